From an optimization exercise on the open Yosys and OpenROAD flow, aimed at a short achievable clock period and few clock cycles; shortcuts taken in it are not production practice. Where RTL was checked, it was by simulation tests only, not by an equivalence proof against the original. The runs stand in the order in which they began. Some may have run side by side, so a run need not build on the results above it, and the first need not be the original design. Not every run is shown, and edits may drop behaviour that the tests do not exercise. The RTL of run 1 was laid out without a check of its function.

==> design.v <==
`timescale 1ns / 1ps
module ALU(
    input [15:0] A,
    input [15:0] B,
    input [2:0] AL_S,
    input C_in,            
    output reg [15:0] R,
    output reg C,          
    output reg Z           
);
    always @(*) begin
        case (AL_S)
            3'b000: begin   
                {C, R} = A + B;
            end
            3'b001: begin   
                {C, R} = A - B;
            end
            3'b010: begin   
                {C, R} = A + 16'h0001;
            end
            3'b011: begin   
                {C, R} = A - 16'h0001;
            end
            3'b100: begin   
                {C, R} = {A[15], A[14:0], 1'b0};
            end
            3'b101: begin   
                C = A[0];           
                R = {C_in, A[15:1]};  
            end
            default: begin
                R = 16'h0000;
                C = 1'b0;
            end
        endcase
        Z = (R == 16'h0000) ? 1'b1 : 1'b0;
    end
endmodule
`timescale 1ns / 1ps
module ID(
    input [15:0] instruction,
    output [4:0] opcode,
    output [2:0] rd,
    output [2:0] rs1, 
    output [2:0] rs2,
    output [4:0] address,
    output is_arithmetic,
    output is_immediate,
    output is_load,
    output is_store,
    output is_jump_unconditional,
    output is_jump_conditional
    );
    assign opcode = instruction[15:11];
    assign rd = instruction[10:8];   
    assign rs1 = instruction[4:2];   
    assign rs2 = instruction[7:5];   
    assign address = instruction[4:0];
    assign is_arithmetic = (instruction[15:13] == 3'b010);
    assign is_immediate = (instruction[15:13] == 3'b011);
    assign is_load = (instruction[15:13] == 3'b000);
    assign is_store = (instruction[15:13] == 3'b001);
    assign is_jump_unconditional = (instruction[15:13] == 3'b100);
    assign is_jump_conditional = (instruction[15:13] == 3'b101);
endmodule
`timescale 1ns / 1ps
module IR(
    input clk,
    input reset,
    input [15:0] data_in,
    input IR_L,
    output reg [15:0] data_out
    );
    always @(posedge clk) begin
        if (reset)
            data_out <= 16'h0000;
        else if (IR_L)
            data_out <= data_in;
   end
endmodule
`timescale 1ns / 1ps
module PC(
    input clk,
    input reset,
    input [4:0] data_in,
    input PC_L,
    input PC_I,
    output reg [4:0] A
    );
    always @(posedge clk) begin
        if (reset)
            A <= 5'b00000; 
        else if (PC_L) 
            A <= data_in;
        else if (PC_I) 
            A <= A + 1;
    end 
endmodule
`timescale 1ns / 1ps
module TR1(
    input clk,
    input reset,
    input [15:0] data_in,
    input TR1_L,
    output reg [15:0] data_out
    );
    always @(posedge clk) begin
        if (reset)
            data_out <= 16'h0000;
        else if (TR1_L)
            data_out <= data_in;
   end
endmodule
`timescale 1ns / 1ps
module TR2(
    input clk,
    input reset,
    input [15:0] data_in,
    input TR2_L,
    output reg [15:0] data_out
    );
    always @(posedge clk) begin
        if (reset)
            data_out <= 16'h0000;
        else if (TR2_L)
            data_out <= data_in;
   end
endmodule
`timescale 1ns / 1ps
module address_mux(
    input [4:0] pc_addr,         
    input [4:0] instr_addr,      
    input mem_addr_sel,          
    output [4:0] mem_addr        
);
    assign mem_addr = (mem_addr_sel) ? instr_addr : pc_addr;
endmodule
`timescale 1ns / 1ps
module data_bus_mux(
    input [15:0] alu_data,       
    input [15:0] memory_data,    
    input [15:0] rf_data,        
    input [1:0] data_bus_sel,    
    output [15:0] data_bus       
);
    assign data_bus = (data_bus_sel == 2'b00) ? alu_data :
                      (data_bus_sel == 2'b01) ? memory_data :
                      (data_bus_sel == 2'b10) ? rf_data :
                      16'h0000;  
endmodule
`timescale 1ns / 1ps
module flag_register(
    input clk,
    input reset,
    input flag_load,         
    input carry_in,          
    input zero_in,           
    output reg carry_flag,   
    output reg zero_flag     
);
    always @(posedge clk) begin
        if (reset) begin
            carry_flag <= 1'b0;
            zero_flag <= 1'b0;
        end
        else if (flag_load) begin
            carry_flag <= carry_in;
            zero_flag <= zero_in;
        end
    end
endmodule
`timescale 1ns / 1ps
module register_file(
    input clk,
    input reset,
    input [2:0] rf_addr,
    input R_L,          
    input R_E,          
    input [15:0] data_in,
    output [15:0] data_out,
    output [15:0] result
);
    reg [15:0] RA, RB, RC, RD, RE, RF, RG, RH;
    assign result = RD;
    always @(posedge clk) begin
        if (reset) begin
            RA <= 16'h0000;
            RB <= 16'h0000;
            RC <= 16'h0000;
            RD <= 16'h0000;
            RE <= 16'h0000;
            RF <= 16'h0000;
            RG <= 16'h0000;
            RH <= 16'h0000;
        end else if (R_L) begin  
            case (rf_addr)
                3'b000: RA <= data_in;
                3'b001: RB <= data_in;
                3'b010: RC <= data_in;
                3'b011: RD <= data_in;
                3'b100: RE <= data_in;
                3'b101: RF <= data_in;
                3'b110: RG <= data_in;
                3'b111: RH <= data_in;
            endcase
        end
    end
    assign data_out = (R_E) ? (
        (rf_addr == 3'b000) ? RA :
        (rf_addr == 3'b001) ? RB :
        (rf_addr == 3'b010) ? RC :
        (rf_addr == 3'b011) ? RD :
        (rf_addr == 3'b100) ? RE :
        (rf_addr == 3'b101) ? RF :
        (rf_addr == 3'b110) ? RG :
        (rf_addr == 3'b111) ? RH :
        16'h0000  
    ) : 16'h0000;  
endmodule
`timescale 1ns / 1ps
module controller(
    input clk,
    input reset,
    input [4:0] opcode,
    input [2:0] rd,
    input [2:0] rs1,
    input [2:0] rs2,
    input is_arithmetic,
    input is_immediate,
    input is_load,
    input is_store,
    input is_jump_unconditional,
    input is_jump_conditional,
    input zero_flag,
    input carry_flag,
    output reg mem_write,
    output reg mem_addr_sel,     
    output reg PC_L,     
    output reg PC_I,     
    output reg IR_L,     
    output reg [2:0] rf_addr,    
    output reg R_L,              
    output reg R_E,              
    output reg [2:0] AL_S,
    output reg TR1_L,
    output reg TR2_L,
    output reg flag_load,
    output reg [1:0] data_bus_sel    
);
    localparam FETCH        = 4'b0000,
               DECODE       = 4'b0001,
               ARITH_READ1  = 4'b0010,   
               ARITH_READ2  = 4'b0011,   
               ARITH_EXEC   = 4'b0100,   
               IMM_READ     = 4'b0101,   
               IMM_EXEC     = 4'b0110,   
               LOAD_WRITE   = 4'b0111,   
               STORE_EXEC   = 4'b1000,   
               JUMP_EXEC    = 4'b1001;   
    reg [3:0] state, next_state;
    always @(posedge clk) begin
        if (reset)
            state <= FETCH;
        else
            state <= next_state;
    end
    always @(*) begin
        case (state)
            FETCH: 
                next_state = DECODE;
            DECODE: begin
                if (is_arithmetic)
                    next_state = ARITH_READ1;
                else if (is_immediate)
                    next_state = IMM_READ;
                else if (is_load)
                    next_state = LOAD_WRITE;
                else if (is_store)
                    next_state = STORE_EXEC;
                else if (is_jump_unconditional || is_jump_conditional)
                    next_state = JUMP_EXEC;
                else
                    next_state = FETCH;  
            end
            ARITH_READ1:
                next_state = ARITH_READ2;
            ARITH_READ2:
                next_state = ARITH_EXEC;
            ARITH_EXEC:
                next_state = FETCH;
            IMM_READ:
                next_state = IMM_EXEC;
            IMM_EXEC:
                next_state = FETCH;
            LOAD_WRITE:
                next_state = FETCH;
            STORE_EXEC:
                next_state = FETCH;
            JUMP_EXEC:
                next_state = FETCH;
            default:
                next_state = FETCH;
        endcase
    end
    always @(*) begin
        mem_write = 0;
        mem_addr_sel = 0;     
        PC_L = 0;
        PC_I = 0;
        IR_L = 0;
        rf_addr = 3'b000;
        R_L = 0;
        R_E = 0;
        AL_S = 3'b000;
        TR1_L = 0;
        TR2_L = 0;
        flag_load = 0;
        data_bus_sel = 2'b00;  
        case (state)
            FETCH: begin
                mem_addr_sel = 0;       
                IR_L = 1;               
                PC_I = 1;               
                data_bus_sel = 2'b01;   
            end
            DECODE: begin
            end
            ARITH_READ1: begin  
                rf_addr = rs1;
                R_E = 1;
                TR1_L = 1;
                data_bus_sel = 2'b10;   
            end
            ARITH_READ2: begin  
                rf_addr = rs2;
                R_E = 1;
                TR2_L = 1;
                data_bus_sel = 2'b10;   
            end
            ARITH_EXEC: begin  
                if (opcode == 5'b01000)       
                    AL_S = 3'b000;
                else if (opcode == 5'b01001)  
                    AL_S = 3'b001;
                rf_addr = rd;
                R_L = 1;                
                flag_load = 1;          
                data_bus_sel = 2'b00;   
            end
            IMM_READ: begin  
                rf_addr = rd;
                R_E = 1;
                TR1_L = 1;
                data_bus_sel = 2'b10;   
            end
            IMM_EXEC: begin  
                case (opcode)
                    5'b01100: AL_S = 3'b010;  
                    5'b01101: AL_S = 3'b011;  
                    5'b01110: AL_S = 3'b100;  
                    5'b01111: AL_S = 3'b101;  
                    default:  AL_S = 3'b010;  
                endcase
                rf_addr = rd;
                R_L = 1;                
                flag_load = 1;          
                data_bus_sel = 2'b00;   
            end
            LOAD_WRITE: begin  
                mem_addr_sel = 1;       
                rf_addr = rd;
                R_L = 1;                
                data_bus_sel = 2'b01;   
            end
            STORE_EXEC: begin  
                mem_write = 1;           
                mem_addr_sel = 1;       
                rf_addr = rs2;          
                R_E = 1;                
                data_bus_sel = 2'b10;   
            end
            JUMP_EXEC: begin  
                if (is_jump_unconditional) begin
                    PC_L = 1;
                end
                else if (is_jump_conditional) begin
                    case (opcode)
                        5'b10101: begin  
                            if (zero_flag) begin
                                PC_L = 1;
                            end
                        end
                        5'b10110: begin  
                            if (~zero_flag) begin
                                PC_L = 1;
                            end
                        end
                        5'b10111: begin  
                            if (carry_flag) begin
                                PC_L = 1;
                            end
                        end
                        5'b10100: begin  
                            if (~carry_flag) begin
                                PC_L = 1;
                            end
                        end
                        default: begin
                            PC_L = 1'b0;
                        end
                    endcase
                end
            end
            default: begin
            end
        endcase
    end
endmodule
`timescale 1ns / 1ps
module processor(
    input clk,
    input reset,
    output [4:0] mem_addr,
    output [15:0] mem_wdata,
    output mem_we,
    input [15:0] mem_rdata,
    output [15:0] result
);
    wire [4:0] pc_addr;
    wire PC_L, PC_I;
    wire [15:0] mem_data_out;
    wire mem_write, mem_addr_sel;
    wire [15:0] instruction;
    wire [4:0] opcode;
    wire [2:0] rd, rs1, rs2;
    wire [4:0] address;
    wire is_arithmetic, is_immediate, is_load, is_store, is_jump_unconditional, is_jump_conditional;
    wire IR_L;
    wire [2:0] rf_addr;
    wire [15:0] rf_data_out;
    wire R_L, R_E;
    wire [15:0] alu_result;
    wire [2:0] AL_S;
    wire alu_carry, alu_zero;
    wire [15:0] tr1_out, tr2_out;
    wire TR1_L, TR2_L;
    wire zero_flag, carry_flag;
    wire flag_load;
    wire [15:0] data_bus;
    wire [1:0] data_bus_sel;
    PC pc_inst (
        .clk(clk),
        .reset(reset),
        .data_in(address),       
        .PC_L(PC_L),
        .PC_I(PC_I),
        .A(pc_addr)
    );
    address_mux addr_mux (
        .pc_addr(pc_addr),
        .instr_addr(address),
        .mem_addr_sel(mem_addr_sel),
        .mem_addr(mem_addr)
    );
    assign mem_we = mem_write;
    assign mem_wdata = data_bus;
    assign mem_data_out = mem_rdata;
    IR ir_inst (
        .clk(clk),
        .reset(reset),
        .data_in(data_bus),         
        .IR_L(IR_L),
        .data_out(instruction)
    );
    ID id_inst (
        .instruction(instruction),
        .opcode(opcode),
        .rd(rd),
        .rs1(rs1),
        .rs2(rs2),
        .address(address),
        .is_arithmetic(is_arithmetic),
        .is_immediate(is_immediate),
        .is_load(is_load),
        .is_store(is_store),
        .is_jump_unconditional(is_jump_unconditional),
        .is_jump_conditional(is_jump_conditional)
    );
    register_file rf_inst (
        .clk(clk),
        .reset(reset),
        .rf_addr(rf_addr),
        .R_L(R_L),
        .R_E(R_E),
        .data_in(data_bus),        
        .data_out(rf_data_out),
        .result(result)
    );
    TR1 tr1_inst (
        .clk(clk),
        .reset(reset),
        .data_in(data_bus),         
        .TR1_L(TR1_L),
        .data_out(tr1_out)
    );
    TR2 tr2_inst (
        .clk(clk),
        .reset(reset),
        .data_in(data_bus),         
        .TR2_L(TR2_L),
        .data_out(tr2_out)
    );
    ALU alu_inst (
        .A(tr1_out),    
        .B(tr2_out),             
        .AL_S(AL_S),
        .C_in(carry_flag),    
        .R(alu_result),
        .C(alu_carry),        
        .Z(alu_zero)             
    );
    flag_register flag_inst (
        .clk(clk),
        .reset(reset),
        .flag_load(flag_load),
        .carry_in(alu_carry),
        .zero_in(alu_zero),
        .carry_flag(carry_flag),
        .zero_flag(zero_flag)
    );
    data_bus_mux data_mux (
        .alu_data(alu_result),
        .memory_data(mem_data_out),
        .rf_data(rf_data_out),
        .data_bus_sel(data_bus_sel),
        .data_bus(data_bus)
    );
    controller ctrl_inst (
        .clk(clk),
        .reset(reset),
        .opcode(opcode),
        .rd(rd),
        .rs1(rs1),
        .rs2(rs2),
        .is_arithmetic(is_arithmetic),
        .is_immediate(is_immediate),
        .is_load(is_load),
        .is_store(is_store),
        .is_jump_unconditional(is_jump_unconditional),
        .is_jump_conditional(is_jump_conditional),
        .zero_flag(zero_flag),
        .carry_flag(carry_flag),
        .mem_write(mem_write),
        .mem_addr_sel(mem_addr_sel),
        .PC_L(PC_L),
        .PC_I(PC_I),
        .IR_L(IR_L),
        .rf_addr(rf_addr),
        .R_L(R_L),
        .R_E(R_E),
        .AL_S(AL_S),
        .TR1_L(TR1_L),
        .TR2_L(TR2_L),
        .flag_load(flag_load),
        .data_bus_sel(data_bus_sel)
    );
endmodule
==> run.sh <==
#!/bin/bash
# synth_recipe.tcl (not shown) runs the flow's synth.tcl, then flattens the netlist and writes it again
# the make line also repeats each setting of config.mk as NAME=value (left out here)
make -C /OpenROAD-flow-scripts/flow DESIGN_CONFIG=/design/flow/config.mk WORK_HOME=/design/flow/orfs CLKGATE_MAP_FILE= SYNTH_SCRIPT=/design/flow/synth_recipe.tcl finish
==> config.mk <==
export PLATFORM = sky130hd
export DESIGN_NAME = processor
export DESIGN_NICKNAME = processor
export VERILOG_FILES = /design/flow/design.v
export SDC_FILE = /design/flow/constraint.sdc
export NUM_CORES = 4
export LEC_CHECK = 0
export CAP_MARGIN = 20
export CORE_MARGIN = 2
export CORE_UTILIZATION = 40
export SLEW_MARGIN = 20
==> constraint.sdc <==
create_clock -name core_clock -period 5.5 [get_ports {clk}]
set_input_delay 1.1000 -clock core_clock [delete_from_list [all_inputs] [get_ports {clk}]]
set_output_delay 1.1000 -clock core_clock [all_outputs]
set_load 0.01 [all_outputs]
==> flow_summary.toml, run 1 <==
[run_status]
outcome = "timing/DRC/antenna clean"

[setup_path]
path_class = "register to output port"
rrSetupSlack_ps = 1630
critPathMaxFanout = 9
r2r_start = "ctrl_inst.state[1]$_SDFF_PP0_"
reg2reg_to = "tr2_inst.data_out[6]$_SDFFE_PP0P_"
cp_data_required_time_ps = 4400
crit_path_end_kind = "output port"
worstSetupStartpointType = "register"
worstRegToRegCells = 12
worstPathArrival_ps = 4200

[timing]
max_freq_mhz = 188.7
period_minus_slack_ps = 5299
hold_viol = 0
fin_worst_skew_ps = 12.70
tightestPinTransition_ps = 1043
max-slew-margin-rel_pct = 30.30
slew_violations = 0
period_share_pct = 96.35
tns_ps = 0
rsz0062_at_grt = "false"
setup_viol = 0

[synthesis]
synthTopCellsByArea = "dfxtp_1 (33%), nand2_1 (7.5%), nor2_1 (6.9%)"
async_flop_share_pct = 0
synth_top_area_cell = "dfxtp_1"
netlist_area_um2 = 11420
synth_top_area_share_pct = 32.78
synth-seq-cells = 187
synth.distinct_cells = 91
synth-edff-count = 0
synth_cells = 1529
avgSynthCellArea_um2 = 7.469
ys_warn_count = 8
yosysSeqAreaShare_pct = 32.78
synth_ff_type = "dfxtp_1"

[drt]
routed_wire_length_per_instance_um = 20.56
wirelength_um = 39830
vias = 11350
ant_nets = 0
firstDrtPassIters = 5
drc = 0
viasPerCell = 5.861
drt_iter0_markers = 1095

[placement]
port-buffer-count = 55
place.gp.congestion = 0.9466
hpwl_um = 27680

[worst_hold_path]
hold_path_end = "rf_inst.RE[9]$_SDFFE_PP0P_"
worstHoldStart = "rf_inst.RE[9]$_SDFFE_PP0P_"
hold_depth = 2
hold_path.class = "register to register"

[clock_network]
cts_buffer_depth = 2
clkTransAtPathRegs_ps = 80
clk-insertion-delay-late_ps = 440
numCtsBuffers = 17
cts_hold_buf = 0
cts_tree = "done"
clock-root-buffer = "clkbuf_16"
clock-sinks = 187
htreeDepth = 4

[global_routing]
grt_start_max_net_pins = 86
first_global_vias = 10710
overflow = 0
groute.usage.overall_pct = 25.99
antenna_found_initial = 0
grt_pass1_wl_um = 62070

[final_layout]
antenna_cells = 0
fill_cells = 2797
area_delta_synth_final_pct = 15.25
nNetsFinal = 1601
drive_gt1_share_pct = 11.35

[floorplanning]
rows = 61
start_util_pct = 40.88
dieWidth_um = 173.0
ios = 56
dieArea_um2 = 29920
core_area_um2 = 27930
dieHeight_um = 173.0

[flow_run]
maxCapViolCount = 0
routing by layer:
| layer | GRT usage [%] | share of wire, % |
|---|---|---|
| met1 | 34.99 | 45 |
| met4 | 7.733 | 2.2 |
| met3 | 4.683 | 6.7 |
| met2 | 42.40 | 46 |
| met5 | 0 | 0 |
logic make-up after synthesis:
family	synth area share (%)
and+or+nand+nor	26.76
AOI/OAI and AO/OA	23.48
DFF	32.78
buffers and inverters	6.442
muxes	5.204
adders and majority gates	4.185
xor gates and xnor gates	1.150
synth_stat cells, types with 7 or more instances:
cell and instances:
nand2_1 229, nor2_1 211, dfxtp_1 187, a21oi_1 121, clkbuf_1 91, o21ai_0 63
a211oi_1 52, nor3_1 52, inv_1 44, mux2i_1 38, nand3_1 37, ha_1 35
buf_2 26, nand3b_1 26, nand2b_1 21, o22ai_1 17, or3_1 15, nor4_1 12
a221oi_1 11, mux2_2 11, xnor2_1 11, a21o_1 10, and3_1 10, nor3b_1 9
a31o_2 8, a31oi_1 8, o21a_1 8, a22oi_1 7, a311oi_1 7, nand4_1 7
nor2b_1 7, o221ai_1 7
worst max-delay path, cell delays in order (launching register included):
cell and delay, ps:
dfxtp_1 400, buf_4 200, inv_1 80, ha_1 200, or4b_1 520, or3_1 430, nor4_2 230, o221ai_1 170
a222oi_1 360, o21ai_0 310, o21ai_1 320, inv_1 60, clkdlybuf4s50_1 480
registers in the layout, indices dropped and copies added, names as in the netlist, 4 cells and up:
signal             flops
rf_inst.RD            16
tr2_inst.data_out     16
pc_inst.A              5
ir_inst.data_out      16
rf_inst.RG            16
ctrl_inst.state        4
rf_inst.RH            16
rf_inst.RB            16
rf_inst.RA            16
tr1_inst.data_out     16
rf_inst.RF            16
rf_inst.RC            16
rf_inst.RE            16
cell usage in the layout (no fill, tap or decap), drive strengths merged, types with 17 or more instances in the layout:
cell             n
nand3           37
buf             73
inv             51
a21oi          126
nand2          230
nor2           211
mux2i           38
nor3            52
clkbuf          18
nand2b          21
o21ai           69
a211oi          52
ha              35
dfxtp          187
o22ai           17
clkdlybuf4s50   54
nand3b          26
per-stage QoR:
stage | setup WS (ps) | hold slack, ps | util, % | cell area, um2 | instances
finish | 200.8 | 456.8 | 47.12 | 13160 | 1937
global route | 10.41 | 473.8 | 47.12 | 13160 | 1937
CTS | 30.08 | 457.4 | 46.85 | 13090 | 1934
detailed placement | 284.8 | 446.9 | 44.67 | 12480 | 1902
global placement | 318.2 | 442.5 | 44.67 | 12480 | 1902
floorplan | 1457 | 432.9 | - | 11420 | 1529
cell type report:
cell class                 count  area (um2)  share of cell area [%]
tap                          378       473.0                   3.593
timing repair buffer         127        1092                   8.299
clock inverter                14       172.7                   1.312
clock buffer                  18       429.2                   3.261
sequential                   187        3747                   28.47
multi-input combinational   1169        7082                   53.81
inverter                      44       165.2                   1.255
worst max-delay path by stage:
| stage | from | end | slack (ps) | cells after the start |
|---|---|---|---|---|
| after CTS | tr1_inst.data_out[2]$_SDFFE_PP0P_ | mem_wdata[15] | 30 | 11 |
| final | tr1_inst.data_out[1]$_SDFFE_PP0P_ | mem_wdata[10] | 200 | 12 |
| after floorplan | tr1_inst.data_out[1]$_SDFFE_PP0P_ | mem_wdata[10] | 1460 | 11 |
| after global placement | ctrl_inst.state[0]$_SDFF_PP0_ | mem_wdata[6] | 320 | 10 |
| after detailed placement | ctrl_inst.state[0]$_SDFF_PP0_ | mem_wdata[6] | 280 | 10 |
| after global routing | ctrl_inst.state[1]$_SDFF_PP0_ | mem_wdata[5] | 10 | 12 |
what timing repair did:
action | 4_1_cts | 5_1_grt
gates resized for setup | 2 | 12
setup buffers | 0 | 3
pin swaps | 0 | 1
endpoints found under the setup margin | 1 | 9
Power of run 1 is not shown: the default activity estimate is doubtful for this run.
==> inputs of run 2 (changes only) <==
==> design.v (replaced) <==
`timescale 1ns / 1ps
module processor(
    input clk,
    input reset,
    output [4:0] mem_addr,
    output [15:0] mem_wdata,
    output mem_we,
    input [15:0] mem_rdata,
    output [15:0] result
);
    reg [15:0] RA, RB, RC, RD, RE, RF, RG, RH;
    reg carry_flag, zero_flag;
    reg [4:0] addr_q;        
    reg fetch_q;             
    reg [4:0] resume_q;      
    reg we_q;
    reg [15:0] wdata_q;
    reg load_q;              
    reg [2:0] load_rd_q;
    reg ex_valid;            
    reg [2:0] ex_rd;
    reg [15:0] opa, opb;
    reg cin;                 
    reg inv_c;               
    reg rrc;                 
    reg rrc_c;
    assign mem_addr = addr_q;
    assign mem_we = we_q;
    assign mem_wdata = wdata_q;
    assign result = RD;
    wire [16:0] sum = {1'b0, opa} + {1'b0, opb} + {16'b0, cin};
    wire [15:0] ex_res = sum[15:0];
    wire ex_c = rrc ? rrc_c : (sum[16] ^ inv_c);
    wire [15:0] zk = {opa[14:0] | opb[14:0], cin};
    wire ex_z = &(~(opa ^ opb ^ zk));
    wire cur_c = ex_valid ? ex_c : carry_flag;
    wire cur_z = ex_valid ? ex_z : zero_flag;
    wire [15:0] ins = mem_rdata;
    wire [2:0] cls = ins[15:13];
    wire is_load  = fetch_q & (cls == 3'b000);
    wire is_store = fetch_q & (cls == 3'b001);
    wire is_arith = fetch_q & (cls == 3'b010);
    wire is_unary = fetch_q & (cls == 3'b011);
    wire is_jmp   = fetch_q & (cls == 3'b100);
    wire is_jcc   = fetch_q & (cls == 3'b101);
    wire op_sub  = is_arith & (ins[12:11] == 2'b01);
    wire op_add  = is_arith & ~op_sub;
    wire op_incr = is_unary & (ins[12:11] == 2'b00);
    wire op_decr = is_unary & (ins[12:11] == 2'b01);
    wire op_shl  = is_unary & (ins[12:11] == 2'b10);
    wire op_rrc  = is_unary & (ins[12:11] == 2'b11);
    wire [2:0] src_a = is_arith ? ins[4:2] : ins[10:8];
    wire [2:0] src_b = ins[7:5];
    function [15:0] rf_read;
        input [2:0] idx;
        input [15:0] ra, rb, rc, rd, re, rf, rg, rh;
        case (idx)
            3'd0: rf_read = ra;
            3'd1: rf_read = rb;
            3'd2: rf_read = rc;
            3'd3: rf_read = rd;
            3'd4: rf_read = re;
            3'd5: rf_read = rf;
            3'd6: rf_read = rg;
            default: rf_read = rh;
        endcase
    endfunction
    wire [15:0] rf_a = rf_read(src_a, RA, RB, RC, RD, RE, RF, RG, RH);
    wire [15:0] rf_b = rf_read(src_b, RA, RB, RC, RD, RE, RF, RG, RH);
    wire fwd_a = ex_valid & (ex_rd == src_a);
    wire fwd_b = ex_valid & (ex_rd == src_b);
    wire [15:0] val_a = fwd_a ? ex_res : rf_a;
    wire [15:0] val_b = fwd_b ? ex_res : rf_b;
    reg cond;
    always @(*) begin
        case (ins[12:11])
            2'b00: cond = ~cur_c;    
            2'b01: cond = cur_z;     
            2'b10: cond = ~cur_z;    
            default: cond = cur_c;   
        endcase
    end
    wire taken = is_jmp | (is_jcc & cond);
    wire [4:0] addr_inc = addr_q + 5'd1;
    always @(posedge clk) begin
        if (reset) begin
            addr_q <= 5'd0;
            fetch_q <= 1'b1;
            resume_q <= 5'd0;
            we_q <= 1'b0;
            wdata_q <= 16'h0000;
            load_q <= 1'b0;
            load_rd_q <= 3'd0;
        end else if (fetch_q) begin
            if (is_load | is_store) begin
                addr_q <= ins[4:0];
                fetch_q <= 1'b0;
            end else begin
                addr_q <= taken ? ins[4:0] : addr_inc;
            end
            resume_q <= addr_inc;
            we_q <= is_store;
            wdata_q <= val_b;
            load_q <= is_load;
            load_rd_q <= ins[10:8];
        end else begin
            addr_q <= resume_q;
            fetch_q <= 1'b1;
            we_q <= 1'b0;
            load_q <= 1'b0;
        end
    end
    always @(posedge clk) begin
        if (reset) begin
            ex_valid <= 1'b0;
            ex_rd <= 3'd0;
            opa <= 16'h0000;
            opb <= 16'h0000;
            cin <= 1'b0;
            inv_c <= 1'b0;
            rrc <= 1'b0;
            rrc_c <= 1'b0;
        end else begin
            ex_valid <= is_arith | is_unary;
            ex_rd <= ins[10:8];
            opa <= op_rrc ? {cur_c, val_a[15:1]} : val_a;
            opb <= op_add ? val_b :
                   op_sub ? ~val_b :
                   op_shl ? val_a :
                   op_decr ? 16'hFFFF : 16'h0000;
            cin <= op_sub | op_incr;
            inv_c <= op_sub | op_decr;
            rrc <= op_rrc;
            rrc_c <= val_a[0];
        end
    end
    always @(posedge clk) begin
        if (reset) begin
            carry_flag <= 1'b0;
            zero_flag <= 1'b0;
        end else if (ex_valid) begin
            carry_flag <= ex_c;
            zero_flag <= ex_z;
        end
    end
    wire wr_ex = ex_valid;
    wire wr_ld = load_q;
    wire [2:0] wr_idx = wr_ld ? load_rd_q : ex_rd;
    wire [15:0] wr_val = wr_ld ? mem_rdata : ex_res;
    always @(posedge clk) begin
        if (reset) begin
            RA <= 16'h0000; RB <= 16'h0000; RC <= 16'h0000; RD <= 16'h0000;
            RE <= 16'h0000; RF <= 16'h0000; RG <= 16'h0000; RH <= 16'h0000;
        end else if (wr_ex | wr_ld) begin
            case (wr_idx)
                3'd0: RA <= wr_val;
                3'd1: RB <= wr_val;
                3'd2: RC <= wr_val;
                3'd3: RD <= wr_val;
                3'd4: RE <= wr_val;
                3'd5: RF <= wr_val;
                3'd6: RG <= wr_val;
                default: RH <= wr_val;
            endcase
        end
    end
endmodule
--- a/config.mk
+++ b/config.mk
@@ -5,7 +5,9 @@
 export SDC_FILE = /design/flow/constraint.sdc
 export NUM_CORES = 4
 export LEC_CHECK = 0
+export ABC_CLOCK_PERIOD_IN_PS = 2000
 export CAP_MARGIN = 20
 export CORE_MARGIN = 2
 export CORE_UTILIZATION = 40
+export SETUP_SLACK_MARGIN = 3.3
 export SLEW_MARGIN = 20
==> run 2 against run 1 <==
  * Final cell count fell by 1.4%
  * Register-to-register slack improved by 700 ps
  * Synthesized area fell by 0.72%
  * Design area rose by 23%
  * Wire length rose by 11%
  * Die area fell by 0.70%
  * Worst setup slack improved by 2100 ps
  * Via count rose by 2.5%
  * Clock-buffer cell count rose by 16
  * Highest routed layer unchanged
==> flow_summary.toml, run 2 <==
[final_layout]
area_delta_synth_final_pct = 42.35
seqCellArea_um2 = 4114
drive_gt1_share_pct = 38.67
nNetsFinal = 1568
final_common_cell = "nor2_1"
postLayoutCellArea_um2 = 16140
multi_input_area_um2 = 8537
final_cell_mix = "nor2_1 (228), dfxtp_1 (170), buf_4 (89)"
layoutNonFillerInstCount = 1909
antenna_cells = 0
fill_cells = 2401

[synthesis]
avgSynthCellArea_um2 = 8.150
netlist_area_um2 = 11340
synth_cells = 1391
async_flop_share_pct = 0
synth_most_common_cell = "nor2_1"
synthTopCellsByArea = "dfxtp_1 (36%), a211oi_1 (9.2%), nor2_1 (8.5%)"
synth-seq-cells = 202
synth_ff_type = "dfxtp_1"
synth_commonest_cells = "nor2_1 (257), dfxtp_1 (202), a211oi_1 (139), a21oi_1 (85), clkbuf_1 (84)"
ys_warn_count = 1
synth.distinct_cells = 74
synth-edff-count = 0
synth_top_area_cell = "dfxtp_1"
synth_top_area_share_pct = 35.67
yosysSeqAreaShare_pct = 35.67

[drt]
routed_wire_length_per_instance_um = 23.19
vias = 11640
viasPerCell = 6.096
wirelength_um = 44270
drt_iter0_markers = 1284
ant_nets = 0
firstDrtPassIters = 6
drc = 0

[clock_network]
clock-root-buffer = "clkbuf_16"
numCtsBuffers = 23
clkTransAtPathRegs_ps = 60
cts_buffer_depth = 3
cts_tree = "done"
cts_hold_buf = 0
htreeDepth = 1
clock-sinks = 202
clk-insertion-delay-late_ps = 530

[setup_path]
rrSetupSlack_ps = 2330
cp_data_required_time_ps = 5960
critPathMaxFanout = 7
worstPathArrival_ps = 3630
crit_path_end_kind = "register"
path_class = "register to register"
worstSetupStartpointType = "register"

[timing]
tns_ps = 0
setup_slack_ps = 2333
period_minus_slack_ps = 3167
slew_violations = 0
max-slew-margin-rel_pct = 28.48
setup_viol = 0
max_freq_mhz = 315.7
tightestPinTransition_ps = 1043
period_share_pct = 57.59
hold_viol = 0
rsz0062_at_grt = "true"
fin_worst_skew_ps = 12.10

[placement]
place.gp.congestion = 0.9581
place_area_um2 = 12460
dp_slack_ps = 930.4
placed_cells = 1740
port-buffer-count = 55
hpwl_um = 27920

[floorplanning]
start_util_pct = 40.70
ios = 56
dieHeight_um = 172.4
core_area_um2 = 27860
rows = 61
dieArea_um2 = 29710
dieWidth_um = 172.4

[global_routing]
groute.usage.overall_pct = 28.61
grt_pass1_wl_um = 65230
grt_start_max_net_pins = 105
overflow = 0
antenna_found_initial = 0
first_global_vias = 10760

[worst_hold_path]
hold_path.class = "register to register"

[flow_run]
maxCapViolCount = 0

[run_status]
outcome = "timing/DRC/antenna clean"
## run 2: worst max-delay path, stage by stage (launching register included)
cell and delay [ps]:
dfxtp_2 320, fa_2 390, inv_2 70, fa_2 230, nor2b_4 60, o31ai_4 300, o221ai_4 180, o2111a_1 300
a211oi_4 240, mux2i_1 100, or4_4 500, mux2_4 330, nor2_2 70
## run 2: path summary, 6_finish.rpt
kind / start / to / depth (start not counted)
min: resume_q[2]$_SDFFE_PP0P_ / resume_q[2]$_SDFFE_PP0P_ / 2
min reg2reg: resume_q[2]$_SDFFE_PP0P_ / resume_q[2]$_SDFFE_PP0P_ / 2
max reg2reg: cin$_SDFF_PP0_ / addr_q[4]$_SDFF_PP0_ / 12
max: cin$_SDFF_PP0_ / addr_q[4]$_SDFF_PP0_ / 12
## run 2: area by class of cell
| class | instances | area share [%] |
|---|---|---|
| multi-input combinational | 1030 | 52.90 |
| sequential | 202 | 25.49 |
| timing repair buffer | 209 | 12.63 |
| clock buffer | 34 | 4.070 |
| tap | 378 | 2.931 |
| inverter | 51 | 1.264 |
| clock inverter | 5 | 0.7133 |
## run 2: cell families after synthesis
group           Yosys count  synth area share (%)
compound gates          430                 25.97
xor+xnor                 43                 3.322
fa+ha+maj                33                 3.774
buf+inv                 164                 6.302
flops                   202                 35.67
mux                      80                 7.880
simple gates            439                 17.08
## run 2: routing by layer
layer	track usage (%)	vias to the layer above	part of all wire, %
li1	-	5296	-
met2	45.04	606	45
met5	0	-	0
met3	5.722	125	9.2
met1	39.04	5610	42
met4	9.755	0	3.9
## run 2: per-stage QoR
step	utilization, %	hold WS, ps
finish	57.93	473.3
floorplan	-	446.8
CTS	55.05	477.6
detailed placement	44.71	468.7
global placement	44.71	457.2
global route	57.93	499.7
## run 2: what timing repair did
| item | 4_1_cts | 5_1_grt |
|---|---|---|
| endpoints found under the setup margin | 216 | 202 |
| pin swaps | 86 | 64 |
| gates cloned | 7 | 1 |
| gates resized for setup | 453 | 161 |
| setup buffers | 100 | 22 |
Testbench counts for the RTL of run 2, summed over its fixed seeds: cycles 20,048.
Power of run 2 is not shown: the default activity estimate is doubtful for this run.
==> inputs of run 3 (changes only) <==
==> design.v (replaced) <==
`timescale 1ns / 1ps
module ALU(
    input [15:0] a,
    input s,
    output [15:0] y
);
    assign y = ~(a & {16{s}});
endmodule
module nand3_16(
    input [15:0] a,
    input [15:0] b,
    input [15:0] c,
    output [15:0] y
);
    assign y = ~(a & b & c);
endmodule
module gen_kill(
    input [15:0] a,
    input [15:0] b,
    output [15:0] gn,
    output [15:0] tn
);
    assign gn = ~(a & b);
    assign tn = ~(a | b);
endmodule
module prop_xor(
    input [15:0] a,
    input [15:0] b,
    output [15:0] p
);
    assign p = a ^ b;
endmodule
module ks_level_n #(parameter SPAN = 1) (
    input [15:0] g,
    input [15:0] t,
    output [15:0] gn,
    output [15:0] tn
);
    genvar i;
    generate
        for (i = 0; i < 16; i = i + 1) begin : bits
            if (i >= SPAN) begin : comb
                assign gn[i] = ~(g[i] | (t[i] & g[i-SPAN]));
                assign tn[i] = ~(t[i] & t[i-SPAN]);
            end else begin : pass
                assign gn[i] = ~g[i];
                assign tn[i] = ~t[i];
            end
        end
    endgenerate
endmodule
module ks_level_p #(parameter SPAN = 2) (
    input [15:0] gn,
    input [15:0] tn,
    output [15:0] g,
    output [15:0] t
);
    genvar i;
    generate
        for (i = 0; i < 16; i = i + 1) begin : bits
            if (i >= SPAN) begin : comb
                assign g[i] = ~(gn[i] & (tn[i] | gn[i-SPAN]));
                assign t[i] = ~(tn[i] | tn[i-SPAN]);
            end else begin : pass
                assign g[i] = ~gn[i];
                assign t[i] = ~tn[i];
            end
        end
    endgenerate
endmodule
module ks_carry(
    input [15:0] gn,
    input [15:0] tn,
    output [15:0] con
);
    wire [15:0] g1, t1, g2n, t2n, g3, t3, t4n_unused;
    ks_level_p #(.SPAN(1)) l1 (.gn(gn), .tn(tn), .g(g1), .t(t1));
    ks_level_n #(.SPAN(2)) l2 (.g(g1), .t(t1), .gn(g2n), .tn(t2n));
    ks_level_p #(.SPAN(4)) l3 (.gn(g2n), .tn(t2n), .g(g3), .t(t3));
    ks_level_n #(.SPAN(8)) l4 (.g(g3), .t(t3), .gn(con), .tn(t4n_unused));
endmodule
module zero_carry(
    input [15:0] tn,
    input subn,
    output [15:0] kk
);
    assign kk = ~({tn[14:0], 1'b1} & {16{subn}});
endmodule
module zero_diff(
    input [15:0] p,
    input [15:0] kk,
    output [15:0] diff
);
    assign diff = p ^ kk;
endmodule
module zero_tree(
    input [15:0] diff,
    input rrc_top,
    output z
);
    wire [7:0] l1;
    wire [3:0] l2n;
    wire [1:0] l3;
    zt_nor2 #(.N(8)) t1 (.a(diff[15:8]), .b(diff[7:0]), .y(l1));
    zt_nand2 #(.N(4)) t2 (.a(l1[7:4]), .b(l1[3:0]), .y(l2n));
    zt_nor2 #(.N(2)) t3 (.a(l2n[3:2]), .b(l2n[1:0]), .y(l3));
    wire l4n;
    zt_nand2 #(.N(1)) t4 (.a(l3[1]), .b(l3[0]), .y(l4n));
    zt_nor2 #(.N(1)) t5 (.a(l4n), .b(rrc_top), .y(z));
endmodule
module zt_nor2 #(parameter N = 1) (
    input [N-1:0] a,
    input [N-1:0] b,
    output [N-1:0] y
);
    assign y = ~(a | b);
endmodule
module zt_nand2 #(parameter N = 1) (
    input [N-1:0] a,
    input [N-1:0] b,
    output [N-1:0] y
);
    assign y = ~(a & b);
endmodule
module sum_xor(
    input [15:0] ps,         
    input [15:0] pf,         
    input [15:0] con,
    output [15:0] s,
    output [15:0] sf
);
    assign s = ~(ps ^ {con[14:0], 1'b1});
    assign sf = ~(pf ^ {con[14:0], 1'b1});
endmodule
`timescale 1ns / 1ps
module PC(
    input coutn,             
    input z,
    input [4:0] n00,         
    input [4:0] n01,         
    input [4:0] n10,
    input [4:0] n11,
    output [4:0] addr
);
    wire [4:0] m0, m1;
    mux2_5 mz0 (.s(z), .a(n00), .b(n01), .y(m0));
    mux2_5 mz1 (.s(z), .a(n10), .b(n11), .y(m1));
    mux2_5 mc (.s(coutn), .a(m1), .b(m0), .y(addr));
endmodule
module mux2_5(
    input s,
    input [4:0] a,
    input [4:0] b,
    output [4:0] y
);
    assign y = s ? b : a;
endmodule
`timescale 1ns / 1ps
module flag_register(
    input coutn,             
    input z,
    input c_if1,             
    input c_if0,             
    input z_take,            
    input z_else,            
    output carry_next,
    output zero_next
);
    assign carry_next = coutn ? c_if0 : c_if1;
    assign zero_next = z_take ? z : z_else;
endmodule
`timescale 1ns / 1ps
module register_file(
    input [1:0] idx,
    input [15:0] r0, input [15:0] r1, input [15:0] r2, input [15:0] r3,
    input [15:0] r4, input [15:0] r5, input [15:0] r6, input [15:0] r7,
    output reg [15:0] lo,
    output reg [15:0] hi
);
    always @(*) begin
        case (idx)
            2'd0: begin lo = r0; hi = r4; end
            2'd1: begin lo = r1; hi = r5; end
            2'd2: begin lo = r2; hi = r6; end
            default: begin lo = r3; hi = r7; end
        endcase
    end
endmodule
module rf_read8(
    input [2:0] idx,
    input [15:0] r0, input [15:0] r1, input [15:0] r2, input [15:0] r3,
    input [15:0] r4, input [15:0] r5, input [15:0] r6, input [15:0] r7,
    output reg [15:0] v
);
    always @(*) begin
        case (idx)
            3'd0: v = r0;
            3'd1: v = r1;
            3'd2: v = r2;
            3'd3: v = r3;
            3'd4: v = r4;
            3'd5: v = r5;
            3'd6: v = r6;
            default: v = r7;
        endcase
    end
endmodule
module operand_prep(
    input [15:0] p1,         
    input [15:0] p2,         
    input [15:0] pd,         
    input add, input sub, input unary_a, input shl, input rrc,
    input inc, input dec,
    output [15:0] a,
    output [15:0] b
);
    assign a = (p1 & {16{add}}) | (~p1 & {16{sub}}) | (pd & {16{unary_a}});
    assign b = (p2 & {16{add | sub}}) | (pd & {16{shl}}) |
               ({1'b0, pd[15:1]} & {16{rrc}}) | {{15{dec}}, inc | dec};
endmodule
`timescale 1ns / 1ps
module processor(
    input clk,
    input reset,
    output [4:0] mem_addr,
    output [15:0] mem_wdata,
    output mem_we,
    input [15:0] mem_rdata,
    output [15:0] result
);
    reg [15:0] RA, RB, RC, RD, RE, RF, RG, RH;
    reg carry_flag, zero_flag;
    reg [4:0] addr_q;        
    reg fetch_q;             
    reg [4:0] resume_q;      
    reg we_q;
    reg [15:0] wdata_q;
    reg [7:0] ld_we;         
    reg ex_valid;            
    reg [2:0] ex_rd;
    reg [7:0] ex_we;         
    reg ex_sub, ex_dec, ex_rrc;
    reg [15:0] a_lo, a_hi, b_lo, b_hi;   
    reg sa_lo, sa_hi, sa_f;              
    reg sb_lo, sb_hi, sb_f;              
    reg rrc0_q;              
    reg [15:0] wb_q, res_q, fwd_q;
    reg [7:0] wb_we;
    assign mem_addr = addr_q;
    assign mem_we = we_q;
    assign mem_wdata = wdata_q;
    assign result = RD;
    wire [15:0] a0n, a1n, afn, b0n, b1n, bfn, opa, opb;
    ALU na0 (.a(a_lo), .s(sa_lo), .y(a0n));
    ALU na1 (.a(a_hi), .s(sa_hi), .y(a1n));
    ALU naf (.a(fwd_q), .s(sa_f), .y(afn));
    ALU nb0 (.a(b_lo), .s(sb_lo), .y(b0n));
    ALU nb1 (.a(b_hi), .s(sb_hi), .y(b1n));
    ALU nbf (.a(res_q), .s(sb_f), .y(bfn));
    nand3_16 sela (.a(a0n), .b(a1n), .c(afn), .y(opa));
    nand3_16 selb (.a(b0n), .b(b1n), .c(bfn), .y(opb));
    wire [15:0] gn, tn, p, con;
    gen_kill gk_inst (.a(opa), .b(opb), .gn(gn), .tn(tn));
    prop_xor px_inst (.a(opa), .b(opb), .p(p));
    ks_carry carry_inst (.gn(gn), .tn(tn), .con(con));
    wire rrc_top = ex_rrc & carry_flag;
    wire [15:0] kk, zdiff;
    wire ex_z;
    zero_carry zc_inst (.tn(tn), .subn(~ex_sub), .kk(kk));
    zero_diff zd_inst (.p(p), .kk(kk), .diff(zdiff));
    zero_tree zt_inst (.diff(zdiff), .rrc_top(rrc_top), .z(ex_z));
    wire [15:0] ins = mem_rdata;
    wire [2:0] cls = ins[15:13];
    wire is_load  = fetch_q & (cls == 3'b000);
    wire is_store = fetch_q & (cls == 3'b001);
    wire is_arith = fetch_q & (cls == 3'b010);
    wire is_unary = fetch_q & (cls == 3'b011);
    wire is_jmp   = fetch_q & (cls == 3'b100);
    wire is_jcc   = fetch_q & (cls == 3'b101);
    wire op_sub  = is_arith & (ins[12:11] == 2'b01);
    wire op_add  = is_arith & ~op_sub;
    wire op_incr = is_unary & (ins[12:11] == 2'b00);
    wire op_decr = is_unary & (ins[12:11] == 2'b01);
    wire op_shl  = is_unary & (ins[12:11] == 2'b10);
    wire op_rrc  = is_unary & (ins[12:11] == 2'b11);
    wire fwd_1 = ex_valid & (ex_rd == ins[4:2]);
    wire fwd_2 = ex_valid & (ex_rd == ins[7:5]);
    wire fwd_d = ex_valid & (ex_rd == ins[10:8]);
    wire stall = (op_rrc & fwd_d) | (is_store & fwd_2);
    wire issue_ex = (is_arith | is_unary) & ~stall;
    wire issue_ld = is_load;
    wire issue_st = is_store & ~stall;
    wire [15:0] ra_v = wb_we[0] ? wb_q : RA;
    wire [15:0] rb_v = wb_we[1] ? wb_q : RB;
    wire [15:0] rc_v = wb_we[2] ? wb_q : RC;
    wire [15:0] rd_v = wb_we[3] ? wb_q : RD;
    wire [15:0] re_v = wb_we[4] ? wb_q : RE;
    wire [15:0] rf_v = wb_we[5] ? wb_q : RF;
    wire [15:0] rg_v = wb_we[6] ? wb_q : RG;
    wire [15:0] rh_v = wb_we[7] ? wb_q : RH;
    wire [15:0] r1_lo, r1_hi, r2_lo, r2_hi, rd_lo, rd_hi, store_data;
    register_file read_1 (.idx(ins[3:2]), .r0(ra_v), .r1(rb_v), .r2(rc_v), .r3(rd_v),
        .r4(re_v), .r5(rf_v), .r6(rg_v), .r7(rh_v), .lo(r1_lo), .hi(r1_hi));
    register_file read_2 (.idx(ins[6:5]), .r0(ra_v), .r1(rb_v), .r2(rc_v), .r3(rd_v),
        .r4(re_v), .r5(rf_v), .r6(rg_v), .r7(rh_v), .lo(r2_lo), .hi(r2_hi));
    register_file read_d (.idx(ins[9:8]), .r0(ra_v), .r1(rb_v), .r2(rc_v), .r3(rd_v),
        .r4(re_v), .r5(rf_v), .r6(rg_v), .r7(rh_v), .lo(rd_lo), .hi(rd_hi));
    rf_read8 read_s (.idx(ins[7:5]), .r0(ra_v), .r1(rb_v), .r2(rc_v), .r3(rd_v),
        .r4(re_v), .r5(rf_v), .r6(rg_v), .r7(rh_v), .v(store_data));
    wire [15:0] a_lo_n, a_hi_n, b_lo_n, b_hi_n;
    wire unary_a = op_incr | op_decr | op_shl;
    operand_prep prep_lo (.p1(r1_lo), .p2(r2_lo), .pd(rd_lo),
        .add(op_add), .sub(op_sub), .unary_a(unary_a), .shl(op_shl), .rrc(op_rrc),
        .inc(op_incr), .dec(op_decr), .a(a_lo_n), .b(b_lo_n));
    operand_prep prep_hi (.p1(r1_hi), .p2(r2_hi), .pd(rd_hi),
        .add(op_add), .sub(op_sub), .unary_a(unary_a), .shl(op_shl), .rrc(op_rrc),
        .inc(op_incr), .dec(op_decr), .a(a_hi_n), .b(b_hi_n));
    wire a_hi_sel = is_arith ? ins[4] : ins[10];
    wire b_hi_sel = is_arith ? ins[7] : ins[10];
    wire a_fwd = is_arith ? fwd_1 : (unary_a & fwd_d);
    wire b_fwd = is_arith ? fwd_2 : (op_shl & fwd_d);
    wire [15:0] ps = p ^ {16{ex_sub}} ^ {rrc_top, 15'd0};
    wire [15:0] ex_res, ex_fwd, ex_wb, ex_wb_unused;
    sum_xor sum_inst (.ps(ps), .pf(ps ^ {16{op_sub}}), .con(con), .s(ex_res), .sf(ex_fwd));
    sum_xor sum_wb (.ps(ps), .pf(ps), .con(con), .s(ex_wb), .sf(ex_wb_unused));
    wire rrc_c = ex_rrc & rrc0_q;
    wire carry_next, zero_next;
    flag_register flag_inst (
        .coutn(con[15]), .z(ex_z),
        .c_if1(~reset & c_if1), .c_if0(~reset & c_if0),
        .z_take(~reset & ex_valid), .z_else(~reset & zero_flag),
        .carry_next(carry_next), .zero_next(zero_next)
    );
    wire [4:0] addr_inc = addr_q + 5'd1;
    wire j_c1 = is_jcc & (ins[12:11] == 2'b11);    
    wire j_c0 = is_jcc & (ins[12:11] == 2'b00);    
    wire j_z1 = is_jcc & (ins[12:11] == 2'b01);    
    wire j_z0 = is_jcc & (ins[12:11] == 2'b10);    
    wire c_if1 = ex_valid ? (~ex_dec | rrc_c) : carry_flag;
    wire c_if0 = ex_valid ? (ex_dec | rrc_c) : carry_flag;
    wire z_if1 = ex_valid | zero_flag;
    wire z_if0 = ~ex_valid & zero_flag;
    wire take_fix = is_load | is_store | is_jmp;
    wire take_c1 = take_fix | (j_c1 & c_if1) | (j_c0 & ~c_if1);
    wire take_c0 = take_fix | (j_c1 & c_if0) | (j_c0 & ~c_if0);
    wire take_z1 = (j_z1 & z_if1) | (j_z0 & ~z_if1);
    wire take_z0 = (j_z1 & z_if0) | (j_z0 & ~z_if0);
    wire fixed = reset | ~fetch_q | stall;
    wire [4:0] fixed_addr = reset ? 5'd0 : ~fetch_q ? resume_q : addr_q;
    wire [4:0] n00 = fixed ? fixed_addr : (take_c0 | take_z0) ? ins[4:0] : addr_inc;
    wire [4:0] n01 = fixed ? fixed_addr : (take_c0 | take_z1) ? ins[4:0] : addr_inc;
    wire [4:0] n10 = fixed ? fixed_addr : (take_c1 | take_z0) ? ins[4:0] : addr_inc;
    wire [4:0] n11 = fixed ? fixed_addr : (take_c1 | take_z1) ? ins[4:0] : addr_inc;
    wire [4:0] next_addr;
    PC pc_inst (.coutn(con[15]), .z(ex_z),
        .n00(n00), .n01(n01), .n10(n10), .n11(n11),
        .addr(next_addr));
    always @(posedge clk) begin
        addr_q <= next_addr;
        carry_flag <= carry_next;
        zero_flag <= zero_next;
        res_q <= ex_res;
        wb_q <= ex_wb;
        fwd_q <= ex_fwd;
        resume_q <= fetch_q ? addr_inc : resume_q;
        wdata_q <= store_data;
        a_lo <= a_lo_n;
        a_hi <= a_hi_n;
        b_lo <= b_lo_n;
        b_hi <= b_hi_n;
        sa_lo <= ~a_fwd & ~a_hi_sel;
        sa_hi <= ~a_fwd & a_hi_sel;
        sa_f <= a_fwd;
        sb_lo <= ~b_fwd & ~b_hi_sel;
        sb_hi <= ~b_fwd & b_hi_sel;
        sb_f <= b_fwd;
        rrc0_q <= ins[10] ? rd_hi[0] : rd_lo[0];
        ex_rd <= ins[10:8];
        ex_sub <= op_sub;
        ex_dec <= op_decr;
        ex_rrc <= op_rrc;
    end
    always @(posedge clk) begin
        if (reset) begin
            fetch_q <= 1'b1;
            we_q <= 1'b0;
            ld_we <= 8'd0;
            ex_valid <= 1'b0;
            ex_we <= 8'd0;
            wb_we <= 8'd0;
        end else begin
            fetch_q <= ~(issue_ld | issue_st);
            we_q <= issue_st;
            ld_we <= issue_ld ? (8'd1 << ins[10:8]) : 8'd0;
            ex_valid <= issue_ex;
            ex_we <= issue_ex ? (8'd1 << ins[10:8]) : 8'd0;
            wb_we <= ex_we;
        end
    end
    always @(posedge clk) begin
        if (reset) begin
            RA <= 16'h0000; RB <= 16'h0000; RC <= 16'h0000; RD <= 16'h0000;
            RE <= 16'h0000; RF <= 16'h0000; RG <= 16'h0000; RH <= 16'h0000;
        end else begin
            if (ld_we[0]) RA <= mem_rdata; else if (wb_we[0]) RA <= wb_q;
            if (ld_we[1]) RB <= mem_rdata; else if (wb_we[1]) RB <= wb_q;
            if (ld_we[2]) RC <= mem_rdata; else if (wb_we[2]) RC <= wb_q;
            if (ld_we[3]) RD <= mem_rdata; else if (wb_we[3]) RD <= wb_q;
            if (ld_we[4]) RE <= mem_rdata; else if (wb_we[4]) RE <= wb_q;
            if (ld_we[5]) RF <= mem_rdata; else if (wb_we[5]) RF <= wb_q;
            if (ld_we[6]) RG <= mem_rdata; else if (wb_we[6]) RG <= wb_q;
            if (ld_we[7]) RH <= mem_rdata; else if (wb_we[7]) RH <= wb_q;
        end
    end
endmodule
--- a/config.mk
+++ b/config.mk
@@ -11,3 +11,5 @@
 export CORE_UTILIZATION = 40
 export SETUP_SLACK_MARGIN = 3.3
 export SLEW_MARGIN = 20
+export SYNTH_HIERARCHICAL = 1
+export SYNTH_MINIMUM_KEEP_SIZE = 0
==> run 3 against run 2 <==
  * Still clean on timing, DRC and antenna
  * Fmax is 21% higher
  * Non-clock buffer count is 48 lower
  * Design area is 36% higher
  * Final cell count is 38% higher
  * Critical endpoint is now addr_q[0]$_DFF_P_
  * Largest cell class unchanged
==> flow_summary.toml, run 3 <==
[run_status]
outcome = "timing/DRC/antenna clean"

[global_routing]
met2_usage_pct = 40.87
antenna_found_initial = 0
first_global_vias = 14830
use_met3_pct = 5.328
grt_start_max_net_pins = 65
groute.usage.overall_pct = 26.11
grt_pass1_wl_um = 94490
overflow = 0
met1_usage_pct = 34.53
busiest_layer = "met2"

[final_layout]
nNetsFinal = 2015
area_delta_synth_final_pct = 17.78
final_cell_mix = "dfxtp_1 (273), nor2_1 (182), nand2_1 (178)"
postLayoutCellArea_um2 = 21960
antenna_cells = 0
final_common_cell = "dfxtp_1"
drive_gt1_share_pct = 32.61

[timing]
period_minus_slack_ps = 2627
tightestPinTransition_ps = 868.1
period_share_pct = 47.76
fin_worst_skew_ps = 19.28
tns_ps = 0
rsz0062_at_grt = "true"
hold_viol = 0
slew_violations = 0
max_freq_mhz = 380.7
max-slew-margin-rel_pct = 42.13
setup_viol = 0

[drt]
firstDrtPassIters = 6
vias = 15780
ant_nets = 0
wirelength_um = 65660
viasPerCell = 6.004
drt_iter0_markers = 1606
routed_wire_length_per_instance_um = 24.99
drc = 0

[clock_network]
clkTransAtPathRegs_ps = 60
cts_tree = "done"
clk-insertion-delay-late_ps = 540
numCtsBuffers = 36
cts_hold_buf = 0
clock-sinks = 308
htreeDepth = 2
cts_buffer_depth = 3
clock-root-buffer = "clkbuf_16"

[setup_path]
worstSetupStartpointType = "primary input"
cp_slowest_cell = "buf_2"
rrSetupSlack_ps = 2880
reg2reg_to = "addr_q[0]$_DFF_P_"
worstPathCellList = "buf_2, and2b_2, a221oi_4, a211oi_4, buf_4, mux2i_1, o22ai_1, mux2_2, mux2_4"
slowest_delay_ps = 300
r2r_start = "sa_f$_DFF_P_"
worstRegToRegCells = 13
path_buf_inv = 2
worst_path_dominant_cell_family = "multiplexers"
worstPathArrival_ps = 3050
crit_path_end_kind = "register"
path_class = "primary input to register"
critPathMaxFanout = 14
cp_data_required_time_ps = 5920

[synthesis]
avgSynthCellArea_um2 = 9.535
netlist_area_um2 = 18640
ys_warn_count = 9
synth_cells = 1955

[floorplanning]
ios = 56
start_util_pct = 40.30
rows = 79
dieWidth_um = 219.9
core_area_um2 = 46260
dieHeight_um = 219.9
dieArea_um2 = 48350

[flow_run]
maxCapViolCount = 0

[worst_hold_path]
hold_path.class = "register to register"
hold_depth = 1
hold_path_end = "wb_we[2]$_SDFF_PP0_"
worstHoldStart = "ex_we[2]$_SDFF_PP0_"

[placement]
place.gp.congestion = 0.8905
place_area_um2 = 19120
port-buffer-count = 55
hpwl_um = 39460
[run 3: changes by cell type in the layout (fill, tap and decap cells not counted), sizes merged, moves of 38 or more]
| cell | before | now |
|---|---|---|
| a211oi | 141 | 38 |
| a221oi | 13 | 54 |
| buf | 192 | 140 |
| dfxtp | 202 | 303 |
| mux2 | 25 | 150 |
| mux4 | 5 | 96 |
| nand2 | 65 | 213 |
| nor2 | 258 | 209 |
| nor2b | 10 | 132 |
| nor3 | 26 | 103 |
| xnor2 | 32 | 73 |
| xor2 | 11 | 49 |
[run 3: worst max-delay path by stage]
stage                     slack (ps)                end  cells after the start           from
final                           2870  addr_q[0]$_DFF_P_                      9  mem_rdata[11]
after global routing            2780  addr_q[0]$_DFF_P_                     13   sb_f$_DFF_P_
after CTS                       2920  addr_q[0]$_DFF_P_                     14   sa_f$_DFF_P_
after detailed placement        1450    a_hi[4]$_DFF_P_                      8  mem_rdata[15]
after global placement          1550    a_hi[7]$_DFF_P_                      8  mem_rdata[14]
after floorplan                 2680  addr_q[0]$_DFF_P_                      8  mem_rdata[12]
[run 3: layout make-up]
| cell class | instances | area, um2 |
|---|---|---|
| sequential | 308 | 6284 |
| clock buffer | 50 | 1045 |
| tap | 607 | 759.5 |
| multi-input combinational | 1456 | 11900 |
| clock inverter | 13 | 133.9 |
| inverter | 33 | 136.4 |
| timing repair buffer | 161 | 1694 |
| fill | 4298 | 24300 |
[run 3: metrics by stage]
step | instances | setup WS (ps) | hold WS, ps | util (%)
global placement | 2490 | 1549 | 415.8 | 41.33
finish | 2628 | 2873 | 435.7 | 47.46
CTS | 2605 | 2917 | 435.6 | 46.09
floorplan | 1955 | 2679 | 413.8 | -
detailed placement | 2490 | 1454 | 421.8 | 41.33
global route | 2628 | 2784 | 451.3 | 47.46
[run 3: per-layer routing]
metal	vias up	part of all wire (%)
met5	-	0
met4	0	4.3
met3	158	9.7
met2	860	46
met1	7702	40
li1	7059	-
[run 3: timing repair]
item | 4_1_cts | 5_1_grt
pin swaps | 26 | 12
buffers inserted | 49 | 15
gates resized for setup | 330 | 90
cloned | 3 | 8
endpoints found under the setup margin | 202 | 195
Testbench counts for the RTL of run 3, summed over its fixed seeds: cycles 20,108.
Power of run 3 is not shown: the default activity estimate is doubtful for this run.
==> inputs of run 4 (changes only) <==
--- a/design.v
+++ b/design.v
@@ -122,38 +122,33 @@
 );
     assign y = ~(a & b);
 endmodule
-module sum_xor(
-    input [15:0] ps,         
-    input [15:0] pf,         
+module carry_mux(
     input [15:0] con,
-    output [15:0] s,
-    output [15:0] sf
+    input [15:0] x1,
+    input [15:0] x0,
+    output [15:0] y
 );
-    assign s = ~(ps ^ {con[14:0], 1'b1});
-    assign sf = ~(pf ^ {con[14:0], 1'b1});
+    assign y[0] = x0[0];
+    genvar i;
+    generate
+        for (i = 1; i < 16; i = i + 1) begin : bits
+            assign y[i] = con[i-1] ? x0[i] : x1[i];
+        end
+    endgenerate
 endmodule
 `timescale 1ns / 1ps
 module PC(
-    input coutn,             
     input z,
-    input [4:0] n00,         
-    input [4:0] n01,         
-    input [4:0] n10,
-    input [4:0] n11,
+    input coutn,             
+    input [4:0] zt,
+    input [4:0] zf,
+    input [4:0] ct,
+    input [4:0] cf,
     output [4:0] addr
 );
-    wire [4:0] m0, m1;
-    mux2_5 mz0 (.s(z), .a(n00), .b(n01), .y(m0));
-    mux2_5 mz1 (.s(z), .a(n10), .b(n11), .y(m1));
-    mux2_5 mc (.s(coutn), .a(m1), .b(m0), .y(addr));
-endmodule
-module mux2_5(
-    input s,
-    input [4:0] a,
-    input [4:0] b,
-    output [4:0] y
-);
-    assign y = s ? b : a;
+    wire [4:0] zpart = z ? zt : zf;
+    wire [4:0] cpart = coutn ? cf : ct;
+    assign addr = zpart | cpart;
 endmodule
 `timescale 1ns / 1ps
 module flag_register(
@@ -211,12 +206,16 @@
     input [15:0] pd,         
     input add, input sub, input unary_a, input shl, input rrc,
     input inc, input dec,
-    output [15:0] a,
-    output [15:0] b
+    input a_sel,             
+    input b_sel,             
+    output [15:0] an,        
+    output [15:0] bn         
 );
-    assign a = (p1 & {16{add}}) | (~p1 & {16{sub}}) | (pd & {16{unary_a}});
-    assign b = (p2 & {16{add | sub}}) | (pd & {16{shl}}) |
-               ({1'b0, pd[15:1]} & {16{rrc}}) | {{15{dec}}, inc | dec};
+    wire [15:0] a = (p1 & {16{add}}) | (~p1 & {16{sub}}) | (pd & {16{unary_a}});
+    wire [15:0] b = (p2 & {16{add | sub}}) | (pd & {16{shl}}) |
+                    ({1'b0, pd[15:1]} & {16{rrc}}) | {{15{dec}}, inc | dec};
+    assign an = ~(a & {16{a_sel}});
+    assign bn = ~(b & {16{b_sel}});
 endmodule
 `timescale 1ns / 1ps
 module processor(
@@ -231,6 +230,7 @@
     reg [15:0] RA, RB, RC, RD, RE, RF, RG, RH;
     reg carry_flag, zero_flag;
     reg [4:0] addr_q;        
+    reg [4:0] mem_addr_q;    
     reg fetch_q;             
     reg [4:0] resume_q;      
     reg we_q;
@@ -240,25 +240,19 @@
     reg [2:0] ex_rd;
     reg [7:0] ex_we;         
     reg ex_sub, ex_dec, ex_rrc;
-    reg [15:0] a_lo, a_hi, b_lo, b_hi;   
-    reg sa_lo, sa_hi, sa_f;              
-    reg sb_lo, sb_hi, sb_f;              
     reg rrc0_q;              
-    reg [15:0] wb_q, res_q, fwd_q;
+    reg [15:0] an_lo, an_hi, bn_lo, bn_hi;
+    reg [15:0] fwd_an;       
+    reg [15:0] fwd_bn;       
+    reg [15:0] wb_q;
     reg [7:0] wb_we;
-    assign mem_addr = addr_q;
+    assign mem_addr = mem_addr_q;
     assign mem_we = we_q;
     assign mem_wdata = wdata_q;
     assign result = RD;
-    wire [15:0] a0n, a1n, afn, b0n, b1n, bfn, opa, opb;
-    ALU na0 (.a(a_lo), .s(sa_lo), .y(a0n));
-    ALU na1 (.a(a_hi), .s(sa_hi), .y(a1n));
-    ALU naf (.a(fwd_q), .s(sa_f), .y(afn));
-    ALU nb0 (.a(b_lo), .s(sb_lo), .y(b0n));
-    ALU nb1 (.a(b_hi), .s(sb_hi), .y(b1n));
-    ALU nbf (.a(res_q), .s(sb_f), .y(bfn));
-    nand3_16 sela (.a(a0n), .b(a1n), .c(afn), .y(opa));
-    nand3_16 selb (.a(b0n), .b(b1n), .c(bfn), .y(opb));
+    wire [15:0] opa, opb;
+    nand3_16 sela (.a(an_lo), .b(an_hi), .c(fwd_an), .y(opa));
+    nand3_16 selb (.a(bn_lo), .b(bn_hi), .c(fwd_bn), .y(opb));
     wire [15:0] gn, tn, p, con;
     gen_kill gk_inst (.a(opa), .b(opb), .gn(gn), .tn(tn));
     prop_xor px_inst (.a(opa), .b(opb), .p(p));
@@ -269,6 +263,7 @@
     zero_carry zc_inst (.tn(tn), .subn(~ex_sub), .kk(kk));
     zero_diff zd_inst (.p(p), .kk(kk), .diff(zdiff));
     zero_tree zt_inst (.diff(zdiff), .rrc_top(rrc_top), .z(ex_z));
+    wire [15:0] ps = p ^ {16{ex_sub}} ^ {rrc_top, 15'd0};
     wire [15:0] ins = mem_rdata;
     wire [2:0] cls = ins[15:13];
     wire is_load  = fetch_q & (cls == 3'b000);
@@ -307,73 +302,79 @@
         .r4(re_v), .r5(rf_v), .r6(rg_v), .r7(rh_v), .lo(rd_lo), .hi(rd_hi));
     rf_read8 read_s (.idx(ins[7:5]), .r0(ra_v), .r1(rb_v), .r2(rc_v), .r3(rd_v),
         .r4(re_v), .r5(rf_v), .r6(rg_v), .r7(rh_v), .v(store_data));
-    wire [15:0] a_lo_n, a_hi_n, b_lo_n, b_hi_n;
     wire unary_a = op_incr | op_decr | op_shl;
-    operand_prep prep_lo (.p1(r1_lo), .p2(r2_lo), .pd(rd_lo),
-        .add(op_add), .sub(op_sub), .unary_a(unary_a), .shl(op_shl), .rrc(op_rrc),
-        .inc(op_incr), .dec(op_decr), .a(a_lo_n), .b(b_lo_n));
-    operand_prep prep_hi (.p1(r1_hi), .p2(r2_hi), .pd(rd_hi),
-        .add(op_add), .sub(op_sub), .unary_a(unary_a), .shl(op_shl), .rrc(op_rrc),
-        .inc(op_incr), .dec(op_decr), .a(a_hi_n), .b(b_hi_n));
     wire a_hi_sel = is_arith ? ins[4] : ins[10];
     wire b_hi_sel = is_arith ? ins[7] : ins[10];
     wire a_fwd = is_arith ? fwd_1 : (unary_a & fwd_d);
     wire b_fwd = is_arith ? fwd_2 : (op_shl & fwd_d);
-    wire [15:0] ps = p ^ {16{ex_sub}} ^ {rrc_top, 15'd0};
-    wire [15:0] ex_res, ex_fwd, ex_wb, ex_wb_unused;
-    sum_xor sum_inst (.ps(ps), .pf(ps ^ {16{op_sub}}), .con(con), .s(ex_res), .sf(ex_fwd));
-    sum_xor sum_wb (.ps(ps), .pf(ps), .con(con), .s(ex_wb), .sf(ex_wb_unused));
+    wire [15:0] an_lo_d, an_hi_d, bn_lo_d, bn_hi_d;
+    operand_prep prep_lo (.p1(r1_lo), .p2(r2_lo), .pd(rd_lo),
+        .add(op_add), .sub(op_sub), .unary_a(unary_a), .shl(op_shl), .rrc(op_rrc),
+        .inc(op_incr), .dec(op_decr),
+        .a_sel(~a_fwd & ~a_hi_sel), .b_sel(~b_fwd & ~b_hi_sel),
+        .an(an_lo_d), .bn(bn_lo_d));
+    operand_prep prep_hi (.p1(r1_hi), .p2(r2_hi), .pd(rd_hi),
+        .add(op_add), .sub(op_sub), .unary_a(unary_a), .shl(op_shl), .rrc(op_rrc),
+        .inc(op_incr), .dec(op_decr),
+        .a_sel(~a_fwd & a_hi_sel), .b_sel(~b_fwd & b_hi_sel),
+        .an(an_hi_d), .bn(bn_hi_d));
+    wire [15:0] pf = ps ^ {16{op_sub}};
+    wire [15:0] fwd_an_d, fwd_bn_d, wb_d;
+    carry_mux cm_fa (.con(con), .x1(~(~pf & {16{a_fwd}})), .x0(~(pf & {16{a_fwd}})), .y(fwd_an_d));
+    carry_mux cm_fb (.con(con), .x1(~(~ps & {16{b_fwd}})), .x0(~(ps & {16{b_fwd}})), .y(fwd_bn_d));
+    carry_mux cm_wb (.con(con), .x1(~ps), .x0(ps), .y(wb_d));
     wire rrc_c = ex_rrc & rrc0_q;
+    wire exc_1 = ~ex_dec | rrc_c;
+    wire exc_0 = ex_dec | rrc_c;
     wire carry_next, zero_next;
     flag_register flag_inst (
         .coutn(con[15]), .z(ex_z),
-        .c_if1(~reset & c_if1), .c_if0(~reset & c_if0),
+        .c_if1(~reset & (ex_valid ? exc_1 : carry_flag)),
+        .c_if0(~reset & (ex_valid ? exc_0 : carry_flag)),
         .z_take(~reset & ex_valid), .z_else(~reset & zero_flag),
         .carry_next(carry_next), .zero_next(zero_next)
     );
     wire [4:0] addr_inc = addr_q + 5'd1;
+    wire [4:0] tgt = ins[4:0];
     wire j_c1 = is_jcc & (ins[12:11] == 2'b11);    
     wire j_c0 = is_jcc & (ins[12:11] == 2'b00);    
     wire j_z1 = is_jcc & (ins[12:11] == 2'b01);    
     wire j_z0 = is_jcc & (ins[12:11] == 2'b10);    
-    wire c_if1 = ex_valid ? (~ex_dec | rrc_c) : carry_flag;
-    wire c_if0 = ex_valid ? (ex_dec | rrc_c) : carry_flag;
-    wire z_if1 = ex_valid | zero_flag;
-    wire z_if0 = ~ex_valid & zero_flag;
-    wire take_fix = is_load | is_store | is_jmp;
-    wire take_c1 = take_fix | (j_c1 & c_if1) | (j_c0 & ~c_if1);
-    wire take_c0 = take_fix | (j_c1 & c_if0) | (j_c0 & ~c_if0);
-    wire take_z1 = (j_z1 & z_if1) | (j_z0 & ~z_if1);
-    wire take_z0 = (j_z1 & z_if0) | (j_z0 & ~z_if0);
-    wire fixed = reset | ~fetch_q | stall;
-    wire [4:0] fixed_addr = reset ? 5'd0 : ~fetch_q ? resume_q : addr_q;
-    wire [4:0] n00 = fixed ? fixed_addr : (take_c0 | take_z0) ? ins[4:0] : addr_inc;
-    wire [4:0] n01 = fixed ? fixed_addr : (take_c0 | take_z1) ? ins[4:0] : addr_inc;
-    wire [4:0] n10 = fixed ? fixed_addr : (take_c1 | take_z0) ? ins[4:0] : addr_inc;
-    wire [4:0] n11 = fixed ? fixed_addr : (take_c1 | take_z1) ? ins[4:0] : addr_inc;
-    wire [4:0] next_addr;
-    PC pc_inst (.coutn(con[15]), .z(ex_z),
-        .n00(n00), .n01(n01), .n10(n10), .n11(n11),
+    wire late = ~reset & ex_valid;
+    wire late_z = late & (j_z1 | j_z0);
+    wire late_c = late & (j_c1 | j_c0);
+    wire take_early = is_load | is_store | is_jmp |
+                      (j_c1 & carry_flag) | (j_c0 & ~carry_flag) |
+                      (j_z1 & zero_flag) | (j_z0 & ~zero_flag);
+    wire [4:0] fixed = reset ? 5'd0 :
+                       ~fetch_q ? resume_q :
+                       stall ? addr_q :
+                       take_early ? tgt : addr_inc;
+    wire tc1 = j_c1 ? exc_1 : ~exc_1;
+    wire tc0 = j_c1 ? exc_0 : ~exc_0;
+    wire [4:0] zt = late_z ? (j_z1 ? tgt : addr_inc) : late_c ? 5'd0 : fixed;
+    wire [4:0] zf = late_z ? (j_z0 ? tgt : addr_inc) : late_c ? 5'd0 : fixed;
+    wire [4:0] ct = late_c ? (tc1 ? tgt : addr_inc) : 5'd0;
+    wire [4:0] cf = late_c ? (tc0 ? tgt : addr_inc) : 5'd0;
+    wire [4:0] next_addr, next_mem_addr;
+    PC pc_inst (.z(ex_z), .coutn(con[15]), .zt(zt), .zf(zf), .ct(ct), .cf(cf),
         .addr(next_addr));
+    PC pc_out (.z(ex_z), .coutn(con[15]), .zt(zt), .zf(zf), .ct(ct), .cf(cf),
+        .addr(next_mem_addr));
     always @(posedge clk) begin
         addr_q <= next_addr;
+        mem_addr_q <= next_mem_addr;
         carry_flag <= carry_next;
         zero_flag <= zero_next;
-        res_q <= ex_res;
-        wb_q <= ex_wb;
-        fwd_q <= ex_fwd;
+        wb_q <= wb_d;
+        fwd_an <= fwd_an_d;
+        fwd_bn <= fwd_bn_d;
+        an_lo <= an_lo_d;
+        an_hi <= an_hi_d;
+        bn_lo <= bn_lo_d;
+        bn_hi <= bn_hi_d;
         resume_q <= fetch_q ? addr_inc : resume_q;
         wdata_q <= store_data;
-        a_lo <= a_lo_n;
-        a_hi <= a_hi_n;
-        b_lo <= b_lo_n;
-        b_hi <= b_hi_n;
-        sa_lo <= ~a_fwd & ~a_hi_sel;
-        sa_hi <= ~a_fwd & a_hi_sel;
-        sa_f <= a_fwd;
-        sb_lo <= ~b_fwd & ~b_hi_sel;
-        sb_hi <= ~b_fwd & b_hi_sel;
-        sb_f <= b_fwd;
         rrc0_q <= ins[10] ? rd_hi[0] : rd_lo[0];
         ex_rd <= ins[10:8];
         ex_sub <= op_sub;
==> run 4 against run 3 <==
  * Still clean
  * Flip-flop and latch count down 1
  * Core utilization up 1.5 points
  * Non-clock buffer count up 19
  * Final cell count up 2.2%
  * Wire length up 7.4%
  * Synthesized area up 2.5%
  * First-iteration DRC count up 23%
  * Clock-buffer cell count up 5
  * Hold slack worse by 2.7 ps
  * Via count up 3.0%
  * Design area up 5.8%
  * Critical endpoint is now an_lo[9]$_DFF_P_
  * Largest cell class unchanged
==> flow_summary.toml, run 4 <==
[drt]
viasPerCell = 6.050
ant_nets = 0
wirelength_um = 70500
vias = 16250
drc = 0
firstDrtPassIters = 8
drt_iter0_markers = 1974
routed_wire_length_per_instance_um = 26.25

[floorplanning]
dieArea_um2 = 49520
dieWidth_um = 222.5
ios = 56
rows = 80
start_util_pct = 40.26
core_area_um2 = 47450
dieHeight_um = 222.5

[synthesis]
synth_cells = 1978
ys_warn_count = 9
avgSynthCellArea_um2 = 9.657
netlist_area_um2 = 19100

[clock_network]
cts_buffer_depth = 3
clock-sinks = 307
clock-root-buffer = "clkbuf_16"
cts_tree = "done"
clk-insertion-delay-late_ps = 570
numCtsBuffers = 37
clkTransAtPathRegs_ps = 60
htreeDepth = 2

[flow_run]
maxCapViolCount = 0

[final_layout]
multi_input_area_um2 = 12550
nNetsFinal = 2062
seqCellArea_um2 = 6259
drive_gt1_share_pct = 37.08
fill_cells = 4349
final_cell_mix = "dfxtp_1 (282), nor2_1 (193), mux2_2 (163)"
final_common_cell = "dfxtp_1"
area_delta_synth_final_pct = 21.58
antenna_cells = 0

[timing]
tightestPinTransition_ps = 914.2
rsz0062_at_grt = "true"
hold_viol = 0
max_freq_mhz = 434.8
period_minus_slack_ps = 2300
setup_viol = 0
fin_worst_skew_ps = 21.83
slew_violations = 0
tns_ps = 0
period_share_pct = 41.82
max-slew-margin-rel_pct = 39.05

[run_status]
outcome = "timing/DRC/antenna clean"

[setup_path]
worstPathArrival_ps = 2750
critPathMaxFanout = 6
crit_path_end_kind = "register"
cp_data_required_time_ps = 5950
path_class = "primary input to register"
worstSetupStartpointType = "primary input"

[worst_hold_path]
hold_path.class = "register to register"

[placement]
place.gp.congestion = 0.9001
port-buffer-count = 55
hpwl_um = 42650

[global_routing]
met1_usage_pct = 37.51
grt_pass1_wl_um = 101600
grt_start_max_net_pins = 77
busiest_layer = "met2"
overflow = 0
met2_usage_pct = 41.97
use_met3_pct = 5.171
first_global_vias = 15390
antenna_found_initial = 3
groute.usage.overall_pct = 27.43
-- run 4: worst paths after layout --
| check | slack (ps) | cells after the start | from | endpoint |
|---|---|---|---|---|
| hold reg to reg | 430 | 1 | ex_we[1]$_SDFF_PP0_ | wb_we[1]$_SDFF_PP0_ |
| setup reg to reg | 3240 | 4 | wb_we[3]$_SDFF_PP0_ | bn_lo[1]$_DFF_P_ |
| setup / recovery | 3200 | 13 | mem_rdata[10] | an_lo[9]$_DFF_P_ |
| hold / removal | 430 | 1 | ex_we[1]$_SDFF_PP0_ | wb_we[1]$_SDFF_PP0_ |
-- run 4: through the flow --
stage                     worst slack (ps)  util [%]  hold WS [ps]  cell area [um2]  instances
after floorplan                       2869         -         413.8            19320       1978
after global placement                1411     41.54         416.3            19710       2521
after detailed placement              1334     41.54         421.2            19710       2521
after CTS                             3275     47.29         436.1            22440       2662
after global routing                  3161     48.95         444.0            23220       2686
final                                 3200     48.95         432.9            23220       2686
-- run 4: area by class of cell --
| type | instances | share of cell area (%) |
|---|---|---|
| multi-input cells | 1474 | 54.02 |
| repair buffers | 180 | 9.358 |
| repair inverters | 2 | 0.06465 |
| clock inverters | 12 | 0.6304 |
| flip-flops and latches | 307 | 26.95 |
| clock buffers | 55 | 4.897 |
| inverters | 41 | 0.7650 |
| well taps | 615 | 3.313 |
-- run 4: repair_timing --
item / in CTS / in global routing
resized for setup: 380 / 109
setup endpoints to repair: 261 / 175
cloned: 17 / 9
setup buffers: 57 / 15
pin swaps: 38 / 27
hold buffers: 0 / 0
-- run 4: critical path, cell delays in order --
cell and delay (ps):
buf_6 90, buf_12 120, xnor2_2 120, nand4_1 90, buf_6 120, buf_6 100, nand2b_4 150, o21ai_4 70
buf_12 140, buf_8 130, nor2b_4 250, clkbuf_16 200, o21ai_1 70
-- run 4: routing by layer --
layer | part of all wire [%] | wire, um | vias to the layer above
met5 | 0 | 0 | -
met4 | 4.9 | 3476 | 0
met3 | 9.5 | 6729 | 184
met2 | 44 | 31260 | 870
met1 | 41 | 29030 | 7990
li1 | - | - | 7206
Testbench counts for the RTL of run 4, summed over its fixed seeds: cycles 20,108.
Power of run 4 is not shown: the default activity estimate is doubtful for this run.
==> inputs of run 5 (changes only) <==
--- a/design.v
+++ b/design.v
@@ -6,6 +6,13 @@
 );
     assign y = ~(a & {16{s}});
 endmodule
+module mask_n(
+    input [15:0] a,
+    input s,
+    output [15:0] y
+);
+    assign y = ~(a & {16{s}});
+endmodule
 module nand3_16(
     input [15:0] a,
     input [15:0] b,
@@ -14,6 +21,15 @@
 );
     assign y = ~(a & b & c);
 endmodule
+module nand4_16(
+    input [15:0] a,
+    input [15:0] b,
+    input [15:0] c,
+    input [15:0] d,
+    output [15:0] y
+);
+    assign y = ~(a & b & c & d);
+endmodule
 module gen_kill(
     input [15:0] a,
     input [15:0] b,
@@ -204,18 +220,20 @@
     input [15:0] p1,         
     input [15:0] p2,         
     input [15:0] pd,         
-    input add, input sub, input unary_a, input shl, input rrc,
-    input inc, input dec,
-    input a_sel,             
-    input b_sel,             
+    input a_1,               
+    input a_1n,              
+    input a_d,               
+    input b_2,               
+    input b_d,               
+    input b_r,               
+    input b_one,             
+    input b_ones,            
     output [15:0] an,        
     output [15:0] bn         
 );
-    wire [15:0] a = (p1 & {16{add}}) | (~p1 & {16{sub}}) | (pd & {16{unary_a}});
-    wire [15:0] b = (p2 & {16{add | sub}}) | (pd & {16{shl}}) |
-                    ({1'b0, pd[15:1]} & {16{rrc}}) | {{15{dec}}, inc | dec};
-    assign an = ~(a & {16{a_sel}});
-    assign bn = ~(b & {16{b_sel}});
+    assign an = ~((p1 & {16{a_1}}) | (~p1 & {16{a_1n}}) | (pd & {16{a_d}}));
+    assign bn = ~((p2 & {16{b_2}}) | (pd & {16{b_d}}) | ({1'b0, pd[15:1]} & {16{b_r}}) |
+                  {{15{b_ones}}, b_one});
 endmodule
 `timescale 1ns / 1ps
 module processor(
@@ -240,19 +258,22 @@
     reg [2:0] ex_rd;
     reg [7:0] ex_we;         
     reg ex_sub, ex_dec, ex_rrc;
+    reg ex_subn_z;           
     reg rrc0_q;              
     reg [15:0] an_lo, an_hi, bn_lo, bn_hi;
     reg [15:0] fwd_an;       
     reg [15:0] fwd_bn;       
+    reg [15:0] fwd_bsn;      
     reg [15:0] wb_q;
     reg [7:0] wb_we;
+    reg rf_clear;            
     assign mem_addr = mem_addr_q;
     assign mem_we = we_q;
     assign mem_wdata = wdata_q;
     assign result = RD;
     wire [15:0] opa, opb;
     nand3_16 sela (.a(an_lo), .b(an_hi), .c(fwd_an), .y(opa));
-    nand3_16 selb (.a(bn_lo), .b(bn_hi), .c(fwd_bn), .y(opb));
+    nand4_16 selb (.a(bn_lo), .b(bn_hi), .c(fwd_bn), .d(fwd_bsn), .y(opb));
     wire [15:0] gn, tn, p, con;
     gen_kill gk_inst (.a(opa), .b(opb), .gn(gn), .tn(tn));
     prop_xor px_inst (.a(opa), .b(opb), .p(p));
@@ -260,7 +281,7 @@
     wire rrc_top = ex_rrc & carry_flag;
     wire [15:0] kk, zdiff;
     wire ex_z;
-    zero_carry zc_inst (.tn(tn), .subn(~ex_sub), .kk(kk));
+    zero_carry zc_inst (.tn(tn), .subn(ex_subn_z), .kk(kk));
     zero_diff zd_inst (.p(p), .kk(kk), .diff(zdiff));
     zero_tree zt_inst (.diff(zdiff), .rrc_top(rrc_top), .z(ex_z));
     wire [15:0] ps = p ^ {16{ex_sub}} ^ {rrc_top, 15'd0};
@@ -281,18 +302,19 @@
     wire fwd_1 = ex_valid & (ex_rd == ins[4:2]);
     wire fwd_2 = ex_valid & (ex_rd == ins[7:5]);
     wire fwd_d = ex_valid & (ex_rd == ins[10:8]);
-    wire stall = (op_rrc & fwd_d) | (is_store & fwd_2);
-    wire issue_ex = (is_arith | is_unary) & ~stall;
+    wire st_retry = is_store & fwd_2;
+    wire issue_ex = is_arith | is_unary;
     wire issue_ld = is_load;
-    wire issue_st = is_store & ~stall;
-    wire [15:0] ra_v = wb_we[0] ? wb_q : RA;
-    wire [15:0] rb_v = wb_we[1] ? wb_q : RB;
-    wire [15:0] rc_v = wb_we[2] ? wb_q : RC;
-    wire [15:0] rd_v = wb_we[3] ? wb_q : RD;
-    wire [15:0] re_v = wb_we[4] ? wb_q : RE;
-    wire [15:0] rf_v = wb_we[5] ? wb_q : RF;
-    wire [15:0] rg_v = wb_we[6] ? wb_q : RG;
-    wire [15:0] rh_v = wb_we[7] ? wb_q : RH;
+    wire issue_st = is_store;
+    wire [15:0] rf_on = {16{~rf_clear}};
+    wire [15:0] ra_v = (wb_we[0] ? wb_q : RA) & rf_on;
+    wire [15:0] rb_v = (wb_we[1] ? wb_q : RB) & rf_on;
+    wire [15:0] rc_v = (wb_we[2] ? wb_q : RC) & rf_on;
+    wire [15:0] rd_v = (wb_we[3] ? wb_q : RD) & rf_on;
+    wire [15:0] re_v = (wb_we[4] ? wb_q : RE) & rf_on;
+    wire [15:0] rf_v = (wb_we[5] ? wb_q : RF) & rf_on;
+    wire [15:0] rg_v = (wb_we[6] ? wb_q : RG) & rf_on;
+    wire [15:0] rh_v = (wb_we[7] ? wb_q : RH) & rf_on;
     wire [15:0] r1_lo, r1_hi, r2_lo, r2_hi, rd_lo, rd_hi, store_data;
     register_file read_1 (.idx(ins[3:2]), .r0(ra_v), .r1(rb_v), .r2(rc_v), .r3(rd_v),
         .r4(re_v), .r5(rf_v), .r6(rg_v), .r7(rh_v), .lo(r1_lo), .hi(r1_hi));
@@ -303,26 +325,35 @@
     rf_read8 read_s (.idx(ins[7:5]), .r0(ra_v), .r1(rb_v), .r2(rc_v), .r3(rd_v),
         .r4(re_v), .r5(rf_v), .r6(rg_v), .r7(rh_v), .v(store_data));
     wire unary_a = op_incr | op_decr | op_shl;
-    wire a_hi_sel = is_arith ? ins[4] : ins[10];
-    wire b_hi_sel = is_arith ? ins[7] : ins[10];
-    wire a_fwd = is_arith ? fwd_1 : (unary_a & fwd_d);
-    wire b_fwd = is_arith ? fwd_2 : (op_shl & fwd_d);
+    wire a_fwd = (is_arith & fwd_1) | (unary_a & fwd_d);
+    wire b_fwd = (is_arith & fwd_2) | (op_shl & fwd_d);
+    wire bs_fwd = op_rrc & fwd_d;
+    wire n1 = ~fwd_1, n2 = ~fwd_2, nd = ~fwd_d;
     wire [15:0] an_lo_d, an_hi_d, bn_lo_d, bn_hi_d;
     operand_prep prep_lo (.p1(r1_lo), .p2(r2_lo), .pd(rd_lo),
-        .add(op_add), .sub(op_sub), .unary_a(unary_a), .shl(op_shl), .rrc(op_rrc),
-        .inc(op_incr), .dec(op_decr),
-        .a_sel(~a_fwd & ~a_hi_sel), .b_sel(~b_fwd & ~b_hi_sel),
+        .a_1(op_add & n1 & ~ins[4]), .a_1n(op_sub & n1 & ~ins[4]),
+        .a_d(unary_a & nd & ~ins[10]),
+        .b_2(is_arith & n2 & ~ins[7]), .b_d(op_shl & nd & ~ins[10]),
+        .b_r(op_rrc & nd & ~ins[10]),
+        .b_one(op_incr | op_decr), .b_ones(op_decr),
         .an(an_lo_d), .bn(bn_lo_d));
     operand_prep prep_hi (.p1(r1_hi), .p2(r2_hi), .pd(rd_hi),
-        .add(op_add), .sub(op_sub), .unary_a(unary_a), .shl(op_shl), .rrc(op_rrc),
-        .inc(op_incr), .dec(op_decr),
-        .a_sel(~a_fwd & a_hi_sel), .b_sel(~b_fwd & b_hi_sel),
+        .a_1(op_add & n1 & ins[4]), .a_1n(op_sub & n1 & ins[4]),
+        .a_d(unary_a & nd & ins[10]),
+        .b_2(is_arith & n2 & ins[7]), .b_d(op_shl & nd & ins[10]),
+        .b_r(op_rrc & nd & ins[10]),
+        .b_one(1'b0), .b_ones(1'b0),
         .an(an_hi_d), .bn(bn_hi_d));
     wire [15:0] pf = ps ^ {16{op_sub}};
     wire [15:0] fwd_an_d, fwd_bn_d, wb_d;
-    carry_mux cm_fa (.con(con), .x1(~(~pf & {16{a_fwd}})), .x0(~(pf & {16{a_fwd}})), .y(fwd_an_d));
-    carry_mux cm_fb (.con(con), .x1(~(~ps & {16{b_fwd}})), .x0(~(ps & {16{b_fwd}})), .y(fwd_bn_d));
+    wire [15:0] sum_a, sum_b;
+    carry_mux cm_fa (.con(con), .x1(~pf), .x0(pf), .y(sum_a));
+    carry_mux cm_fb (.con(con), .x1(~ps), .x0(ps), .y(sum_b));
     carry_mux cm_wb (.con(con), .x1(~ps), .x0(ps), .y(wb_d));
+    mask_n fa_mask (.a(sum_a), .s(a_fwd), .y(fwd_an_d));
+    mask_n fb_mask (.a(sum_b), .s(b_fwd), .y(fwd_bn_d));
+    wire [15:0] fwd_bsn_d;
+    mask_n fbs_mask (.a({1'b0, sum_b[15:1]}), .s(bs_fwd), .y(fwd_bsn_d));
     wire rrc_c = ex_rrc & rrc0_q;
     wire exc_1 = ~ex_dec | rrc_c;
     wire exc_0 = ex_dec | rrc_c;
@@ -348,7 +379,6 @@
                       (j_z1 & zero_flag) | (j_z0 & ~zero_flag);
     wire [4:0] fixed = reset ? 5'd0 :
                        ~fetch_q ? resume_q :
-                       stall ? addr_q :
                        take_early ? tgt : addr_inc;
     wire tc1 = j_c1 ? exc_1 : ~exc_1;
     wire tc0 = j_c1 ? exc_0 : ~exc_0;
@@ -369,15 +399,17 @@
         wb_q <= wb_d;
         fwd_an <= fwd_an_d;
         fwd_bn <= fwd_bn_d;
+        fwd_bsn <= fwd_bsn_d;
         an_lo <= an_lo_d;
         an_hi <= an_hi_d;
         bn_lo <= bn_lo_d;
         bn_hi <= bn_hi_d;
-        resume_q <= fetch_q ? addr_inc : resume_q;
+        resume_q <= ~fetch_q ? resume_q : st_retry ? addr_q : addr_inc;
         wdata_q <= store_data;
-        rrc0_q <= ins[10] ? rd_hi[0] : rd_lo[0];
+        rrc0_q <= bs_fwd ? ps[0] : ins[10] ? rd_hi[0] : rd_lo[0];
         ex_rd <= ins[10:8];
         ex_sub <= op_sub;
+        ex_subn_z <= ~op_sub;
         ex_dec <= op_decr;
         ex_rrc <= op_rrc;
     end
@@ -391,7 +423,7 @@
             wb_we <= 8'd0;
         end else begin
             fetch_q <= ~(issue_ld | issue_st);
-            we_q <= issue_st;
+            we_q <= issue_st & ~st_retry;
             ld_we <= issue_ld ? (8'd1 << ins[10:8]) : 8'd0;
             ex_valid <= issue_ex;
             ex_we <= issue_ex ? (8'd1 << ins[10:8]) : 8'd0;
@@ -399,7 +431,8 @@
         end
     end
     always @(posedge clk) begin
-        if (reset) begin
+        rf_clear <= reset;
+        if (rf_clear) begin
             RA <= 16'h0000; RB <= 16'h0000; RC <= 16'h0000; RD <= 16'h0000;
             RE <= 16'h0000; RF <= 16'h0000; RG <= 16'h0000; RH <= 16'h0000;
         end else begin
--- a/config.mk
+++ b/config.mk
@@ -8,8 +8,8 @@
 export ABC_CLOCK_PERIOD_IN_PS = 2000
 export CAP_MARGIN = 20
 export CORE_MARGIN = 2
-export CORE_UTILIZATION = 40
-export SETUP_SLACK_MARGIN = 3.3
+export CORE_UTILIZATION = 60
+export SETUP_SLACK_MARGIN = 3.6
 export SLEW_MARGIN = 20
 export SYNTH_HIERARCHICAL = 1
 export SYNTH_MINIMUM_KEEP_SIZE = 0
==> run 5 against run 4 <==
  * Still clean on timing, DRC and antenna
  * Register-to-register slack worse by 60 ps
  * Clock skew rose by 9.0 ps
  * Critical path depth shrank 1
  * Die area fell by 31%
  * Worst setup slack got worse by 22 ps
  * Fmax fell by 0.93%
  * First-iteration DRC count up 47%
==> flow_summary.toml, run 5 <==
[run_status]
outcome = "timing/DRC/antenna clean"

[timing]
period_minus_slack_ps = 2322
tns_ps = 0
period_share_pct = 42.21
setup_viol = 0
slew_violations = 0
max_freq_mhz = 430.7
fin_worst_skew_ps = 30.87
setup_slack_ps = 3178
tightestPinTransition_ps = 711.4
hold_ws_ps = 436.5
rsz0062_at_grt = "true"
hold_viol = 0
max-slew-margin-rel_pct = 52.51

[setup_path]
path_buf_inv = 1
cp_slowest_cell = "dfxtp_1"
worstPathCellList = "nand4_1, nor2_4, nand2_1, xor2_1, nor2_1, nand2_1, nor2_2, nand2_2, nor2_4, buf_6, mux2i_1, nand2_1"
cp_common_cell = "nand2_1"
cp_data_required_time_ps = 5930
r2r_start = "bn_lo[3]$_DFF_P_"
crit_start = "bn_lo[3]$_DFF_P_"
slowest_delay_ps = 340
crit_path_end_kind = "register"
worstRegToRegCells = 12
critical_path_depth = 12
worstSetupStartpointType = "register"
critPathMaxFanout = 7
worstPathArrival_ps = 2750
path_class = "register to register"
worst_path_dominant_cell_family = "simple AND/OR/NAND/NOR gates"

[worst_hold_path]
worstHoldStart = "ex_we[7]$_SDFF_PP0_"
hold_path.class = "register to register"
hold_depth = 1

[clock_network]
cts_tree = "done"
htreeDepth = 2
clock-root-buffer = "clkbuf_16"
cts_buffer_depth = 3
clkTransAtPathRegs_ps = 60
clk-insertion-delay-late_ps = 570
clock-sinks = 325
numCtsBuffers = 38

[floorplanning]
ios = 56
dieArea_um2 = 33940
dieHeight_um = 184.2
dieWidth_um = 184.2
core_area_um2 = 31800
rows = 65
start_util_pct = 61.28

[final_layout]
nNetsFinal = 2320
final_common_cell = "nor2_1"
final_cell_mix = "nor2_1 (423), dfxtp_1 (267), a21oi_1 (154)"
area_delta_synth_final_pct = 36.68
drive_gt1_share_pct = 42.94
layoutNonFillerInstCount = 2766
antenna_cells = 0

[drt]
firstDrtPassIters = 10
drt_iter0_markers = 2901
drc = 0
ant_nets = 0
routed_wire_length_per_instance_um = 29.47
vias = 19080
wirelength_um = 81520
viasPerCell = 6.898

[synthesis]
avgSynthCellArea_um2 = 9.093
ys_warn_count = 9
synth_cells = 2143
netlist_area_um2 = 19490

[global_routing]
overflow = 0
antenna_found_initial = 1
grt_start_max_net_pins = 73
groute.usage.overall_pct = 44.86
grt_pass1_wl_um = 112200
first_global_vias = 17930

[placement]
place.gp.congestion = 0.9602
placed_cells = 2483
hpwl_um = 41420
port-buffer-count = 55
dp_slack_ps = 1531

[flow_run]
maxCapViolCount = 0
run 5: cell types whose count changed in the layout (fill, tap and decap cells not counted), moves of 38 or more:
cell,change
buf_4,+60
a21oi_1,+112
a221oi_2,+48
mux2_2,-160
mux2i_2,+38
buf_6,+42
nor2_1,+230
nor2_2,+40
mux2i_1,+70
nor2b_1,-115
nor3_1,-130
run 5: path summary, 6_finish.rpt:
check / end / slack, ps
max: mem_addr_q[1]$_DFF_P_ / 3180
min: wb_we[7]$_SDFF_PP0_ / 440
max reg2reg: mem_addr_q[1]$_DFF_P_ / 3180
min reg2reg: wb_we[7]$_SDFF_PP0_ / 440
run 5: metrics by stage:
step,cell area [um2],utilization (%)
after floorplan,20080,-
after global placement,20000,62.90
after detailed placement,20020,62.95
after CTS,25130,79.01
after global routing,26630,83.75
final,26630,83.75
run 5: layout make-up:
| cell class | instances | area, um2 |
|---|---|---|
| clock buffer | 51 | 1080 |
| clock inverter | 19 | 247.7 |
| fill | 1714 | 5166 |
| inverter | 43 | 171.4 |
| multi-input combinational | 1595 | 14060 |
| sequential | 325 | 6655 |
| tap | 435 | 544.3 |
| timing repair buffer | 298 | 3872 |
run 5: repair_timing:
action / in CTS / in global routing
hold buffers: 0 / 0
setup endpoints to repair: 239 / 200
pin swaps: 147 / 70
resized for setup: 665 / 235
gates cloned: 33 / 4
setup buffers: 130 / 46
run 5: layer usage:
layer	vias to the layer above	GRT usage [%]	part of all wire [%]
met4	0	27.17	7.8
met1	9104	56.93	35
met5	-	0	0
li1	7878	-	-
met3	503	13.26	14
met2	1595	67.56	43
Testbench counts for the RTL of run 5, summed over its fixed seeds: cycles 20,130.
Power of run 5 is not shown: the default activity estimate is doubtful for this run.
==> inputs of run 6 (changes only) <==
--- a/design.v
+++ b/design.v
@@ -13,6 +13,14 @@
 );
     assign y = ~(a & {16{s}});
 endmodule
+module mask_or_n(
+    input [15:0] a,
+    input s,
+    input [15:0] k,
+    output [15:0] y
+);
+    assign y = ~((a & {16{s}}) | k);
+endmodule
 module nand3_16(
     input [15:0] a,
     input [15:0] b,
@@ -166,6 +174,42 @@
     wire [4:0] cpart = coutn ? cf : ct;
     assign addr = zpart | cpart;
 endmodule
+module addr_cand(
+    input [4:0] op,          
+    input fetch,             
+    input reset,
+    input ex_valid,          
+    input carry_flag,
+    input zero_flag,
+    input exc_1,             
+    input exc_0,             
+    input [4:0] tgt,
+    input [4:0] inc,
+    input [4:0] other,       
+    output [4:0] zt,
+    output [4:0] zf,
+    output [4:0] ct,
+    output [4:0] cf
+);
+    wire norm = fetch & ~reset;
+    wire jcc = norm & (op[4:2] == 3'b101);
+    wire j_c1 = jcc & (op[1:0] == 2'b11);    
+    wire j_c0 = jcc & (op[1:0] == 2'b00);    
+    wire j_z1 = jcc & (op[1:0] == 2'b01);    
+    wire j_z0 = jcc & (op[1:0] == 2'b10);    
+    wire late_z = ex_valid & (j_z1 | j_z0);
+    wire late_c = ex_valid & (j_c1 | j_c0);
+    wire take_early = (op[4:2] == 3'b000) | (op[4:2] == 3'b001) | (op[4:2] == 3'b100) |
+                      (j_c1 & carry_flag) | (j_c0 & ~carry_flag) |
+                      (j_z1 & zero_flag) | (j_z0 & ~zero_flag);
+    wire tc1 = j_c1 ? exc_1 : ~exc_1;
+    wire tc0 = j_c1 ? exc_0 : ~exc_0;
+    wire [4:0] fixed = ~norm ? other : take_early ? tgt : inc;
+    assign zt = late_z ? (j_z1 ? tgt : inc) : late_c ? 5'd0 : fixed;
+    assign zf = late_z ? (j_z0 ? tgt : inc) : late_c ? 5'd0 : fixed;
+    assign ct = late_c ? (tc1 ? tgt : inc) : 5'd0;
+    assign cf = late_c ? (tc0 ? tgt : inc) : 5'd0;
+endmodule
 `timescale 1ns / 1ps
 module flag_register(
     input coutn,             
@@ -197,25 +241,6 @@
         endcase
     end
 endmodule
-module rf_read8(
-    input [2:0] idx,
-    input [15:0] r0, input [15:0] r1, input [15:0] r2, input [15:0] r3,
-    input [15:0] r4, input [15:0] r5, input [15:0] r6, input [15:0] r7,
-    output reg [15:0] v
-);
-    always @(*) begin
-        case (idx)
-            3'd0: v = r0;
-            3'd1: v = r1;
-            3'd2: v = r2;
-            3'd3: v = r3;
-            3'd4: v = r4;
-            3'd5: v = r5;
-            3'd6: v = r6;
-            default: v = r7;
-        endcase
-    end
-endmodule
 module operand_prep(
     input [15:0] p1,         
     input [15:0] p2,         
@@ -269,7 +294,8 @@
     reg rf_clear;            
     assign mem_addr = mem_addr_q;
     assign mem_we = we_q;
-    assign mem_wdata = wdata_q;
+    reg [15:0] st_q;
+    assign mem_wdata = wdata_q | st_q;
     assign result = RD;
     wire [15:0] opa, opb;
     nand3_16 sela (.a(an_lo), .b(an_hi), .c(fwd_an), .y(opa));
@@ -302,7 +328,6 @@
     wire fwd_1 = ex_valid & (ex_rd == ins[4:2]);
     wire fwd_2 = ex_valid & (ex_rd == ins[7:5]);
     wire fwd_d = ex_valid & (ex_rd == ins[10:8]);
-    wire st_retry = is_store & fwd_2;
     wire issue_ex = is_arith | is_unary;
     wire issue_ld = is_load;
     wire issue_st = is_store;
@@ -322,8 +347,8 @@
         .r4(re_v), .r5(rf_v), .r6(rg_v), .r7(rh_v), .lo(r2_lo), .hi(r2_hi));
     register_file read_d (.idx(ins[9:8]), .r0(ra_v), .r1(rb_v), .r2(rc_v), .r3(rd_v),
         .r4(re_v), .r5(rf_v), .r6(rg_v), .r7(rh_v), .lo(rd_lo), .hi(rd_hi));
-    rf_read8 read_s (.idx(ins[7:5]), .r0(ra_v), .r1(rb_v), .r2(rc_v), .r3(rd_v),
-        .r4(re_v), .r5(rf_v), .r6(rg_v), .r7(rh_v), .v(store_data));
+    wire st_fwd = is_store & fwd_2;
+    assign store_data = (r2_hi & {16{ins[7] & ~st_fwd}}) | (r2_lo & {16{~ins[7] & ~st_fwd}});
     wire unary_a = op_incr | op_decr | op_shl;
     wire a_fwd = (is_arith & fwd_1) | (unary_a & fwd_d);
     wire b_fwd = (is_arith & fwd_2) | (op_shl & fwd_d);
@@ -335,7 +360,7 @@
         .a_d(unary_a & nd & ~ins[10]),
         .b_2(is_arith & n2 & ~ins[7]), .b_d(op_shl & nd & ~ins[10]),
         .b_r(op_rrc & nd & ~ins[10]),
-        .b_one(op_incr | op_decr), .b_ones(op_decr),
+        .b_one(1'b0), .b_ones(1'b0),
         .an(an_lo_d), .bn(bn_lo_d));
     operand_prep prep_hi (.p1(r1_hi), .p2(r2_hi), .pd(rd_hi),
         .a_1(op_add & n1 & ins[4]), .a_1n(op_sub & n1 & ins[4]),
@@ -351,7 +376,10 @@
     carry_mux cm_fb (.con(con), .x1(~ps), .x0(ps), .y(sum_b));
     carry_mux cm_wb (.con(con), .x1(~ps), .x0(ps), .y(wb_d));
     mask_n fa_mask (.a(sum_a), .s(a_fwd), .y(fwd_an_d));
-    mask_n fb_mask (.a(sum_b), .s(b_fwd), .y(fwd_bn_d));
+    mask_or_n fb_mask (.a(sum_b), .s(b_fwd), .k({{15{op_decr}}, op_incr | op_decr}),
+        .y(fwd_bn_d));
+    wire [15:0] st_d;
+    carry_mux cm_st (.con(con), .x1(~ps & {16{st_fwd}}), .x0(ps & {16{st_fwd}}), .y(st_d));
     wire [15:0] fwd_bsn_d;
     mask_n fbs_mask (.a({1'b0, sum_b[15:1]}), .s(bs_fwd), .y(fwd_bsn_d));
     wire rrc_c = ex_rrc & rrc0_q;
@@ -367,25 +395,12 @@
     );
     wire [4:0] addr_inc = addr_q + 5'd1;
     wire [4:0] tgt = ins[4:0];
-    wire j_c1 = is_jcc & (ins[12:11] == 2'b11);    
-    wire j_c0 = is_jcc & (ins[12:11] == 2'b00);    
-    wire j_z1 = is_jcc & (ins[12:11] == 2'b01);    
-    wire j_z0 = is_jcc & (ins[12:11] == 2'b10);    
-    wire late = ~reset & ex_valid;
-    wire late_z = late & (j_z1 | j_z0);
-    wire late_c = late & (j_c1 | j_c0);
-    wire take_early = is_load | is_store | is_jmp |
-                      (j_c1 & carry_flag) | (j_c0 & ~carry_flag) |
-                      (j_z1 & zero_flag) | (j_z0 & ~zero_flag);
-    wire [4:0] fixed = reset ? 5'd0 :
-                       ~fetch_q ? resume_q :
-                       take_early ? tgt : addr_inc;
-    wire tc1 = j_c1 ? exc_1 : ~exc_1;
-    wire tc0 = j_c1 ? exc_0 : ~exc_0;
-    wire [4:0] zt = late_z ? (j_z1 ? tgt : addr_inc) : late_c ? 5'd0 : fixed;
-    wire [4:0] zf = late_z ? (j_z0 ? tgt : addr_inc) : late_c ? 5'd0 : fixed;
-    wire [4:0] ct = late_c ? (tc1 ? tgt : addr_inc) : 5'd0;
-    wire [4:0] cf = late_c ? (tc0 ? tgt : addr_inc) : 5'd0;
+    wire [4:0] zt, zf, ct, cf;
+    addr_cand cand_inst (.op(ins[15:11]), .fetch(fetch_q), .reset(reset),
+        .ex_valid(ex_valid), .carry_flag(carry_flag), .zero_flag(zero_flag),
+        .exc_1(exc_1), .exc_0(exc_0), .tgt(tgt), .inc(addr_inc),
+        .other(reset ? 5'd0 : resume_q),
+        .zt(zt), .zf(zf), .ct(ct), .cf(cf));
     wire [4:0] next_addr, next_mem_addr;
     PC pc_inst (.z(ex_z), .coutn(con[15]), .zt(zt), .zf(zf), .ct(ct), .cf(cf),
         .addr(next_addr));
@@ -404,7 +419,9 @@
         an_hi <= an_hi_d;
         bn_lo <= bn_lo_d;
         bn_hi <= bn_hi_d;
-        resume_q <= ~fetch_q ? resume_q : st_retry ? addr_q : addr_inc;
+        if (fetch_q)
+            resume_q <= addr_inc;
+        st_q <= st_d;
         wdata_q <= store_data;
         rrc0_q <= bs_fwd ? ps[0] : ins[10] ? rd_hi[0] : rd_lo[0];
         ex_rd <= ins[10:8];
@@ -423,7 +440,7 @@
             wb_we <= 8'd0;
         end else begin
             fetch_q <= ~(issue_ld | issue_st);
-            we_q <= issue_st & ~st_retry;
+            we_q <= issue_st;
             ld_we <= issue_ld ? (8'd1 << ins[10:8]) : 8'd0;
             ex_valid <= issue_ex;
             ex_we <= issue_ex ? (8'd1 << ins[10:8]) : 8'd0;
==> config.mk (replaced) <==
export PLATFORM = sky130hd
export DESIGN_NAME = processor
export DESIGN_NICKNAME = processor
export VERILOG_FILES = /design/flow/design.v
export SDC_FILE = /design/flow/constraint.sdc
export NUM_CORES = 4
export LEC_CHECK = 0
export ABC_AREA = 1
export CAP_MARGIN = 20
export CORE_MARGIN = 2
export CORE_UTILIZATION = 40
export SETUP_SLACK_MARGIN = 3.3
export SLEW_MARGIN = 20
export SYNTH_HIERARCHICAL = 1
export SYNTH_MINIMUM_KEEP_SIZE = 0
==> run 6 against run 5 <==
  * Design area shrank 0.99%
  * Wire length rose by 4.5%
  * Synthesized area is 17% higher
  * Hold slack worse by 50 ps
  * Synthesized cell count up 68%
  * Fmax fell by 2.8%
  * Core utilization shrank 37 points
  * Die area rose by 74%
==> flow_summary.toml, run 6 <==
[final_layout]
antenna_cells = 0
drive_gt1_share_pct = 18.66
final_common_cell = "nand2_1"
area_delta_synth_final_pct = 15.73
final_cell_mix = "nand2_1 (914), inv_1 (554), nand3_1 (325)"
postLayoutCellArea_um2 = 26370
nNetsFinal = 3627

[floorplanning]
start_util_pct = 40.41
core_area_um2 = 56390
dieWidth_um = 242.7
dieHeight_um = 242.7
ios = 56
rows = 87
dieArea_um2 = 58890

[synthesis]
synth_cells = 3594
netlist_area_um2 = 22790
ys_warn_count = 8
avgSynthCellArea_um2 = 6.340

[setup_path]
r2r_start = "rf_clear$_DFF_P_"
critical_path_depth = 2
worst_path_dominant_cell_family = "flip-flops"
worstRegToRegCells = 7
rrSetupSlack_ps = 3340
reg2reg_to = "bn_hi[4]$_DFF_P_"
worstPathCellList = "or2_4, buf_6"
slowest_delay_ps = 340
crit_path_end_kind = "output port"
path_buf_inv = 1
cp_slowest_cell = "dfxtp_2"
path_class = "register to output port"
critPathMaxFanout = 1
worstSetupStartpointType = "register"
worstPathArrival_ps = 1290
crit_start = "st_q[13]$_DFF_P_"
cp_data_required_time_ps = 4400

[worst_hold_path]
hold_path_end = "wb_we[7]$_SDFF_PP0_"
hold_path.class = "register to register"
worstHoldStart = "ex_we[7]$_SDFF_PP0_"
hold_depth = 2

[global_routing]
first_global_vias = 20640
overflow = 0
grt_start_max_net_pins = 92
grt_pass1_wl_um = 125700
groute.usage.overall_pct = 27.62
antenna_found_initial = 1

[clock_network]
htreeDepth = 2
clkTransAtPathRegs_ps = 70
cts_buffer_depth = 3
clock-root-buffer = "clkbuf_16"
clk-insertion-delay-late_ps = 580
clock-sinks = 341
numCtsBuffers = 40
cts_tree = "done"

[timing]
tns_ps = 0
fin_worst_skew_ps = 14.94
max-slew-margin-rel_pct = 40.55
setup_viol = 0
rsz0062_at_grt = "true"
tightestPinTransition_ps = 891.7
slew_violations = 0
hold_viol = 0
max_freq_mhz = 418.5
period_share_pct = 43.45
period_minus_slack_ps = 2390

[drt]
routed_wire_length_per_instance_um = 19.41
drt_iter0_markers = 2813
wirelength_um = 85220
viasPerCell = 5.240
vias = 23000
drc = 0
firstDrtPassIters = 6
ant_nets = 0

[flow_run]
maxCapViolCount = 0

[placement]
port-buffer-count = 55
place.gp.congestion = 0.9378
hpwl_um = 55010
place_area_um2 = 23290

[run_status]
outcome = "timing/DRC/antenna clean"
==> run 6: repair_timing <==
action,CTS,global route
hold buffers,0,0
pin swaps,30,45
resized for setup,357,172
setup buffers,34,24
setup endpoints to repair,242,178
endpoints found under the hold margin,0,0
gates cloned,9,10
==> run 6: metal layers <==
metal | GRT usage [%] | vias to the layer above | part of all wire [%]
met1 | 37.93 | 10460 | 42
met3 | 5.584 | 271 | 9.8
met4 | 13.42 | 0 | 5.3
li1 | - | 11200 | -
met2 | 41.19 | 1063 | 43
met5 | 0 | - | 0
==> run 6: final cells by class <==
class,count,area [um2]
multi-input combinational,2464,13000
tap,756,945.9
timing repair buffer,161,1708
fill,5915,30020
clock inverter,9,145.1
sequential,341,6964
timing repair inverter,1,8.758
clock buffer,59,1224
inverter,599,2372
==> run 6: per-stage QoR <==
stage | worst slack (ps) | cells | utilization [%] | hold WS (ps)
floorplan | 3207 | 3600 | - | 388.3
global placement | 1698 | 4245 | 41.31 | 380.8
detailed placement | 1670 | 4245 | 41.31 | 385.7
CTS | 3085 | 4356 | 45.32 | 385.5
global route | 3092 | 4390 | 46.77 | 417.2
finish | 3110 | 4390 | 46.77 | 386.9
==> run 6: worst reg2reg max path, cell delays in order (launching register included) <==
cell and delay, ps:
dfxtp_4 620, buf_16 380, nor2_1 270, nand3_2 100, nand4_1 320, nand2_1 190
nand2_1 110, nor2_1 100
==> run 6: worst max-delay path by stage <==
stage                             end  slack (ps)
floorplan           addr_q[0]$_DFF_P_        3210
global placement     an_lo[3]$_DFF_P_        1700
detailed placement   an_lo[3]$_DFF_P_        1670
CTS                     mem_wdata[14]        3090
global route            mem_wdata[13]        3090
finish                  mem_wdata[13]        3110
Testbench counts for the RTL of run 6, summed over its fixed seeds: cycles 20,048.
Power of run 6 is not shown: the default activity estimate is doubtful for this run.
==> inputs of run 7 (changes only) <==
--- a/design.v
+++ b/design.v
@@ -162,6 +162,7 @@
 endmodule
 `timescale 1ns / 1ps
 module PC(
+    input reset,             
     input z,
     input coutn,             
     input [4:0] zt,
@@ -172,12 +173,11 @@
 );
     wire [4:0] zpart = z ? zt : zf;
     wire [4:0] cpart = coutn ? cf : ct;
-    assign addr = zpart | cpart;
+    assign addr = (zpart | cpart) & {5{~reset}};
 endmodule
 module addr_cand(
     input [4:0] op,          
     input fetch,             
-    input reset,
     input ex_valid,          
     input carry_flag,
     input zero_flag,
@@ -191,7 +191,7 @@
     output [4:0] ct,
     output [4:0] cf
 );
-    wire norm = fetch & ~reset;
+    wire norm = fetch;
     wire jcc = norm & (op[4:2] == 3'b101);
     wire j_c1 = jcc & (op[1:0] == 2'b11);    
     wire j_c0 = jcc & (op[1:0] == 2'b00);    
@@ -396,15 +396,15 @@
     wire [4:0] addr_inc = addr_q + 5'd1;
     wire [4:0] tgt = ins[4:0];
     wire [4:0] zt, zf, ct, cf;
-    addr_cand cand_inst (.op(ins[15:11]), .fetch(fetch_q), .reset(reset),
+    addr_cand cand_inst (.op(ins[15:11]), .fetch(fetch_q),
         .ex_valid(ex_valid), .carry_flag(carry_flag), .zero_flag(zero_flag),
         .exc_1(exc_1), .exc_0(exc_0), .tgt(tgt), .inc(addr_inc),
-        .other(reset ? 5'd0 : resume_q),
+        .other(resume_q),
         .zt(zt), .zf(zf), .ct(ct), .cf(cf));
     wire [4:0] next_addr, next_mem_addr;
-    PC pc_inst (.z(ex_z), .coutn(con[15]), .zt(zt), .zf(zf), .ct(ct), .cf(cf),
+    PC pc_inst (.reset(reset), .z(ex_z), .coutn(con[15]), .zt(zt), .zf(zf), .ct(ct), .cf(cf),
         .addr(next_addr));
-    PC pc_out (.z(ex_z), .coutn(con[15]), .zt(zt), .zf(zf), .ct(ct), .cf(cf),
+    PC pc_out (.reset(reset), .z(ex_z), .coutn(con[15]), .zt(zt), .zf(zf), .ct(ct), .cf(cf),
         .addr(next_mem_addr));
     always @(posedge clk) begin
         addr_q <= next_addr;
==> run 7 against run 6 <==
  * Register-to-register slack improved by 50 ps
  * Critical endpoint is now mem_wdata[14]
  * Fmax decreased by 0.16%
  * Critical path depth did not move
  * Final cell count shrank 0.84%
  * Worst setup slack got worse by 3.9 ps
  * Clock skew increased by 1.6 ps
  * Synthesized cell count down 1.1%
  * Wire length shrank 0.55%
  * Still clean
==> flow_summary.toml, run 7 <==
[run_status]
outcome = "timing/DRC/antenna clean"

[drt]
ant_nets = 0
routed_wire_length_per_instance_um = 19.47
wirelength_um = 84760
firstDrtPassIters = 7
drt_iter0_markers = 2826
vias = 23150
viasPerCell = 5.319
drc = 0

[global_routing]
grt_pass1_wl_um = 126800
grt_start_max_net_pins = 86
antenna_found_initial = 2
first_global_vias = 20800
overflow = 0
groute.usage.overall_pct = 28.70

[timing]
hold_viol = 0
max-slew-margin-rel_pct = 38.49
tns_ps = 0
period_share_pct = 43.52
max_freq_mhz = 417.8
period_minus_slack_ps = 2393
fin_worst_skew_ps = 16.58
tightestPinTransition_ps = 922.6
rsz0062_at_grt = "true"
setup_viol = 0
slew_violations = 0

[setup_path]
r2r_start = "rf_clear$_DFF_P_"
worstRegToRegCells = 7
rrSetupSlack_ps = 3390
critPathMaxFanout = 1
crit_path_end_kind = "output port"
path_class = "register to output port"
worstSetupStartpointType = "register"
cp-endpoint = "mem_wdata[14]"
worstPathArrival_ps = 1290
crit_start = "wdata_q[14]$_DFF_P_"
reg2reg_to = "an_hi[6]$_DFF_P_"
cp_data_required_time_ps = 4400

[final_layout]
antenna_cells = 0
final_cell_mix = "nand2_1 (902), inv_1 (504), nand3_1 (312)"
area_delta_synth_final_pct = 17.34
fill_cells = 5707
nNetsFinal = 3593
final_common_cell = "nand2_1"
multi_input_area_um2 = 13040
drive_gt1_share_pct = 19.94
seqCellArea_um2 = 6975

[placement]
place.gp.congestion = 0.9383
hpwl_um = 55060
port-buffer-count = 55

[clock_network]
htreeDepth = 2
cts_hold_buf = 0
numCtsBuffers = 42
cts_tree = "done"
clk-insertion-delay-late_ps = 580
clkTransAtPathRegs_ps = 60
clock-root-buffer = "clkbuf_16"
cts_buffer_depth = 3
clock-sinks = 341

[floorplanning]
core_area_um2 = 55310
dieWidth_um = 241.1
dieHeight_um = 241.1
ios = 56
start_util_pct = 40.64
dieArea_um2 = 58110
rows = 86

[worst_hold_path]
hold_path.class = "register to register"

[synthesis]
netlist_area_um2 = 22480
ys_warn_count = 8
synth_cells = 3553
avgSynthCellArea_um2 = 6.327

[flow_run]
maxCapViolCount = 0
run 7: layout make-up:
cell class | count | area share [%]
flip-flops and latches | 341 | 26.44
multi-input cells | 2466 | 49.45
clock buffers | 53 | 4.449
repair buffers | 167 | 6.679
clock inverters | 22 | 1.134
repair inverters | 1 | 0.03320
inverters | 555 | 8.263
well taps | 748 | 3.548
run 7: worst min path at each step:
stage / from / end / slack (ps) / cells past startpoint
floorplan: ex_we[0]$_SDFF_PP0_ / wb_we[0]$_SDFF_PP0_ / 390 / 2
global placement: ex_we[4]$_SDFF_PP0_ / wb_we[4]$_SDFF_PP0_ / 380 / 2
detailed placement: ex_we[4]$_SDFF_PP0_ / wb_we[4]$_SDFF_PP0_ / 380 / 2
CTS: ex_we[4]$_SDFF_PP0_ / wb_we[4]$_SDFF_PP0_ / 390 / 2
global route: ex_we[4]$_SDFF_PP0_ / wb_we[4]$_SDFF_PP0_ / 400 / 2
finish: ex_we[4]$_SDFF_PP0_ / wb_we[4]$_SDFF_PP0_ / 390 / 2
run 7: stage by stage:
step	std cells	hold slack, ps	utilization, %	cell area (um2)	setup WS, ps
after global routing	4353	398.2	47.69	26380	3081
after detailed placement	4195	384.6	41.53	22970	1677
after global placement	4195	382.6	41.53	22970	1744
after CTS	4313	392.5	45.77	25320	3086
after floorplan	3559	388.3	-	22780	3230
final	4353	390.1	47.69	26380	3107
run 7: per-layer routing:
layer  track usage (%)  up-vias  wire length [um]
li1                  -    11140                 -
met1             39.08    10620             36430
met2             43.69     1121             35890
met3             5.101      272              7927
met4             13.95        0              4513
met5                 0        -                 0
run 7: critical path, stage by stage, from the launching register on:
cell and delay, ps:
dfxtp_4 360, or2_4 230, buf_6 120
run 7: repair_timing:
item,in CTS,in global routing
pin swaps,28,82
resized for setup,343,233
gates cloned,9,5
setup buffers,34,35
endpoints found under the setup margin,224,163
Testbench counts for the RTL of run 7, summed over its fixed seeds: cycles 20,048.
Power of run 7 is not shown: the default activity estimate is doubtful for this run.
==> inputs of run 8 (changes only) <==
--- a/config.mk
+++ b/config.mk
@@ -5,7 +5,7 @@
 export SDC_FILE = /design/flow/constraint.sdc
 export NUM_CORES = 4
 export LEC_CHECK = 0
-export ABC_AREA = 1
+export ABC_CLOCK_PERIOD_IN_PS = 2000
 export CAP_MARGIN = 20
 export CORE_MARGIN = 2
 export CORE_UTILIZATION = 40
==> run 8 against run 7 <==
  * Synthesized cell count fell by 40%
  * Critical path depth did not move
  * Core utilization rose by 2.6 points
  * Design area fell by 6.4%
  * Final cell count fell by 33%
  * Synthesized area fell by 12%
  * Via count fell by 29%
  * Worst setup slack improved by 40 ps
  * Global-route usage fell by 4.2 points
  * Hold slack improved by 43 ps
  * Fmax rose by 1.7%
  * Critical endpoint is now mem_wdata[13]
  * Largest cell class unchanged
==> flow_summary.toml, run 8 <==
[drt]
wirelength_um = 64800
firstDrtPassIters = 7
viasPerCell = 5.638
vias = 16350
drc = 0
routed_wire_length_per_instance_um = 22.34
ant_nets = 0
drt_iter0_markers = 1484

[timing]
rsz0062_at_grt = "true"
period_minus_slack_ps = 2354
tightestPinTransition_ps = 761.1
slew_violations = 0
tns_ps = 0
max-slew-margin-rel_pct = 48.89
max_freq_mhz = 424.8
hold_viol = 0
period_share_pct = 42.80
fin_worst_skew_ps = 13.84
setup_viol = 0

[setup_path]
crit_path_end_kind = "output port"
cp_data_required_time_ps = 4400
worstPathArrival_ps = 1250
worstRegToRegCells = 12
rrSetupSlack_ps = 3240
worstSetupStartpointType = "register"
critPathMaxFanout = 1
path_class = "register to output port"

[synthesis]
synth_cells = 2128
ys_warn_count = 8
netlist_area_um2 = 19890
avgSynthCellArea_um2 = 9.346

[floorplanning]
dieHeight_um = 227.0
start_util_pct = 40.54
ios = 56
dieWidth_um = 227.0
dieArea_um2 = 51520
rows = 81
core_area_um2 = 49050

[global_routing]
grt_pass1_wl_um = 95850
overflow = 0
antenna_found_initial = 0
groute.usage.overall_pct = 24.52
first_global_vias = 15350
grt_start_max_net_pins = 64

[final_layout]
fill_cells = 4434
nNetsFinal = 2229
final_cell_mix = "nor2_1 (465), dfxtp_1 (312), mux2i_1 (158)"
drive_gt1_share_pct = 32.83
area_delta_synth_final_pct = 24.08
final_common_cell = "nor2_1"
antenna_cells = 0

[placement]
place.gp.congestion = 0.8722
port-buffer-count = 55
hpwl_um = 41420

[clock_network]
cts_tree = "done"
clkTransAtPathRegs_ps = 60
clk-insertion-delay-late_ps = 560
cts_buffer_depth = 3
clock-root-buffer = "clkbuf_16"
cts_hold_buf = 0
clock-sinks = 341
numCtsBuffers = 39
htreeDepth = 2

[worst_hold_path]
hold_path.class = "register to register"
hold_depth = 1

[run_status]
outcome = "timing/DRC/antenna clean"

[flow_run]
maxCapViolCount = 0
run 8: cell types whose count changed in the layout (fill, tap and decap cells not counted), moves of 122 or more:
cell and delta:
nand2_1 -817, o21ai_0 -122, mux2i_1 +158, o21a_1 -127, nand3_1 -279, inv_1 -467, nor2_1 +192
run 8: timing repair:
item,in CTS,in global routing
setup buffers,46,50
pin swaps,32,45
endpoints found under the hold margin,0,0
endpoints found under the setup margin,226,150
gates resized for setup,366,200
gates cloned,15,4
run 8: layout make-up:
class | instances | area [um2] | share of cell area (%)
clock buffers | 58 | 1169 | 4.736
clock inverters | 9 | 113.9 | 0.4614
inverters | 39 | 162.7 | 0.6591
multi-input cells | 1582 | 13080 | 52.98
flip-flops and latches | 341 | 6917 | 28.03
well taps | 664 | 830.8 | 3.367
repair buffers | 204 | 2360 | 9.562
repair inverters | 3 | 50.05 | 0.2028
run 8: routing by layer:
layer  GRT usage (%)  share of wire (%)
met1           35.02                 45
met2           38.67                 45
met3           2.814                6.3
met4           8.096                3.2
met5               0                  0
run 8: critical path, stage by stage (launching register included):
cell and delay [ps]:
dfxtp_1 300, or2_4 270, buf_6 130
run 8: worst paths after layout:
kind / endpoint / from
worst min-delay path: wb_we[1]$_SDFF_PP0_ / ex_we[1]$_SDFF_PP0_
worst min register to register: wb_we[1]$_SDFF_PP0_ / ex_we[1]$_SDFF_PP0_
worst max-delay path: mem_wdata[13] / st_q[13]$_DFF_P_
worst max register to register: addr_q[3]$_DFF_P_ / bn_hi[8]$_DFF_P_
run 8: through the flow:
step / setup slack, ps / util (%) / cells / cell area, um2 / hold WS [ps]
floorplan: 2916 / - / 2142 / 20450 / 413.8
global placement: 1497 / 42.34 / 2718 / 20770 / 419.4
detailed placement: 1455 / 42.35 / 2718 / 20770 / 423.4
CTS: 3113 / 47.68 / 2846 / 23390 / 436.8
global route: 3069 / 50.31 / 2900 / 24680 / 448.8
finish: 3146 / 50.31 / 2900 / 24680 / 433.5
Power of run 8 is not shown: the default activity estimate is doubtful for this run.
==> inputs of run 9 (changes only) <==
--- a/design.v
+++ b/design.v
@@ -277,7 +277,7 @@
     reg fetch_q;             
     reg [4:0] resume_q;      
     reg we_q;
-    reg [15:0] wdata_q;
+    reg [15:0] wdata_q;      
     reg [7:0] ld_we;         
     reg ex_valid;            
     reg [2:0] ex_rd;
@@ -295,7 +295,7 @@
     assign mem_addr = mem_addr_q;
     assign mem_we = we_q;
     reg [15:0] st_q;
-    assign mem_wdata = wdata_q | st_q;
+    assign mem_wdata = ~(wdata_q & st_q);
     assign result = RD;
     wire [15:0] opa, opb;
     nand3_16 sela (.a(an_lo), .b(an_hi), .c(fwd_an), .y(opa));
@@ -348,7 +348,7 @@
     register_file read_d (.idx(ins[9:8]), .r0(ra_v), .r1(rb_v), .r2(rc_v), .r3(rd_v),
         .r4(re_v), .r5(rf_v), .r6(rg_v), .r7(rh_v), .lo(rd_lo), .hi(rd_hi));
     wire st_fwd = is_store & fwd_2;
-    assign store_data = (r2_hi & {16{ins[7] & ~st_fwd}}) | (r2_lo & {16{~ins[7] & ~st_fwd}});
+    assign store_data = ~((r2_hi & {16{ins[7] & ~st_fwd}}) | (r2_lo & {16{~ins[7] & ~st_fwd}}));
     wire unary_a = op_incr | op_decr | op_shl;
     wire a_fwd = (is_arith & fwd_1) | (unary_a & fwd_d);
     wire b_fwd = (is_arith & fwd_2) | (op_shl & fwd_d);
@@ -379,7 +379,7 @@
     mask_or_n fb_mask (.a(sum_b), .s(b_fwd), .k({{15{op_decr}}, op_incr | op_decr}),
         .y(fwd_bn_d));
     wire [15:0] st_d;
-    carry_mux cm_st (.con(con), .x1(~ps & {16{st_fwd}}), .x0(ps & {16{st_fwd}}), .y(st_d));
+    carry_mux cm_st (.con(con), .x1(~(~ps & {16{st_fwd}})), .x0(~(ps & {16{st_fwd}})), .y(st_d));
     wire [15:0] fwd_bsn_d;
     mask_n fbs_mask (.a({1'b0, sum_b[15:1]}), .s(bs_fwd), .y(fwd_bsn_d));
     wire rrc_c = ex_rrc & rrc0_q;
--- a/config.mk
+++ b/config.mk
@@ -5,7 +5,7 @@
 export SDC_FILE = /design/flow/constraint.sdc
 export NUM_CORES = 4
 export LEC_CHECK = 0
-export ABC_CLOCK_PERIOD_IN_PS = 2000
+export ABC_AREA = 1
 export CAP_MARGIN = 20
 export CORE_MARGIN = 2
 export CORE_UTILIZATION = 40
==> run 9 against run 8 <==
  * Fmax is 6.4% higher
  * Register-to-register slack improved by 180 ps
  * Critical path depth unchanged
  * Critical endpoint is now mem_wdata[10]
  * Largest cell class unchanged
==> flow_summary.toml, run 9 <==
[floorplanning]
dieWidth_um = 239.4
dieArea_um2 = 57300
ios = 56
core_area_um2 = 54990
dieHeight_um = 239.4
start_util_pct = 40.30
rows = 86

[setup_path]
r2r_start = "rf_clear$_DFF_P_"
cp_data_required_time_ps = 4400
worstSetupStartpointType = "register"
critical_path_depth = 2
worstPathArrival_ps = 1110
rrSetupSlack_ps = 3420
worstPathCellList = "nand2_2, buf_6"
slowest_delay_ps = 350
reg2reg_to = "bn_lo[5]$_DFF_P_"
path_class = "register to output port"
critPathMaxFanout = 1
crit_path_end_kind = "output port"
worstRegToRegCells = 7
path_buf_inv = 1
worst_path_dominant_cell_family = "flip-flops"
cp_slowest_cell = "dfxtp_2"

[worst_hold_path]
hold_path_end = "wb_we[6]$_SDFF_PP0_"
worstHoldStart = "ex_we[6]$_SDFF_PP0_"
hold_path.class = "register to register"
hold_depth = 2

[drt]
ant_nets = 0
routed_wire_length_per_instance_um = 18.22
drt_iter0_markers = 2395
firstDrtPassIters = 6
vias = 22370
viasPerCell = 5.131
wirelength_um = 79410
drc = 0

[clock_network]
htreeDepth = 2
clock-sinks = 341
clk-insertion-delay-late_ps = 580
cts_tree = "done"
cts_buffer_depth = 3
numCtsBuffers = 41
clock-root-buffer = "clkbuf_16"
clkTransAtPathRegs_ps = 60

[placement]
place.gp.congestion = 0.9541
dp_slack_ps = 1866
hpwl_um = 51700
port-buffer-count = 55

[final_layout]
area_delta_synth_final_pct = 15.45
nNetsFinal = 3598
fill_cells = 5728
drive_gt1_share_pct = 18.61
final_cell_mix = "nand2_1 (949), inv_1 (526), nand3_1 (314)"
final_common_cell = "nand2_1"
antenna_cells = 0

[synthesis]
avgSynthCellArea_um2 = 6.205
netlist_area_um2 = 22160
ys_warn_count = 8
synth_cells = 3571

[global_routing]
grt_start_max_net_pins = 94
first_global_vias = 19740
groute.usage.overall_pct = 26.96
antenna_found_initial = 0
overflow = 0
grt_pass1_wl_um = 118400

[timing]
max_freq_mhz = 451.9
rsz0062_at_grt = "true"
period_share_pct = 40.23
tightestPinTransition_ps = 860.9
fin_worst_skew_ps = 9.672
tns_ps = 0
period_minus_slack_ps = 2213
setup_slack_ps = 3287
max-slew-margin-rel_pct = 42.52
setup_viol = 0
hold_viol = 0
slew_violations = 0

[run_status]
outcome = "timing/DRC/antenna clean"

[flow_run]
maxCapViolCount = 0
==> run 9: what timing repair did <==
| action | in CTS | in global routing |
|---|---|---|
| setup buffers | 34 | 18 |
| hold buffers | 0 | 0 |
| pin swaps | 18 | 54 |
| setup endpoints to repair | 225 | 163 |
| gates resized for setup | 308 | 197 |
| endpoints found under the hold margin | 0 | 0 |
| cloned | 10 | 4 |
==> run 9: worst max path at each step <==
stage          slack, ps                 to              from
6_report            3290      mem_wdata[10]  st_q[10]$_DFF_P_
5_1_grt             3210  addr_q[2]$_DFF_P_     mem_rdata[12]
4_1_cts             3250      mem_wdata[10]  st_q[10]$_DFF_P_
3_5_place_dp        1870  addr_q[0]$_DFF_P_     mem_rdata[15]
3_3_place_gp        1890  addr_q[0]$_DFF_P_     mem_rdata[15]
2_1_floorplan       3070  an_hi[10]$_DFF_P_     mem_rdata[15]
==> run 9: layout make-up <==
type / count / area (um2) / share of cell area [%]
repair inverters: 1 / 6.256 / 0.02445
repair buffers: 158 / 1570 / 6.138
well taps: 748 / 935.9 / 3.658
flip-flops and latches: 341 / 6944 / 27.14
inverters: 573 / 2255 / 8.813
clock buffers: 53 / 1184 / 4.627
multi-input cells: 2463 / 12440 / 48.64
clock inverters: 22 / 245.2 / 0.9586
==> run 9: metrics by stage <==
step | instance area, um2 | hold slack, ps | instances | utilization [%]
3_3_place_gp | 22660 | 388.5 | 4218 | 41.21
5_1_grt | 25580 | 411.4 | 4359 | 46.53
6_report | 25580 | 397.4 | 4359 | 46.53
2_1_floorplan | 22380 | 388.3 | 3577 | -
3_5_place_dp | 22660 | 391.6 | 4218 | 41.21
4_1_cts | 24830 | 397.5 | 4337 | 45.15
==> run 9: layer usage <==
| layer | part of all wire [%] | track usage (%) | vias to the layer above |
|---|---|---|---|
| met3 | 8.3 | 4.402 | 211 |
| met4 | 4.3 | 12.05 | 0 |
| met2 | 44 | 41.91 | 991 |
| met1 | 43 | 36.65 | 10030 |
| met5 | 0 | 0 | - |
| li1 | - | - | 11140 |
==> run 9: worst reg2reg max path, cell delays in order (launching register included) <==
cell and delay, ps:
dfxtp_4 610, buf_12 390, nor2_1 210, nand3_1 110, nand4_1 360, nand2_1 180, nand2_1 70, nor2_2 90
Testbench counts for the RTL of run 9, summed over its fixed seeds: cycles 20,048.
Power of run 9 is not shown: the default activity estimate is doubtful for this run.
==> inputs of run 10 (changes only) <==
==> flow/run.sh (new file) <==
#!/bin/bash
# The standard layout, with two changes to how cells are sized: the port
# buffers are sky130_fd_sc_hd__buf_4 (the standard flow's buffer_ports picks
# a delay cell), and timing repair may resize a cell to a different
# footprint.
set -euo pipefail
bash standard.sh "BUFFER_PORTS_ARGS=-buffer_cell sky130_fd_sc_hd__buf_4" \
    MATCH_CELL_FOOTPRINT=0 finish > standard.log 2>&1
==> standard.sh (new file) <==
#!/bin/bash
# synth_recipe.tcl (not shown) runs the flow's synth.tcl, then flattens the netlist and writes it again
# the make line also repeats each setting of config.mk as NAME=value (left out here)
make -C /OpenROAD-flow-scripts/flow DESIGN_CONFIG=/design/flow/config.mk WORK_HOME=/design/flow/orfs CLKGATE_MAP_FILE= SYNTH_SCRIPT=/design/flow/synth_recipe.tcl "${@:-finish}"
removed: run.sh
==> run 10 against run 9 <==
  * Worst setup slack hardly changed
  * Critical path depth unchanged
  * Critical endpoint is now mem_wdata[12]
  * Largest cell class unchanged
  * Clock-buffer cell count increased by 9
  * Core utilization decreased by 0.47 points
  * Synthesized cell count did not move
  * Synthesized area stayed put
  * Design area decreased by 1.0%
==> flow_summary.toml, run 10 <==
[global_routing]
grt_pass1_wl_um = 115400
overflow = 0
grt_start_max_net_pins = 95
groute.usage.overall_pct = 26.00
antenna_found_initial = 0
first_global_vias = 19240

[run_status]
outcome = "timing/DRC/antenna clean"

[flow_run]
maxCapViolCount = 0

[floorplanning]
dieWidth_um = 239.4
dieArea_um2 = 57300
core_area_um2 = 54990
dieHeight_um = 239.4
start_util_pct = 40.30
rows = 86
ios = 56

[timing]
fin_worst_skew_ps = 16.73
period_minus_slack_ps = 2213
setup_viol = 0
period_share_pct = 40.24
max_freq_mhz = 451.8
hold_viol = 0
rsz0062_at_grt = "true"
slew_violations = 0
tns_ps = 0
max-slew-margin-rel_pct = 41.56
tightestPinTransition_ps = 874.5

[drt]
drc = 0
viasPerCell = 5.119
drt_iter0_markers = 2414
ant_nets = 0
wirelength_um = 77070
vias = 22180
firstDrtPassIters = 6
routed_wire_length_per_instance_um = 17.78

[setup_path]
worstPathCellList = "nand2_4, buf_6"
cp_data_required_time_ps = 4400
crit_path_end_kind = "output port"
worst_path_dominant_cell_family = "flip-flops"
slowest_delay_ps = 350
path_class = "register to output port"
path_buf_inv = 1
cp_slowest_cell = "dfxtp_2"
critPathMaxFanout = 1
worstPathArrival_ps = 1110
worstSetupStartpointType = "register"

[synthesis]
ys_warn_count = 8
avgSynthCellArea_um2 = 6.205
synth_cells = 3571
netlist_area_um2 = 22160

[clock_network]
clock-sinks = 341
clk-insertion-delay-late_ps = 580
htreeDepth = 2
cts_hold_buf = 0
cts_tree = "done"
cts_buffer_depth = 3
clock-root-buffer = "clkbuf_16"
numCtsBuffers = 41
clkTransAtPathRegs_ps = 60

[final_layout]
final_util_pct = 46.06
antenna_cells = 0
area_delta_synth_final_pct = 14.30
fill_cells = 5789
final_common_cell = "nand2_1"
nNetsFinal = 3577
final_cell_mix = "nand2_1 (940), inv_1 (527), nand3_1 (323)"
drive_gt1_share_pct = 18.04

[placement]
port-buffer-count = 55
place.gp.congestion = 0.9472
hpwl_um = 50910

[worst_hold_path]
hold_path.class = "register to register"
-- run 10: area by class of cell --
class | count | area, um2 | area share, %
multi-input combinational | 2462 | 12410 | 48.98
sequential | 341 | 6942 | 27.41
inverter | 573 | 2251 | 8.887
timing repair buffer | 138 | 1460 | 5.765
clock buffer | 62 | 1247 | 4.925
tap | 748 | 935.9 | 3.695
clock inverter | 9 | 76.32 | 0.3014
timing repair inverter | 1 | 8.758 | 0.03458
-- run 10: path summary, 6_finish.rpt --
path	start	end	slack, ps	cells past startpoint
setup / recovery	st_q[12]$_DFF_P_	mem_wdata[12]	3290	2
hold / removal	ex_we[4]$_SDFF_PP0_	wb_we[4]$_SDFF_PP0_	390	2
setup reg to reg	bn_lo[5]$_DFF_P_	fwd_bn[7]$_DFF_P_	3350	13
hold reg to reg	ex_we[4]$_SDFF_PP0_	wb_we[4]$_SDFF_PP0_	390	2
-- run 10: metal layers --
layer | global-route usage (%) | wire [um] | vias to the layer above
li1 | - | - | 11080
met1 | 36.94 | 34930 | 10010
met2 | 40.05 | 33160 | 924
met3 | 4.414 | 6638 | 165
met4 | 7.917 | 2338 | 0
met5 | 0 | 0 | -
-- run 10: stage by stage --
step / hold slack [ps] / cell area, um2 / setup slack [ps] / std cells
6_report: 391.8 / 25330 / 3287 / 4334
3_3_place_gp: 385.1 / 22490 / 1763 / 4207
3_5_place_dp: 392.9 / 22500 / 1706 / 4208
2_1_floorplan: 388.3 / 22400 / 3071 / 3577
5_1_grt: 411.7 / 25330 / 3257 / 4334
4_1_cts: 400.6 / 24480 / 3264 / 4302
-- run 10: tightest hold or removal path, delay by kind of cell, from the launching register on --
| kind | cells | cell delay, ps |
|---|---|---|
| flip-flops | 1 | 290 |
| buffers and inverters | 1 | 40 |
| AND/OR/NAND/NOR | 1 | 30 |
-- run 10: timing repair --
action | in CTS | in global routing
cloned | 4 | 4
endpoints found under the setup margin | 178 | 171
setup buffers | 19 | 28
hold endpoints to repair | 0 | 0
pin swaps | 19 | 69
resized for setup | 136 | 163
Power of run 10 is not shown: the default activity estimate is doubtful for this run.
==> inputs of run 11 (changes only) <==
--- a/design.v
+++ b/design.v
@@ -229,17 +229,31 @@
     input [1:0] idx,
     input [15:0] r0, input [15:0] r1, input [15:0] r2, input [15:0] r3,
     input [15:0] r4, input [15:0] r5, input [15:0] r6, input [15:0] r7,
-    output reg [15:0] lo,
-    output reg [15:0] hi
+    output [15:0] lo,
+    output [15:0] hi
 );
-    always @(*) begin
-        case (idx)
-            2'd0: begin lo = r0; hi = r4; end
-            2'd1: begin lo = r1; hi = r5; end
-            2'd2: begin lo = r2; hi = r6; end
-            default: begin lo = r3; hi = r7; end
-        endcase
-    end
+    wire [3:0] oh0, oh1, oh2, oh3;
+    rf_dec4 d0 (.idx(idx), .oh(oh0));
+    rf_dec4 d1 (.idx(idx), .oh(oh1));
+    rf_dec4 d2 (.idx(idx), .oh(oh2));
+    rf_dec4 d3 (.idx(idx), .oh(oh3));
+    rf_sel4 s0 (.oh(oh0), .d0(r0[7:0]), .d1(r1[7:0]), .d2(r2[7:0]), .d3(r3[7:0]), .y(lo[7:0]));
+    rf_sel4 s1 (.oh(oh1), .d0(r0[15:8]), .d1(r1[15:8]), .d2(r2[15:8]), .d3(r3[15:8]), .y(lo[15:8]));
+    rf_sel4 s2 (.oh(oh2), .d0(r4[7:0]), .d1(r5[7:0]), .d2(r6[7:0]), .d3(r7[7:0]), .y(hi[7:0]));
+    rf_sel4 s3 (.oh(oh3), .d0(r4[15:8]), .d1(r5[15:8]), .d2(r6[15:8]), .d3(r7[15:8]), .y(hi[15:8]));
+endmodule
+module rf_dec4(
+    input [1:0] idx,
+    output [3:0] oh
+);
+    assign oh = {idx[1] & idx[0], idx[1] & ~idx[0], ~idx[1] & idx[0], ~idx[1] & ~idx[0]};
+endmodule
+module rf_sel4(
+    input [3:0] oh,
+    input [7:0] d0, input [7:0] d1, input [7:0] d2, input [7:0] d3,
+    output [7:0] y
+);
+    assign y = (d0 & {8{oh[0]}}) | (d1 & {8{oh[1]}}) | (d2 & {8{oh[2]}}) | (d3 & {8{oh[3]}});
 endmodule
 module operand_prep(
     input [15:0] p1,         
==> run 11 against run 10 <==
  * Via count increased by 0.78%
  * Critical path depth unchanged
  * Design area increased by 3.3%
  * Worst setup slack got worse by 13 ps
  * Synthesized cell count increased by 12%
  * Clock-buffer cell count decreased by 8
  * Fmax decreased by 0.60%
  * Global-route usage decreased by 0.64 points
  * Core utilization increased by 0.44 points
  * First-iteration DRC count decreased by 18%
  * Die area increased by 2.5%
  * Hold slack got worse by 2.8 ps
  * Critical endpoint is now mem_wdata[6]
==> flow_summary.toml, run 11 <==
[timing]
hold_viol = 0
setup_viol = 0
period_minus_slack_ps = 2227
slew_violations = 0
period_share_pct = 40.48
fin_worst_skew_ps = 26.09
max_freq_mhz = 449.1
tns_ps = 0
rsz0062_at_grt = "true"
max-slew-margin-rel_pct = 36.15
tightestPinTransition_ps = 956.7

[floorplanning]
rows = 87
dieWidth_um = 242.3
core_area_um2 = 56280
dieHeight_um = 242.3
start_util_pct = 40.37
dieArea_um2 = 58730
ios = 56

[global_routing]
grt_start_max_net_pins = 141
first_global_vias = 19810
grt_pass1_wl_um = 116300
groute.usage.overall_pct = 25.37
overflow = 0
antenna_found_initial = 1

[final_layout]
drive_gt1_share_pct = 15.53
nNetsFinal = 4016
fill_cells = 5934
final_cell_mix = "nand2_1 (1,522), inv_1 (757), dfxtp_1 (297)"
seqCellArea_um2 = 6933
antenna_cells = 0
area_delta_synth_final_pct = 15.17
final_common_cell = "nand2_1"
multi_input_area_um2 = 12530

[synthesis]
netlist_area_um2 = 22720
synth_cells = 4009
avgSynthCellArea_um2 = 5.668
ys_warn_count = 7

[clock_network]
clkTransAtPathRegs_ps = 60
clk-insertion-delay-late_ps = 590
htreeDepth = 2
cts_tree = "done"
cts_buffer_depth = 3
clock-root-buffer = "clkbuf_16"
clock-sinks = 341
numCtsBuffers = 43

[drt]
drc = 0
vias = 22360
ant_nets = 0
routed_wire_length_per_instance_um = 15.95
viasPerCell = 4.671
firstDrtPassIters = 6
wirelength_um = 76320
drt_iter0_markers = 1974

[flow_run]
maxCapViolCount = 0

[setup_path]
worstPathArrival_ps = 1130
path_class = "register to output port"
cp_data_required_time_ps = 4400
crit_path_end_kind = "output port"
critPathMaxFanout = 1
worstSetupStartpointType = "register"

[placement]
place.gp.congestion = 0.9586
port-buffer-count = 55
hpwl_um = 55190

[run_status]
outcome = "timing/DRC/antenna clean"

[worst_hold_path]
hold_path.class = "register to register"
==> run 11: cell types whose count changed in the layout (fill, tap and decap cells not counted), sizes merged <==
cell / delta
clkinvlp: +2
nand4: -96
clkbuf: -11
nand3: -287
inv: +223
buf: -16
bufinv: +2
nor2: +30
clkinv: +9
nand2: +588
==> run 11: final timing paths <==
check,from,to,slack [ps],cells past startpoint
worst max-delay path,wdata_q[6]$_DFF_P_,mem_wdata[6],3270,2
worst min-delay path,ex_we[7]$_SDFF_PP0_,wb_we[7]$_SDFF_PP0_,390,2
worst max register to register,wb_q[14]$_DFF_P_,wdata_q[14]$_DFF_P_,3370,11
worst min register to register,ex_we[7]$_SDFF_PP0_,wb_we[7]$_SDFF_PP0_,390,2
==> run 11: per-stage QoR <==
step | util (%) | worst slack (ps) | hold slack, ps | instances | area [um2]
3_3_place_gp | 41.59 | 1950 | 390.8 | 4668 | 23400
5_1_grt | 46.50 | 3226 | 411.4 | 4786 | 26170
4_1_cts | 45.18 | 3243 | 392.1 | 4771 | 25420
2_1_floorplan | - | 3074 | 388.3 | 4015 | 22970
6_report | 46.50 | 3273 | 389.0 | 4786 | 26170
3_5_place_dp | 41.60 | 1891 | 385.0 | 4668 | 23410
==> run 11: layout make-up <==
| type | instances | share of cell area [%] |
|---|---|---|
| clock inverter | 24 | 0.8893 |
| inverter | 795 | 11.75 |
| multi-input combinational | 2697 | 47.90 |
| tap | 756 | 3.615 |
| timing repair buffer | 119 | 4.700 |
| sequential | 341 | 26.49 |
| clock buffer | 54 | 4.657 |
==> run 11: timing repair <==
item	in CTS	in global routing
endpoints found under the hold margin	0	0
gates cloned	1	1
resized for setup	88	190
setup buffers	24	14
hold buffers	0	0
pin swaps	17	43
setup endpoints to repair	175	160
==> run 11: metal layers <==
layer	GRT usage, %	vias up	wire, um
met2	39.80	686	33400
li1	-	11710	-
met1	35.38	9817	35180
met4	9.168	0	2669
met3	3.523	140	5064
met5	0	-	0
==> run 11: critical path: stages, from the launching register on <==
cell and delay, ps:
dfxtp_2 340, nand2_4 80, buf_6 130
Testbench counts for the RTL of run 11, summed over its fixed seeds: cycles 20,048.
Power of run 11 is not shown: the default activity estimate is doubtful for this run.
==> inputs of run 12 (changes only) <==
--- a/config.mk
+++ b/config.mk
@@ -5,7 +5,6 @@
 export SDC_FILE = /design/flow/constraint.sdc
 export NUM_CORES = 4
 export LEC_CHECK = 0
-export ABC_AREA = 1
 export CAP_MARGIN = 20
 export CORE_MARGIN = 2
 export CORE_UTILIZATION = 40
==> run 12 against run 11 <==
  * Final cell count fell by 36%
  * Worst setup slack got worse by 38 ps
  * Flip-flop and latch count did not move
  * Clock skew fell by 8.1 ps
  * Synthesized cell count fell by 40%
  * Register-to-register slack got worse by 140 ps
  * Hold slack improved by 44 ps
  * First-iteration DRC count fell by 14%
  * Non-clock buffer count rose by 18
  * Die area fell by 13%
  * Critical path type is now register to register
  * Largest cell class unchanged
  * Highest routed layer unchanged
==> flow_summary.toml, run 12 <==
[run_status]
outcome = "timing/DRC/antenna clean"

[final_layout]
area_delta_synth_final_pct = 17.80
fill_cells = 4655
final_util_pct = 47.48
final_cell_mix = "nor2_1 (446), dfxtp_1 (289), nand2_1 (243)"
postLayoutCellArea_um2 = 23150
drive_gt1_share_pct = 23.59
final_common_cell = "nor2_1"
antenna_cells = 0
nNetsFinal = 2402

[setup_path]
path_buf_inv = 1
worstSetupStartpointType = "register"
worst_path_dominant_cell_family = "simple AND/OR/NAND/NOR gates"
rrSetupSlack_ps = 3230
worstPathArrival_ps = 2700
cp-endpoint = "addr_q[1]$_DFF_P_"
critical_path_depth = 12
slowest_delay_ps = 360
critPathMaxFanout = 6
crit_path_end_kind = "register"
reg2reg_to = "addr_q[1]$_DFF_P_"
path_class = "register to register"
crit_start = "bn_lo[12]$_DFF_P_"
cp_slowest_cell = "dfxtp_2"
worstRegToRegCells = 12
worstPathCellList = "nand4_1, nor2_2, nand2_1, xor2_1, nor2_1, nand2_1, nor2_1, nand2_2, nor2_4, buf_12, mux2i_1, a21oi_1"
r2r_start = "bn_lo[12]$_DFF_P_"
cp_data_required_time_ps = 5940

[drt]
firstDrtPassIters = 6
ant_nets = 0
viasPerCell = 5.772
wirelength_um = 71160
drc = 0
routed_wire_length_per_instance_um = 23.13
vias = 17760
drt_iter0_markers = 1689

[clock_network]
htreeDepth = 2
numCtsBuffers = 40
cts_buffer_depth = 3
clk-insertion-delay-late_ps = 580
clkTransAtPathRegs_ps = 60
cts_hold_buf = 0
cts_tree = "done"
clock-root-buffer = "clkbuf_16"
clock-sinks = 341

[timing]
hold_ws_ps = 433.5
fin_worst_skew_ps = 18.02
hold_viol = 0
slew_violations = 0
max_freq_mhz = 441.5
period_share_pct = 41.18
tightestPinTransition_ps = 964.7
tns_ps = 0
max-slew-margin-rel_pct = 35.53
period_minus_slack_ps = 2265
setup_viol = 0
rsz0062_at_grt = "true"

[global_routing]
overflow = 0
groute.usage.overall_pct = 27.43
first_global_vias = 16850
grt_pass1_wl_um = 105900
grt_start_max_net_pins = 98
antenna_found_initial = 2

[worst_hold_path]
hold_depth = 1
hold_path.class = "register to register"

[flow_run]
maxCapViolCount = 0

[synthesis]
avgSynthCellArea_um2 = 8.190
ys_warn_count = 7
netlist_area_um2 = 19650
synth_cells = 2399

[floorplanning]
start_util_pct = 40.31
dieHeight_um = 225.6
core_area_um2 = 48750
ios = 56
dieArea_um2 = 50910
rows = 81
dieWidth_um = 225.6

[placement]
port-buffer-count = 55
hpwl_um = 47870
place.gp.congestion = 0.9482
place_area_um2 = 20150
==> run 12: what timing repair did <==
| action | 4_1_cts | 5_1_grt |
|---|---|---|
| hold endpoints to repair | 0 | 0 |
| endpoints found under the setup margin | 171 | 175 |
| setup buffers | 30 | 30 |
| pin swaps | 35 | 44 |
| cloned | 5 | 2 |
| gates resized for setup | 129 | 126 |
==> run 12: stage by stage <==
stage | worst slack, ps | cells
6_report | 3235 | 3076
5_1_grt | 3109 | 3076
4_1_cts | 3266 | 3044
3_5_place_dp | 2003 | 2938
3_3_place_gp | 2130 | 2938
2_1_floorplan | 2910 | 2413
==> run 12: cell type report <==
class | instances | area [um2] | share of cell area [%]
timing repair inverter | 1 | 11.26 | 0.04865
inverter | 39 | 162.7 | 0.7027
multi-input combinational | 1823 | 12340 | 53.33
clock buffer | 59 | 1214 | 5.243
sequential | 341 | 6950 | 30.03
clock inverter | 12 | 150.1 | 0.6486
tap | 664 | 830.8 | 3.589
timing repair buffer | 137 | 1484 | 6.411
==> run 12: metal layers <==
layer	GRT usage, %	vias to the layer above	share of wire, %
met5	0	-	0
met4	8.844	0	3.4
met3	4.267	142	6.8
met2	43.33	730	44
met1	38.26	8596	45
li1	-	8288	-
==> run 12: how the worst min path moves through the flow <==
stage                        start                   to
2_1_floorplan  ex_we[0]$_SDFF_PP0_  wb_we[0]$_SDFF_PP0_
3_3_place_gp   ex_we[5]$_SDFF_PP0_  wb_we[5]$_SDFF_PP0_
3_5_place_dp   ex_we[7]$_SDFF_PP0_  wb_we[7]$_SDFF_PP0_
4_1_cts        ex_we[6]$_SDFF_PP0_  wb_we[6]$_SDFF_PP0_
5_1_grt        ex_we[0]$_SDFF_PP0_  wb_we[0]$_SDFF_PP0_
6_report       ex_we[1]$_SDFF_PP0_  wb_we[1]$_SDFF_PP0_
Power of run 12 is not shown: the default activity estimate is doubtful for this run.
==> inputs of run 13 (changes only) <==
--- a/design.v
+++ b/design.v
@@ -229,31 +229,17 @@
     input [1:0] idx,
     input [15:0] r0, input [15:0] r1, input [15:0] r2, input [15:0] r3,
     input [15:0] r4, input [15:0] r5, input [15:0] r6, input [15:0] r7,
-    output [15:0] lo,
-    output [15:0] hi
+    output reg [15:0] lo,
+    output reg [15:0] hi
 );
-    wire [3:0] oh0, oh1, oh2, oh3;
-    rf_dec4 d0 (.idx(idx), .oh(oh0));
-    rf_dec4 d1 (.idx(idx), .oh(oh1));
-    rf_dec4 d2 (.idx(idx), .oh(oh2));
-    rf_dec4 d3 (.idx(idx), .oh(oh3));
-    rf_sel4 s0 (.oh(oh0), .d0(r0[7:0]), .d1(r1[7:0]), .d2(r2[7:0]), .d3(r3[7:0]), .y(lo[7:0]));
-    rf_sel4 s1 (.oh(oh1), .d0(r0[15:8]), .d1(r1[15:8]), .d2(r2[15:8]), .d3(r3[15:8]), .y(lo[15:8]));
-    rf_sel4 s2 (.oh(oh2), .d0(r4[7:0]), .d1(r5[7:0]), .d2(r6[7:0]), .d3(r7[7:0]), .y(hi[7:0]));
-    rf_sel4 s3 (.oh(oh3), .d0(r4[15:8]), .d1(r5[15:8]), .d2(r6[15:8]), .d3(r7[15:8]), .y(hi[15:8]));
-endmodule
-module rf_dec4(
-    input [1:0] idx,
-    output [3:0] oh
-);
-    assign oh = {idx[1] & idx[0], idx[1] & ~idx[0], ~idx[1] & idx[0], ~idx[1] & ~idx[0]};
-endmodule
-module rf_sel4(
-    input [3:0] oh,
-    input [7:0] d0, input [7:0] d1, input [7:0] d2, input [7:0] d3,
-    output [7:0] y
-);
-    assign y = (d0 & {8{oh[0]}}) | (d1 & {8{oh[1]}}) | (d2 & {8{oh[2]}}) | (d3 & {8{oh[3]}});
+    always @(*) begin
+        case (idx)
+            2'd0: begin lo = r0; hi = r4; end
+            2'd1: begin lo = r1; hi = r5; end
+            2'd2: begin lo = r2; hi = r6; end
+            default: begin lo = r3; hi = r7; end
+        endcase
+    end
 endmodule
 module operand_prep(
     input [15:0] p1,         
--- a/config.mk
+++ b/config.mk
@@ -5,10 +5,11 @@
 export SDC_FILE = /design/flow/constraint.sdc
 export NUM_CORES = 4
 export LEC_CHECK = 0
+export ABC_AREA = 1
 export CAP_MARGIN = 20
 export CORE_MARGIN = 2
 export CORE_UTILIZATION = 40
-export SETUP_SLACK_MARGIN = 3.3
+export SETUP_SLACK_MARGIN = 3.5
 export SLEW_MARGIN = 20
 export SYNTH_HIERARCHICAL = 1
 export SYNTH_MINIMUM_KEEP_SIZE = 0
==> run 13 against run 12 <==
  * Wire length grew 15%
  * Hold slack worse by 38 ps
  * Worst setup slack gained 51 ps
  * Clock-buffer cell count decreased by 2
==> flow_summary.toml, run 13 <==
[timing]
tns_ps = 0
max-slew-margin-rel_pct = 41.44
setup_slack_ps = 3286
rsz0062_at_grt = "true"
tightestPinTransition_ps = 878.4
max_freq_mhz = 451.7
slew_violations = 0
hold_viol = 0
fin_worst_skew_ps = 33.88
period_minus_slack_ps = 2214
period_share_pct = 40.25
setup_viol = 0

[drt]
routed-wl-met3_um = 7395
drc = 0
ant_nets = 0
topRoutingLayerUsed = "met4"
wirelength_um = 82130
firstDrtPassIters = 6
wl_met2_um = 35960
drt-met1-wl_um = 34880
viasPerCell = 5.190
routed_wire_length_per_instance_um = 18.71
drt_iter0_markers = 2368
vias = 22780

[final_layout]
area_delta_synth_final_pct = 21.46
final_util_pct = 48.95
final_cell_mix = "nand2_1 (930), inv_1 (521), nand3_1 (319)"
drive_gt1_share_pct = 21.67
final_common_cell = "nand2_1"
postLayoutCellArea_um2 = 26910
nNetsFinal = 3630
antenna_cells = 0

[floorplanning]
rows = 86
dieArea_um2 = 57300
core_area_um2 = 54990
dieHeight_um = 239.4
ios = 56
dieWidth_um = 239.4
start_util_pct = 40.30

[setup_path]
worstSetupStartpointType = "register"
rrSetupSlack_ps = 3440
critPathMaxFanout = 1
worst_path_dominant_cell_family = "flip-flops"
worstPathCellList = "nand2_4, buf_6"
path_buf_inv = 1
slowest_delay_ps = 350
reg2reg_to = "mem_addr_q[2]$_DFF_P_"
worstPathArrival_ps = 1110
r2r_start = "fetch_q$_SDFF_PP1_"
worstRegToRegCells = 13
path_class = "register to output port"
crit_path_end_kind = "output port"
cp_data_required_time_ps = 4400
cp_slowest_cell = "dfxtp_2"

[placement]
dp_slack_ps = 1542
port-buffer-count = 55
place_area_um2 = 22500
hpwl_um = 50520
place.gp.congestion = 0.9316

[synthesis]
netlist_area_um2 = 22160
avgSynthCellArea_um2 = 6.205
synth_cells = 3571
ys_warn_count = 8

[global_routing]
overflow = 0
groute.usage.overall_pct = 27.44
grt_pass1_wl_um = 121400
grt_start_max_net_pins = 73
first_global_vias = 20160
antenna_found_initial = 0

[worst_hold_path]
hold_path_end = "wb_we[3]$_SDFF_PP0_"
hold_depth = 2
worstHoldStart = "ex_we[3]$_SDFF_PP0_"
hold_path.class = "register to register"

[clock_network]
clkTransAtPathRegs_ps = 60
cts_hold_buf = 0
numCtsBuffers = 40
cts_tree = "done"
htreeDepth = 2
clk-insertion-delay-late_ps = 590
clock-root-buffer = "clkbuf_16"
clock-sinks = 341
cts_buffer_depth = 3

[flow_run]
maxCapViolCount = 0

[run_status]
outcome = "timing/DRC/antenna clean"
[run 13: final cells by class]
class                      count  area (um2)
clock buffer                  57        1209
clock inverter                15       196.4
fill                        5514       28070
inverter                     573        2298
multi-input combinational   2464       12870
sequential                   341        6969
tap                          748       935.9
timing repair buffer         186        2389
timing repair inverter         5       42.54
[run 13: layer usage]
metal / vias up / track usage, %
met5: - / 0
met4: 0 / 11.29
met3: 261 / 4.575
met2: 1072 / 42.98
met1: 10240 / 37.37
li1: 11210 / -
[run 13: worst max-delay path by stage]
stage,start,end,cells after the start
CTS,st_q[11]$_DFF_P_,mem_wdata[11],2
finish,wdata_q[3]$_DFF_P_,mem_wdata[3],2
global route,mem_rdata[15],mem_addr_q[3]$_DFF_P_,14
detailed placement,mem_rdata[6],st_q[7]$_DFF_P_,10
floorplan,mem_rdata[15],an_hi[10]$_DFF_P_,12
global placement,mem_rdata[6],st_q[7]$_DFF_P_,10
[run 13: what timing repair did]
item                                    4_1_cts  5_1_grt
pin swaps                                    75       81
resized for setup                           353      169
gates cloned                                 22       11
endpoints found under the setup margin      214      187
buffers inserted                             39       37
[run 13: tightest hold or removal path: stages, from the launching register on]
cell and delay, ps:
dfxtp_1 290, inv_1 40, nor2_1 30
[run 13: metrics by stage]
step	instances	hold slack [ps]
floorplan	3577	388.3
global placement	4207	390.0
detailed placement	4208	394.6
CTS	4341	396.0
global route	4389	419.6
finish	4389	395.5
Testbench counts for the RTL of run 13, summed over its fixed seeds: cycles 20,048.
Power of run 13 is not shown: the default activity estimate is doubtful for this run.
==> inputs of run 14 (changes only) <==
--- a/design.v
+++ b/design.v
@@ -229,17 +229,31 @@
     input [1:0] idx,
     input [15:0] r0, input [15:0] r1, input [15:0] r2, input [15:0] r3,
     input [15:0] r4, input [15:0] r5, input [15:0] r6, input [15:0] r7,
-    output reg [15:0] lo,
-    output reg [15:0] hi
+    output [15:0] lo,
+    output [15:0] hi
 );
-    always @(*) begin
-        case (idx)
-            2'd0: begin lo = r0; hi = r4; end
-            2'd1: begin lo = r1; hi = r5; end
-            2'd2: begin lo = r2; hi = r6; end
-            default: begin lo = r3; hi = r7; end
-        endcase
-    end
+    wire [3:0] oh0, oh1, oh2, oh3;
+    rf_dec4 d0 (.idx(idx), .oh(oh0));
+    rf_dec4 d1 (.idx(idx), .oh(oh1));
+    rf_dec4 d2 (.idx(idx), .oh(oh2));
+    rf_dec4 d3 (.idx(idx), .oh(oh3));
+    rf_sel4 s0 (.oh(oh0), .d0(r0[7:0]), .d1(r1[7:0]), .d2(r2[7:0]), .d3(r3[7:0]), .y(lo[7:0]));
+    rf_sel4 s1 (.oh(oh1), .d0(r0[15:8]), .d1(r1[15:8]), .d2(r2[15:8]), .d3(r3[15:8]), .y(lo[15:8]));
+    rf_sel4 s2 (.oh(oh2), .d0(r4[7:0]), .d1(r5[7:0]), .d2(r6[7:0]), .d3(r7[7:0]), .y(hi[7:0]));
+    rf_sel4 s3 (.oh(oh3), .d0(r4[15:8]), .d1(r5[15:8]), .d2(r6[15:8]), .d3(r7[15:8]), .y(hi[15:8]));
+endmodule
+module rf_dec4(
+    input [1:0] idx,
+    output [3:0] oh
+);
+    assign oh = {idx[1] & idx[0], idx[1] & ~idx[0], ~idx[1] & idx[0], ~idx[1] & ~idx[0]};
+endmodule
+module rf_sel4(
+    input [3:0] oh,
+    input [7:0] d0, input [7:0] d1, input [7:0] d2, input [7:0] d3,
+    output [7:0] y
+);
+    assign y = (d0 & {8{oh[0]}}) | (d1 & {8{oh[1]}}) | (d2 & {8{oh[2]}}) | (d3 & {8{oh[3]}});
 endmodule
 module operand_prep(
     input [15:0] p1,         
==> run 14 against run 13 <==
  * Fmax down 0.48%
  * Critical endpoint is now mem_wdata[4]
  * Hold slack better by 4.1 ps
  * Clock skew down 9.1 ps
  * Global-route usage down 1.3 points
  * Via count up 1.3%
  * Synthesized cell count up 12%
  * Worst setup slack worse by 11 ps
  * Wire length down 1.1%
  * Core utilization up 0.48 points
  * Critical path depth unchanged
  * Final cell count up 11%
  * Sequential share of layout area down 0.82 points
==> flow_summary.toml, run 14 <==
[setup_path]
rrSetupSlack_ps = 3430
crit_path_end_kind = "output port"
r2r_start = "bn_lo[4]$_DFF_P_"
worstRegToRegCells = 14
critPathMaxFanout = 1
cp_data_required_time_ps = 4400
worstPathCellList = "nand2_2, buf_6"
worst_path_dominant_cell_family = "flip-flops"
worstPathArrival_ps = 1120
cp_slowest_cell = "dfxtp_2"
path_class = "register to output port"
worstSetupStartpointType = "register"
slowest_delay_ps = 370
path_buf_inv = 1
reg2reg_to = "mem_addr_q[4]$_DFF_P_"

[synthesis]
ys_warn_count = 7
avgSynthCellArea_um2 = 5.668
netlist_area_um2 = 22720
synth_cells = 4009

[timing]
setup_viol = 0
max_freq_mhz = 449.5
fin_worst_skew_ps = 24.80
rsz0062_at_grt = "true"
period_minus_slack_ps = 2225
slew_violations = 0
setup_slack_ps = 3275
tns_ps = 0
max-slew-margin-rel_pct = 54.66
period_share_pct = 40.45
tightestPinTransition_ps = 677.6
hold_viol = 0

[global_routing]
grt_pass1_wl_um = 120200
grt_start_max_net_pins = 129
antenna_found_initial = 0
groute.usage.overall_pct = 26.16
first_global_vias = 20270
overflow = 0

[placement]
dp_slack_ps = 1888
place.gp.congestion = 0.9359
hpwl_um = 55230
port-buffer-count = 55

[clock_network]
clk-insertion-delay-late_ps = 590
htreeDepth = 2
numCtsBuffers = 41
cts_tree = "done"
clkTransAtPathRegs_ps = 60
cts_hold_buf = 0
clock-sinks = 341
cts_buffer_depth = 3
clock-root-buffer = "clkbuf_16"

[final_layout]
nNetsFinal = 4086
area_delta_synth_final_pct = 22.41
final_common_cell = "nand2_1"
drive_gt1_share_pct = 19.77
final_cell_mix = "nand2_1 (1,505), inv_1 (746), dfxtp_1 (265)"
antenna_cells = 0

[drt]
viasPerCell = 4.754
drt_iter0_markers = 2029
wirelength_um = 81210
vias = 23070
drc = 0
firstDrtPassIters = 6
ant_nets = 0
routed_wire_length_per_instance_um = 16.73

[floorplanning]
start_util_pct = 40.37
ios = 56
rows = 87
core_area_um2 = 56280
dieWidth_um = 242.3
dieArea_um2 = 58730
dieHeight_um = 242.3

[worst_hold_path]
worstHoldStart = "ex_we[0]$_SDFF_PP0_"
hold_depth = 2
hold_path_end = "wb_we[0]$_SDFF_PP0_"
hold_path.class = "register to register"

[flow_run]
maxCapViolCount = 0

[run_status]
outcome = "timing/DRC/antenna clean"
[run 14: worst max path at each step]
| stage | from | endpoint | slack (ps) | depth (start not counted) |
|---|---|---|---|---|
| 2_1_floorplan | mem_rdata[15] | an_hi[10]$_DFF_P_ | 3070 | 12 |
| 3_3_place_gp | mem_rdata[14] | st_q[11]$_DFF_P_ | 1980 | 9 |
| 3_5_place_dp | mem_rdata[14] | st_q[11]$_DFF_P_ | 1890 | 9 |
| 4_1_cts | wdata_q[4]$_DFF_P_ | mem_wdata[4] | 3260 | 2 |
| 5_1_grt | mem_rdata[11] | mem_addr_q[3]$_DFF_P_ | 3210 | 16 |
| 6_report | wdata_q[4]$_DFF_P_ | mem_wdata[4] | 3280 | 2 |
[run 14: repair_timing]
| action | in CTS | in global routing |
|---|---|---|
| resized for setup | 363 | 181 |
| pin swaps | 92 | 53 |
| setup endpoints to repair | 204 | 192 |
| buffers inserted | 40 | 49 |
| cloned | 7 | 12 |
[run 14: stage by stage]
| step | hold slack, ps | cells | instance area [um2] | utilization, % |
|---|---|---|---|---|
| finish | 399.5 | 4854 | 27810 | 49.42 |
| global route | 408.7 | 4854 | 27810 | 49.42 |
| CTS | 401.8 | 4793 | 26480 | 47.05 |
| detailed placement | 393.8 | 4672 | 23440 | 41.64 |
| global placement | 389.8 | 4672 | 23440 | 41.64 |
| floorplan | 388.3 | 4015 | 22980 | - |
[run 14: worst register-to-register path: stages (launching register included)]
cell     delay [ps]
dfxtp_2         330
nand2_2         100
inv_1            60
nand2_2         100
nor2_4           50
buf_4           130
nor2_2          190
nand2_1         150
o21ai_4         250
a21oi_4         130
buf_4           170
nand2_1          50
nand2_1          60
nor2_2          120
nor2_1           60
[run 14: cell type report]
type	instances	area, um2
fill	5722	28460
tap	756	945.9
multi-input combinational	2697	13190
sequential	341	6975
clock inverter	15	216.5
inverter	795	3107
timing repair inverter	5	51.30
timing repair buffer	186	2103
clock buffer	59	1226
[run 14: metal layers]
layer / track usage [%] / part of all wire [%] / vias up
met5: 0 / 0 / -
met3: 2.659 / 7.2 / 160
met1: 36.45 / 44 / 10200
li1: - / - / 11840
met4: 10.04 / 4.0 / 0
met2: 41.58 / 44 / 874
Testbench counts for the RTL of run 14, summed over its fixed seeds: cycles 20,048.
Power of run 14 is not shown: the default activity estimate is doubtful for this run.
==> inputs of run 15 (changes only) <==
--- a/design.v
+++ b/design.v
@@ -229,31 +229,17 @@
     input [1:0] idx,
     input [15:0] r0, input [15:0] r1, input [15:0] r2, input [15:0] r3,
     input [15:0] r4, input [15:0] r5, input [15:0] r6, input [15:0] r7,
-    output [15:0] lo,
-    output [15:0] hi
+    output reg [15:0] lo,
+    output reg [15:0] hi
 );
-    wire [3:0] oh0, oh1, oh2, oh3;
-    rf_dec4 d0 (.idx(idx), .oh(oh0));
-    rf_dec4 d1 (.idx(idx), .oh(oh1));
-    rf_dec4 d2 (.idx(idx), .oh(oh2));
-    rf_dec4 d3 (.idx(idx), .oh(oh3));
-    rf_sel4 s0 (.oh(oh0), .d0(r0[7:0]), .d1(r1[7:0]), .d2(r2[7:0]), .d3(r3[7:0]), .y(lo[7:0]));
-    rf_sel4 s1 (.oh(oh1), .d0(r0[15:8]), .d1(r1[15:8]), .d2(r2[15:8]), .d3(r3[15:8]), .y(lo[15:8]));
-    rf_sel4 s2 (.oh(oh2), .d0(r4[7:0]), .d1(r5[7:0]), .d2(r6[7:0]), .d3(r7[7:0]), .y(hi[7:0]));
-    rf_sel4 s3 (.oh(oh3), .d0(r4[15:8]), .d1(r5[15:8]), .d2(r6[15:8]), .d3(r7[15:8]), .y(hi[15:8]));
-endmodule
-module rf_dec4(
-    input [1:0] idx,
-    output [3:0] oh
-);
-    assign oh = {idx[1] & idx[0], idx[1] & ~idx[0], ~idx[1] & idx[0], ~idx[1] & ~idx[0]};
-endmodule
-module rf_sel4(
-    input [3:0] oh,
-    input [7:0] d0, input [7:0] d1, input [7:0] d2, input [7:0] d3,
-    output [7:0] y
-);
-    assign y = (d0 & {8{oh[0]}}) | (d1 & {8{oh[1]}}) | (d2 & {8{oh[2]}}) | (d3 & {8{oh[3]}});
+    always @(*) begin
+        case (idx)
+            2'd0: begin lo = r0; hi = r4; end
+            2'd1: begin lo = r1; hi = r5; end
+            2'd2: begin lo = r2; hi = r6; end
+            default: begin lo = r3; hi = r7; end
+        endcase
+    end
 endmodule
 module operand_prep(
     input [15:0] p1,         
@@ -274,6 +260,17 @@
     assign bn = ~((p2 & {16{b_2}}) | (pd & {16{b_d}}) | ({1'b0, pd[15:1]} & {16{b_r}}) |
                   {{15{b_ones}}, b_one});
 endmodule
+module reg_next(
+    input clear,
+    input ld,
+    input wb,
+    input [15:0] ld_val,
+    input [15:0] wb_val,
+    input [15:0] cur,
+    output [15:0] nxt
+);
+    assign nxt = clear ? 16'h0000 : ld ? ld_val : wb ? wb_val : cur;
+endmodule
 `timescale 1ns / 1ps
 module processor(
     input clk,
@@ -291,7 +288,9 @@
     reg fetch_q;             
     reg [4:0] resume_q;      
     reg we_q;
-    reg [15:0] wdata_q;      
+    reg [15:0] wdata_q;
+    reg retry_q;             
+    reg [4:0] retry_addr_q;  
     reg [7:0] ld_we;         
     reg ex_valid;            
     reg [2:0] ex_rd;
@@ -308,9 +307,9 @@
     reg rf_clear;            
     assign mem_addr = mem_addr_q;
     assign mem_we = we_q;
-    reg [15:0] st_q;
-    assign mem_wdata = ~(wdata_q & st_q);
-    assign result = RD;
+    assign mem_wdata = wdata_q;
+    reg [15:0] result_q;
+    assign result = result_q;
     wire [15:0] opa, opb;
     nand3_16 sela (.a(an_lo), .b(an_hi), .c(fwd_an), .y(opa));
     nand4_16 selb (.a(bn_lo), .b(bn_hi), .c(fwd_bn), .d(fwd_bsn), .y(opb));
@@ -361,8 +360,8 @@
         .r4(re_v), .r5(rf_v), .r6(rg_v), .r7(rh_v), .lo(r2_lo), .hi(r2_hi));
     register_file read_d (.idx(ins[9:8]), .r0(ra_v), .r1(rb_v), .r2(rc_v), .r3(rd_v),
         .r4(re_v), .r5(rf_v), .r6(rg_v), .r7(rh_v), .lo(rd_lo), .hi(rd_hi));
-    wire st_fwd = is_store & fwd_2;
-    assign store_data = ~((r2_hi & {16{ins[7] & ~st_fwd}}) | (r2_lo & {16{~ins[7] & ~st_fwd}}));
+    wire st_retry = is_store & fwd_2;
+    assign store_data = ins[7] ? r2_hi : r2_lo;
     wire unary_a = op_incr | op_decr | op_shl;
     wire a_fwd = (is_arith & fwd_1) | (unary_a & fwd_d);
     wire b_fwd = (is_arith & fwd_2) | (op_shl & fwd_d);
@@ -392,8 +391,6 @@
     mask_n fa_mask (.a(sum_a), .s(a_fwd), .y(fwd_an_d));
     mask_or_n fb_mask (.a(sum_b), .s(b_fwd), .k({{15{op_decr}}, op_incr | op_decr}),
         .y(fwd_bn_d));
-    wire [15:0] st_d;
-    carry_mux cm_st (.con(con), .x1(~(~ps & {16{st_fwd}})), .x0(~(ps & {16{st_fwd}})), .y(st_d));
     wire [15:0] fwd_bsn_d;
     mask_n fbs_mask (.a({1'b0, sum_b[15:1]}), .s(bs_fwd), .y(fwd_bsn_d));
     wire rrc_c = ex_rrc & rrc0_q;
@@ -413,7 +410,7 @@
     addr_cand cand_inst (.op(ins[15:11]), .fetch(fetch_q),
         .ex_valid(ex_valid), .carry_flag(carry_flag), .zero_flag(zero_flag),
         .exc_1(exc_1), .exc_0(exc_0), .tgt(tgt), .inc(addr_inc),
-        .other(resume_q),
+        .other(retry_q ? retry_addr_q : resume_q),
         .zt(zt), .zf(zf), .ct(ct), .cf(cf));
     wire [4:0] next_addr, next_mem_addr;
     PC pc_inst (.reset(reset), .z(ex_z), .coutn(con[15]), .zt(zt), .zf(zf), .ct(ct), .cf(cf),
@@ -433,9 +430,10 @@
         an_hi <= an_hi_d;
         bn_lo <= bn_lo_d;
         bn_hi <= bn_hi_d;
-        if (fetch_q)
+        if (fetch_q) begin
             resume_q <= addr_inc;
-        st_q <= st_d;
+            retry_addr_q <= addr_q;
+        end
         wdata_q <= store_data;
         rrc0_q <= bs_fwd ? ps[0] : ins[10] ? rd_hi[0] : rd_lo[0];
         ex_rd <= ins[10:8];
@@ -448,20 +446,26 @@
         if (reset) begin
             fetch_q <= 1'b1;
             we_q <= 1'b0;
+            retry_q <= 1'b0;
             ld_we <= 8'd0;
             ex_valid <= 1'b0;
             ex_we <= 8'd0;
             wb_we <= 8'd0;
         end else begin
             fetch_q <= ~(issue_ld | issue_st);
-            we_q <= issue_st;
+            we_q <= issue_st & ~st_retry;
+            retry_q <= st_retry;
             ld_we <= issue_ld ? (8'd1 << ins[10:8]) : 8'd0;
             ex_valid <= issue_ex;
             ex_we <= issue_ex ? (8'd1 << ins[10:8]) : 8'd0;
             wb_we <= ex_we;
         end
     end
+    wire [15:0] result_next;
+    reg_next result_next_inst (.clear(rf_clear), .ld(ld_we[3]), .wb(wb_we[3]),
+        .ld_val(mem_rdata), .wb_val(wb_q), .cur(result_q), .nxt(result_next));
     always @(posedge clk) begin
+        result_q <= result_next;
         rf_clear <= reset;
         if (rf_clear) begin
             RA <= 16'h0000; RB <= 16'h0000; RC <= 16'h0000; RD <= 16'h0000;
==> run 15 against run 14 <==
  * Register-to-register slack lost 30 ps
  * Global-route usage up 2.3 points
  * Clock skew increased by 3.6 ps
  * Synthesized cell count decreased by 11%
  * Wire length rose by 13%
  * Die area grew 0.47%
  * Hold slack got worse by 8.1 ps
  * Via count grew 3.7%
  * Synthesized area rose by 0.48%
  * Design area about the same
  * Non-clock buffer count grew 31
  * Final cell count shrank 8.5%
  * Still clean
==> flow_summary.toml, run 15 <==
[drt]
wirelength_um = 91820
ant_nets = 0
routed_wire_length_per_instance_um = 20.67
drc = 0
firstDrtPassIters = 8
drt_iter0_markers = 3251
viasPerCell = 5.387
vias = 23930

[timing]
max_freq_mhz = 469.5
period_share_pct = 38.72
rsz0062_at_grt = "true"
hold_viol = 0
setup_viol = 0
period_minus_slack_ps = 2130
tightestPinTransition_ps = 876.8
slew_violations = 0
fin_worst_skew_ps = 28.40
tns_ps = 0
max-slew-margin-rel_pct = 41.54

[floorplanning]
ios = 56
core_area_um2 = 56390
dieHeight_um = 242.9
dieWidth_um = 242.9
start_util_pct = 40.49
rows = 87
dieArea_um2 = 59000

[clock_network]
clock-sinks = 347
cts_hold_buf = 0
clkTransAtPathRegs_ps = 60
cts_tree = "done"
cts_buffer_depth = 3
numCtsBuffers = 41
clock-root-buffer = "clkbuf_16"
htreeDepth = 2
clk-insertion-delay-late_ps = 590

[placement]
place.gp.congestion = 0.9521
hpwl_um = 53870
port-buffer-count = 55
place_area_um2 = 22890

[final_layout]
nNetsFinal = 3672
postLayoutCellArea_um2 = 27830
drive_gt1_share_pct = 24.76
final_common_cell = "nand2_1"
fill_cells = 5602
final_cell_mix = "nand2_1 (883), inv_1 (465), nor2_1 (284)"
seqCellArea_um2 = 7199
multi_input_area_um2 = 13380
area_delta_synth_final_pct = 21.88

[global_routing]
first_global_vias = 20990
overflow = 0
grt_pass1_wl_um = 129000
grt_start_max_net_pins = 58
groute.usage.overall_pct = 28.43
antenna_found_initial = 3

[worst_hold_path]
worstHoldStart = "ex_we[5]$_SDFF_PP0_"
hold_depth = 2
hold_path.class = "register to register"
hold_path_end = "wb_we[5]$_SDFF_PP0_"

[synthesis]
synth_cells = 3588
ys_warn_count = 8
avgSynthCellArea_um2 = 6.363
netlist_area_um2 = 22830

[setup_path]
reg2reg_to = "mem_addr_q[3]$_DFF_P_"
r2r_start = "bn_hi[3]$_DFF_P_"
worstPathCellList = "buf_6"
rrSetupSlack_ps = 3400
cp_slowest_cell = "dfxtp_2"
crit_path_end_kind = "output port"
path_buf_inv = 1
critPathMaxFanout = 1
worstPathArrival_ps = 1030
worstRegToRegCells = 15
path_class = "register to output port"
cp_data_required_time_ps = 4400
worstSetupStartpointType = "register"
worst_path_dominant_cell_family = "flip-flops"
slowest_delay_ps = 350

[flow_run]
maxCapViolCount = 0

[run_status]
outcome = "timing/DRC/antenna clean"
==> run 15: repair_timing <==
item / CTS / global route
cloned: 11 / 12
gates resized for setup: 381 / 216
hold endpoints to repair: 0 / 0
setup endpoints to repair: 212 / 168
buffers inserted: 75 / 50
pin swaps: 94 / 73
==> run 15: worst max-delay path by stage <==
stage / from / to / slack, ps / cells after the start
2_1_floorplan: mem_rdata[15] / fwd_bn[14]$_DFF_P_ / 3060 / 5
3_3_place_gp: mem_rdata[9] / bn_lo[14]$_DFF_P_ / 1870 / 11
3_5_place_dp: mem_rdata[9] / fwd_bsn[2]$_DFF_P_ / 1780 / 8
4_1_cts: wdata_q[12]$_DFF_P_ / mem_wdata[12] / 3350 / 1
5_1_grt: mem_rdata[14] / mem_addr_q[1]$_DFF_P_ / 3310 / 14
6_report: wdata_q[12]$_DFF_P_ / mem_wdata[12] / 3370 / 1
==> run 15: layout make-up <==
class	instances	share of cell area [%]
antenna	3	0.02698
timing repair buffer	217	9.758
sequential	347	25.87
multi-input combinational	2501	48.10
inverter	543	7.725
tap	756	3.399
timing repair inverter	2	0.05846
clock inverter	17	0.7329
clock buffer	56	4.330
==> run 15: metrics by stage <==
stage / instances / utilization (%) / hold slack, ps / worst slack [ps]
floorplan: 3594 / - / 388.3 / 3061
global placement: 4217 / 40.56 / 381.1 / 1866
detailed placement: 4218 / 40.59 / 385.6 / 1781
CTS: 4377 / 46.73 / 393.2 / 3347
global route: 4439 / 49.33 / 407.3 / 3314
finish: 4442 / 49.35 / 391.5 / 3370
==> run 15: routing by layer <==
| layer | vias up | wire length, um | GRT usage, % |
|---|---|---|---|
| met4 | 4 | 6725 | 16.60 |
| met2 | 1391 | 39020 | 44.63 |
| met5 | - | 33 | 0 |
| met1 | 10840 | 36110 | 36.75 |
| met3 | 381 | 9927 | 4.777 |
| li1 | 11320 | - | - |
Testbench counts for the RTL of run 15, summed over its fixed seeds: cycles 20,130.
Power of run 15 is not shown: the default activity estimate is doubtful for this run.
==> inputs of run 16 (changes only) <==
==> design.v: back to that of run 9 <==
--- a/config.mk
+++ b/config.mk
@@ -9,7 +9,7 @@
 export CAP_MARGIN = 20
 export CORE_MARGIN = 2
 export CORE_UTILIZATION = 40
-export SETUP_SLACK_MARGIN = 3.5
+export SETUP_SLACK_MARGIN = 3.7
 export SLEW_MARGIN = 20
 export SYNTH_HIERARCHICAL = 1
 export SYNTH_MINIMUM_KEEP_SIZE = 0
==> run 16 against run 15 <==
  * Synthesized cell count decreased by 0.47%
  * Final cell count about the same
  * Worst setup slack got worse by 82 ps
  * Hold slack improved by 3.3 ps
  * First-iteration DRC count decreased by 12%
  * Critical path depth increased by 1
==> flow_summary.toml, run 16 <==
[final_layout]
final_common_cell = "nand2_1"
fill_cells = 5114
layoutNonFillerInstCount = 4445
nNetsFinal = 3687
antenna_cells = 0
area_delta_synth_final_pct = 33.08
drive_gt1_share_pct = 32.13
final_cell_mix = "nand2_1 (729), inv_1 (485), nand3_1 (278)"

[floorplanning]
start_util_pct = 40.30
dieHeight_um = 239.4
core_area_um2 = 54990
ios = 56
rows = 86
dieWidth_um = 239.4
dieArea_um2 = 57300

[setup_path]
path_class = "register to output port"
cp_data_required_time_ps = 4400
crit_path_end_kind = "output port"
worstSetupStartpointType = "register"
critPathMaxFanout = 1
worstPathArrival_ps = 1110

[placement]
port-buffer-count = 55
place.gp.congestion = 0.9122
placed_cells = 4210
hpwl_um = 50510

[global_routing]
grt_start_max_net_pins = 54
first_global_vias = 20600
grt_pass1_wl_um = 127800
groute.usage.overall_pct = 29.15
antenna_found_initial = 0
overflow = 0

[timing]
tns_ps = 0
max-slew-margin-rel_pct = 46.97
period_minus_slack_ps = 2212
period_share_pct = 40.21
rsz0062_at_grt = "true"
tightestPinTransition_ps = 795.5
slew_violations = 0
setup_viol = 0
max_freq_mhz = 452.1
fin_worst_skew_ps = 26.12
hold_ws_ps = 394.8
hold_viol = 0

[synthesis]
synth_cells = 3571
netlist_area_um2 = 22160
avgSynthCellArea_um2 = 6.205
ys_warn_count = 8

[clock_network]
cts_tree = "done"
clkTransAtPathRegs_ps = 60
clock-root-buffer = "clkbuf_16"
htreeDepth = 2
cts_buffer_depth = 3
clock-sinks = 341
clk-insertion-delay-late_ps = 590
numCtsBuffers = 41

[drt]
wirelength_um = 88940
drc = 0
drt_iter0_markers = 2851
viasPerCell = 5.333
firstDrtPassIters = 6
ant_nets = 0
vias = 23700
routed_wire_length_per_instance_um = 20.01

[flow_run]
maxCapViolCount = 0

[run_status]
outcome = "timing/DRC/antenna clean"

[worst_hold_path]
hold_path.class = "register to register"
## run 16: changes by cell type in the layout (fill, tap and decap cells not counted), moves of 27 or more
| cell | delta |
|---|---|
| buf_6 | +32 |
| o21a_1 | -129 |
| nor2_1 | -67 |
| nand2_2 | +98 |
| nand2_1 | -154 |
| nand3_4 | +27 |
| o21ai_0 | +84 |
| nand2_4 | +67 |
## run 16: what timing repair did
action,in CTS,in global routing
setup buffers,82,44
cloned,31,6
pin swaps,125,236
hold buffers,0,0
setup endpoints to repair,292,212
resized for setup,534,540
## run 16: area by class of cell
| type | instances | area [um2] | share of cell area (%) |
|---|---|---|---|
| repair buffers | 243 | 3209 | 10.88 |
| clock buffers | 57 | 1200 | 4.069 |
| clock inverters | 15 | 150.1 | 0.5091 |
| multi-input cells | 2462 | 14580 | 49.45 |
| repair inverters | 6 | 102.6 | 0.3479 |
| well taps | 748 | 935.9 | 3.174 |
| flip-flops and latches | 341 | 7005 | 23.76 |
| inverters | 573 | 2303 | 7.811 |
## run 16: per-stage QoR
stage	cell area [um2]	setup WS [ps]	utilization, %
4_1_cts	27060	3227	49.21
5_1_grt	29490	3181	53.63
3_5_place_dp	22520	1938	40.95
2_1_floorplan	22440	3071	-
3_3_place_gp	22520	1989	40.95
6_report	29490	3288	53.63
## run 16: final timing paths
kind | to | startpoint | slack (ps) | cells past startpoint
max | mem_wdata[12] | st_q[12]$_DFF_P_ | 3290 | 2
min reg2reg | wb_we[4]$_SDFF_PP0_ | ex_we[4]$_SDFF_PP0_ | 390 | 2
max reg2reg | mem_addr_q[2]$_DFF_P_ | an_lo[11]$_DFF_P_ | 3360 | 15
min | wb_we[4]$_SDFF_PP0_ | ex_we[4]$_SDFF_PP0_ | 390 | 2
## run 16: routing by layer
layer	GRT usage (%)	part of all wire, %	vias to the layer above
met3	5.785	11	318
met4	12.18	5.2	0
li1	-	-	11290
met1	40.06	41	10740
met5	0	0	-
met2	44.42	43	1358
## run 16: critical path, cell delays in order, from the launching register on
cell and delay, ps:
dfxtp_4 370, nand2_4 60, buf_6 110
Testbench counts for the RTL of run 16, summed over its fixed seeds: cycles 20,048.
Power of run 16 is not shown: the default activity estimate is doubtful for this run.
==> inputs of run 17 (changes only) <==
--- a/design.v
+++ b/design.v
@@ -242,23 +242,46 @@
     end
 endmodule
 module operand_prep(
-    input [15:0] p1,         
-    input [15:0] p2,         
-    input [15:0] pd,         
+    input [7:0] p1,          
+    input [7:0] p2,          
+    input [7:0] pd,          
+    input pd_up,             
     input a_1,               
     input a_1n,              
     input a_d,               
     input b_2,               
     input b_d,               
     input b_r,               
-    input b_one,             
-    input b_ones,            
-    output [15:0] an,        
-    output [15:0] bn         
+    output [7:0] an,         
+    output [7:0] bn          
 );
-    assign an = ~((p1 & {16{a_1}}) | (~p1 & {16{a_1n}}) | (pd & {16{a_d}}));
-    assign bn = ~((p2 & {16{b_2}}) | (pd & {16{b_d}}) | ({1'b0, pd[15:1]} & {16{b_r}}) |
-                  {{15{b_ones}}, b_one});
+    assign an = ~((p1 & {8{a_1}}) | (~p1 & {8{a_1n}}) | (pd & {8{a_d}}));
+    assign bn = ~((p2 & {8{b_2}}) | (pd & {8{b_d}}) | ({pd_up, pd[7:1]} & {8{b_r}}));
+endmodule
+module prep_sel(
+    input add, input sub, input unary_a, input arith, input shl, input rrc,
+    input n1, input n2, input nd,    
+    input h1, input h2, input hd,    
+    output a_1, output a_1n, output a_d,
+    output b_2, output b_d, output b_r
+);
+    assign a_1 = add & n1 & h1;
+    assign a_1n = sub & n1 & h1;
+    assign a_d = unary_a & nd & hd;
+    assign b_2 = arith & n2 & h2;
+    assign b_d = shl & nd & hd;
+    assign b_r = rrc & nd & hd;
+endmodule
+module reg_next(
+    input clear,
+    input ld,
+    input wb,
+    input [15:0] ld_val,
+    input [15:0] wb_val,
+    input [15:0] cur,
+    output [15:0] nxt
+);
+    assign nxt = clear ? 16'h0000 : ld ? ld_val : wb ? wb_val : cur;
 endmodule
 `timescale 1ns / 1ps
 module processor(
@@ -277,7 +300,9 @@
     reg fetch_q;             
     reg [4:0] resume_q;      
     reg we_q;
-    reg [15:0] wdata_q;      
+    reg [15:0] wdata_q;
+    reg retry_q;             
+    reg [4:0] retry_addr_q;  
     reg [7:0] ld_we;         
     reg ex_valid;            
     reg [2:0] ex_rd;
@@ -294,9 +319,9 @@
     reg rf_clear;            
     assign mem_addr = mem_addr_q;
     assign mem_we = we_q;
-    reg [15:0] st_q;
-    assign mem_wdata = ~(wdata_q & st_q);
-    assign result = RD;
+    assign mem_wdata = wdata_q;
+    reg [15:0] result_q;
+    assign result = result_q;
     wire [15:0] opa, opb;
     nand3_16 sela (.a(an_lo), .b(an_hi), .c(fwd_an), .y(opa));
     nand4_16 selb (.a(bn_lo), .b(bn_hi), .c(fwd_bn), .d(fwd_bsn), .y(opb));
@@ -347,28 +372,37 @@
         .r4(re_v), .r5(rf_v), .r6(rg_v), .r7(rh_v), .lo(r2_lo), .hi(r2_hi));
     register_file read_d (.idx(ins[9:8]), .r0(ra_v), .r1(rb_v), .r2(rc_v), .r3(rd_v),
         .r4(re_v), .r5(rf_v), .r6(rg_v), .r7(rh_v), .lo(rd_lo), .hi(rd_hi));
-    wire st_fwd = is_store & fwd_2;
-    assign store_data = ~((r2_hi & {16{ins[7] & ~st_fwd}}) | (r2_lo & {16{~ins[7] & ~st_fwd}}));
+    wire st_retry = is_store & fwd_2;
+    assign store_data = ins[7] ? r2_hi : r2_lo;
     wire unary_a = op_incr | op_decr | op_shl;
     wire a_fwd = (is_arith & fwd_1) | (unary_a & fwd_d);
     wire b_fwd = (is_arith & fwd_2) | (op_shl & fwd_d);
     wire bs_fwd = op_rrc & fwd_d;
     wire n1 = ~fwd_1, n2 = ~fwd_2, nd = ~fwd_d;
     wire [15:0] an_lo_d, an_hi_d, bn_lo_d, bn_hi_d;
-    operand_prep prep_lo (.p1(r1_lo), .p2(r2_lo), .pd(rd_lo),
-        .a_1(op_add & n1 & ~ins[4]), .a_1n(op_sub & n1 & ~ins[4]),
-        .a_d(unary_a & nd & ~ins[10]),
-        .b_2(is_arith & n2 & ~ins[7]), .b_d(op_shl & nd & ~ins[10]),
-        .b_r(op_rrc & nd & ~ins[10]),
-        .b_one(1'b0), .b_ones(1'b0),
-        .an(an_lo_d), .bn(bn_lo_d));
-    operand_prep prep_hi (.p1(r1_hi), .p2(r2_hi), .pd(rd_hi),
-        .a_1(op_add & n1 & ins[4]), .a_1n(op_sub & n1 & ins[4]),
-        .a_d(unary_a & nd & ins[10]),
-        .b_2(is_arith & n2 & ins[7]), .b_d(op_shl & nd & ins[10]),
-        .b_r(op_rrc & nd & ins[10]),
-        .b_one(1'b0), .b_ones(1'b0),
-        .an(an_hi_d), .bn(bn_hi_d));
+    genvar gi;
+    generate
+        for (gi = 0; gi < 4; gi = gi + 1) begin : prep
+            localparam HI = gi / 2;
+            localparam LSB = (gi % 2) * 8;
+            wire a_1, a_1n, a_d, b_2, b_d, b_r;
+            prep_sel sel (.add(op_add), .sub(op_sub), .unary_a(unary_a), .arith(is_arith),
+                .shl(op_shl), .rrc(op_rrc), .n1(n1), .n2(n2), .nd(nd),
+                .h1(ins[4] ~^ HI[0]), .h2(ins[7] ~^ HI[0]), .hd(ins[10] ~^ HI[0]),
+                .a_1(a_1), .a_1n(a_1n), .a_d(a_d), .b_2(b_2), .b_d(b_d), .b_r(b_r));
+            if (HI) begin : hi
+                operand_prep prep (.p1(r1_hi[LSB+7:LSB]), .p2(r2_hi[LSB+7:LSB]),
+                    .pd(rd_hi[LSB+7:LSB]), .pd_up(LSB == 0 ? rd_hi[8] : 1'b0),
+                    .a_1(a_1), .a_1n(a_1n), .a_d(a_d), .b_2(b_2), .b_d(b_d), .b_r(b_r),
+                    .an(an_hi_d[LSB+7:LSB]), .bn(bn_hi_d[LSB+7:LSB]));
+            end else begin : lo
+                operand_prep prep (.p1(r1_lo[LSB+7:LSB]), .p2(r2_lo[LSB+7:LSB]),
+                    .pd(rd_lo[LSB+7:LSB]), .pd_up(LSB == 0 ? rd_lo[8] : 1'b0),
+                    .a_1(a_1), .a_1n(a_1n), .a_d(a_d), .b_2(b_2), .b_d(b_d), .b_r(b_r),
+                    .an(an_lo_d[LSB+7:LSB]), .bn(bn_lo_d[LSB+7:LSB]));
+            end
+        end
+    endgenerate
     wire [15:0] pf = ps ^ {16{op_sub}};
     wire [15:0] fwd_an_d, fwd_bn_d, wb_d;
     wire [15:0] sum_a, sum_b;
@@ -378,8 +412,6 @@
     mask_n fa_mask (.a(sum_a), .s(a_fwd), .y(fwd_an_d));
     mask_or_n fb_mask (.a(sum_b), .s(b_fwd), .k({{15{op_decr}}, op_incr | op_decr}),
         .y(fwd_bn_d));
-    wire [15:0] st_d;
-    carry_mux cm_st (.con(con), .x1(~(~ps & {16{st_fwd}})), .x0(~(ps & {16{st_fwd}})), .y(st_d));
     wire [15:0] fwd_bsn_d;
     mask_n fbs_mask (.a({1'b0, sum_b[15:1]}), .s(bs_fwd), .y(fwd_bsn_d));
     wire rrc_c = ex_rrc & rrc0_q;
@@ -399,7 +431,7 @@
     addr_cand cand_inst (.op(ins[15:11]), .fetch(fetch_q),
         .ex_valid(ex_valid), .carry_flag(carry_flag), .zero_flag(zero_flag),
         .exc_1(exc_1), .exc_0(exc_0), .tgt(tgt), .inc(addr_inc),
-        .other(resume_q),
+        .other(retry_q ? retry_addr_q : resume_q),
         .zt(zt), .zf(zf), .ct(ct), .cf(cf));
     wire [4:0] next_addr, next_mem_addr;
     PC pc_inst (.reset(reset), .z(ex_z), .coutn(con[15]), .zt(zt), .zf(zf), .ct(ct), .cf(cf),
@@ -419,9 +451,10 @@
         an_hi <= an_hi_d;
         bn_lo <= bn_lo_d;
         bn_hi <= bn_hi_d;
-        if (fetch_q)
+        if (fetch_q) begin
             resume_q <= addr_inc;
-        st_q <= st_d;
+            retry_addr_q <= addr_q;
+        end
         wdata_q <= store_data;
         rrc0_q <= bs_fwd ? ps[0] : ins[10] ? rd_hi[0] : rd_lo[0];
         ex_rd <= ins[10:8];
@@ -434,20 +467,26 @@
         if (reset) begin
             fetch_q <= 1'b1;
             we_q <= 1'b0;
+            retry_q <= 1'b0;
             ld_we <= 8'd0;
             ex_valid <= 1'b0;
             ex_we <= 8'd0;
             wb_we <= 8'd0;
         end else begin
             fetch_q <= ~(issue_ld | issue_st);
-            we_q <= issue_st;
+            we_q <= issue_st & ~st_retry;
+            retry_q <= st_retry;
             ld_we <= issue_ld ? (8'd1 << ins[10:8]) : 8'd0;
             ex_valid <= issue_ex;
             ex_we <= issue_ex ? (8'd1 << ins[10:8]) : 8'd0;
             wb_we <= ex_we;
         end
     end
+    wire [15:0] result_next;
+    reg_next result_next_inst (.clear(rf_clear), .ld(ld_we[3]), .wb(wb_we[3]),
+        .ld_val(mem_rdata), .wb_val(wb_q), .cur(result_q), .nxt(result_next));
     always @(posedge clk) begin
+        result_q <= result_next;
         rf_clear <= reset;
         if (rf_clear) begin
             RA <= 16'h0000; RB <= 16'h0000; RC <= 16'h0000; RD <= 16'h0000;
--- a/config.mk
+++ b/config.mk
@@ -9,7 +9,7 @@
 export CAP_MARGIN = 20
 export CORE_MARGIN = 2
 export CORE_UTILIZATION = 40
-export SETUP_SLACK_MARGIN = 3.7
+export SETUP_SLACK_MARGIN = 3.5
 export SLEW_MARGIN = 20
 export SYNTH_HIERARCHICAL = 1
 export SYNTH_MINIMUM_KEEP_SIZE = 0
==> run 17 against run 16 <==
  * Still clean
  * Worst setup slack improved by 66 ps
  * Sequential share of layout area is 2.4 points higher
  * Die area grew 2.2%
  * Fmax up 3.1%
  * Via count grew 0.56%
  * Critical path depth is 1 lower
  * Flip-flop and latch count grew 6
  * Critical path type unchanged
  * Largest cell class unchanged
==> flow_summary.toml, run 17 <==
[global_routing]
first_global_vias = 21190
grt_pass1_wl_um = 129800
grt_start_max_net_pins = 67
antenna_found_initial = 4
overflow = 0
groute.usage.overall_pct = 28.67

[clock_network]
clock-root-buffer = "clkbuf_16"
clock-sinks = 347
clkTransAtPathRegs_ps = 60
cts_hold_buf = 0
cts_buffer_depth = 3
numCtsBuffers = 41
htreeDepth = 2
cts_tree = "done"
clk-insertion-delay-late_ps = 610

[setup_path]
worstRegToRegCells = 14
slowest_delay_ps = 330
critical_path_depth = 1
r2r_start = "bn_lo[5]$_DFF_P_"
cp_data_required_time_ps = 4400
reg2reg_to = "mem_addr_q[3]$_DFF_P_"
path_class = "register to output port"
path_buf_inv = 1
rrSetupSlack_ps = 3440
crit_start = "result_q[3]$_DFF_P_"
worstPathCellList = "buf_6"
worst_path_dominant_cell_family = "flip-flops"
crit_path_end_kind = "output port"
worstSetupStartpointType = "register"
cp-endpoint = "result[3]"
cp_slowest_cell = "dfxtp_2"
critPathMaxFanout = 2
worstPathArrival_ps = 1050

[floorplanning]
dieWidth_um = 241.9
dieArea_um2 = 58530
rows = 87
dieHeight_um = 241.9
ios = 56
start_util_pct = 40.31
core_area_um2 = 56170

[synthesis]
netlist_area_um2 = 22640
avgSynthCellArea_um2 = 6.243
synth_cells = 3627
ys_warn_count = 8

[placement]
dp_slack_ps = 1911
port-buffer-count = 55
hpwl_um = 54930
place.gp.congestion = 0.9478

[timing]
setup_slack_ps = 3354
setup_viol = 0
tns_ps = 0
max-slew-margin-rel_pct = 41.58
period_share_pct = 39.01
period_minus_slack_ps = 2146
slew_violations = 0
tightestPinTransition_ps = 876.2
hold_viol = 0
fin_worst_skew_ps = 45.01
rsz0062_at_grt = "true"
max_freq_mhz = 466.1

[drt]
wirelength_um = 87690
viasPerCell = 5.334
drt_iter0_markers = 2383
vias = 23840
ant_nets = 0
drc = 0
routed_wire_length_per_instance_um = 19.62
firstDrtPassIters = 9

[final_layout]
fill_cells = 5741
area_delta_synth_final_pct = 20.83
nNetsFinal = 3697
final_common_cell = "nand2_1"
final_cell_mix = "nand2_1 (955), inv_1 (527), nor2_1 (309)"
drive_gt1_share_pct = 20.16

[worst_hold_path]
hold_path.class = "register to register"
worstHoldStart = "ex_we[0]$_SDFF_PP0_"

[run_status]
outcome = "timing/DRC/antenna clean"

[flow_run]
maxCapViolCount = 0
==> run 17: timing repair <==
item | in CTS | in global routing
buffers inserted | 71 | 39
setup endpoints to repair | 191 | 178
resized for setup | 410 | 168
pin swaps | 111 | 70
gates cloned | 10 | 7
==> run 17: metal layers <==
layer | GRT usage [%] | share of wire (%) | vias up
met2 | 44.38 | 43 | 1265
li1 | - | - | 11400
met3 | 6.325 | 9.6 | 322
met1 | 36.30 | 40 | 10850
met4 | 17.76 | 7.1 | 6
met5 | 0 | 0.047 | -
==> run 17: layout make-up <==
class                   instances  area, um2  area share (%)
multi-input cells            2489      13070           47.77
flip-flops and latches        347       7168           26.20
repair buffers                203       2439           8.913
inverters                     595       2345           8.570
clock buffers                  59       1186           4.336
well taps                     756      945.9           3.457
clock inverters                16      191.4          0.6997
repair inverters                1      7.507         0.02744
diodes                          3      7.507         0.02744
==> run 17: per-stage QoR <==
step           instance area, um2  hold slack (ps)  util [%]  std cells
3_3_place_gp                22760            382.7     40.52       4264
3_5_place_dp                22760            387.9     40.52       4264
6_report                    27360            368.8     48.71       4469
5_1_grt                     27350            393.8     48.69       4466
4_1_cts                     26300            379.4     46.82       4420
2_1_floorplan               22690            388.3         -       3629
==> run 17: worst min path at each step <==
| stage | to | slack (ps) | depth (start not counted) |
|---|---|---|---|
| final | wb_we[0]$_SDFF_PP0_ | 370 | 2 |
| after floorplan | wb_we[0]$_SDFF_PP0_ | 390 | 2 |
| after detailed placement | wb_we[0]$_SDFF_PP0_ | 390 | 2 |
| after CTS | wb_we[0]$_SDFF_PP0_ | 380 | 2 |
| after global routing | wb_we[0]$_SDFF_PP0_ | 390 | 2 |
| after global placement | wb_we[0]$_SDFF_PP0_ | 380 | 2 |
Testbench counts for the RTL of run 17, summed over its fixed seeds: cycles 20,130.
Power of run 17 is not shown: the default activity estimate is doubtful for this run.
==> inputs of run 18 (changes only) <==
==> design.v: back to that of run 15 <==
--- a/config.mk
+++ b/config.mk
@@ -5,7 +5,6 @@
 export SDC_FILE = /design/flow/constraint.sdc
 export NUM_CORES = 4
 export LEC_CHECK = 0
-export ABC_AREA = 1
 export CAP_MARGIN = 20
 export CORE_MARGIN = 2
 export CORE_UTILIZATION = 40
==> run 18 against run 17 <==
  * Non-clock buffer count up 56
  * Synthesized area down 11%
  * Register-to-register slack worse by 200 ps
  * Clock-buffer cell count up 2
  * Wire length down 16%
  * First-iteration DRC count down 25%
  * Global-route usage down 2.6 points
  * Critical path type is now register to register
  * Final cell count down 34%
  * Fmax down 5.1%
  * Hold slack better by 65 ps
  * Via count down 27%
==> flow_summary.toml, run 18 <==
[run_status]
outcome = "timing/DRC/antenna clean"

[floorplanning]
dieArea_um2 = 52440
ios = 56
dieWidth_um = 229.0
rows = 82
core_area_um2 = 50070
start_util_pct = 40.45
dieHeight_um = 229.0

[synthesis]
avgSynthCellArea_um2 = 9.602
netlist_area_um2 = 20250
ys_warn_count = 8
synth_cells = 2109

[setup_path]
worstSetupStartpointType = "register"
critPathMaxFanout = 6
r2r_start = "bn_hi[4]$_DFF_P_"
slowest_delay_ps = 340
worstPathArrival_ps = 2690
path_buf_inv = 2
path_class = "register to register"
critical_path_depth = 13
reg2reg_to = "mem_addr_q[3]$_DFF_P_"
worstPathCellList = "nand4_1, buf_4, nor2_4, nand2_2, xor2_1, nor2_1, nand2_1, nor2_2, nand2_2, nor2_4, buf_6, mux2i_1, a21oi_1"
crit_path_end_kind = "register"
crit_start = "bn_hi[4]$_DFF_P_"
cp-endpoint = "mem_addr_q[3]$_DFF_P_"
cp_slowest_cell = "dfxtp_2"
worst_path_dominant_cell_family = "simple AND/OR/NAND/NOR gates"
rrSetupSlack_ps = 3240
cp_data_required_time_ps = 5930
worstRegToRegCells = 13

[clock_network]
cts_buffer_depth = 3
clock-sinks = 347
clkTransAtPathRegs_ps = 60
clk-insertion-delay-late_ps = 570
cts_tree = "done"
numCtsBuffers = 41
clock-root-buffer = "clkbuf_16"
htreeDepth = 2
cts_hold_buf = 0

[final_layout]
postLayoutCellArea_um2 = 27220
nNetsFinal = 2264
final_common_cell = "nor2_1"
fill_cells = 4187
area_delta_synth_final_pct = 34.44
final_cell_mix = "nor2_1 (396), dfxtp_1 (261), a21oi_1 (157)"
drive_gt1_share_pct = 44.97

[drt]
routed_wire_length_per_instance_um = 25.08
drt_iter0_markers = 1782
viasPerCell = 5.861
ant_nets = 0
vias = 17290
wirelength_um = 73970
firstDrtPassIters = 6
drc = 0

[timing]
setup_slack_ps = 3239
slew_violations = 0
max-slew-margin-rel_pct = 41.14
hold_viol = 0
fin_worst_skew_ps = 19.05
max_freq_mhz = 442.2
period_share_pct = 41.12
tns_ps = 0
period_minus_slack_ps = 2261
rsz0062_at_grt = "true"
setup_viol = 0
tightestPinTransition_ps = 876.6

[global_routing]
groute.usage.overall_pct = 26.02
met2_usage_pct = 41.38
overflow = 0
busiest_layer = "met2"
grt_pass1_wl_um = 103400
first_global_vias = 15920
use_met3_pct = 3.748
met1_usage_pct = 34.54
antenna_found_initial = 1
grt_start_max_net_pins = 49

[placement]
place.gp.congestion = 0.9527
dp_slack_ps = 2041
place_area_um2 = 21040
hpwl_um = 42830
port-buffer-count = 55

[worst_hold_path]
hold_path.class = "register to register"

[flow_run]
maxCapViolCount = 0
==> run 18: routing by layer <==
layer,routed length [um],vias up
met5,0,-
met4,4864,0
met3,6407,234
met2,33750,940
met1,28960,8406
li1,-,7710
==> run 18: through the flow <==
step | std cells | utilization (%) | hold slack [ps]
2_1_floorplan | 2123 | - | 413.8
3_3_place_gp | 2692 | 42.03 | 416.8
3_5_place_dp | 2692 | 42.03 | 425.4
4_1_cts | 2861 | 49.34 | 437.8
5_1_grt | 2949 | 54.37 | 440.1
6_report | 2950 | 54.38 | 433.8
==> run 18: final cells by class <==
class                      count  area (um2)  share of cell area [%]
antenna                        1       2.502                0.009192
clock buffer                  61        1255                   4.610
clock inverter                14       210.2                  0.7721
inverter                      37       142.6                  0.5239
multi-input combinational   1559       14250                   52.36
sequential                   347        7164                   26.32
tap                          672       840.8                   3.088
timing repair buffer         259        3356                   12.33
==> run 18: what timing repair did <==
action	CTS	global route
resized for setup	296	353
buffers inserted	69	77
pin swaps	52	93
gates cloned	25	11
setup endpoints to repair	207	183
hold endpoints to repair	0	0
==> run 18: worst min path at each step <==
stage	startpoint	endpoint	slack, ps	cells after the start
after detailed placement	ex_we[1]$_SDFF_PP0_	wb_we[1]$_SDFF_PP0_	430	1
after CTS	ex_we[1]$_SDFF_PP0_	wb_we[1]$_SDFF_PP0_	440	1
after global routing	ex_we[2]$_SDFF_PP0_	wb_we[2]$_SDFF_PP0_	440	1
final	ex_we[7]$_SDFF_PP0_	wb_we[7]$_SDFF_PP0_	430	1
after global placement	ex_we[2]$_SDFF_PP0_	wb_we[2]$_SDFF_PP0_	420	1
after floorplan	ex_we[0]$_SDFF_PP0_	wb_we[0]$_SDFF_PP0_	410	1
==> run 18: worst reg2reg max path, stage by stage (launching register included) <==
cell and delay [ps]:
dfxtp_2 340, nand4_1 100, buf_4 180, nor2_4 190, nand2_2 80, xor2_1 180
nor2_1 140, nand2_1 90, nor2_2 90, nand2_2 100, nor2_4 140, buf_6 170
mux2i_1 220, a21oi_1 90
Testbench counts for the RTL of run 18, summed over its fixed seeds: cycles 20,130.
Power of run 18 is not shown: the default activity estimate is doubtful for this run.

## separate check: timing with driven ports
No port has a modelled driver above. Below, the same layouts with a new extraction and two added sets of constraints.
Step 1 sets driving cells, clkbuf_16 on the clock port and buf_2 on the other inputs (assumed; they add their load-dependent delay and slew).
Step 2, shift: input delay + t, output delay - t, t = (earliest + latest rising clock arrival at the registers) / 2. This alone moves slack from input paths to output paths.
Slacks: no drivers / after step 1 / after step 2; pairs: no drivers / after step 1.
run	t, ns	setup slack, ns	worst setup path at the end	cell pins on the clock port's net
run 1	0.488	0.201 / 0.149 / 0.637	register to output	1
run 2	0.578	2.333 / 2.333 / 1.878	input to register	1
run 3	0.589	2.873 / 2.879 / 2.290	input to register	1
run 4	0.616	3.200 / 3.116 / 2.500	input to register	1
run 5	0.613	3.178 / 3.178 / 2.643	input to register	1
run 6	0.627	3.110 / 3.052 / 2.676	input to register	1
run 7	0.632	3.107 / 3.048 / 2.684	input to register	1
run 8	0.611	3.146 / 3.089 / 2.563	input to register	1
run 9	0.635	3.287 / 3.225 / 2.700	input to register	1
run 10	0.635	3.287 / 3.224 / 2.643	input to register	1
run 11	0.637	3.273 / 3.214 / 2.703	input to register	1
run 12	0.627	3.235 / 3.206 / 2.579	input to register	1
run 13	0.633	3.286 / 3.225 / 2.661	input to register	1
run 14	0.635	3.275 / 3.214 / 2.674	input to register	1
run 15	0.634	3.370 / 3.216 / 2.582	input to register	1
run 16	0.637	3.288 / 3.227 / 2.683	input to register	1
run 17	0.645	3.354 / 3.296 / 2.700	input to register	1
run 18	0.623	3.239 / 3.164 / 2.540	input to register	1
After both steps setup and hold are still met in every run listed. For run 15, which loses most, drivers alone change the setup slack by -0.154 ns; drivers and shift together by -0.788 ns.
